Context: an optimization exercise on an open-source flow, tuned for small area. The choices shown serve that exercise and are no tape-out recipe.
Only simulation tests tie the RTL to the original design; equivalence was not proved.
The runs stand in the order in which they began. Some may have run side by side, so a run need not build on the results above it, and the first need not be the original design.
Not every run is shown, and edits may drop behaviour that the tests do not exercise.
The clock cells of runs 9 to 19 come from the design's own scripts or RTL, not from TritonCTS.
The clock input has no modelled driver; a real chip could not lean on it and would need a root buffer or a full tree.

===== flow/run.sh =====
#!/bin/bash
# synth_recipe.tcl (not shown) runs the flow's synth.tcl, then flattens the netlist and writes it again
# the make line also repeats each setting of config.mk as NAME=value (left out here)
make -C /OpenROAD-flow-scripts/flow DESIGN_CONFIG=/design/flow/config.mk WORK_HOME=/design/flow/orfs CLKGATE_MAP_FILE= SYNTH_SCRIPT=/design/flow/synth_recipe.tcl finish

===== flow/config.mk =====
export PLATFORM = sky130hd
export DESIGN_NAME = ds18b20_light
export DESIGN_NICKNAME = ds18b20_light
export VERILOG_FILES = /design/flow/design.v
export SDC_FILE = /design/flow/constraint.sdc
export NUM_CORES = 4
export LEC_CHECK = 0
export CAP_MARGIN = 20
export CORE_MARGIN = 2
export CORE_UTILIZATION = 40
export SLEW_MARGIN = 20

===== flow/constraint.sdc =====
create_clock -name core_clock -period 20.0 [get_ports {clk}]
set_input_delay 4.0000 -clock core_clock [delete_from_list [all_inputs] [get_ports {clk}]]
set_output_delay 4.0000 -clock core_clock [all_outputs]
set_load 0.01 [all_outputs]

===== flow/design.v =====
`timescale 1ns / 1ps
module BCD(clk,rst,DATA_IN,DATA_OUT);
input              clk;
input              rst;
input    [7 :0]    DATA_IN;
output   [11:0]    DATA_OUT;
  reg [11:0] DATA_OUT;
  wire[2:0]  c_in;
  wire[2:0]  c_out;
  reg [3:0]  dec_sreg0;
  reg [3:0]  dec_sreg1;
  reg [3:0]  dec_sreg2;
  wire[3:0]  next_sreg0,next_sreg1,next_sreg2;
  reg [3:0]  bit_cnt;
  reg [7:0]  bin_sreg;
wire load=~|bit_cnt;
wire convert_ready= (bit_cnt==4'h9);
wire convert_end= (bit_cnt==4'ha);
always @ (posedge clk or posedge rst)
begin
  if(rst) bit_cnt<=4'h0;
  else if(convert_end) bit_cnt<=4'h0;
  else bit_cnt<=bit_cnt+4'h1;
end
always @ (posedge clk or posedge rst)
begin
  if(rst) bin_sreg<=8'h00;
  else if(load) bin_sreg<=DATA_IN[7:0];
  else bin_sreg <={bin_sreg[6:0],1'b0};
end
assign c_in[0] =bin_sreg[7];
assign c_in[1] =(dec_sreg0>=5);
assign c_in[2] =(dec_sreg1>=5);
assign c_out[0]=c_in[1];
assign c_out[1]=c_in[2];
assign c_out[2]=(dec_sreg2>=5);
assign next_sreg0=c_out[0]? ({dec_sreg0[2:0],c_in[0]}+4'h6):({dec_sreg0[2:0],c_in[0]});
assign next_sreg1=c_out[1]? ({dec_sreg1[2:0],c_in[1]}+4'h6):({dec_sreg1[2:0],c_in[1]});
assign next_sreg2=c_out[2]? ({dec_sreg2[2:0],c_in[2]}+4'h6):({dec_sreg2[2:0],c_in[2]});
always @ (posedge clk or posedge rst)
begin
  if(rst)
    begin
      dec_sreg0<=4'h0;
      dec_sreg1<=4'h0;
      dec_sreg2<=4'h0;
    end
  else if(load)
    begin
      dec_sreg0<=4'h0;
      dec_sreg1<=4'h0;
      dec_sreg2<=4'h0;
    end
  else
    begin
      dec_sreg0<=next_sreg0;
      dec_sreg1<=next_sreg1;
      dec_sreg2<=next_sreg2;
    end
end
always @ (posedge clk or posedge rst)
begin
  if(rst)
      DATA_OUT<=12'h000;
  else if(convert_ready)
    begin
      DATA_OUT[3:0]<=dec_sreg0;
      DATA_OUT[7:4]<=dec_sreg1;
      DATA_OUT[11:8]<=dec_sreg2;
    end
end
endmodule
`timescale 1 ns / 1 ns
module btn_xd(i_clk, i_rst, i_btn, o_btn);
   parameter [18:0] n = 19'b1111010000100100000;
   input            i_clk;
   input            i_rst;
   input            i_btn;
   output           o_btn;
   reg              o_btn;
   reg [18:0]       count;
   always @(posedge i_clk or posedge i_rst)
      begin
         if (i_rst)
         begin
            count <= {19{1'b0}};
            o_btn <= 1'b0;
         end
         else if (i_btn == 1'b1)
         begin
            if (count == n)
               count <= count;
            else
               count <= count + 1;
            if (count == n - 1)
               o_btn <= 1'b1;
            else
               o_btn <= 1'b0;
         end
         else
            count <= {19{1'b0}};
      end
endmodule
`timescale 1ns / 1ps
module data_c(clk,rst,data_DS,data_Light,dataout,btn,flag);
input clk,rst,btn;
input [15:0] data_Light,data_DS;
output[15:0] dataout;
output flag;
reg flag;
reg [8:0] count;
reg [15:0] dataout;
always @(posedge clk or posedge rst) begin
	if (rst) begin
	flag <= 1'b1;
	end
	else if (btn) begin
	flag <= !flag;
	end
end
always @(posedge clk or posedge rst) begin
	if (rst) begin
	count <= 0;
	dataout <= 0;
	end
	else if (count[8] == 1'b1) begin
		if(flag)
		dataout <= data_DS;
		else begin
		dataout <= data_Light;
		end
	end
	else begin
	count <= count + 1'b1;
	end
end
endmodule
`timescale 1ns / 1ps
module ds18b20_drive(
  input         clk,                   
  input         rst,                  
  input         one_wire,              
  output        one_wire_pull,         
  output [15:0] temperature           
);
reg [5:0] cnt;                         
always @ (posedge clk or posedge rst)
  if (rst)
    cnt <= 0;
  else
    if (cnt == 49)
      cnt <= 0;
    else
      cnt <= cnt + 1'b1;
wire tick_1us = (cnt == 25);
reg [19:0] cnt_1us;                       
reg cnt_1us_clear;                        
always @ (posedge clk or posedge rst)
  if (rst)
    cnt_1us <= 0;
  else if (tick_1us)
  begin
    if (cnt_1us_clear)
      cnt_1us <= 0;
    else
      cnt_1us <= cnt_1us + 1'b1;
  end
parameter S00     = 5'h00;
parameter S0      = 5'h01;
parameter S1      = 5'h03;
parameter S2      = 5'h02;
parameter S3      = 5'h06;
parameter S4      = 5'h07;
parameter S5      = 5'h05;
parameter S6      = 5'h04;
parameter S7      = 5'h0C;
parameter WRITE0  = 5'h0D;
parameter WRITE1  = 5'h0F;
parameter WRITE00 = 5'h0E;
parameter WRITE01 = 5'h0A;
parameter READ0   = 5'h0B;
parameter READ1   = 5'h09;
parameter READ2   = 5'h08;
parameter READ3   = 5'h18;
reg [4:0] state;                       
reg one_wire_buf;                       
reg [15:0] temperature_buf;            
reg [5:0] step;                         
reg [3:0] bit_valid;                   
always @(posedge clk, posedge rst)
begin
  if (rst)
  begin
    one_wire_buf    <= 1'b1;
    step            <= 0;
    state           <= S00;
    cnt_1us_clear   <= 1;
    temperature_buf <= 0;
    bit_valid       <= 0;
  end
  else if (tick_1us)
  begin
    case (state)
      S00 : begin
              temperature_buf <= 16'h001F;
              state           <= S0;
            end
      S0 :  begin                       
              cnt_1us_clear <= 1;
              one_wire_buf  <= 0;
              state         <= S1;
            end
      S1 :  begin
              cnt_1us_clear <= 0;
              if (cnt_1us == 500)          
              begin
                cnt_1us_clear <= 1;
                one_wire_buf  <= 1'b1;  
                state         <= S2;
              end
            end
      S2 :  begin
              cnt_1us_clear <= 0;
              if (cnt_1us == 100)          
              begin
                cnt_1us_clear <= 1;
                state         <= S3;
              end
            end
      S3 :  if (~one_wire)               
              state <= S4;
            else if (one_wire)           
              state <= S0;
      S4 :  begin
              cnt_1us_clear <= 0;
              if (cnt_1us == 400)          
              begin
                cnt_1us_clear <= 1;
                state         <= S5;
              end
            end
      S5 :  begin                       
              if      (step == 0)        
              begin
                step  <= step + 1'b1;
                state <= WRITE0;
              end
              else if (step == 1)
              begin
                step  <= step + 1'b1;
                state <= WRITE0;
              end
              else if (step == 2)
              begin
                one_wire_buf <= 0;
                step         <= step + 1'b1;
                state        <= WRITE01;
              end
              else if (step == 3)
              begin
                one_wire_buf <= 0;
                step         <= step + 1'b1;
                state        <= WRITE01;
              end
              else if (step == 4)
              begin
                step  <= step + 1'b1;
                state <= WRITE0;
              end
              else if (step == 5)
              begin
                step  <= step + 1'b1;
                state <= WRITE0;
              end
              else if (step == 6)
              begin
                one_wire_buf <= 0;
                step         <= step + 1'b1;
                state        <= WRITE01;
              end
              else if (step == 7)
              begin
                one_wire_buf <= 0;
                step         <= step + 1'b1;
                state        <= WRITE01;
              end
              else if (step == 8)        
              begin
                step  <= step + 1'b1;
                state <= WRITE0;
              end
              else if (step == 9)
              begin
                step  <= step + 1'b1;
                state <= WRITE0;
              end
              else if (step == 10)
              begin
                one_wire_buf <= 0;
                step         <= step + 1'b1;
                state        <= WRITE01;
              end
              else if (step == 11)
              begin
                step  <= step + 1'b1;
                state <= WRITE0;
              end
              else if (step == 12)
              begin
                step  <= step + 1'b1;
                state <= WRITE0;
              end
              else if (step == 13)
              begin
                step  <= step + 1'b1;
                state <= WRITE0;
              end
              else if (step == 14)
              begin
                one_wire_buf <= 0;
                step         <= step + 1'b1;
                state        <= WRITE01;
              end
              else if (step == 15)
              begin
                step  <= step + 1'b1;
                state <= WRITE0;
              end
              else if (step == 16)
              begin
                one_wire_buf <= 1'b1;
                step         <= step + 1'b1;
                state        <= S6;
              end
              else if (step == 17)       
              begin
                step  <= step + 1'b1;
                state <= WRITE0;
              end
              else if (step == 18)
              begin
                step  <= step + 1'b1;
                state <= WRITE0;
              end
              else if (step == 19)
              begin
                one_wire_buf <= 0;
                step         <= step + 1'b1;
                state        <= WRITE01;
              end
              else if (step == 20)
              begin
                step  <= step + 1'b1;
                state <= WRITE01;
                one_wire_buf <= 0;
              end
              else if (step == 21)
              begin
                step  <= step + 1'b1;
                state <= WRITE0;
              end
              else if (step == 22)
              begin
                step  <= step + 1'b1;
                state <= WRITE0;
              end
              else if (step == 23)
              begin
                one_wire_buf <= 0;
                step         <= step + 1'b1;
                state        <= WRITE01;
              end
              else if (step == 24)
              begin
                one_wire_buf <= 0;
                step         <= step + 1'b1;
                state        <= WRITE01;
              end
              else if (step == 25)       
              begin
                step  <= step + 1'b1;
                state <= WRITE0;
              end
              else if (step == 26)
              begin
                one_wire_buf <= 0;
                step         <= step + 1'b1;
                state        <= WRITE01;
              end
              else if (step == 27)
              begin
                one_wire_buf <= 0;
                step         <= step + 1'b1;
                state        <= WRITE01;
              end
              else if (step == 28)
              begin
                one_wire_buf <= 0;
                step         <= step + 1'b1;
                state        <= WRITE01;
              end
              else if (step == 29)
              begin
                one_wire_buf <= 0;
                step         <= step + 1'b1;
                state        <= WRITE01;
              end
              else if (step == 30)
              begin
                one_wire_buf <= 0;
                step         <= step + 1'b1;
                state        <= WRITE01;
              end
              else if (step == 31)
              begin
                step  <= step + 1'b1;
                state <= WRITE0;
              end
              else if (step == 32)
              begin
                one_wire_buf <= 0;
                step         <= step + 1'b1;
                state        <= WRITE01;
              end
              else if (step == 33)
              begin
                step  <= step + 1'b1;
                state <= S7;
              end
            end
      S6 :  begin
              cnt_1us_clear <= 0;
              if (cnt_1us == 750000 | one_wire)      
              begin
                cnt_1us_clear <= 1;
                state         <= S0;     
              end
            end
      S7 :  begin                       
              if      (step == 34)
              begin
                bit_valid    <= 0;
                one_wire_buf <= 0;
                step         <= step + 1'b1;
                state        <= READ0;
              end
              else if (step == 35)
              begin
                bit_valid    <= bit_valid + 1'b1;
                one_wire_buf <= 0;
                step         <= step + 1'b1;
                state        <= READ0;
              end
              else if (step == 36)
              begin
                bit_valid    <= bit_valid + 1'b1;
                one_wire_buf <= 0;
                step         <= step + 1'b1;
                state        <= READ0;
              end
              else if (step == 37)
              begin
                bit_valid    <= bit_valid + 1'b1;
                one_wire_buf <= 0;
                step         <= step + 1'b1;
                state        <= READ0;
              end
              else if (step == 38)
              begin
                bit_valid    <= bit_valid + 1'b1;
                one_wire_buf <= 0;
                step         <= step + 1'b1;
                state        <= READ0;
              end
              else if (step == 39)
              begin
                bit_valid    <= bit_valid + 1'b1;
                one_wire_buf <= 0;
                step         <= step + 1'b1;
                state        <= READ0;
              end
              else if (step == 40)
              begin
                bit_valid    <= bit_valid + 1'b1;
                one_wire_buf <= 0;
                step         <= step + 1'b1;
                state        <= READ0;
              end
              else if (step == 41)
              begin
                bit_valid    <= bit_valid + 1'b1;
                one_wire_buf <= 0;
                step         <= step + 1'b1;
                state        <= READ0;
              end
              else if (step == 42)
              begin
                bit_valid    <= bit_valid + 1'b1;
                one_wire_buf <= 0;
                step         <= step + 1'b1;
                state        <= READ0;
              end
              else if (step == 43)
              begin
                bit_valid    <= bit_valid + 1'b1;
                one_wire_buf <= 0;
                step         <= step + 1'b1;
                state        <= READ0;
              end
              else if (step == 44)
              begin
                bit_valid    <= bit_valid + 1'b1;
                one_wire_buf <= 0;
                step         <= step + 1'b1;
                state        <= READ0;
              end
              else if (step == 45)
              begin
                bit_valid    <= bit_valid + 1'b1;
                one_wire_buf <= 0;
                step         <= step + 1'b1;
                state        <= READ0;
              end
              else if (step == 46)
              begin
                bit_valid    <= bit_valid + 1'b1;
                one_wire_buf <= 0;
                step         <= step + 1'b1;
                state        <= READ0;
              end
              else if (step == 47)
              begin
                bit_valid    <= bit_valid + 1'b1;
                one_wire_buf <= 0;
                step         <= step + 1'b1;
                state        <= READ0;
              end
              else if (step == 48)
              begin
                bit_valid    <= bit_valid + 1'b1;
                one_wire_buf <= 0;
                step         <= step + 1'b1;
                state        <= READ0;
              end
              else if (step == 49)
              begin
                bit_valid    <= bit_valid + 1'b1;
                one_wire_buf <= 0;
                step         <= step + 1'b1;
                state        <= READ0;
              end
              else if (step == 50)
              begin
                step  <= 0;
                state <= S0;
              end
            end
      WRITE0 :
            begin
              cnt_1us_clear <= 0;
              one_wire_buf  <= 0;        
              if (cnt_1us == 80)         
              begin
                cnt_1us_clear <= 1;
                one_wire_buf  <= 1'b1;  
                state         <= WRITE00;
              end
            end
      WRITE00 :                         
              state <= S5;
      WRITE01 :                         
              state <= WRITE1;
      WRITE1 :
            begin
              cnt_1us_clear <= 0;
              one_wire_buf  <= 1'b1;     
              if (cnt_1us == 80)         
              begin
                cnt_1us_clear <= 1;
                state         <= S5;
              end
            end
      READ0 : state <= READ1;           
      READ1 :
            begin
              cnt_1us_clear <= 0;
              one_wire_buf  <= 1'b1;    
              if (cnt_1us == 10)         
              begin
                cnt_1us_clear <= 1;
                state         <= READ2;
              end
            end
      READ2 :                           
            begin
              temperature_buf[bit_valid] <= one_wire;
              state                      <= READ3;
            end
      READ3 :
            begin
              cnt_1us_clear <= 0;
              if (cnt_1us == 55)         
              begin
                cnt_1us_clear <= 1;
                state         <= S7;
              end
            end
      default : state <= S00;
    endcase
  end
end
assign one_wire_pull = ~one_wire_buf;   
reg [15:4] reg_temperature;
assign temperature[3 : 0] = (temperature_buf[3:0] * 10) >> 4;
assign temperature[15: 4] =  reg_temperature[15:4] ;
  wire[2:0] c_in;
  wire[2:0] c_out;
  reg [3:0] dec_sreg0;
  reg [3:0] dec_sreg1;
  reg [3:0] dec_sreg2;
  wire[3:0] next_sreg0,next_sreg1,next_sreg2;
  reg [3:0] bit_cnt;
  reg [7:0] bin_sreg;
wire load=~|bit_cnt;
wire convert_ready= (bit_cnt==4'h9);
wire convert_end= (bit_cnt==4'ha);
always @ (posedge clk or posedge rst)
begin
  if(rst) bit_cnt<=4'h0;
  else if(convert_end) bit_cnt<=4'h0;
  else bit_cnt<=bit_cnt+4'h1;
end
always @ (posedge clk or posedge rst)
begin
  if(rst) bin_sreg<=8'h00;
  else if(load) bin_sreg<=temperature_buf[11:4];
  else bin_sreg <={bin_sreg[6:0],1'b0};
end
assign c_in[0] =bin_sreg[7];
assign c_in[1] =(dec_sreg0>=5);
assign c_in[2] =(dec_sreg1>=5);
assign c_out[0]=c_in[1];
assign c_out[1]=c_in[2];
assign c_out[2]=(dec_sreg2>=5);
assign next_sreg0=c_out[0]? ({dec_sreg0[2:0],c_in[0]}+4'h6):({dec_sreg0[2:0],c_in[0]});
assign next_sreg1=c_out[1]? ({dec_sreg1[2:0],c_in[1]}+4'h6):({dec_sreg1[2:0],c_in[1]});
assign next_sreg2=c_out[2]? ({dec_sreg2[2:0],c_in[2]}+4'h6):({dec_sreg2[2:0],c_in[2]});
always @ (posedge clk or posedge rst)
begin
  if(rst)
    begin
      dec_sreg0<=4'h0;
      dec_sreg1<=4'h0;
      dec_sreg2<=4'h0;
    end
  else if(load)
    begin
      dec_sreg0<=4'h0;
      dec_sreg1<=4'h0;
      dec_sreg2<=4'h0;
    end
  else
    begin
      dec_sreg0<=next_sreg0;
      dec_sreg1<=next_sreg1;
      dec_sreg2<=next_sreg2;
    end
end
always @ (posedge clk or posedge rst)
begin
  if(rst)
      reg_temperature<=12'h000;
  else if(convert_ready)
    begin
      reg_temperature[7:4]<=dec_sreg0;
      reg_temperature[11:8]<=dec_sreg1;
      reg_temperature[15:12]<=dec_sreg2;
    end
end
endmodule
`timescale 1ns / 1ps
module seg_drive(
  input         i_clk,
  input         i_rst,
  input  [3:0]  i_turn_off,              
  input  [3:0]  i_dp,                    
  input  [15:0] i_data,                  
  output [7:0]  o_seg,                  
  output [3:0]  o_sel                   
);
reg [10:0] cnt;
always @ (posedge i_clk or posedge i_rst)
  if (i_rst)
    cnt <= 0;
  else cnt <= cnt + 1'b1;
wire seg7_clk_rise = (cnt == 11'h3FF);
reg [2:0]  seg7_addr;                    
always @ (posedge i_clk or posedge i_rst)
  if (i_rst)
    seg7_addr <= 0;
  else if (seg7_clk_rise)
    seg7_addr <= seg7_addr + 1'b1;
reg [3:0] o_sel_r;                      
always @ (seg7_addr)
	begin
        o_sel_r = 4'b1111;
  case (seg7_addr)
    0 : o_sel_r = 4'b1110;
    1 : o_sel_r = 4'b1101;
    2 : o_sel_r = 4'b1011;
    3 : o_sel_r = 4'b0111;
  endcase
  end
reg turn_off_r;                         
always @ (seg7_addr or i_turn_off)
begin
        turn_off_r = 1'b0;
  case (seg7_addr)
    0 : turn_off_r = i_turn_off[0];
    1 : turn_off_r = i_turn_off[1];
    2 : turn_off_r = i_turn_off[2];
    3 : turn_off_r = i_turn_off[3];
  endcase
end
reg dp_r;                               
always @ (seg7_addr or i_dp)
  begin
        dp_r = 1'b0;
  case (seg7_addr)
    0 : dp_r = i_dp[0];
    1 : dp_r = i_dp[1];
    2 : dp_r = i_dp[2];
    3 : dp_r = i_dp[3];
  endcase
  end
reg [3:0] seg_data_r;                   
always @ (seg7_addr or i_data)
  begin
        seg_data_r = 4'b0000;
  case (seg7_addr)
    0 : seg_data_r = i_data[3:0];
    1 : seg_data_r = i_data[7:4];
    2 : seg_data_r = i_data[11:8];
    3 : seg_data_r = i_data[15:12];
  endcase
  end
reg [7:0] o_seg_r;                      
always @ (posedge i_clk or posedge i_rst)
  if (i_rst)
    o_seg_r <= 8'hFF;                   
  else
    if(turn_off_r)                      
      o_seg_r <= 8'hFF;
    else
      if(!dp_r)
      begin
        case(seg_data_r)                
          4'h0 : o_seg_r <= 8'hC0;
          4'h1 : o_seg_r <= 8'hF9;
          4'h2 : o_seg_r <= 8'hA4;
          4'h3 : o_seg_r <= 8'hB0;
          4'h4 : o_seg_r <= 8'h99;
          4'h5 : o_seg_r <= 8'h92;
          4'h6 : o_seg_r <= 8'h82;
          4'h7 : o_seg_r <= 8'hF8;
          4'h8 : o_seg_r <= 8'h80;
          4'h9 : o_seg_r <= 8'h90;
          4'hA : o_seg_r <= 8'hFE;
          4'hB : o_seg_r <= 8'hFD;
          4'hC : o_seg_r <= 8'hFB;
          4'hD : o_seg_r <= 8'hF7;
          4'hE : o_seg_r <= 8'hEF;
          4'hF : o_seg_r <= 8'hDF;
        endcase
      end
      else
      begin
        case(seg_data_r)                
          4'h0 : o_seg_r <= 8'hC0 ^ 8'h80;
          4'h1 : o_seg_r <= 8'hF9 ^ 8'h80;
          4'h2 : o_seg_r <= 8'hA4 ^ 8'h80;
          4'h3 : o_seg_r <= 8'hB0 ^ 8'h80;
          4'h4 : o_seg_r <= 8'h99 ^ 8'h80;
          4'h5 : o_seg_r <= 8'h92 ^ 8'h80;
          4'h6 : o_seg_r <= 8'h82 ^ 8'h80;
          4'h7 : o_seg_r <= 8'hF8 ^ 8'h80;
          4'h8 : o_seg_r <= 8'h80 ^ 8'h80;
          4'h9 : o_seg_r <= 8'h90 ^ 8'h80;
          4'hA : o_seg_r <= 8'hFE ^ 8'h80;
          4'hB : o_seg_r <= 8'hFD ^ 8'h80;
          4'hC : o_seg_r <= 8'hFB ^ 8'h80;
          4'hD : o_seg_r <= 8'hF7 ^ 8'h80;
          4'hE : o_seg_r <= 8'hEF ^ 8'h80;
          4'hF : o_seg_r <= 8'hDF ^ 8'h80;
        endcase
      end
assign o_sel = o_sel_r;                 
assign o_seg = o_seg_r;                 
endmodule
module tlc549_drive(clk,cs,sdate,clk_ad,reset,dateout);
input          clk,reset,sdate;
output         cs,clk_ad;
output  [7:0]  dateout;
reg            cs,clk_ad_r,clk_r;
reg     [7:0]  dateout, dateout_r;
reg     [7:0]  count;
reg     [2:0]  temp;
reg     [3:0]  cnt;
reg     [2:0]  c_st;
reg            mark;
reg            flag;
parameter [2:0]s0=0,s1=1,s2=2;
wire clk_r_rise  = ~(count<119) & ~clk_r;
wire clk_ad_rise = ~clk_ad_r & ~clk_r;
always@(posedge clk or negedge reset)
begin
    if(!reset) begin
        count<=0;
        clk_r<=0;
    end
    else if(count<119)
        count<=count+1;
    else begin
        clk_r<=~clk_r;
        count<=0;
    end
end
always@(posedge clk or negedge reset)
begin
    if(!reset)
        clk_ad_r<=1;
    else
        clk_ad_r<=~clk_r;
end
assign clk_ad=clk_ad_r;
always@(posedge clk or negedge reset)
begin
    if(!reset) begin
        c_st<=s0;
        cs<=1;
        mark<=0;
        temp<=0;
    end
    else if(clk_r_rise)
        case(c_st)
            s0:
            begin
                cs<=1;
                mark<=0;
                if(temp==3)
                begin
                    temp<=0;
                    c_st<=s1;
                end
                else begin
                    temp<=temp+1;
                    c_st<=s0;
                end
            end
            s1:
            begin
                cs<=0;
                mark<=1;
                c_st<=s2;
            end
            s2:
            begin
                cs<=0;
                mark<=1;
                if(flag==1)
                    c_st<=s0;
                else
                    c_st<=s2;
            end
            default:c_st<=s0;
        endcase
end
always@(posedge clk or negedge reset)
begin
    if(!reset) begin
        cnt<=0;
        flag<=0;
    end
    else if(clk_ad_rise & mark==1)
    if(cnt==8)
        begin
            cnt<=0;
            flag<=1;
        end
   else
        begin
            cnt<=cnt+1;
            flag<=0;
        end
end
always@(posedge clk or negedge reset)
begin
    if(!reset) begin
        dateout<=0;
        dateout_r<=0;
    end
    else if(clk_ad_rise & mark==1)
    if(flag==1)
        dateout<=dateout_r;
    else
        dateout_r<={dateout_r[6:0],sdate};
end
endmodule
`timescale 1ns / 1ps
module ds18b20_light(clk,rst,ds18b20_in,ds18b20_pull,the_btn,SEG7_SEG,SEG7_SEL,ADC549_DATA,ADC549_CLK,ADC549_CS_N,led);
input  clk,rst,the_btn,ADC549_DATA;
input  ds18b20_in;      
output ds18b20_pull;    
output ADC549_CLK,ADC549_CS_N;
output [7:0] led;
output [7:0] SEG7_SEG;
output [3:0] SEG7_SEL;
wire [15:0] t_buf_inside;
reg [7:0] led;
ds18b20_drive ds18b20_0(
	.clk(clk),
	.rst(rst),
	.one_wire(ds18b20_in),
	.one_wire_pull(ds18b20_pull),
	.temperature(t_buf_inside));
wire   [7 :0] ad_data;
wire   [15:0] segdata;
wire   [11:0] wire_bcd;
wire   [7 :0] change;
assign change = 8'b11111111-ad_data;
assign segdata = {4'b0000,wire_bcd};
tlc549_drive tlc549(
    .clk              (clk),
    .reset            (~rst),
    .dateout          (ad_data),
    .cs               (ADC549_CS_N),
    .clk_ad           (ADC549_CLK),
    .sdate            (ADC549_DATA));
BCD bcd(
    .clk              (clk),
    .rst              (rst),
    .DATA_IN          (change),
    .DATA_OUT         (wire_bcd));
wire xd_btn;
btn_xd btn_xd(
	.i_clk(clk),
	.i_rst(rst),
	.i_btn(the_btn),
	.o_btn(xd_btn));
wire [15:0] data_display;
wire flag;
data_c data(
	.clk(clk),
	.rst(rst),
	.flag(flag),
	.data_DS(t_buf_inside),
	.data_Light(segdata),
	.dataout(data_display),
	.btn(xd_btn));
wire [3:0] dp_in,turn_off_in;
assign dp_in = flag?(4'b0010):(4'b0000) ;
assign turn_off_in =4'b0000;
seg_drive seg(
  .i_clk            (clk),
  .i_rst            (rst),
  .i_turn_off       (turn_off_in),
  .i_dp             (dp_in),
  .i_data           (data_display),
  .o_seg            (SEG7_SEG),
  .o_sel            (SEG7_SEL)
);
always @(*) begin
	led = 0;
	if (rst) begin
	led = 0;
	end
	else if (change>8'b11011111) begin led[7:0] = 8'b11111111; end
	else if (change>8'b10111111) begin led[6:0] = 7'b1111111; end
	else if (change>8'b10011111) begin led[5:0] = 6'b111111; end
	else if (change>8'b01111111) begin led[4:0] = 5'b11111; end
	else if (change>8'b01011111) begin led[3:0] = 4'b1111; end
	else if (change>8'b00111111) begin led[2:0] = 3'b111; end
	else if (change>8'b00011111) begin led[1:0] = 2'b11; end
	else if (change>8'b00000010) begin led[0:0] = 1'b1; end
	else led = 1'b0;
end
endmodule

==> impl_metrics.py, run 1 <==
metrics = {
    "outcome": {
        "status": "complete, no violations",
    },
    "die": {
        "num_io_pins": 28,
        "die_w_um": 180,
        "core-area_um2": 30500,
        "num_rows": 64,
        "die_area_um2": 32300,
        "initial_core_util": 0.404,
        "dieHeight_um": 180,
    },
    "cts": {
        "cts_tree": "yes",
        "path_clk_slew_ns": 0.06,
        "ctsResizeCount": 0,
        "clockBufferDepth": 3,
        "hold_buffers": 0,
        "post_cts_buffers": 0,
        "cts_root_buffer": "clkbuf_16",
        "cts_made_buffers": 26,
        "clk_latency_ns": 0.52,
        "cts_max_level": 1,
        "cts_sinks": 233,
    },
    "yosys": {
        "avgSynthCellArea_um2": 9.87,
        "synth_commonest_cells": "220 x dfrtp_1, 122 x nor2_1, 98 x nand2_1",
        "yosysWarnings": 7,
        "yosysTopAreaCellShare": 0.446,
        "async_flop_share": 1.00,
        "synth_area_um2": 12300,
        "ys.flop_type": "dfrtp_1",
        "syn_inst": 1250,
        "synth.most_common_cell": "dfrtp_1",
        "synth.distinct_cells": 78,
        "synth_seq_area_share": 0.474,
        "yosys-top-cells-area": "dfrtp_1 45%, ha_1 5.3%, mux2_2 4.9%",
        "yosysTopAreaCell": "dfrtp_1",
        "synth_edf_count": 0,
        "ys_seq_elements": 233,
        "synthesis.nets": 1308,
    },
    "global_routing": {
        "grt_pass1_vias": 8678,
        "grt_pass1_wl_um": 42300,
        "antenna_found_initial": 0,
        "gr-total-overflow": 0,
        "track_usage": 0.151,
        "grt_max_degree": 91,
    },
    "final_layout": {
        "diodes": 0,
        "multi_input_area_um2": 6080,
        "fill_cells": 2870,
        "regArea_um2": 5850,
        "stdcell_area_um2": 13800,
        "fin_nets": 1318,
        "layout-drive-gt1-share": 0.109,
        "syn_to_final_growth_pct": 12.0,
    },
    "routing": {
        "vias_per_cell": 5.36,
        "drc": 0,
        "drt_iter0_drc": 621,
        "postRouteAntennaNets": 0,
        "num_vias": 8972,
        "wirelength_um": 23800,
        "routedWlPerCell_um": 14.2,
        "drtPass1Iterations": 5,
    },
    "timing": {
        "worst_slew_pin_slew_ns": 1.05,
        "max_slew_margin": 0.296,
        "setup_viol": 0,
        "min_period_ns": 9.85,
        "layout_worst_path_cycle_share": 0.492,
        "max_freq_mhz": 102,
        "slew_violations": 0,
        "finClkSkew_ns": 0.0124,
        "rsz0062_at_grt": "false",
        "setup_tns_ns": 0,
        "hold_viol_final": 0,
        "holdWs_ns": 0.448,
    },
    "worst_setup_path": {
        "crit_arrival_ns": 5.85,
        "crit_path_end_kind": "output port",
        "critPathSlowestCell": "clkdlybuf4s50_1",
        "cp_cell_sequence": "clkdlybuf4s50_1 > inv_8 > a21o_1 > clkdlybuf4s50_1",
        "worstSetupStartpointType": "input port",
        "path_buf_inv": 3,
        "r2r_setup_slack_ns": 16.76,
        "crit_required_ns": 16.00,
        "path_class": "in2out",
        "path_common_cell": "clkdlybuf4s50_1",
        "slowest_delay_ns": 0.60,
        "critPathMaxFanout": 90,
        "path_delay_family": "buffers and inverters",
    },
    "placed_design": {
        "gp_congestion": 0.853,
        "portBuffers": 27,
        "dp_hpwl_um": 16000,
        "place_area_um2": 13000,
    },
    "job": {
        "max_cap_violations": 0,
    },
    "worst_hold_path": {
        "hold_path_class": "reg2reg",
    },
}
## state kept, by name, indices dropped and copies added, names as in the netlist, 9 cells and up
signal                     flops
ds18b20_0.reg_temperature     12
ds18b20_0.temperature_buf     12
ds18b20_0.cnt_1us             20
data.count                     9
btn_xd.count                  19
bcd.DATA_OUT                  12
seg.cnt                       11
data.dataout                  16
## metrics by stage
step	utilization	cells	setup slack (ns)
6_report	0.453	1674	10.15
5_1_grt	0.453	1674	9.97
2_1_floorplan	-	1250	6.65
3_3_place_gp	0.425	1628	10.09
3_5_place_dp	0.425	1628	10.07
4_1_cts	0.453	1674	10.07
## logic make-up after synthesis
logic type | after synthesis | share of synthesized area
adders and majority gates | 53 | 0.0544
AOI/OAI and AO/OA | 262 | 0.136
and+or+nand+nor | 459 | 0.193
xor gates and xnor gates | 64 | 0.0454
DFF | 233 | 0.474
buffers and inverters | 107 | 0.0337
other | 1 | 0.000304
muxes | 71 | 0.0635
## worst register-to-register path: stages, from the launching register on
cell and delay [ns]:
dfrtp_1 0.46, inv_1 0.11, ha_1 0.58, mux2i_1 0.23, o2111ai_1 0.41, a311oi_1 0.27, a211oi_1 0.63, nand3_1 0.17
o31ai_1 0.28
## cell usage in the layout, fill, tap and decap left out, drive strengths merged, types with 15 or more instances in the layout
cell	n
xnor2	38
clkbuf	39
nand2b	23
clkdlybuf4s50	27
nand2	98
and3	15
or3	17
and2	28
dfrtp	220
ha	52
o21ai	68
inv	57
nor4	16
a21oi	77
nor3	25
nand4	16
nand3	47
xor2	26
nor2	122
mux2	58
## final timing paths
path | from | endpoint | depth (start not counted)
worst max-delay path | rst | led[0] | 4
worst min-delay path | btn_xd.o_btn | data.flag | 1
worst max register to register | ds18b20_0.step[0] | ds18b20_0.step[3] | 8
worst min register to register | btn_xd.o_btn | data.flag | 1
max in group asynchronous | rst | btn_xd.count[2] | 4
min in group asynchronous | rst | tlc549.dateout[7] | 2
## area by class of cell
cell class | instances | share of cell area
timing repair buffer | 33 | 0.0231
inverter | 56 | 0.0158
sequential | 233 | 0.423
tap | 396 | 0.0359
clock buffer | 39 | 0.0565
clock inverter | 7 | 0.00543
multi-input combinational | 910 | 0.440
## layer usage
layer,track usage,vias up,share of wire
met1,0.217,4341,0.49
met4,0.0325,0,0.018
met3,0.0213,33,0.036
li1,-,4449,-
met2,0.242,149,0.46
met5,0,-,0
Power of run 1 is not shown: the default activity estimate is doubtful for this run.
==> run 2, diff against run 1 <==
==> flow/design.v (replaced) <==
`timescale 1ns / 1ps
module ds18b20_light(clk,rst,ds18b20_in,ds18b20_pull,the_btn,SEG7_SEG,SEG7_SEL,ADC549_DATA,ADC549_CLK,ADC549_CS_N,led);
input  clk,rst,the_btn,ADC549_DATA;
input  ds18b20_in;      
output ds18b20_pull;    
output ADC549_CLK,ADC549_CS_N;
output [7:0] led;
output [7:0] SEG7_SEG;
output [3:0] SEG7_SEL;
reg [3:0] bc;
always @(posedge clk or posedge rst)
  if (rst) bc <= 4'd0;
  else if (bc == 4'd10) bc <= 4'd0;
  else bc <= bc + 4'd1;
wire bc0 = (bc == 4'd0);
reg [13:0] u;
always @(posedge clk or posedge rst)
  if (rst) u <= 14'd1023;
  else u <= u + 14'd1;
reg started;                           
always @(posedge clk or posedge rst)
  if (rst) started <= 1'b0;
  else if (u[10] & u[8]) started <= 1'b1;
wire first = ~started & (&u[9:0]);     
wire [2:0] a_now = u[13:11] + {2'b00, &u[10:0]};
assign SEG7_SEL = (a_now == 3'd0) ? 4'b1110 :
                  (a_now == 3'd1) ? 4'b1101 :
                  (a_now == 3'd2) ? 4'b1011 :
                  (a_now == 3'd3) ? 4'b0111 : 4'b1111;
reg [18:0] bcount;
reg        o_btn;
always @(posedge clk or posedge rst)
  if (rst) begin
    bcount <= 19'd0;
    o_btn  <= 1'b0;
  end else if (the_btn) begin
    if (bcount != 19'd500000) bcount <= bcount + 19'd1;
    o_btn <= (bcount == 19'd499999);
  end else
    bcount <= 19'd0;
reg flag0, flag1, flag2;
always @(posedge clk or posedge rst)
  if (rst) begin
    flag0 <= 1'b1; flag1 <= 1'b1; flag2 <= 1'b1;
  end else begin
    flag0 <= flag0 ^ o_btn;
    flag1 <= flag0;
    flag2 <= flag1;
  end
reg [6:0] c120;
reg       clk_r;
reg [3:0] slot;
reg       f1;                           
always @(posedge clk or posedge rst)
  if (rst) begin
    c120 <= 7'd0; clk_r <= 1'b0; slot <= 4'd0; f1 <= 1'b1;
  end else if (c120 == 7'd119) begin
    c120 <= 7'd0;
    clk_r <= ~clk_r;
    if (clk_r) begin
      if (slot == 4'd13) slot <= 4'd0;
      else if (slot == 4'd4) begin
        slot <= f1 ? 4'd5 : 4'd6;
        f1 <= 1'b0;
      end else slot <= slot + 4'd1;
    end
  end else
    c120 <= c120 + 7'd1;
reg clk_ad_r;
always @(posedge clk or posedge rst)
  if (rst) clk_ad_r <= 1'b1;
  else clk_ad_r <= ~clk_r;
assign ADC549_CLK = clk_ad_r;
wire a_ev = (c120 == 7'd119) & ~clk_r;    
wire b_ev = (c120 == 7'd0) & ~clk_r;      
reg cs;
always @(posedge clk or posedge rst)
  if (rst) cs <= 1'b1;
  else if (a_ev & (slot == 4'd0)) cs <= 1'b1;
  else if (a_ev & (slot == 4'd4)) cs <= 1'b0;
assign ADC549_CS_N = cs;
wire ad_load  = b_ev & (slot == 4'd0);
wire ad_shift = b_ev & (slot >= 4'd5);
reg [7:0] ad_sr;                       
always @(posedge clk or posedge rst)
  if (rst) ad_sr <= 8'd0;
  else if (ad_shift) ad_sr <= {ad_sr[6:0], ADC549_DATA};
reg [1:0] pl;                           
reg [7:0] ad_d;
always @(posedge clk or posedge rst)
  if (rst) begin
    pl <= 2'd0; ad_d <= 8'd0;
  end else if (ad_load) pl <= 2'd1;
  else if (bc0) begin
    if (pl == 2'd1) pl <= 2'd2;
    else if (pl == 2'd2) begin
      pl <= 2'd0;
      ad_d <= ad_sr;
    end
  end
wire [7:0] ad_data = (pl != 2'd0) ? ad_sr : ad_d;
wire [7:0] change = ~ad_data;
assign led = rst ? 8'h00 :
             (change > 8'hDF) ? 8'hFF :
             (change > 8'hBF) ? 8'h7F :
             (change > 8'h9F) ? 8'h3F :
             (change > 8'h7F) ? 8'h1F :
             (change > 8'h5F) ? 8'h0F :
             (change > 8'h3F) ? 8'h07 :
             (change > 8'h1F) ? 8'h03 :
             (change > 8'h02) ? 8'h01 : 8'h00;
reg [5:0] c50;
always @(posedge clk or posedge rst)
  if (rst) c50 <= 6'd0;
  else if (c50 == 6'd49) c50 <= 6'd0;
  else c50 <= c50 + 6'd1;
wire tick = (c50 == 6'd25);
localparam [4:0] S00 = 5'd0,  S0 = 5'd1,  S1 = 5'd2,  S2 = 5'd3,  S3 = 5'd4,
                 S4 = 5'd5,  S5 = 5'd6,  S6 = 5'd7,  S7 = 5'd8,
                 WR0 = 5'd9, WR00 = 5'd10, WR01 = 5'd11, WR1 = 5'd12,
                 RD0 = 5'd13, RD1 = 5'd14, RD2 = 5'd15, RD3 = 5'd16;
reg [4:0]  st;
reg [19:0] k;           
reg [5:0]  sp;          
reg        owb;         
reg        pbit;        
reg [1:0]  pt;          
reg [3:0]  tl;          
reg [7:0]  th;          
wire k501 = (k == 20'd501);
wire k101 = (k == 20'd101);
wire k401 = (k == 20'd401);
wire k81  = (k == 20'd81);
wire k11  = (k == 20'd11);
wire k56  = (k == 20'd56);
wire kend = (k == 20'd750001);
reg wbit;
always @(*)
  case (sp)
    6'd15, 6'd16, 6'd19, 6'd20, 6'd23, 6'd27,
    6'd32, 6'd33, 6'd36, 6'd37, 6'd39, 6'd40, 6'd41, 6'd42, 6'd43, 6'd45: wbit = 1'b1;
    default: wbit = 1'b0;
  endcase
reg       adv;        
reg [4:0] nst;
always @(*) begin
  adv = 1'b1;
  nst = st;
  case (st)
    S00:  nst = S0;
    S0:   nst = S1;
    S1:   begin adv = k501; nst = S2; end
    S2:   begin adv = k101; nst = S3; end
    S3:   nst = ds18b20_in ? S0 : S4;
    S4:   begin adv = k401; nst = S5; end
    S5:   if (sp == 6'd29) nst = S6;
          else if (sp == 6'd46) nst = S7;
          else nst = wbit ? WR01 : WR0;
    S6:   begin adv = kend | ds18b20_in; nst = S0; end
    S7:   nst = (sp == 6'd63) ? S0 : RD0;
    WR0:  begin adv = k81; nst = WR00; end
    WR00: nst = S5;
    WR01: nst = WR1;
    WR1:  begin adv = k81; nst = S5; end
    RD0:  nst = RD1;
    RD1:  begin adv = k11; nst = RD2; end
    RD2:  nst = RD3;
    RD3:  begin adv = k56; nst = S7; end
    default: nst = S00;
  endcase
end
always @(posedge clk or posedge rst)
  if (rst) begin
    st <= S00; k <= 20'd0; sp <= 6'd13; owb <= 1'b1;
  end else if (tick) begin
    k <= adv ? 20'd0 : k + 20'd1;
    if (adv) st <= nst;
    case (st)
      S0:   owb <= 1'b0;
      S1:   if (k501) owb <= 1'b1;
      S5:   begin
              sp <= sp + 6'd1;
              if (sp == 6'd29) owb <= 1'b1;
              else if (sp != 6'd46 && wbit) owb <= 1'b0;
            end
      S7:   if (sp == 6'd63) sp <= 6'd13;
            else begin sp <= sp + 6'd1; owb <= 1'b0; end
      WR0:  owb <= k81;
      WR1:  owb <= 1'b1;
      RD1:  owb <= 1'b1;
      default: ;
    endcase
  end
assign ds18b20_pull = ~owb;
wire rd_ev = tick & (st == RD2);
always @(posedge clk)
  if (rd_ev) pbit <= ds18b20_in;
always @(posedge clk or posedge rst)
  if (rst) pt <= 2'd0;
  else if (rd_ev) pt <= 2'd1;
  else if (bc0) begin
    if (pt == 2'd1) pt <= 2'd2;
    else if (pt == 2'd2) pt <= 2'd0;
  end
wire [3:0] idx = sp[3:0];
wire commit_lo = (pt != 2'd0) & (c50 == 6'd27) & (idx[3:2] == 2'd0);
wire commit_hi = (pt == 2'd2) & bc0;
always @(posedge clk or posedge rst)
  if (rst) tl <= 4'hF;
  else if (commit_lo) tl[idx[1:0]] <= pbit;
always @(posedge clk or posedge rst)
  if (rst) th <= 8'h01;
  else if (commit_hi && idx >= 4'd4 && idx <= 4'd11) th[idx - 4'd4] <= pbit;
wire [2:0] a = u[13:11];           
wire [7:0] x = flag2 ? th : ~ad_d;
function [3:0] add3;
  input [3:0] v;
  add3 = (v >= 4'd5) ? v + 4'd3 : v;
endfunction
wire [3:0] d1 = add3({1'b0, x[7:5]});
wire [3:0] d2 = add3({d1[2:0], x[4]});
wire [3:0] d3 = add3({d2[2:0], x[3]});
wire [3:0] d4 = add3({d3[2:0], x[2]});
wire [3:0] d5 = add3({d4[2:0], x[1]});
wire [3:0] e1 = add3({1'b0, d1[3], d2[3], d3[3]});
wire [3:0] e2 = add3({e1[2:0], d4[3]});
wire [3:0] ones = {d5[2:0], x[0]};
wire [3:0] tens = {e2[2:0], d5[3]};
wire [3:0] hund = {2'b00, e1[3], e2[3]};
wire [7:0] fr = {tl, 3'b000} + {2'b00, tl, 1'b0};
wire [3:0] frac = fr[7:4];
reg [3:0] nib;
always @(*)
  if (!started || a[2]) nib = 4'd0;
  else if (flag2)
    case (a[1:0])
      2'd0: nib = frac;
      2'd1: nib = ones;
      2'd2: nib = tens;
      default: nib = hund;
    endcase
  else
    case (a[1:0])
      2'd0: nib = ones;
      2'd1: nib = tens;
      2'd2: nib = hund;
      default: nib = 4'd0;
    endcase
reg [6:0] seg;
always @(*)
  case (nib)
    4'h0: seg = 7'h40;
    4'h1: seg = 7'h79;
    4'h2: seg = 7'h24;
    4'h3: seg = 7'h30;
    4'h4: seg = 7'h19;
    4'h5: seg = 7'h12;
    4'h6: seg = 7'h02;
    4'h7: seg = 7'h78;
    4'h8: seg = 7'h00;
    4'h9: seg = 7'h10;
    4'hA: seg = 7'h7E;
    4'hB: seg = 7'h7D;
    4'hC: seg = 7'h7B;
    4'hD: seg = 7'h77;
    4'hE: seg = 7'h6F;
    default: seg = 7'h5F;
  endcase
wire dp = flag1 & (a == 3'd1);
assign SEG7_SEG = first ? 8'hFF : {~dp, seg};
endmodule
==> run 2 against run 1 <==
Compared with the run above: still clean; final area fell by 28%; core utilization rose by 0.44 points; non-clock buffer count fell by 2; hold slack got worse by 0.076 ns; global-route usage rose by 2.1 points; die area fell by 28%; cell count fell by 22%; largest cell class unchanged.
==> impl_metrics.py, run 2 <==
metrics = {
    "global_routing": {
        "grt_pass1_vias": 6744,
        "grt_pass1_wl_um": 33400,
        "antenna_found_initial": 0,
        "gr-total-overflow": 0,
        "track_usage": 0.171,
        "grt_max_degree": 77,
    },
    "timing": {
        "hold_viol_final": 0,
        "min_period_ns": 12.16,
        "setup_tns_ns": 0,
        "worst_slew_pin_slew_ns": 1.01,
        "max_slew_margin": 0.308,
        "rsz0062_at_grt": "false",
        "finClkSkew_ns": 0.00905,
        "setup_viol": 0,
        "layout_worst_path_cycle_share": 0.608,
        "max_freq_mhz": 82.3,
        "slew_violations": 0,
    },
    "final_layout": {
        "regArea_um2": 3240,
        "diodes": 0,
        "layout-drive-gt1-share": 0.116,
        "largest_register": "k",
        "largest_reg_flops": 20,
        "layout_common_cells": "103 x nand2_1, 102 x dfrtp_1, 89 x nor2_1, 50 x o21ai_0, 45 x a21oi_1",
        "fin_nets": 1050,
        "fin_cells": 1298,
        "final_common_cell": "nand2_1",
        "syn_to_final_growth_pct": 13.0,
        "fill_cells": 2067,
        "top_regs": "k (20), bcount (19), u (14)",
        "multi_input_area_um2": 5180,
        "stdcell_area_um2": 9910,
    },
    "yosys": {
        "async_flop_share": 0.992,
        "synthesis.nets": 1038,
        "syn_inst": 993,
        "synth_area_um2": 8770,
        "synth_seq_area_share": 0.369,
        "yosys-top-cells-area": "dfrtp_1 29%, dfstp_2 7.5%, ha_1 5.6%",
        "synth_edf_count": 1,
        "synth.most_common_cell": "nand2_1",
        "ys_seq_elements": 128,
        "synth_commonest_cells": "103 x nand2_1, 102 x dfrtp_1, 89 x nor2_1",
        "ys.flop_type": "dfrtp_1",
        "yosysTopAreaCellShare": 0.291,
        "yosysTopAreaCell": "dfrtp_1",
        "avgSynthCellArea_um2": 8.83,
        "yosysWarnings": 1,
        "synth.distinct_cells": 92,
    },
    "worst_setup_path": {
        "crit_path_end_kind": "output port",
        "r2r_cells": 10,
        "slowest_delay_ns": 0.90,
        "path_common_cell": "ha_1",
        "crit_required_ns": 16.00,
        "reg2reg_from": "st[1]",
        "worstSetupStartpointType": "register",
        "r2r_end": "st[3]",
        "critPathMaxFanout": 34,
        "crit_arrival_ns": 8.16,
        "path_class": "reg2out",
        "critPathSlowestCell": "dfstp_2",
        "r2r_setup_slack_ns": 15.84,
    },
    "cts": {
        "clk_latency_ns": 0.42,
        "hold_buffers": 0,
        "cts_sinks": 128,
        "cts_made_buffers": 17,
        "cts_max_level": 4,
        "clockBufferDepth": 2,
        "path_clk_slew_ns": 0.06,
        "cts_tree": "yes",
        "ctsResizeCount": 0,
        "post_cts_buffers": 0,
        "cts_root_buffer": "clkbuf_16",
    },
    "worst_hold_path": {
        "holdCritStartpoint": "flag1",
        "whs_path_depth": 0,
        "hold_path_class": "reg2reg",
        "hold_path_end": "flag2",
    },
    "routing": {
        "drc": 0,
        "drtPass1Iterations": 5,
        "routedWlPerCell_um": 14.7,
        "postRouteAntennaNets": 0,
        "wirelength_um": 19100,
        "num_vias": 7150,
        "drt_iter0_drc": 431,
        "vias_per_cell": 5.51,
    },
    "die": {
        "die_area_um2": 23100,
        "die_w_um": 152,
        "num_io_pins": 28,
        "initial_core_util": 0.404,
        "num_rows": 54,
        "dieHeight_um": 152,
        "core-area_um2": 21700,
    },
    "placed_design": {
        "place_area_um2": 9250,
        "placedCellCount": 1266,
        "gp_congestion": 0.852,
        "dp_hpwl_um": 13800,
        "portBuffers": 27,
    },
    "outcome": {
        "status": "complete, no violations",
    },
    "job": {
        "max_cap_violations": 0,
    },
}
-- run 2: cell types whose count changed after synthesis, sizes merged, moves of 9 or more --
cell    change
inv         -9
mux2       -29
dfrtp     -118
a21oi      -28
dfstp      +12
ha         -13
nor2       -32
o21ai      -15
clkbuf     -13
-- run 2: final cells by class --
type / count / share of cell area
Clock inverter: 10 / 0.0183
Timing Repair Buffer: 31 / 0.0303
Sequential cell: 128 / 0.327
Inverter: 48 / 0.0184
Multi-Input combinational cell: 779 / 0.523
Tap cell: 280 / 0.0353
Clock buffer: 22 / 0.0480
-- run 2: worst max path at each step --
stage	startpoint	end
after floorplan	rst	led[3]
after global placement	flag2	SEG7_SEG[0]
after detailed placement	flag2	SEG7_SEG[0]
after CTS	flag2	SEG7_SEG[0]
after global routing	flag2	SEG7_SEG[0]
final	flag2	SEG7_SEG[0]
-- run 2: worst max-delay path, delay by kind of cell (launching register included) --
family / cells / cell delay [ns]
AO/OA/AOI/OAI: 10 / 2.55
adder cells (fa/ha/maj): 4 / 0.89
buffers and inverters: 5 / 0.85
flip-flops: 1 / 0.90
multiplexers: 2 / 1.24
AND/OR/NAND/NOR: 7 / 1.28
-- run 2: cells by family after synthesis --
logic type,synth area share
simple gates,0.237
compound gates,0.180
flops,0.369
buf+inv,0.0402
xor+xnor,0.0618
mux,0.0532
fa+ha+maj,0.0591
-- run 2: through the flow --
step           hold slack, ns   util  setup slack [ns]
3_3_place_gp            0.370  0.427              8.58
5_1_grt                 0.380  0.457              7.09
4_1_cts                 0.376  0.457              7.87
2_1_floorplan           0.351      -              8.43
3_5_place_dp            0.371  0.427              8.33
6_report                0.372  0.457              7.84
-- run 2: per-layer routing --
metal | share of wire | track usage | up-vias
li1 | - | - | 3628
met1 | 0.50 | 0.246 | 3398
met2 | 0.45 | 0.265 | 107
met3 | 0.035 | 0.0337 | 17
met4 | 0.013 | 0.0432 | 0
met5 | 0 | 0 | -
Power of run 2 is not shown: the default activity estimate is doubtful for this run.
==> run 3, diff against run 2 <==
==> flow/design.v (replaced) <==
`timescale 1ns / 1ps
module ds_time(
  input        clk, rst,
  output [2:0] pos_prev,      
  output [2:0] pos_now,       
  output reg   started,       
  output       first,         
  output reg [2:0] a5,        
  output       tick,          
  output       tick2,         
  output       upd,           
  output       a_ev,          
  output       b_ev,          
  output       s_ev,          
  output       h_ev,          
  output       bc0            
);
reg [13:0] u;
reg [2:0]  b5;
reg [1:0]  m3;
reg [3:0]  bc;
always @(posedge clk or posedge rst)
  if (rst) begin
    u <= 14'd1023; a5 <= 3'd0; b5 <= 3'd0; m3 <= 2'd0; bc <= 4'd0; started <= 1'b0;
  end else begin
    u  <= u + 14'd1;
    a5 <= (a5 == 3'd4) ? 3'd0 : a5 + 3'd1;
    if (a5 == 3'd4) b5 <= (b5 == 3'd4) ? 3'd0 : b5 + 3'd1;
    m3 <= (m3 == 2'd2) ? 2'd0 : m3 + 2'd1;
    bc <= (bc == 4'd10) ? 4'd0 : bc + 4'd1;
    if (u[10] & u[8]) started <= 1'b1;
  end
assign pos_prev = u[13:11];
assign pos_now  = u[13:11] + {2'b00, &u[10:0]};
assign first    = ~started & (&u[9:0]);
wire   h     = ~u[0] ^ a5[0] ^ b5[0];
assign tick  = ~u[0] & (a5 == 3'd0) & (b5 == 3'd0);
assign tick2 = ~u[0] & (a5 == 3'd2) & (b5 == 3'd0);
assign upd   = h & (b5 == 3'd1);
wire   m14   = (m3 == 2'd2) & (a5 == 3'd4);      
assign a_ev  = m14 & (u[3:0] == 4'd6);
assign s_ev  = m14 & (u[3:0] == 4'd14);
assign h_ev  = m14 & (u[2:0] == 3'd6);
assign b_ev  = (m3 == 2'd0) & (a5 == 3'd0) & (u[3:0] == 4'd15);
assign bc0   = (bc == 4'd0);
endmodule
module ds_btn(
  input      clk, rst, btn,
  output reg o_btn
);
reg [18:0] lf;
reg        sat;
wire hit = (lf == 19'h2b44b);          
wire run = btn & ~rst;
always @(posedge clk)
  if (run) begin
    lf  <= {lf[17:0], ~(lf[18] ^ lf[17] ^ lf[16] ^ lf[13])};
    sat <= sat | hit;
  end else begin
    lf  <= 19'd0;
    sat <= 1'b0;
  end
always @(posedge clk or posedge rst)
  if (rst) o_btn <= 1'b0;
  else if (btn) o_btn <= hit & ~sat;
endmodule
module ds_adc(
  input            clk, rst, sdata,
  input            a_ev, b_ev, s_ev, h_ev, bc0,
  output reg       clk_ad,
  output reg       cs,
  output [7:0]     sample,       
  output reg [7:0] sample_d      
);
reg       clk_r;
reg [3:0] slot;
reg       f1;                     
always @(posedge clk or posedge rst)
  if (rst) begin
    clk_r <= 1'b0; slot <= 4'd0; f1 <= 1'b1; clk_ad <= 1'b1; cs <= 1'b1;
  end else begin
    if (h_ev) clk_r <= ~clk_r;
    if (s_ev) begin
      if (slot == 4'd13) slot <= 4'd0;
      else if (slot == 4'd4) begin
        slot <= f1 ? 4'd5 : 4'd6;
        f1 <= 1'b0;
      end else slot <= slot + 4'd1;
    end
    clk_ad <= ~clk_r;
    if (a_ev & (slot == 4'd0)) cs <= 1'b1;
    else if (a_ev & (slot == 4'd4)) cs <= 1'b0;
  end
wire ad_load  = b_ev & (slot == 4'd0) & ~f1;
wire ad_shift = b_ev & (slot >= 4'd5);
reg [7:0] sr;
always @(posedge clk)
  if (ad_shift) sr <= {sr[6:0], sdata};
reg [1:0] pl;                      
always @(posedge clk or posedge rst)
  if (rst) begin
    pl <= 2'd0; sample_d <= 8'd0;
  end else if (ad_load) pl <= 2'd1;
  else if (bc0) begin
    if (pl == 2'd1) pl <= 2'd2;
    else if (pl == 2'd2) begin
      pl <= 2'd0;
      sample_d <= sr;
    end
  end
assign sample = (pl != 2'd0) ? sr : sample_d;
endmodule
module ds_ow(
  input            clk, rst, bus, tick, tick2, upd, bc0,
  input      [2:0] a5,
  output           pull,
  output reg [3:0] tl,           
  output reg [7:0] th            
);
localparam [4:0] S00 = 5'd0,  S0 = 5'd1,  S1 = 5'd2,  S2 = 5'd3,  S3 = 5'd4,
                 S4 = 5'd5,  S5 = 5'd6,  S6 = 5'd7,  S7 = 5'd8,
                 WR0 = 5'd9, WR00 = 5'd10, WR01 = 5'd11, WR1 = 5'd12,
                 RD0 = 5'd13, RD1 = 5'd14, RD2 = 5'd15, RD3 = 5'd16;
reg [4:0]  st;
reg [5:0]  sp;          
reg        owb;         
reg        pbit;        
reg [1:0]  pt;          
reg        adv;         
reg [4:0]  nst;
reg [19:0] kr;
reg        kc, clr, km;
wire       j0 = (a5 == 3'd0);
wire       cin = j0 | kc;
wire [4:0] ksum = {1'b0, kr[3:0]} + {4'd0, cin};
wire [3:0] knew = upd ? (clr ? 4'd0 : ksum[3:0]) : kr[3:0];
reg [19:0] kw;
always @(*)
  case (st)
    S1:       kw = 20'd501;
    S2:       kw = 20'd101;
    S4:       kw = 20'd401;
    S6:       kw = 20'd750001;
    WR0, WR1: kw = 20'd81;
    RD1:      kw = 20'd11;
    RD3:      kw = 20'd56;
    default:  kw = 20'd0;
  endcase
reg [3:0] kwn;
always @(*)
  case (a5)
    3'd0: kwn = kw[3:0];
    3'd1: kwn = kw[7:4];
    3'd2: kwn = kw[11:8];
    3'd3: kwn = kw[15:12];
    default: kwn = kw[19:16];
  endcase
always @(posedge clk) begin
  kr <= {knew, kr[19:4]};
  kc <= ksum[4];
  km <= (j0 | km) & (&(kr[3:0] | ~kwn));
  if (tick) clr <= adv;
end
wire k501 = km, k101 = km, k401 = km, k81 = km, k11 = km, k56 = km, kend = km;
reg wbit;
always @(*)
  case (sp)
    6'd15, 6'd16, 6'd19, 6'd20, 6'd23, 6'd27,
    6'd32, 6'd33, 6'd36, 6'd37, 6'd39, 6'd40, 6'd41, 6'd42, 6'd43, 6'd45: wbit = 1'b1;
    default: wbit = 1'b0;
  endcase
always @(*) begin
  adv = 1'b1;
  nst = st;
  case (st)
    S00:  nst = S0;
    S0:   nst = S1;
    S1:   begin adv = k501; nst = S2; end
    S2:   begin adv = k101; nst = S3; end
    S3:   nst = bus ? S0 : S4;
    S4:   begin adv = k401; nst = S5; end
    S5:   if (sp == 6'd29) nst = S6;
          else if (sp == 6'd46) nst = S7;
          else nst = wbit ? WR01 : WR0;
    S6:   begin adv = kend | bus; nst = S0; end
    S7:   nst = (sp == 6'd63) ? S0 : RD0;
    WR0:  begin adv = k81; nst = WR00; end
    WR00: nst = S5;
    WR01: nst = WR1;
    WR1:  begin adv = k81; nst = S5; end
    RD0:  nst = RD1;
    RD1:  begin adv = k11; nst = RD2; end
    RD2:  nst = RD3;
    RD3:  begin adv = k56; nst = S7; end
    default: nst = S00;
  endcase
end
always @(posedge clk or posedge rst)
  if (rst) begin
    st <= S00; sp <= 6'd13; owb <= 1'b1;
  end else if (tick) begin
    if (adv) st <= nst;
    case (st)
      S0:   owb <= 1'b0;
      S1:   if (k501) owb <= 1'b1;
      S5:   begin
              sp <= sp + 6'd1;
              if (sp == 6'd29) owb <= 1'b1;
              else if (sp != 6'd46 && wbit) owb <= 1'b0;
            end
      S7:   if (sp == 6'd63) sp <= 6'd13;
            else begin sp <= sp + 6'd1; owb <= 1'b0; end
      WR0:  owb <= k81;
      WR1:  owb <= 1'b1;
      RD1:  owb <= 1'b1;
      default: ;
    endcase
  end
assign pull = ~owb;
wire rd_ev = tick & (st == RD2);
always @(posedge clk)
  if (rd_ev) pbit <= bus;
always @(posedge clk or posedge rst)
  if (rst) pt <= 2'd0;
  else if (rd_ev) pt <= 2'd1;
  else if (bc0) begin
    if (pt == 2'd1) pt <= 2'd2;
    else if (pt == 2'd2) pt <= 2'd0;
  end
wire [3:0] idx = sp[3:0];
wire commit_lo = (pt != 2'd0) & tick2 & (idx[3:2] == 2'd0);
wire commit_hi = (pt == 2'd2) & bc0;
always @(posedge clk or posedge rst)
  if (rst) tl <= 4'hF;
  else if (commit_lo) tl[idx[1:0]] <= pbit;
always @(posedge clk or posedge rst)
  if (rst) th <= 8'h01;
  else if (commit_hi && idx >= 4'd4 && idx <= 4'd11) th[idx - 4'd4] <= pbit;
endmodule
module ds_disp(
  input        clk, rst, btn, started, first,
  input  [2:0] a,
  input  [3:0] tl,
  input  [7:0] th,
  input  [7:0] sample_d,
  output [7:0] seg_out
);
reg flag0, flag1, flag2;
always @(posedge clk or posedge rst)
  if (rst) begin
    flag0 <= 1'b1; flag1 <= 1'b1; flag2 <= 1'b1;
  end else begin
    flag0 <= flag0 ^ btn;
    flag1 <= flag0;
    flag2 <= flag1;
  end
wire [7:0] x = flag2 ? th : ~sample_d;
function [3:0] add3;
  input [3:0] v;
  add3 = (v >= 4'd5) ? v + 4'd3 : v;
endfunction
wire [3:0] d1 = add3({1'b0, x[7:5]});
wire [3:0] d2 = add3({d1[2:0], x[4]});
wire [3:0] d3 = add3({d2[2:0], x[3]});
wire [3:0] d4 = add3({d3[2:0], x[2]});
wire [3:0] d5 = add3({d4[2:0], x[1]});
wire [3:0] e1 = add3({1'b0, d1[3], d2[3], d3[3]});
wire [3:0] e2 = add3({e1[2:0], d4[3]});
wire [3:0] ones = {d5[2:0], x[0]};
wire [3:0] tens = {e2[2:0], d5[3]};
wire [3:0] hund = {2'b00, e1[3], e2[3]};
wire [7:0] fr = {tl, 3'b000} + {2'b00, tl, 1'b0};
wire [3:0] frac = fr[7:4];
reg [3:0] nib;
always @(*)
  if (!started || a[2]) nib = 4'd0;
  else if (flag2)
    case (a[1:0])
      2'd0: nib = frac;
      2'd1: nib = ones;
      2'd2: nib = tens;
      default: nib = hund;
    endcase
  else
    case (a[1:0])
      2'd0: nib = ones;
      2'd1: nib = tens;
      2'd2: nib = hund;
      default: nib = 4'd0;
    endcase
reg [6:0] seg;
always @(*)
  case (nib)
    4'h0: seg = 7'h40;
    4'h1: seg = 7'h79;
    4'h2: seg = 7'h24;
    4'h3: seg = 7'h30;
    4'h4: seg = 7'h19;
    4'h5: seg = 7'h12;
    4'h6: seg = 7'h02;
    4'h7: seg = 7'h78;
    4'h8: seg = 7'h00;
    4'h9: seg = 7'h10;
    4'hA: seg = 7'h7E;
    4'hB: seg = 7'h7D;
    4'hC: seg = 7'h7B;
    4'hD: seg = 7'h77;
    4'hE: seg = 7'h6F;
    default: seg = 7'h5F;
  endcase
wire dp = flag1 & (a == 3'd1);
assign seg_out = first ? 8'hFF : {~dp, seg};
endmodule
module ds18b20_light(clk,rst,ds18b20_in,ds18b20_pull,the_btn,SEG7_SEG,SEG7_SEL,ADC549_DATA,ADC549_CLK,ADC549_CS_N,led);
input  clk,rst,the_btn,ADC549_DATA;
input  ds18b20_in;      
output ds18b20_pull;    
output ADC549_CLK,ADC549_CS_N;
output [7:0] led;
output [7:0] SEG7_SEG;
output [3:0] SEG7_SEL;
wire [2:0] pos_prev, pos_now;
wire started, first, tick, tick2, upd, a_ev, b_ev, s_ev, h_ev, bc0;
wire [2:0] a5;
ds_time tm(.clk(clk), .rst(rst), .pos_prev(pos_prev), .pos_now(pos_now), .started(started),
  .first(first), .a5(a5), .tick(tick), .tick2(tick2), .upd(upd), .a_ev(a_ev), .b_ev(b_ev), .s_ev(s_ev), .h_ev(h_ev), .bc0(bc0));
assign SEG7_SEL = (pos_now == 3'd0) ? 4'b1110 :
                  (pos_now == 3'd1) ? 4'b1101 :
                  (pos_now == 3'd2) ? 4'b1011 :
                  (pos_now == 3'd3) ? 4'b0111 : 4'b1111;
wire o_btn;
ds_btn bt(.clk(clk), .rst(rst), .btn(the_btn), .o_btn(o_btn));
wire [7:0] sample, sample_d;
ds_adc ad(.clk(clk), .rst(rst), .sdata(ADC549_DATA), .a_ev(a_ev), .b_ev(b_ev), .s_ev(s_ev),
  .h_ev(h_ev), .bc0(bc0), .clk_ad(ADC549_CLK), .cs(ADC549_CS_N), .sample(sample), .sample_d(sample_d));
wire [7:0] change = ~sample;
assign led = rst ? 8'h00 :
             (change > 8'hDF) ? 8'hFF :
             (change > 8'hBF) ? 8'h7F :
             (change > 8'h9F) ? 8'h3F :
             (change > 8'h7F) ? 8'h1F :
             (change > 8'h5F) ? 8'h0F :
             (change > 8'h3F) ? 8'h07 :
             (change > 8'h1F) ? 8'h03 :
             (change > 8'h02) ? 8'h01 : 8'h00;
wire [3:0] tl;
wire [7:0] th;
ds_ow ow(.clk(clk), .rst(rst), .bus(ds18b20_in), .tick(tick), .tick2(tick2), .upd(upd), .a5(a5), .bc0(bc0),
  .pull(ds18b20_pull), .tl(tl), .th(th));
ds_disp dsp(.clk(clk), .rst(rst), .btn(o_btn), .started(started), .first(first), .a(pos_prev),
  .tl(tl), .th(th), .sample_d(sample_d), .seg_out(SEG7_SEG));
endmodule
==> run 3 against run 2 <==
Compared with the run above: still clean; via count down 14%; fmax down 2.6%; non-clock buffer count down 1; sequential share of layout area up 1.1 points; die area down 9.7%; hold slack worse by 0.047 ns; clock-buffer cell count down 3; global-route usage down 0.35 points; synthesized cell count down 14%; final area down 9.0%; sequential cell count down 1; critical path depth up 5; critical path type unchanged; critical endpoint is now SEG7_SEG[3]; largest cell class unchanged.
==> impl_metrics.py, run 3 <==
metrics = {
    "yosys": {
        "synth_seq_area_share": 0.386,
        "synthesis.nets": 917,
        "ys_seq_elements": 127,
        "synth_commonest_cells": "73 x nand2_1, 65 x nor2_1, 55 x ha_1",
        "yosysTopAreaCellShare": 0.158,
        "synth_area_um2": 7900,
        "async_flop_share": 0.591,
        "synth.distinct_cells": 93,
        "yosys-top-cells-area": "dfrtp_1 16%, dfxtp_1 11%, ha_1 8.7%",
        "ys.flop_type": "dfrtp_1",
        "synth.most_common_cell": "nand2_1",
        "syn_inst": 856,
        "yosysTopAreaCell": "dfrtp_1",
        "synth_edf_count": 10,
        "avgSynthCellArea_um2": 9.23,
        "yosysWarnings": 5,
    },
    "worst_setup_path": {
        "r2r_cells": 8,
        "crit_required_ns": 16.00,
        "crit_path_end_kind": "output port",
        "r2r_end": "ad.sample_d[2]",
        "crit_arrival_ns": 8.48,
        "slowest_delay_ns": 0.89,
        "crit_path_start": "dsp.flag2",
        "path_common_cell": "ha_1",
        "crit_path_end": "SEG7_SEG[3]",
        "reg2reg_from": "tm.a5[0]",
        "worstSetupStartpointType": "register",
        "path_class": "reg2out",
        "critPathSlowestCell": "dfstp_2",
        "critPathMaxFanout": 32,
        "r2r_setup_slack_ns": 17.19,
    },
    "die": {
        "num_io_pins": 28,
        "core-area_um2": 19400,
        "die_area_um2": 20900,
        "initial_core_util": 0.407,
        "dieHeight_um": 145,
        "die_w_um": 145,
        "num_rows": 51,
    },
    "cts": {
        "cts_tree": "yes",
        "clockBufferDepth": 2,
        "cts_root_buffer": "clkbuf_16",
        "cts_max_level": 4,
        "hold_buffers": 0,
        "ctsResizeCount": 0,
        "path_clk_slew_ns": 0.06,
        "clk_latency_ns": 0.42,
        "cts_sinks": 127,
        "post_cts_buffers": 0,
        "cts_made_buffers": 17,
    },
    "global_routing": {
        "gr-total-overflow": 0,
        "grt_max_degree": 77,
        "track_usage": 0.168,
        "grt_pass1_wl_um": 27900,
        "antenna_found_initial": 0,
        "grt_pass1_vias": 5694,
    },
    "timing": {
        "setup_tns_ns": 0,
        "finClkSkew_ns": 0.00898,
        "holdWs_ns": 0.324,
        "worst_slew_pin_slew_ns": 0.966,
        "hold_viol_final": 0,
        "min_period_ns": 12.48,
        "slew_violations": 0,
        "max_freq_mhz": 80.1,
        "layout_worst_path_cycle_share": 0.624,
        "setup_viol": 0,
        "max_slew_margin": 0.355,
        "rsz0062_at_grt": "false",
    },
    "final_layout": {
        "layout-drive-gt1-share": 0.131,
        "diodes": 0,
        "largest_register": "ow.kr",
        "fin_nets": 943,
        "top_regs": "ow.kr (20), bt.lf (19), tm.u (14)",
        "fill_cells": 1912,
        "layout_common_cells": "73 x nand2_1, 65 x nor2_1, 55 x ha_1, 53 x o21ai_0, 51 x a21oi_1",
        "final_common_cell": "nand2_1",
        "largest_reg_flops": 20,
        "syn_to_final_growth_pct": 14.2,
    },
    "worst_hold_path": {
        "hold_path_class": "reg2reg",
    },
    "placed_design": {
        "portBuffers": 27,
        "gp_congestion": 0.845,
        "dp_hpwl_um": 11900,
    },
    "routing": {
        "num_vias": 6176,
        "routedWlPerCell_um": 14.3,
        "drt_iter0_drc": 465,
        "drtPass1Iterations": 5,
        "vias_per_cell": 5.33,
        "drc": 0,
        "wirelength_um": 16600,
        "postRouteAntennaNets": 0,
    },
    "outcome": {
        "status": "complete, no violations",
    },
    "job": {
        "max_cap_violations": 0,
    },
}
run 3: critical path, delay by kind of cell, from the launching register on:
kind	cells	cell delay, ns
AO/OA/AOI/OAI	9	1.46
XOR/XNOR	4	1.03
adder cells (fa/ha/maj)	5	1.48
buffers and inverters	2	0.70
flip-flops	1	0.89
AND/OR/NAND/NOR	13	2.43
run 3: layer usage:
| metal | part of all wire | routed length, um | vias up | global-route usage |
|---|---|---|---|---|
| met5 | 0 | 0 | - | 0 |
| met4 | 0.0088 | 145 | 0 | 0.0496 |
| met3 | 0.031 | 521 | 11 | 0.0344 |
| met2 | 0.45 | 7410 | 94 | 0.249 |
| met1 | 0.51 | 8490 | 2948 | 0.245 |
| li1 | - | - | 3123 | - |
run 3: cells by family after synthesis:
family,share of synthesized area
XOR/XNOR,0.0407
AND/OR/NAND/NOR,0.213
AO/OA/AOI/OAI,0.190
flip-flops,0.386
adder cells (fa/ha/maj),0.0896
buffers and inverters,0.0374
multiplexers,0.0424
run 3: cell type report:
type / instances / area [um^2] / area share
multi-input cells: 653 / 4560 / 0.505
flip-flops and latches: 127 / 3050 / 0.338
clock buffers: 19 / 475 / 0.0527
well taps: 265 / 332 / 0.0367
repair buffers: 30 / 293 / 0.0324
inverters: 53 / 200 / 0.0222
clock inverters: 12 / 119 / 0.0132
run 3: through the flow:
stage	std cells	area [um^2]	util	setup WS [ns]
final	1159	9020	0.465	7.52
after global routing	1159	9020	0.465	6.76
after CTS	1159	9020	0.465	7.52
after detailed placement	1128	8430	0.435	8.01
after global placement	1128	8430	0.435	8.17
after floorplan	856	7900	-	9.45
run 3: worst min path at each step:
stage	startpoint	to	slack, ns	cells after the start
2_1_floorplan	ow.kr[4]	ow.kr[0]	0.31	0
3_3_place_gp	ow.kr[8]	ow.kr[4]	0.31	0
3_5_place_dp	ow.kr[12]	ow.kr[8]	0.31	0
4_1_cts	ow.kr[14]	ow.kr[10]	0.33	0
5_1_grt	ow.kr[17]	ow.kr[13]	0.33	0
6_report	ow.kr[14]	ow.kr[10]	0.32	0
Power of run 3 is not shown: the default activity estimate is doubtful for this run.
==> run 4, diff against run 3 <==
--- a/flow/config.mk
+++ b/flow/config.mk
@@ -8,4 +8,5 @@
 export CAP_MARGIN = 20
 export CORE_MARGIN = 2
 export CORE_UTILIZATION = 40
+export CTS_BUF_LIST = sky130_fd_sc_hd__clkbuf_4
 export SLEW_MARGIN = 20
==> run 4 against run 3 <==
Compared with the run above: largest cell class unchanged; sequential cell count unchanged; synthesized cell count unchanged; critical path depth is the same; global-route usage down 0.25 points; die area unchanged; cell count hardly changed; core utilization decreased by 1.5 points; wire length decreased by 1.0%; non-clock buffer count is the same.
==> impl_metrics.py, run 4 <==
metrics = {
    "outcome": {
        "status": "complete, no violations",
    },
    "yosys": {
        "synth_area_um2": 7900,
        "synth.most_common_cell": "nand2_1",
        "ys.flop_type": "dfrtp_1",
        "yosys-top-cells-area": "dfrtp_1 16%, dfxtp_1 11%, ha_1 8.7%",
        "yosysTopAreaCellShare": 0.158,
        "async_flop_share": 0.591,
        "synth_commonest_cells": "73 x nand2_1, 65 x nor2_1, 55 x ha_1",
        "yosysTopAreaCell": "dfrtp_1",
        "syn_inst": 856,
        "avgSynthCellArea_um2": 9.23,
        "ys_seq_elements": 127,
        "synth_seq_area_share": 0.386,
        "synth_edf_count": 10,
        "synth.distinct_cells": 93,
        "synthesis.nets": 917,
        "yosysWarnings": 5,
    },
    "final_layout": {
        "fin_nets": 943,
        "regArea_um2": 3050,
        "syn_to_final_growth_pct": 10.6,
        "layout_common_cells": "73 x nand2_1, 65 x nor2_1, 55 x ha_1, 53 x o21ai_0, 51 x a21oi_1",
        "fill_cells": 1949,
        "largest_register": "ow.kr",
        "largest_reg_flops": 20,
        "post-route-util": 0.451,
        "final_common_cell": "nand2_1",
        "layout-drive-gt1-share": 0.131,
        "top_regs": "ow.kr (20), bt.lf (19), tm.u (14)",
        "multi_input_area_um2": 4560,
    },
    "worst_hold_path": {
        "hold_path_end": "ow.kr[2]",
        "hold_path_class": "reg2reg",
        "whs_path_depth": 0,
        "holdCritStartpoint": "ow.kr[6]",
    },
    "global_routing": {
        "grt_pass1_wl_um": 27600,
        "grt_pass1_vias": 5678,
        "antenna_found_initial": 1,
        "grt_max_degree": 77,
        "track_usage": 0.165,
        "gr-total-overflow": 0,
    },
    "timing": {
        "setup_tns_ns": 0,
        "setup_viol": 0,
        "layout_worst_path_cycle_share": 0.631,
        "hold_viol_final": 0,
        "max_slew_margin": 0.358,
        "min_period_ns": 12.62,
        "worst_slew_pin_slew_ns": 0.962,
        "slew_violations": 0,
        "finClkSkew_ns": 0.0118,
        "rsz0062_at_grt": "false",
        "max_freq_mhz": 79.2,
    },
    "die": {
        "dieHeight_um": 145,
        "die_w_um": 145,
        "num_rows": 51,
        "core-area_um2": 19400,
        "die_area_um2": 20900,
        "num_io_pins": 28,
        "initial_core_util": 0.407,
    },
    "worst_setup_path": {
        "path_class": "reg2out",
        "path_common_cell": "ha_1",
        "r2r_end": "ad.sample_d[2]",
        "crit_required_ns": 16.00,
        "r2r_cells": 8,
        "crit_path_end_kind": "output port",
        "r2r_setup_slack_ns": 17.18,
        "critPathMaxFanout": 32,
        "reg2reg_from": "tm.a5[0]",
        "slowest_delay_ns": 0.91,
        "worstSetupStartpointType": "register",
        "crit_arrival_ns": 8.62,
        "critPathSlowestCell": "dfstp_2",
    },
    "cts": {
        "clk_latency_ns": 0.54,
        "clockBufferDepth": 2,
        "cts_max_level": 4,
        "hold_buffers": 0,
        "ctsResizeCount": 0,
        "cts_root_buffer": "clkbuf_4",
        "cts_sinks": 127,
        "cts_tree": "yes",
        "path_clk_slew_ns": 0.11,
        "post_cts_buffers": 0,
        "cts_made_buffers": 17,
    },
    "routing": {
        "drt_iter0_drc": 522,
        "vias_per_cell": 5.31,
        "met1Wirelength_um": 8330,
        "routedWlPerCell_um": 14.1,
        "drtPass1Iterations": 5,
        "routed-wl-met3_um": 539,
        "wirelength_um": 16400,
        "top_layer": "met4",
        "num_vias": 6158,
        "postRouteAntennaNets": 0,
        "wl_met2_um": 7360,
        "drc": 0,
    },
    "placed_design": {
        "dp_hpwl_um": 11900,
        "gp_congestion": 0.845,
        "portBuffers": 27,
    },
    "job": {
        "max_cap_violations": 0,
    },
}
-- run 4: cell counts after synthesis --
No cell type changed its count.
-- run 4: cells by family after synthesis --
family	count (synthesis)	synth area share
AOI/OAI and AO/OA	215	0.190
adders and majority gates	56	0.0896
DFF	127	0.386
and+or+nand+nor	317	0.213
muxes	30	0.0424
xor gates and xnor gates	35	0.0407
buffers and inverters	76	0.0374
-- run 4: how the worst max path moves through the flow --
stage | startpoint | endpoint | slack, ns | cells after the start
after floorplan | ad.sample_d[7] | SEG7_SEG[3] | 9.45 | 32
after global placement | dsp.flag2 | SEG7_SEG[3] | 8.17 | 33
after detailed placement | dsp.flag2 | SEG7_SEG[3] | 8.01 | 33
after CTS | dsp.flag2 | SEG7_SEG[3] | 7.35 | 33
after global routing | dsp.flag2 | SEG7_SEG[3] | 6.58 | 33
final | dsp.flag2 | SEG7_SEG[3] | 7.38 | 33
-- run 4: critical path, delay by kind of cell (launching register included) --
| kind | cells | cell delay (ns) |
|---|---|---|
| buf+inv | 2 | 0.70 |
| fa+ha+maj | 5 | 1.49 |
| xor+xnor | 4 | 1.03 |
| simple gates | 13 | 2.43 |
| compound gates | 9 | 1.46 |
| flops | 1 | 0.91 |
-- run 4: cell type report --
cell class	count	share of cell area
Clock inverter	14	0.0205
Sequential cell	127	0.349
Timing Repair Buffer	30	0.0335
Inverter	53	0.0229
Multi-Input combinational cell	653	0.521
Clock buffer	17	0.0146
Antenna cell	1	0.000286
Tap cell	265	0.0379
-- run 4: per-layer routing --
metal,vias up,global-route usage
met5,-,0
met1,2922,0.242
met2,99,0.246
met4,0,0.0485
met3,16,0.0328
li1,3121,-
-- run 4: through the flow --
step                area, um^2  setup slack (ns)  std cells  hold WS (ns)
floorplan                 7900              9.45        856         0.310
global placement          8430              8.17       1128         0.310
detailed placement        8430              8.01       1128         0.313
CTS                       8740              7.35       1159         0.341
global route              8740              6.58       1160         0.346
finish                    8740              7.38       1160         0.338
Power of run 4 is not shown: the default activity estimate is doubtful for this run.
==> run 5, diff against run 4 <==
--- a/flow/config.mk
+++ b/flow/config.mk
@@ -7,6 +7,8 @@
 export LEC_CHECK = 0
 export CAP_MARGIN = 20
 export CORE_MARGIN = 2
-export CORE_UTILIZATION = 40
-export CTS_BUF_LIST = sky130_fd_sc_hd__clkbuf_4
+export CORE_UTILIZATION = 60
+export CTS_BUF_LIST = sky130_fd_sc_hd__clkbuf_8
+export CTS_CLUSTER_DIAMETER = 150
+export CTS_CLUSTER_SIZE = 40
 export SLEW_MARGIN = 20
==> run 5 against run 4 <==
Compared with the run above: die area is 33% lower; sequential share of layout area is 0.055 points higher; clock-buffer cell count is the same; global-route usage grew 8.9 points; fmax is 0.63% lower; clock skew down 0.0042 ns; cell count shrank 8.1%; sequential cell count is the same; critical path type unchanged; critical endpoint unchanged.
==> impl_metrics.py, run 5 <==
metrics = {
    "yosys": {
        "syn_inst": 856,
        "yosysTopAreaCellShare": 0.158,
        "synth_edf_count": 10,
        "synth_area_um2": 7900,
        "synth_commonest_cells": "73 x nand2_1, 65 x nor2_1, 55 x ha_1",
        "yosysWarnings": 5,
        "ys.flop_type": "dfrtp_1",
        "yosys-top-cells-area": "dfrtp_1 16%, dfxtp_1 11%, ha_1 8.7%",
        "yosysTopAreaCell": "dfrtp_1",
        "async_flop_share": 0.591,
        "synthesis.nets": 917,
        "synth_seq_area_share": 0.386,
        "synth.distinct_cells": 93,
        "synth.most_common_cell": "nand2_1",
        "ys_seq_elements": 127,
        "avgSynthCellArea_um2": 9.23,
    },
    "die": {
        "num_io_pins": 28,
        "die_w_um": 119,
        "die_area_um2": 14100,
        "num_rows": 41,
        "initial_core_util": 0.621,
        "core-area_um2": 12700,
        "dieHeight_um": 119,
    },
    "routing": {
        "drt_iter0_drc": 533,
        "drc": 0,
        "routedWlPerCell_um": 16.3,
        "drtPass1Iterations": 5,
        "vias_per_cell": 5.96,
        "wirelength_um": 17400,
        "num_vias": 6354,
        "postRouteAntennaNets": 0,
    },
    "cts": {
        "post_cts_buffers": 0,
        "cts_sinks": 127,
        "cts_max_level": 4,
        "clockBufferDepth": 2,
        "cts_made_buffers": 17,
        "hold_buffers": 0,
        "path_clk_slew_ns": 0.09,
        "cts_tree": "yes",
        "clk_latency_ns": 0.46,
        "ctsResizeCount": 0,
        "cts_root_buffer": "clkbuf_8",
    },
    "worst_setup_path": {
        "worstSetupStartpointType": "register",
        "path_class": "reg2out",
        "path_common_cell": "ha_1",
        "critPathMaxFanout": 32,
        "crit_path_end_kind": "output port",
        "crit_arrival_ns": 8.70,
        "slowest_delay_ns": 0.88,
        "crit_required_ns": 16.00,
        "critPathSlowestCell": "dfstp_2",
    },
    "final_layout": {
        "syn_to_final_growth_pct": 10.4,
        "diodes": 0,
        "fin_nets": 942,
        "fill_cells": 1046,
        "layout-drive-gt1-share": 0.131,
        "multi_input_area_um2": 4560,
        "largest_reg_flops": 20,
        "final_common_cell": "nand2_1",
        "regArea_um2": 3050,
        "largest_register": "ow.kr",
        "top_regs": "ow.kr (20), bt.lf (19), tm.u (14)",
        "layout_common_cells": "73 x nand2_1, 65 x nor2_1, 55 x ha_1, 53 x o21ai_0, 51 x a21oi_1",
    },
    "timing": {
        "worst_slew_pin_slew_ns": 1.01,
        "min_period_ns": 12.70,
        "holdWs_ns": 0.327,
        "slew_violations": 0,
        "setup_viol": 0,
        "rsz0062_at_grt": "false",
        "finClkSkew_ns": 0.00760,
        "max_slew_margin": 0.320,
        "max_freq_mhz": 78.7,
        "setup_tns_ns": 0,
        "layout_worst_path_cycle_share": 0.635,
        "hold_viol_final": 0,
    },
    "global_routing": {
        "grtUsageMet2": 0.408,
        "grt_util_met1": 0.348,
        "gr-max-usage-layer": "met2",
        "grt_pass1_vias": 6125,
        "met3_usage": 0.0565,
        "gr-total-overflow": 0,
        "grt_pass1_wl_um": 29300,
        "antenna_found_initial": 0,
        "grt_max_degree": 76,
        "track_usage": 0.254,
    },
    "outcome": {
        "status": "complete, no violations",
    },
    "job": {
        "max_cap_violations": 0,
    },
    "placed_design": {
        "dp_hpwl_um": 12600,
        "gp_congestion": 0.899,
        "portBuffers": 27,
    },
    "worst_hold_path": {
        "hold_path_class": "reg2reg",
    },
}
run 5: worst max-delay path, delay by kind of cell, from the launching register on:
family / cells / cell delay, ns
simple gates: 13 / 2.45
compound gates: 9 / 1.57
fa+ha+maj: 5 / 1.55
xor+xnor: 4 / 1.10
flops: 1 / 0.88
buf+inv: 2 / 0.71
run 5: metrics by stage:
stage	setup slack, ns	cell area (um^2)	instances	utilization
final	7.30	8730	1066	0.686
after global routing	6.67	8730	1066	0.686
after CTS	7.33	8730	1066	0.686
after detailed placement	7.91	8310	1034	0.653
after global placement	8.21	8310	1034	0.653
after floorplan	9.45	7900	856	-
run 5: final timing paths:
| path | slack (ns) | cells past startpoint | from | to |
|---|---|---|---|---|
| max in group asynchronous | 14.99 | 3 | rst | ow.th[6] |
| worst min-delay path | 0.33 | 0 | ow.kr[10] | ow.kr[6] |
| worst min register to register | 0.33 | 0 | ow.kr[10] | ow.kr[6] |
| worst max-delay path | 7.30 | 33 | dsp.flag2 | SEG7_SEG[3] |
| worst max register to register | 16.93 | 7 | tm.bc[1] | ow.th[4] |
| min in group asynchronous | 4.42 | 3 | rst | tm.u[13] |
run 5: cells by family (layout without fill, tap and decap cells):
| logic type | after synthesis | in the layout | share of synthesized area |
|---|---|---|---|
| fa+ha+maj | 56 | 56 | 0.0896 |
| xor+xnor | 35 | 35 | 0.0407 |
| flops | 127 | 127 | 0.386 |
| compound gates | 215 | 215 | 0.190 |
| simple gates | 317 | 317 | 0.213 |
| mux | 30 | 30 | 0.0424 |
| buf+inv | 76 | 114 | 0.0374 |
run 5: metal layers:
layer  vias up  wire length (um)
met2       141              8250
met5         -                 0
met1      3075              8260
li1       3118                 -
met4         0               229
met3        20               668
run 5: final cells by class:
class                           count  share of cell area
Multi-Input combinational cell    653               0.522
Sequential cell                   127               0.349
Timing Repair Buffer               29              0.0327
Clock buffer                       17              0.0268
Tap cell                          172              0.0247
Inverter                           53              0.0228
Clock inverter                     15              0.0214
Power of run 5 is not shown: the default activity estimate is doubtful for this run.
==> run 6, diff against run 5 <==
==> flow/flow/run.sh (new file) <==
#!/bin/bash
# Layout: the standard ORFS flow with two changes:
#  * ports are buffered with sky130_fd_sc_hd__buf_1 (the smallest buffer)
#  * CTS uses clkbuf_8 and inserts no dummy loads
# make's full output goes to make.log; each ORFS step logs under orfs/logs.
set -euo pipefail
CTS="-sink_clustering_enable -repair_clock_nets -dont_use_dummy_load -buf_list sky130_fd_sc_hd__clkbuf_8"
BUF="-buffer_cell sky130_fd_sc_hd__buf_1"
export CTS_ARGS="$CTS" BUFFER_PORTS_ARGS="$BUF"
bash standard.sh "CTS_ARGS=$CTS" "BUFFER_PORTS_ARGS=$BUF" finish > make.log 2>&1
==> flow/standard.sh (new file) <==
#!/bin/bash
# synth_recipe.tcl (not shown) runs the flow's synth.tcl, then flattens the netlist and writes it again
# the make line also repeats each setting of config.mk as NAME=value (left out here)
make -C /OpenROAD-flow-scripts/flow DESIGN_CONFIG=/design/flow/config.mk WORK_HOME=/design/flow/orfs CLKGATE_MAP_FILE= SYNTH_SCRIPT=/design/flow/synth_recipe.tcl "${@:-finish}"
--- a/flow/config.mk
+++ b/flow/config.mk
@@ -7,8 +7,5 @@
 export LEC_CHECK = 0
 export CAP_MARGIN = 20
 export CORE_MARGIN = 2
-export CORE_UTILIZATION = 60
-export CTS_BUF_LIST = sky130_fd_sc_hd__clkbuf_8
-export CTS_CLUSTER_DIAMETER = 150
-export CTS_CLUSTER_SIZE = 40
+export CORE_UTILIZATION = 40
 export SLEW_MARGIN = 20
removed: flow/run.sh
==> run 6 against run 5 <==
Compared with the run above: hold slack improved by 0.0039 ns; core utilization fell by 25 points; critical path depth did not move; die area rose by 48%; cell count rose by 7.4%; first-iteration DRC count fell by 23%; wire length fell by 7.5%; critical endpoint unchanged.
==> impl_metrics.py, run 6 <==
metrics = {
    "routing": {
        "num_vias": 6067,
        "drc": 0,
        "postRouteAntennaNets": 0,
        "routedWlPerCell_um": 14.1,
        "drt_iter0_drc": 409,
        "vias_per_cell": 5.30,
        "wirelength_um": 16100,
        "drtPass1Iterations": 5,
    },
    "outcome": {
        "status": "complete, no violations",
    },
    "yosys": {
        "synth.most_common_cell": "nand2_1",
        "avgSynthCellArea_um2": 9.23,
        "ys_seq_elements": 127,
        "yosysTopAreaCell": "dfrtp_1",
        "yosysTopAreaCellShare": 0.158,
        "synth_seq_area_share": 0.386,
        "synthesis.nets": 917,
        "syn_inst": 856,
        "async_flop_share": 0.591,
        "synth.distinct_cells": 93,
        "yosys-top-cells-area": "dfrtp_1 16%, dfxtp_1 11%, ha_1 8.7%",
        "synth_area_um2": 7900,
        "ys.flop_type": "dfrtp_1",
        "yosysWarnings": 5,
        "synth_edf_count": 10,
        "synth_commonest_cells": "73 x nand2_1, 65 x nor2_1, 55 x ha_1",
    },
    "final_layout": {
        "syn_to_final_growth_pct": 7.52,
        "layout_common_cells": "73 x nand2_1, 65 x nor2_1, 55 x ha_1, 53 x o21ai_0, 51 x a21oi_1",
        "largest_reg_flops": 20,
        "multi_input_area_um2": 4560,
        "fill_cells": 1961,
        "fin_nets": 943,
        "final_common_cell": "nand2_1",
        "regArea_um2": 3050,
        "layout-drive-gt1-share": 0.117,
        "top_regs": "ow.kr (20), bt.lf (19), tm.u (14)",
        "diodes": 0,
        "largest_register": "ow.kr",
    },
    "placed_design": {
        "gp_congestion": 0.861,
        "dp_hpwl_um": 11800,
        "dp_slack_ns": 8.38,
        "portBuffers": 27,
    },
    "die": {
        "core-area_um2": 19400,
        "num_io_pins": 28,
        "die_area_um2": 20900,
        "dieHeight_um": 145,
        "initial_core_util": 0.407,
        "die_w_um": 145,
        "num_rows": 51,
    },
    "worst_setup_path": {
        "path_common_cell": "ha_1",
        "critPathSlowestCell": "dfstp_2",
        "crit_required_ns": 16.00,
        "path_class": "reg2out",
        "worstSetupStartpointType": "register",
        "critPathMaxFanout": 32,
        "path_delay_family": "simple AND/OR/NAND/NOR gates",
        "crit_arrival_ns": 8.09,
        "slowest_delay_ns": 0.88,
        "crit_path_end_kind": "output port",
        "path_buf_inv": 2,
    },
    "cts": {
        "cts_made_buffers": 17,
        "clockBufferDepth": 2,
        "cts_sinks": 127,
        "cts_root_buffer": "clkbuf_8",
        "ctsResizeCount": 0,
        "clk_latency_ns": 0.42,
        "post_cts_buffers": 0,
        "hold_buffers": 0,
        "cts_max_level": 4,
        "cts_tree": "yes",
        "path_clk_slew_ns": 0.07,
    },
    "global_routing": {
        "grt_pass1_wl_um": 27400,
        "grt_max_degree": 77,
        "grt_pass1_vias": 5708,
        "track_usage": 0.161,
        "antenna_found_initial": 0,
        "gr-total-overflow": 0,
    },
    "timing": {
        "setup_viol": 0,
        "layout_worst_path_cycle_share": 0.605,
        "worst_slew_pin_slew_ns": 0.951,
        "hold_viol_final": 0,
        "max_slew_margin": 0.366,
        "setup_tns_ns": 0,
        "finClkSkew_ns": 0.0151,
        "max_freq_mhz": 82.7,
        "slew_violations": 0,
        "holdWs_ns": 0.331,
        "setup_ws_ns": 7.91,
        "min_period_ns": 12.09,
        "rsz0062_at_grt": "false",
    },
    "worst_hold_path": {
        "hold_path_class": "reg2reg",
    },
    "job": {
        "max_cap_violations": 0,
    },
}
run 6: area by class of cell:
cell class,instances,share of cell area
Multi-Input combinational cell,653,0.536
Sequential cell,127,0.359
Tap cell,265,0.0390
Clock buffer,17,0.0275
Inverter,53,0.0236
Timing Repair Buffer,30,0.0146
run 6: worst register-to-register path: stages (launching register included):
cell	delay [ns]
dfrtp_1	0.44
inv_1	0.11
ha_1	0.28
nand2_1	0.20
or4_1	0.55
nor4_1	0.52
nor4bb_1	0.12
buf_4	0.20
mux2_2	0.27
run 6: path summary, 6_finish.rpt:
kind / from / to / slack [ns] / cells past startpoint
worst min-delay path: ow.kr[6] / ow.kr[2] / 0.33 / 0
worst min register to register: ow.kr[6] / ow.kr[2] / 0.33 / 0
worst max register to register: tm.a5[0] / ad.sample_d[6] / 17.20 / 8
min in group asynchronous: rst / bt.o_btn / 3.94 / 3
max in group asynchronous: rst / ad.sample_d[2] / 15.44 / 3
worst max-delay path: dsp.flag2 / SEG7_SEG[3] / 7.91 / 33
run 6: per-layer routing:
metal  track usage  wire length [um]  part of all wire
met5             0                 0                 0
met1         0.231              8150              0.51
met4        0.0414               198             0.012
met3        0.0311               505             0.031
met2         0.251              7240              0.45
run 6: through the flow:
stage	std cells	utilization	area [um^2]
after detailed placement	1128	0.426	8260
after CTS	1145	0.438	8500
after global routing	1145	0.438	8500
after global placement	1128	0.426	8260
after floorplan	856	-	7900
final	1145	0.438	8500
run 6: cells by family after synthesis:
family | Yosys count | synth area share
xor gates and xnor gates | 35 | 0.0407
DFF | 127 | 0.386
muxes | 30 | 0.0424
buffers and inverters | 76 | 0.0374
AOI/OAI and AO/OA | 215 | 0.190
adders and majority gates | 56 | 0.0896
and+or+nand+nor | 317 | 0.213
Power of run 6 is not shown: the default activity estimate is doubtful for this run.
==> run 7, diff against run 6 <==
==> flow/flow/run.sh (replaced) <==
#!/bin/bash
# Layout: the standard ORFS flow (standard.sh) with these changes:
#  * synthesis maps the logic with an area-oriented ABC script
#    (flow/abc_area.script, used through a copy of ORFS's scripts folder;
#    registers are mapped by the standard steps and left as they are)
#  * ports are buffered with sky130_fd_sc_hd__buf_1
#  * CTS uses clkbuf_8 and inserts no dummy loads
# make's full output goes to make.log; each ORFS step logs under orfs/logs.
set -euo pipefail
here=$(pwd)
rm -rf "$here/scripts_area"
cp -r "$FLOW_HOME/scripts" "$here/scripts_area"
cp "$here/flow/abc_area.script" "$here/scripts_area/abc_area.script"
CTS="-sink_clustering_enable -repair_clock_nets -dont_use_dummy_load -buf_list sky130_fd_sc_hd__clkbuf_8"
BUF="-buffer_cell sky130_fd_sc_hd__buf_1"
export CTS_ARGS="$CTS" BUFFER_PORTS_ARGS="$BUF"
bash standard.sh "SCRIPTS_DIR=$here/scripts_area" "ABC_AREA=1" "CTS_ARGS=$CTS" "BUFFER_PORTS_ARGS=$BUF" finish > make.log 2>&1
==> flow/flow/abc_area.script (new file) <==
strash
&get -n
&deepsyn -T 20
&put
&get -n
&dch
&nf -R 1000
&put
topo
==> run 7 against run 6 <==
Compared with the run above: still clean on timing, DRC and antenna; wire length down 17%; setup slack better by 0.77 ns; core utilization up 0.50 points; synthesized area down 16%; clock skew up 0.011 ns; sequential share of layout area up 5.9 points; final area down 14%; synthesized cell count down 19%; critical path depth down 3; critical path type unchanged; critical endpoint unchanged.
==> impl_metrics.py, run 7 <==
metrics = {
    "outcome": {
        "status": "complete, no violations",
    },
    "cts": {
        "ctsResizeCount": 0,
        "cts_made_buffers": 17,
        "cts_tree": "yes",
        "cts_root_buffer": "clkbuf_8",
        "cts_sinks": 127,
        "clockBufferDepth": 2,
        "cts_max_level": 4,
        "path_clk_slew_ns": 0.06,
        "post_cts_buffers": 0,
        "hold_buffers": 0,
        "clk_latency_ns": 0.42,
    },
    "routing": {
        "drc": 0,
        "drtPass1Iterations": 5,
        "vias_per_cell": 5.29,
        "routedWlPerCell_um": 13.9,
        "postRouteAntennaNets": 0,
        "num_vias": 5070,
        "wirelength_um": 13300,
        "drt_iter0_drc": 219,
    },
    "yosys": {
        "avgSynthCellArea_um2": 9.64,
        "synth_top_family_by_area": "simple AND/OR/NAND/NOR gates",
        "synth_fa_ha_area_frac": 0.106,
        "synth_commonest_cells": "61 x nor2_1, 58 x nand2_1, 55 x ha_1",
        "yosysTopAreaCell": "dfrtp_1",
        "synth.distinct_cells": 56,
        "synthesis.nets": 753,
        "async_flop_share": 0.591,
        "synth-xor-area-share": 0.0394,
        "ys.flop_type": "dfrtp_1",
        "synth_area_um2": 6670,
        "synth.most_common_cell": "nor2_1",
        "synthSimpleGateAreaFrac": 0.187,
        "yosys-top-cells-area": "dfrtp_1 19%, dfxtp_1 13%, ha_1 10%",
        "yosysTopAreaCellShare": 0.188,
        "synth_seq_area_share": 0.457,
        "synth_edf_count": 10,
        "synth-compound-area-share": 0.151,
        "yosysWarnings": 5,
        "ys_seq_elements": 127,
        "syn_inst": 692,
        "synthMuxAreaShare": 0.0295,
    },
    "worst_setup_path": {
        "critPathMaxFanout": 20,
        "r2r_cells": 8,
        "crit_arrival_ns": 7.32,
        "path_buf_inv": 4,
        "crit_required_ns": 16.00,
        "crit_path_start": "dsp.flag2",
        "critPathSlowestCell": "dfstp_2",
        "slowest_delay_ns": 0.72,
        "worstSetupStartpointType": "register",
        "reg2reg_from": "tm.a5[0]",
        "path_class": "reg2out",
        "r2r_end": "ad.slot[3]",
        "crit_path_end_kind": "output port",
        "r2r_setup_slack_ns": 17.04,
        "path_delay_family": "simple AND/OR/NAND/NOR gates",
        "path_common_cell": "ha_1",
    },
    "global_routing": {
        "track_usage": 0.160,
        "antenna_found_initial": 0,
        "grt_max_degree": 39,
        "grt_pass1_wl_um": 23300,
        "gr-total-overflow": 0,
        "grt_pass1_vias": 5021,
    },
    "die": {
        "dieHeight_um": 133,
        "num_io_pins": 28,
        "die_w_um": 133,
        "core-area_um2": 16500,
        "num_rows": 47,
        "initial_core_util": 0.405,
        "die_area_um2": 17700,
    },
    "final_layout": {
        "fin_nets": 801,
        "largest_register": "ow.kr",
        "layout_common_cells": "61 x nor2_1, 58 x nand2_1, 55 x ha_1, 53 x a21oi_1, 52 x clkinv_1",
        "final_common_cell": "nor2_1",
        "top_regs": "ow.kr (20), bt.lf (19), tm.u (14)",
        "layout-drive-gt1-share": 0.0610,
        "syn_to_final_growth_pct": 9.38,
        "diodes": 0,
        "stdcell_area_um2": 7290,
        "largest_reg_flops": 20,
    },
    "timing": {
        "max_freq_mhz": 88.3,
        "setup_viol": 0,
        "setup_tns_ns": 0,
        "layout_worst_path_cycle_share": 0.566,
        "min_period_ns": 11.32,
        "rsz0062_at_grt": "false",
        "setup_ws_ns": 8.68,
        "hold_viol_final": 0,
        "max_slew_margin": 0.449,
        "finClkSkew_ns": 0.0261,
        "slew_violations": 0,
        "worst_slew_pin_slew_ns": 0.824,
    },
    "worst_hold_path": {
        "whs_path_depth": 0,
        "hold_path_class": "reg2reg",
        "holdCritStartpoint": "ow.kr[18]",
        "hold_path_end": "ow.kr[14]",
    },
    "placed_design": {
        "portBuffers": 27,
        "place_area_um2": 7050,
        "dp_hpwl_um": 9890,
        "gp_congestion": 0.866,
        "dp_slack_ns": 9.20,
    },
    "job": {
        "max_cap_violations": 0,
    },
}
## run 7: through the flow
step | utilization | instances | hold slack [ns]
global placement | 0.428 | 940 | 0.310
global route | 0.443 | 958 | 0.331
floorplan | - | 692 | 0.310
CTS | 0.442 | 957 | 0.328
finish | 0.443 | 958 | 0.326
detailed placement | 0.428 | 940 | 0.312
## run 7: per-layer routing
layer | vias up | GRT usage | part of all wire
met5 | - | 0 | 0
met4 | 0 | 0.0473 | 0.011
met3 | 12 | 0.0400 | 0.028
met2 | 82 | 0.271 | 0.49
met1 | 2432 | 0.203 | 0.47
li1 | 2544 | - | -
## run 7: layout make-up
type,count,area [um^2]
well taps,220,275
repair buffers,29,116
multi-input cells,512,3420
flip-flops and latches,127,3050
fillers,1576,9170
inverters,53,199
clock buffers,17,234
## run 7: how the worst max path moves through the flow
| stage | to | slack (ns) | cells after the start |
|---|---|---|---|
| final | SEG7_SEG[3] | 8.68 | 30 |
| after global routing | SEG7_SEG[5] | 7.81 | 30 |
| after CTS | SEG7_SEG[3] | 8.70 | 30 |
| after detailed placement | SEG7_SEG[3] | 9.20 | 30 |
| after global placement | SEG7_SEG[3] | 9.63 | 30 |
| after floorplan | SEG7_SEG[3] | 10.09 | 29 |
## run 7: cells by family (layout without fill, tap and decap cells)
family	count (synthesis)	after routing
and+or+nand+nor	246	246
AOI/OAI and AO/OA	162	162
DFF	127	127
adders and majority gates	56	56
buffers and inverters	53	99
xor gates and xnor gates	30	30
muxes	18	18
Power of run 7 is not shown: the default activity estimate is doubtful for this run.
==> run 8, diff against run 7 <==
--- a/flow/design.v
+++ b/flow/design.v
@@ -117,17 +117,15 @@
   output reg [3:0] tl,           
   output reg [7:0] th            
 );
-localparam [4:0] S00 = 5'd0,  S0 = 5'd1,  S1 = 5'd2,  S2 = 5'd3,  S3 = 5'd4,
-                 S4 = 5'd5,  S5 = 5'd6,  S6 = 5'd7,  S7 = 5'd8,
-                 WR0 = 5'd9, WR00 = 5'd10, WR01 = 5'd11, WR1 = 5'd12,
-                 RD0 = 5'd13, RD1 = 5'd14, RD2 = 5'd15, RD3 = 5'd16;
-reg [4:0]  st;
+localparam [3:0] S00 = 4'd0, S1 = 4'd1, S2 = 4'd2, S4 = 4'd3, S5 = 4'd4, S6 = 4'd5,
+                 S7 = 4'd6, WR0 = 4'd7, WR1 = 4'd8, RD1 = 4'd9, RD3 = 4'd10;
+reg [3:0]  st;
 reg [5:0]  sp;          
 reg        owb;         
 reg        pbit;        
 reg [1:0]  pt;          
 reg        adv;         
-reg [4:0]  nst;
+reg [3:0]  nst;
 reg [19:0] kr;
 reg        kc, clr, km;
 wire       j0 = (a5 == 3'd0);
@@ -137,14 +135,15 @@
 reg [19:0] kw;
 always @(*)
   case (st)
-    S1:       kw = 20'd501;
-    S2:       kw = 20'd101;
-    S4:       kw = 20'd401;
-    S6:       kw = 20'd750001;
-    WR0, WR1: kw = 20'd81;
-    RD1:      kw = 20'd11;
-    RD3:      kw = 20'd56;
-    default:  kw = 20'd0;
+    S1:      kw = 20'd502;
+    S2:      kw = 20'd102;
+    S4:      kw = 20'd401;
+    S6:      kw = 20'd750001;
+    WR0:     kw = 20'd81;
+    WR1:     kw = 20'd82;
+    RD1:     kw = 20'd12;
+    RD3:     kw = 20'd57;
+    default: kw = 20'd0;
   endcase
 reg [3:0] kwn;
 always @(*)
@@ -161,7 +160,6 @@
   km <= (j0 | km) & (&(kr[3:0] | ~kwn));
   if (tick) clr <= adv;
 end
-wire k501 = km, k101 = km, k401 = km, k81 = km, k11 = km, k56 = km, kend = km;
 reg wbit;
 always @(*)
   case (sp)
@@ -173,25 +171,19 @@
   adv = 1'b1;
   nst = st;
   case (st)
-    S00:  nst = S0;
-    S0:   nst = S1;
-    S1:   begin adv = k501; nst = S2; end
-    S2:   begin adv = k101; nst = S3; end
-    S3:   nst = bus ? S0 : S4;
-    S4:   begin adv = k401; nst = S5; end
+    S00:  nst = S1;
+    S1:   begin adv = km; nst = S2; end
+    S2:   begin adv = km; nst = bus ? S1 : S4; end
+    S4:   begin adv = km; nst = S5; end
     S5:   if (sp == 6'd29) nst = S6;
           else if (sp == 6'd46) nst = S7;
-          else nst = wbit ? WR01 : WR0;
-    S6:   begin adv = kend | bus; nst = S0; end
-    S7:   nst = (sp == 6'd63) ? S0 : RD0;
-    WR0:  begin adv = k81; nst = WR00; end
-    WR00: nst = S5;
-    WR01: nst = WR1;
-    WR1:  begin adv = k81; nst = S5; end
-    RD0:  nst = RD1;
-    RD1:  begin adv = k11; nst = RD2; end
-    RD2:  nst = RD3;
-    RD3:  begin adv = k56; nst = S7; end
+          else nst = wbit ? WR1 : WR0;
+    S6:   begin adv = km | bus; nst = S1; end
+    S7:   nst = (sp == 6'd63) ? S1 : RD1;
+    WR0:  begin adv = owb & ~clr; nst = S5; end
+    WR1:  begin adv = km; nst = S5; end
+    RD1:  begin adv = km; nst = RD3; end
+    RD3:  begin adv = km; nst = S7; end
     default: nst = S00;
   endcase
 end
@@ -201,8 +193,8 @@
   end else if (tick) begin
     if (adv) st <= nst;
     case (st)
-      S0:   owb <= 1'b0;
-      S1:   if (k501) owb <= 1'b1;
+      S1:   if (clr) owb <= 1'b0;
+            else if (km) owb <= 1'b1;
       S5:   begin
               sp <= sp + 6'd1;
               if (sp == 6'd29) owb <= 1'b1;
@@ -210,14 +202,15 @@
             end
       S7:   if (sp == 6'd63) sp <= 6'd13;
             else begin sp <= sp + 6'd1; owb <= 1'b0; end
-      WR0:  owb <= k81;
-      WR1:  owb <= 1'b1;
-      RD1:  owb <= 1'b1;
+      WR0:  if (clr) owb <= 1'b0;
+            else if (km) owb <= 1'b1;
+      WR1:  if (!clr) owb <= 1'b1;
+      RD1:  if (!clr) owb <= 1'b1;
       default: ;
     endcase
   end
 assign pull = ~owb;
-wire rd_ev = tick & (st == RD2);
+wire rd_ev = tick & (st == RD3) & clr;
 always @(posedge clk)
   if (rd_ev) pbit <= bus;
 always @(posedge clk or posedge rst)
==> flow/flow/run.sh (replaced) <==
#!/bin/bash
# Layout: the standard ORFS flow (standard.sh) with these changes:
#  * synthesis maps the logic with an area-oriented ABC script
#    (flow/abc_area.script, used through a copy of ORFS's scripts folder)
#    and without the adder extraction step (ADDER_MAP_FILE empty), so ABC
#    also optimises the counters; registers are mapped by the standard
#    steps and left as they are
#  * ports are buffered with sky130_fd_sc_hd__buf_1
#  * CTS uses clkbuf_8 and inserts no dummy loads
# make's full output goes to make.log; each ORFS step logs under orfs/logs.
set -euo pipefail
here=$(pwd)
rm -rf "$here/scripts_area"
cp -r "$FLOW_HOME/scripts" "$here/scripts_area"
cp "$here/flow/abc_area.script" "$here/scripts_area/abc_area.script"
CTS="-sink_clustering_enable -repair_clock_nets -dont_use_dummy_load -buf_list sky130_fd_sc_hd__clkbuf_8"
BUF="-buffer_cell sky130_fd_sc_hd__buf_1"
export CTS_ARGS="$CTS" BUFFER_PORTS_ARGS="$BUF"
bash standard.sh "SCRIPTS_DIR=$here/scripts_area" "ABC_AREA=1" "ADDER_MAP_FILE=" \
  "CTS_ARGS=$CTS" "BUFFER_PORTS_ARGS=$BUF" finish > make.log 2>&1
==> flow/flow/abc_area.script (replaced) <==
strash
&get -n
&deepsyn -T 30
&put
dch
amap
strash
dch
amap
topo
==> run 8 against run 7 <==
Compared with the run above: sequential share of layout area grew 7.7 points; register-to-register slack better by 0.09 ns; still clean; wire length down 17%; clock-buffer cell count unchanged; global-route usage increased by 0.26 points; critical path type unchanged; synthesized cell count is 7.7% lower; final area is 16% lower; clock skew hardly changed; setup slack gained 1.2 ns; non-clock buffer count is 1 lower.
==> impl_metrics.py, run 8 <==
metrics = {
    "outcome": {
        "status": "complete, no violations",
    },
    "worst_setup_path": {
        "crit_path_start": "dsp.flag2",
        "path_class": "reg2out",
        "worstSetupStartpointType": "register",
        "reg2reg_from": "tm.u[0]",
        "crit_arrival_ns": 6.12,
        "r2r_end": "tm.u[13]",
        "crit_path_end_kind": "output port",
        "crit_required_ns": 16.00,
        "r2r_setup_slack_ns": 17.13,
        "r2r_cells": 14,
        "critPathMaxFanout": 10,
    },
    "cts": {
        "cts_tree": "yes",
        "clk_latency_ns": 0.42,
        "clockBufferDepth": 2,
        "hold_buffers": 0,
        "cts_root_buffer": "clkbuf_8",
        "ctsResizeCount": 0,
        "path_clk_slew_ns": 0.08,
        "cts_sinks": 126,
        "cts_made_buffers": 17,
        "cts_max_level": 4,
        "post_cts_buffers": 0,
    },
    "yosys": {
        "synth_commonest_cells": "139 x nor2_1, 92 x clkinv_1, 49 x dfrtp_1",
        "synth.distinct_cells": 42,
        "synthesis.nets": 644,
        "synth-xor-area-share": 0,
        "synthSimpleGateAreaFrac": 0.212,
        "async_flop_share": 0.587,
        "ys_seq_elements": 126,
        "ys.flop_type": "dfrtp_1",
        "synthMuxAreaShare": 0,
        "syn_inst": 639,
        "yosysTopAreaCell": "dfrtp_1",
        "yosys-top-cells-area": "dfrtp_1 22%, dfxtp_1 15%, dfstp_2 12%",
        "synth_fa_ha_area_frac": 0,
        "synth_area_um2": 5540,
        "synth_seq_area_share": 0.546,
        "synth.most_common_cell": "nor2_1",
        "yosysTopAreaCellShare": 0.221,
        "synth_edf_count": 10,
        "avgSynthCellArea_um2": 8.66,
        "synth_top_family_by_area": "simple AND/OR/NAND/NOR gates",
        "yosysWarnings": 5,
        "synth-compound-area-share": 0.179,
    },
    "final_layout": {
        "layout_common_cells": "139 x nor2_1, 91 x clkinv_1, 49 x dfrtp_1, 47 x nand2_1, 42 x dfxtp_1",
        "diodes": 0,
        "stdcell_area_um2": 6100,
        "fin_nets": 691,
        "largest_reg_flops": 20,
        "multi_input_area_um2": 2170,
        "fill_cells": 1329,
        "regArea_um2": 3020,
        "layout-drive-gt1-share": 0.0658,
        "syn_to_final_growth_pct": 10.3,
        "top_regs": "ow.kr (20), bt.lf (19), tm.u (14)",
        "final_common_cell": "nor2_1",
        "fin_cells": 860,
        "largest_register": "ow.kr",
    },
    "timing": {
        "setup_viol": 0,
        "max_slew_margin": 0.374,
        "min_period_ns": 10.12,
        "max_freq_mhz": 98.8,
        "finClkSkew_ns": 0.0266,
        "slew_violations": 0,
        "layout_worst_path_cycle_share": 0.506,
        "hold_viol_final": 0,
        "worst_slew_pin_slew_ns": 0.939,
        "setup_tns_ns": 0,
        "holdWs_ns": 0.311,
        "rsz0062_at_grt": "false",
    },
    "global_routing": {
        "grt_pass1_wl_um": 19500,
        "gr-max-usage-layer": "met2",
        "grt_pass1_vias": 4256,
        "gr-total-overflow": 0,
        "track_usage": 0.162,
        "grtUsageMet2": 0.262,
        "grt_max_degree": 78,
        "antenna_found_initial": 0,
        "met3_usage": 0.0346,
        "grt_util_met1": 0.218,
    },
    "die": {
        "die_area_um2": 14800,
        "core-area_um2": 13400,
        "die_w_um": 122,
        "dieHeight_um": 122,
        "num_rows": 42,
        "initial_core_util": 0.413,
        "num_io_pins": 28,
    },
    "worst_hold_path": {
        "holdCritStartpoint": "ow.kr[16]",
        "hold_path_end": "ow.kr[12]",
        "hold_path_class": "reg2reg",
        "whs_path_depth": 0,
    },
    "placed_design": {
        "place_area_um2": 5870,
        "portBuffers": 27,
        "placedCellCount": 843,
        "gp_congestion": 0.879,
        "dp_hpwl_um": 8170,
    },
    "routing": {
        "drtPass1Iterations": 5,
        "routedWlPerCell_um": 12.9,
        "drc": 0,
        "drt_iter0_drc": 251,
        "postRouteAntennaNets": 0,
        "vias_per_cell": 5.22,
        "wirelength_um": 11100,
        "num_vias": 4492,
    },
    "job": {
        "max_cap_violations": 0,
    },
}
==> run 8: cell count changes after synthesis, sizes merged, moves of 12 or more <==
| cell | previous run | this run |
|---|---|---|
| nor2 | 61 | 139 |
| a21oi | 53 | 27 |
| o22ai | 6 | 24 |
| clkinv | 53 | 92 |
| ha | 55 | 0 |
| and2 | 26 | 2 |
| xnor2 | 19 | 0 |
| nor3 | 9 | 21 |
| mux2 | 13 | 0 |
==> run 8: kinds of logic (layout without fill, tap and decap cells) <==
| group | after synthesis | in the layout |
|---|---|---|
| AOI/OAI and AO/OA | 153 | 153 |
| buffers and inverters | 92 | 137 |
| and+or+nand+nor | 268 | 268 |
| DFF | 126 | 126 |
==> run 8: metal layers <==
metal  vias up  part of all wire
li1       2293                 -
met1      2092              0.48
met2        95              0.47
met3        12             0.036
met4         0             0.011
met5         -                 0
==> run 8: worst max-delay path: stages, from the launching register on <==
cell	delay, ns
dfstp_2	0.63
clkinv_1	0.27
o22ai_1	0.38
clkinv_1	0.15
nand2_1	0.14
clkinv_1	0.11
nor4_1	0.39
nor2_1	0.12
o22ai_1	0.32
o21ai_0	0.22
nor2b_1	0.20
nor2_1	0.23
clkinv_1	0.17
o22ai_1	0.26
nor2_1	0.08
o21ai_0	0.28
clkinv_1	0.17
nand2_1	0.09
a31oi_1	0.08
nor3_1	0.37
nand2b_1	0.16
nand2_1	0.14
nor2_1	0.05
o21ai_0	0.22
nor2b_1	0.20
o21bai_1	0.13
buf_1	0.16
==> run 8: cell type report <==
cell class,count,share of cell area
timing repair buffer,28,0.0178
tap,176,0.0361
multi-input combinational,421,0.356
inverter,92,0.0566
sequential,126,0.495
clock buffer,17,0.0383
==> run 8: how the worst max path moves through the flow <==
stage	to	slack, ns	cells after the start
floorplan	led[0]	9.05	4
CTS	SEG7_SEG[3]	9.95	26
global route	SEG7_SEG[3]	9.14	26
global placement	led[0]	10.12	7
detailed placement	led[0]	10.04	7
finish	SEG7_SEG[3]	9.88	26
==> run 8: through the flow <==
step                worst slack [ns]  utilization
floorplan                       9.05            -
global placement               10.12        0.438
detailed placement             10.04        0.438
CTS                             9.95        0.455
global route                    9.14        0.456
finish                          9.88        0.456
Power of run 8 is not shown: the default activity estimate is doubtful for this run.
==> run 9, diff against run 8 <==
==> flow/flow/run.sh (replaced) <==
#!/bin/bash
# Layout: the standard ORFS flow (standard.sh) with these changes:
#  * synthesis maps the logic with an area-oriented ABC script
#    (flow/abc_area.script, used through a copy of ORFS's scripts folder)
#    and without the adder extraction step (ADDER_MAP_FILE empty), so ABC
#    also optimises the counters; registers are mapped by the standard
#    steps and left as they are
#  * ports are buffered with sky130_fd_sc_hd__buf_1
#  * the clock tree is built by flow/mcts.tcl (run before CTS): the clock
#    port drives one clkbuf_8, which drives 8 clkbuf_8, one for each eighth
#    of the registers by placement
# make's full output goes to make.log; each ORFS step logs under orfs/logs.
set -euo pipefail
here=$(pwd)
rm -rf "$here/scripts_area"
cp -r "$FLOW_HOME/scripts" "$here/scripts_area"
cp "$here/flow/abc_area.script" "$here/scripts_area/abc_area.script"
BUF="-buffer_cell sky130_fd_sc_hd__buf_1"
export BUFFER_PORTS_ARGS="$BUF" PRE_CTS_TCL="$here/flow/mcts.tcl"
bash standard.sh "SCRIPTS_DIR=$here/scripts_area" "ABC_AREA=1" "ADDER_MAP_FILE=" \
  "PRE_CTS_TCL=$here/flow/mcts.tcl" "BUFFER_PORTS_ARGS=$BUF" finish > make.log 2>&1
==> flow/flow/mcts.tcl (new file) <==
proc mcts_split { items n } {
  set groups [list $items]
  set axis 1
  while {[llength $groups] < $n} {
    set ng {}
    foreach g $groups {
      set s [lsort -real -index $axis $g]
      set h [expr {[llength $s] / 2}]
      lappend ng [lrange $s 0 [expr {$h - 1}]] [lrange $s $h end]
    }
    set groups $ng
    set axis [expr {3 - $axis}]
  }
  return $groups
}
proc mcts_centre { g } {
  set sx 0.0; set sy 0.0
  foreach e $g { set sx [expr {$sx + [lindex $e 1]}]; set sy [expr {$sy + [lindex $e 2]}] }
  set n [llength $g]
  return [list [expr {int($sx / $n)}] [expr {int($sy / $n)}]]
}
proc mcts_buffer { name cell innet x y } {
  set block [ord::get_db_block]
  set inst [odb::dbInst_create $block [[ord::get_db] findMaster $cell] $name]
  set net [odb::dbNet_create $block "${name}_net"]
  $net setSigType CLOCK
  [$inst findITerm A] connect $innet
  [$inst findITerm X] connect $net
  $inst setLocation $x $y
  $inst setPlacementStatus PLACED
  return $net
}
proc mcts_build { nl leafcell nr rootcell } {
  set block [ord::get_db_block]
  set clknet [$block findNet clk]
  set sinks {}
  foreach it [$clknet getITerms] {
    set bb [[$it getInst] getBBox]
    lappend sinks [list $it [expr {([$bb xMin] + [$bb xMax]) / 2.0}] [expr {([$bb yMin] + [$bb yMax]) / 2.0}]]
  }
  foreach it [$clknet getITerms] { $it disconnect }
  set leaves [mcts_split $sinks $nl]
  # leaf centres, grouped for the roots
  set lc {}
  set i 0
  foreach g $leaves { lappend lc [concat [list $i] [mcts_centre $g]]; incr i }
  if {$nr > 0} {
    set rgroups [mcts_split $lc $nr]
  } else {
    set rgroups [list $lc]
  }
  set r 0
  foreach rg $rgroups {
    if {$nr > 0} {
      set c [mcts_centre $rg]
      set innet [mcts_buffer "mcts_root_$r" $rootcell $clknet [lindex $c 0] [lindex $c 1]]
    } else {
      set innet $clknet
    }
    foreach e $rg {
      set li [lindex $e 0]
      set net [mcts_buffer "mcts_leaf_$li" $leafcell $innet [lindex $e 1] [lindex $e 2]]
      foreach s [lindex $leaves $li] { [lindex $s 0] connect $net }
    }
    incr r
  }
  puts "mcts: [llength $sinks] clock pins, $nl leaf buffers ($leafcell), $nr root buffers ($rootcell)"
}

# Used as ORFS's PRE_CTS_TCL: build the tree, then make the step's
# clock_tree_synthesis call a no-op (the rest of the CTS step, timing repair
# and legalisation, runs as usual).
mcts_build 8 sky130_fd_sc_hd__clkbuf_8 1 sky130_fd_sc_hd__clkbuf_8
set_propagated_clock [all_clocks]
proc clock_tree_synthesis { args } {
  puts "clock_tree_synthesis skipped: the clock tree was built by flow/mcts.tcl"
}
==> run 9 against run 8 <==
Compared with the run above: synthesized area did not move; fmax up 0.28%; setup slack gained 0.028 ns; sequential share of layout area is 0.91 points higher; final area shrank 1.8%; cell count shrank 0.93%; first-iteration DRC count rose by 3.6%; core utilization is 0.82 points lower; register-to-register slack worse by 0.02 ns; hold slack gained 0.011 ns; clock skew shrank 0.013 ns; critical endpoint unchanged.
==> impl_metrics.py, run 9 <==
metrics = {
    "outcome": {
        "status": "complete, no violations",
    },
    "worst_setup_path": {
        "slowest_delay_ns": 0.64,
        "path_common_cell": "clkinv_1",
        "crit_required_ns": 16.00,
        "crit_path_end_kind": "output port",
        "critPathSlowestCell": "dfstp_2",
        "crit_arrival_ns": 6.09,
        "r2r_cells": 14,
        "path_delay_family": "simple AND/OR/NAND/NOR gates",
        "reg2reg_from": "tm.u[0]",
        "path_buf_inv": 6,
        "r2r_end": "tm.u[13]",
        "path_class": "reg2out",
        "worstSetupStartpointType": "register",
        "critPathMaxFanout": 10,
        "path_depth": 26,
        "r2r_setup_slack_ns": 17.11,
    },
    "final_layout": {
        "top_regs": "ow.kr (20), bt.lf (19), tm.u (14)",
        "diodes": 0,
        "layout-drive-gt1-share": 0.0547,
        "largest_register": "ow.kr",
        "final_common_cell": "nor2_1",
        "largest_reg_flops": 20,
        "fin_cells": 852,
        "layout_common_cells": "139 x nor2_1, 91 x clkinv_1, 49 x dfrtp_1, 47 x nand2_1, 42 x dfxtp_1",
        "fin_nets": 683,
        "syn_to_final_growth_pct": 8.27,
    },
    "routing": {
        "vias_per_cell": 5.23,
        "wirelength_um": 10900,
        "num_vias": 4452,
        "drtPass1Iterations": 4,
        "postRouteAntennaNets": 0,
        "routedWlPerCell_um": 12.8,
        "drc": 0,
        "drt_iter0_drc": 260,
    },
    "die": {
        "die_area_um2": 14800,
        "core-area_um2": 13400,
        "die_w_um": 122,
        "num_rows": 42,
        "initial_core_util": 0.413,
        "dieHeight_um": 122,
        "num_io_pins": 28,
    },
    "yosys": {
        "synthMuxAreaShare": 0,
        "synth.most_common_cell": "nor2_1",
        "synth_area_um2": 5540,
        "ys_seq_elements": 126,
        "syn_inst": 639,
        "ys.flop_type": "dfrtp_1",
        "yosys-top-cells-area": "dfrtp_1 22%, dfxtp_1 15%, dfstp_2 12%",
        "avgSynthCellArea_um2": 8.66,
        "synthSimpleGateAreaFrac": 0.212,
        "async_flop_share": 0.587,
        "synth-compound-area-share": 0.179,
        "synth_fa_ha_area_frac": 0,
        "yosysTopAreaCellShare": 0.221,
        "yosysTopAreaCell": "dfrtp_1",
        "synth_edf_count": 10,
        "synth_top_family_by_area": "simple AND/OR/NAND/NOR gates",
        "synth_commonest_cells": "139 x nor2_1, 92 x clkinv_1, 49 x dfrtp_1",
        "synthesis.nets": 644,
        "synth_seq_area_share": 0.546,
        "synth-xor-area-share": 0,
        "yosysWarnings": 5,
        "synth.distinct_cells": 42,
    },
    "cts": {
        "ctsResizeCount": 0,
        "post_cts_buffers": 0,
        "clk_latency_ns": 0.38,
        "hold_buffers": 0,
        "path_clk_slew_ns": 0.10,
    },
    "timing": {
        "finClkSkew_ns": 0.0139,
        "min_period_ns": 10.09,
        "max_slew_margin": 0.380,
        "setup_tns_ns": 0,
        "layout_worst_path_cycle_share": 0.504,
        "worst_slew_pin_slew_ns": 0.930,
        "max_freq_mhz": 99.1,
        "slew_violations": 0,
        "hold_viol_final": 0,
        "holdWs_ns": 0.322,
        "setup_viol": 0,
        "rsz0062_at_grt": "false",
    },
    "worst_hold_path": {
        "holdCritStartpoint": "ow.kr[5]",
        "hold_path_class": "reg2reg",
        "whs_path_depth": 0,
        "hold_path_end": "ow.kr[1]",
    },
    "placed_design": {
        "dp_hpwl_um": 8170,
        "gp_congestion": 0.879,
        "portBuffers": 27,
        "placedCellCount": 843,
    },
    "global_routing": {
        "grt_pass1_vias": 4157,
        "grt_pass1_wl_um": 19100,
        "track_usage": 0.151,
        "gr-total-overflow": 0,
        "antenna_found_initial": 0,
        "grt_max_degree": 78,
    },
    "job": {
        "max_cap_violations": 0,
    },
}
[run 9: layout make-up]
type                       instances  area [um^2]
multi-input combinational        421         2170
buffer                             9          124
tap                              176          220
fill                            1349         7410
sequential                       126         3020
timing repair buffer              28          109
inverter                          92          345
[run 9: worst max-delay path by stage]
stage | from | to | slack, ns
after floorplan | rst | led[0] | 9.05
after global placement | rst | led[0] | 10.12
after detailed placement | rst | led[0] | 10.04
after CTS | dsp.flag2 | SEG7_SEG[3] | 9.96
after global routing | dsp.flag2 | SEG7_SEG[3] | 9.16
final | dsp.flag2 | SEG7_SEG[3] | 9.91
[run 9: logic make-up (layout without fill, tap and decap cells)]
group / Yosys count / count (layout)
simple gates: 268 / 268
compound gates: 153 / 153
flops: 126 / 126
buf+inv: 92 / 129
[run 9: worst register-to-register path, cell delays in order (launching register included)]
cell and delay (ns):
dfstp_2 0.55, clkinv_1 0.14, nor2_1 0.19, clkinv_1 0.10, nor2_1 0.24, and2_0 0.22, and3_1 0.21, nand2_1 0.14
nor2_1 0.19, nand2_1 0.13, nor2_1 0.18, nand2_1 0.11, nor2_1 0.18, nor2_1 0.06, a21oi_1 0.17
[run 9: metal layers]
| layer | GRT usage | wire length, um | vias up |
|---|---|---|---|
| li1 | - | - | 2281 |
| met1 | 0.210 | 5220 | 2070 |
| met2 | 0.262 | 5090 | 85 |
| met3 | 0.0131 | 386 | 16 |
| met4 | 0.0237 | 173 | 0 |
| met5 | 0 | 0 | - |
[run 9: metrics by stage]
stage / setup WS (ns) / instance area, um^2 / utilization
4_1_cts: 9.96 / 5990 / 0.447
3_3_place_gp: 10.12 / 5870 / 0.438
5_1_grt: 9.16 / 5990 / 0.447
6_report: 9.91 / 5990 / 0.447
3_5_place_dp: 10.04 / 5870 / 0.438
2_1_floorplan: 9.05 / 5540 / -
Power of run 9 is not shown: the default activity estimate is doubtful for this run.
==> run 10, diff against run 9 <==
--- a/flow/design.v
+++ b/flow/design.v
@@ -126,40 +126,41 @@
 reg [1:0]  pt;          
 reg        adv;         
 reg [3:0]  nst;
-reg [19:0] kr;
+reg [14:0] kr;
 reg        kc, clr, km;
 wire       j0 = (a5 == 3'd0);
 wire       cin = j0 | kc;
-wire [4:0] ksum = {1'b0, kr[3:0]} + {4'd0, cin};
-wire [3:0] knew = upd ? (clr ? 4'd0 : ksum[3:0]) : kr[3:0];
-reg [19:0] kw;
+wire [3:0] ksum = {1'b0, kr[2:0]} + {3'd0, cin};
+wire [2:0] knew = upd ? (clr ? 3'd0 : ksum[2:0]) : kr[2:0];
+reg [14:0] kw;
 always @(*)
   case (st)
-    S1:      kw = 20'd502;
-    S2:      kw = 20'd102;
-    S4:      kw = 20'd401;
-    S6:      kw = 20'd750001;
-    WR0:     kw = 20'd81;
-    WR1:     kw = 20'd82;
-    RD1:     kw = 20'd12;
-    RD3:     kw = 20'd57;
-    default: kw = 20'd0;
+    S1:      kw = 15'd502;
+    S2:      kw = 15'd102;
+    S4:      kw = 15'd401;
+    S6:      kw = 15'd29105;       
+    WR0:     kw = 15'd81;
+    WR1:     kw = 15'd82;
+    RD1:     kw = 15'd12;
+    RD3:     kw = 15'd57;
+    default: kw = 15'd0;
   endcase
-reg [3:0] kwn;
+reg [2:0] kwn;
 always @(*)
   case (a5)
-    3'd0: kwn = kw[3:0];
-    3'd1: kwn = kw[7:4];
-    3'd2: kwn = kw[11:8];
-    3'd3: kwn = kw[15:12];
-    default: kwn = kw[19:16];
+    3'd0: kwn = kw[2:0];
+    3'd1: kwn = kw[5:3];
+    3'd2: kwn = kw[8:6];
+    3'd3: kwn = kw[11:9];
+    default: kwn = kw[14:12];
   endcase
 always @(posedge clk) begin
-  kr <= {knew, kr[19:4]};
-  kc <= ksum[4];
-  km <= (j0 | km) & (&(kr[3:0] | ~kwn));
+  kr <= {knew, kr[14:3]};
+  kc <= ksum[3];
+  km <= (j0 | km) & (&(kr[2:0] | ~kwn));
   if (tick) clr <= adv;
 end
+wire s6end = km & (sp == 6'd52);
 reg wbit;
 always @(*)
   case (sp)
@@ -178,7 +179,7 @@
     S5:   if (sp == 6'd29) nst = S6;
           else if (sp == 6'd46) nst = S7;
           else nst = wbit ? WR1 : WR0;
-    S6:   begin adv = km | bus; nst = S1; end
+    S6:   begin adv = s6end | bus; nst = S1; end
     S7:   nst = (sp == 6'd63) ? S1 : RD1;
     WR0:  begin adv = owb & ~clr; nst = S5; end
     WR1:  begin adv = km; nst = S5; end
@@ -200,6 +201,8 @@
               if (sp == 6'd29) owb <= 1'b1;
               else if (sp != 6'd46 && wbit) owb <= 1'b0;
             end
+      S6:   if (adv) sp <= 6'd30;
+            else if (kc) sp <= sp + 6'd1;
       S7:   if (sp == 6'd63) sp <= 6'd13;
             else begin sp <= sp + 6'd1; owb <= 1'b0; end
       WR0:  if (clr) owb <= 1'b0;
==> run 10 against run 9 <==
Compared with the run above: sequential share of layout area decreased by 0.62 points; sequential cell count fell by 5; core utilization decreased by 0.42 points; register-to-register slack got worse by 0.49 ns; critical path type is now in2out; clock skew is 0.0033 ns lower.
==> impl_metrics.py, run 10 <==
metrics = {
    "global_routing": {
        "grt_max_degree": 78,
        "grtUsageMet2": 0.270,
        "gr-total-overflow": 0,
        "grt_util_met1": 0.218,
        "track_usage": 0.157,
        "grt_pass1_wl_um": 19400,
        "grt_pass1_vias": 4229,
        "antenna_found_initial": 0,
        "met3_usage": 0.0165,
        "gr-max-usage-layer": "met2",
    },
    "routing": {
        "num_vias": 4480,
        "routedWlPerCell_um": 13.2,
        "drt_iter0_drc": 235,
        "drtPass1Iterations": 4,
        "drc": 0,
        "wirelength_um": 11100,
        "vias_per_cell": 5.31,
        "postRouteAntennaNets": 0,
    },
    "timing": {
        "worst_slew_pin_slew_ns": 0.936,
        "min_period_ns": 10.01,
        "rsz0062_at_grt": "false",
        "max_freq_mhz": 99.9,
        "finClkSkew_ns": 0.0106,
        "slew_violations": 0,
        "hold_viol_final": 0,
        "setup_viol": 0,
        "setup_tns_ns": 0,
        "max_slew_margin": 0.376,
        "layout_worst_path_cycle_share": 0.500,
    },
    "worst_setup_path": {
        "crit_arrival_ns": 6.01,
        "crit_required_ns": 16.00,
        "r2r_setup_slack_ns": 16.62,
        "path_class": "in2out",
        "reg2reg_from": "ow.st[0]",
        "critPathMaxFanout": 77,
        "r2r_cells": 12,
        "crit_path_end_kind": "output port",
        "r2r_end": "ow.sp[3]",
        "worstSetupStartpointType": "input port",
    },
    "cts": {
        "clk_latency_ns": 0.37,
        "path_clk_slew_ns": 0.09,
        "hold_buffers": 0,
        "ctsResizeCount": 0,
        "post_cts_buffers": 0,
    },
    "placed_design": {
        "portBuffers": 27,
        "dp_hpwl_um": 8400,
        "placedCellCount": 835,
        "gp_congestion": 0.872,
    },
    "yosys": {
        "synth_commonest_cells": "139 x nor2_1, 88 x clkinv_1, 49 x dfrtp_1",
        "synth_seq_area_share": 0.540,
        "avgSynthCellArea_um2": 8.58,
        "synth.most_common_cell": "nor2_1",
        "synth.distinct_cells": 43,
        "synth_fa_ha_area_frac": 0,
        "synth_area_um2": 5420,
        "synth-compound-area-share": 0.174,
        "synthMuxAreaShare": 0,
        "synth_edf_count": 10,
        "yosys-top-cells-area": "dfrtp_1 23%, dfxtp_1 14%, dfstp_2 12%",
        "yosysTopAreaCellShare": 0.226,
        "synthesis.nets": 636,
        "synth_top_family_by_area": "simple AND/OR/NAND/NOR gates",
        "ys.flop_type": "dfrtp_1",
        "yosysTopAreaCell": "dfrtp_1",
        "synth-xor-area-share": 0,
        "syn_inst": 631,
        "synthSimpleGateAreaFrac": 0.225,
        "async_flop_share": 0.612,
        "ys_seq_elements": 121,
        "yosysWarnings": 5,
    },
    "die": {
        "num_rows": 42,
        "core-area_um2": 13200,
        "die_area_um2": 14500,
        "dieHeight_um": 120,
        "num_io_pins": 28,
        "initial_core_util": 0.409,
        "die_w_um": 120,
    },
    "final_layout": {
        "fin_cells": 844,
        "largest_register": "bt.lf",
        "syn_to_final_growth_pct": 8.36,
        "layout-drive-gt1-share": 0.0539,
        "fin_nets": 675,
        "largest_reg_flops": 19,
        "diodes": 0,
        "layout_common_cells": "139 x nor2_1, 87 x clkinv_1, 49 x dfrtp_1, 43 x nand2_1, 41 x o21ai_0",
        "top_regs": "bt.lf (19), ow.kr (15), tm.u (14)",
        "final_common_cell": "nor2_1",
    },
    "worst_hold_path": {
        "whs_path_depth": 0,
        "hold_path_class": "reg2reg",
        "holdCritStartpoint": "ow.kr[14]",
        "hold_path_end": "ow.kr[11]",
    },
    "outcome": {
        "status": "complete, no violations",
    },
    "job": {
        "max_cap_violations": 0,
    },
}
run 10: cell count changes after synthesis, moves of 3 or more:
cell,previous run,this run
o21a_1,12,8
o22ai_1,24,18
or2_0,12,4
clkinv_1,92,88
a21oi_1,27,31
dfxtp_1,42,37
nand2_1,47,43
a211oi_1,3,6
o22a_1,11,3
a31oi_1,12,8
or3_1,4,8
o21ai_0,34,41
nor2b_1,13,18
run 10: how the worst max path moves through the flow:
stage	startpoint	endpoint	cells after the start
2_1_floorplan	rst	led[0]	4
3_3_place_gp	rst	led[0]	7
6_report	rst	led[0]	7
4_1_cts	rst	led[0]	7
3_5_place_dp	rst	led[0]	7
5_1_grt	rst	led[0]	7
run 10: routing by layer:
metal / wire [um] / vias up
met5: 0 / -
met4: 195 / 0
met3: 430 / 17
met2: 5210 / 89
met1: 5290 / 2114
li1: - / 2260
run 10: area by class of cell:
| class | count | area (um^2) |
|---|---|---|
| plain buffers | 9 | 124 |
| well taps | 176 | 220 |
| repair buffers | 28 | 109 |
| inverters | 88 | 330 |
| fillers | 1333 | 7370 |
| multi-input cells | 422 | 2160 |
| flip-flops and latches | 121 | 2920 |
run 10: metrics by stage:
| step | cell area (um^2) | utilization | setup WS, ns | hold slack [ns] |
|---|---|---|---|---|
| after CTS | 5870 | 0.443 | 9.87 | 0.326 |
| after global routing | 5870 | 0.443 | 9.59 | 0.327 |
| after global placement | 5740 | 0.434 | 9.96 | 0.311 |
| final | 5870 | 0.443 | 9.99 | 0.326 |
| after floorplan | 5420 | - | 9.05 | 0.310 |
| after detailed placement | 5740 | 0.434 | 9.88 | 0.314 |
run 10: worst max-delay path, cell delays in order:
cell	delay, ns
buf_1	0.10
inv_2	0.05
buf_4	0.70
o221ai_1	0.48
o21ai_0	0.29
a31o_1	0.20
buf_1	0.17
run 10: kinds of logic after synthesis:
group	count (synthesis)
AO/OA/AOI/OAI	149
buffers and inverters	88
flip-flops	121
AND/OR/NAND/NOR	273
Power of run 10 is not shown: the default activity estimate is doubtful for this run.
==> run 11, diff against run 10 <==
--- a/flow/design.v
+++ b/flow/design.v
@@ -15,15 +15,19 @@
   output       h_ev,          
   output       bc0            
 );
-reg [13:0] u;
+reg [13:10] uh;
+reg [9:0]  un;                          
+wire [13:0] u = {uh, ~un};
+wire [13:0] u1 = u + 14'd1;
 reg [2:0]  b5;
 reg [1:0]  m3;
 reg [3:0]  bc;
 always @(posedge clk or posedge rst)
   if (rst) begin
-    u <= 14'd1023; a5 <= 3'd0; b5 <= 3'd0; m3 <= 2'd0; bc <= 4'd0; started <= 1'b0;
+    uh <= 4'd0; un <= 10'd0; a5 <= 3'd0; b5 <= 3'd0; m3 <= 2'd0; bc <= 4'd0; started <= 1'b0;
   end else begin
-    u  <= u + 14'd1;
+    uh <= u1[13:10];
+    un <= ~u1[9:0];
     a5 <= (a5 == 3'd4) ? 3'd0 : a5 + 3'd1;
     if (a5 == 3'd4) b5 <= (b5 == 3'd4) ? 3'd0 : b5 + 3'd1;
     m3 <= (m3 == 2'd2) ? 2'd0 : m3 + 2'd1;
@@ -48,16 +52,16 @@
   input      clk, rst, btn,
   output reg o_btn
 );
-reg [18:0] lf;
+reg [18:0] q;
 reg        sat;
-wire hit = (lf == 19'h2b44b);          
+wire hit = (q == (19'h2b44b ^ 19'h2AAAA));    
 wire run = btn & ~rst;
 always @(posedge clk)
   if (run) begin
-    lf  <= {lf[17:0], ~(lf[18] ^ lf[17] ^ lf[16] ^ lf[13])};
+    q   <= {~q[17:0], ~(q[18] ^ q[17] ^ q[16] ^ q[13])};
     sat <= sat | hit;
   end else begin
-    lf  <= 19'd0;
+    q   <= 19'h2AAAA;
     sat <= 1'b0;
   end
 always @(posedge clk or posedge rst)
==> run 11 against run 10 <==
Compared with the run above: critical endpoint is now SEG7_SEG[4]; highest routed layer unchanged; final area increased by 0.92%; setup slack got worse by 0.30 ns; hold slack improved by 0.0058 ns; synthesized area increased by 0.90%; die area increased by 0.87%; sequential cell count unchanged; first-iteration DRC count increased by 29%; critical path depth increased by 22; still clean on timing, DRC and antenna.
==> impl_metrics.py, run 11 <==
metrics = {
    "outcome": {
        "status": "complete, no violations",
    },
    "placed_design": {
        "place_area_um2": 5790,
        "placedCellCount": 858,
        "gp_congestion": 0.897,
        "portBuffers": 27,
        "dp_hpwl_um": 8950,
    },
    "global_routing": {
        "grt_pass1_vias": 4451,
        "grt_pass1_wl_um": 20600,
        "grt_util_met1": 0.235,
        "met3_usage": 0.0132,
        "antenna_found_initial": 0,
        "gr-max-usage-layer": "met2",
        "grtUsageMet2": 0.281,
        "track_usage": 0.165,
        "gr-total-overflow": 0,
        "grt_max_degree": 76,
    },
    "worst_setup_path": {
        "path_delay_family": "simple AND/OR/NAND/NOR gates",
        "crit_required_ns": 16.00,
        "critPathSlowestCell": "dfstp_2",
        "slowest_delay_ns": 0.67,
        "path_class": "reg2out",
        "crit_arrival_ns": 6.30,
        "path_common_cell": "clkinv_1",
        "path_buf_inv": 8,
        "worstSetupStartpointType": "register",
        "crit_path_end_kind": "output port",
        "critPathMaxFanout": 13,
    },
    "yosys": {
        "yosysWarnings": 5,
        "yosysTopAreaCellShare": 0.270,
        "synthesis.nets": 659,
        "yosys-top-cells-area": "dfrtp_1 27%, dfxtp_1 14%, nor2_1 10%",
        "yosysTopAreaCell": "dfrtp_1",
        "synth_edf_count": 10,
        "syn_inst": 654,
        "ys_seq_elements": 121,
        "synth_area_um2": 5460,
        "synth_seq_area_share": 0.533,
        "synth_commonest_cells": "150 x nor2_1, 93 x clkinv_1, 59 x dfrtp_1",
        "ys.flop_type": "dfrtp_1",
        "synth.most_common_cell": "nor2_1",
        "synth.distinct_cells": 43,
        "avgSynthCellArea_um2": 8.35,
        "async_flop_share": 0.612,
    },
    "cts": {
        "path_clk_slew_ns": 0.11,
        "hold_buffers": 0,
        "clk_latency_ns": 0.38,
        "ctsResizeCount": 0,
        "post_cts_buffers": 0,
    },
    "worst_hold_path": {
        "hold_path_class": "reg2reg",
    },
    "routing": {
        "drt_iter0_drc": 302,
        "num_vias": 4559,
        "drc": 0,
        "routedWlPerCell_um": 13.8,
        "vias_per_cell": 5.25,
        "drtPass1Iterations": 5,
        "wirelength_um": 11900,
        "postRouteAntennaNets": 0,
    },
    "final_layout": {
        "fin_cells": 868,
        "top_regs": "bt.q (19), ow.kr (15), tm.un (10)",
        "stdcell_area_um2": 5920,
        "largest_register": "bt.q",
        "diodes": 0,
        "final_common_cell": "nor2_1",
        "layout_common_cells": "150 x nor2_1, 92 x clkinv_1, 59 x dfrtp_1, 58 x nand2_1, 37 x dfxtp_1",
        "syn_to_final_growth_pct": 8.38,
        "largest_reg_flops": 19,
        "layout-drive-gt1-share": 0.0390,
        "fill_cells": 1303,
        "fin_nets": 699,
    },
    "timing": {
        "layout_worst_path_cycle_share": 0.515,
        "finClkSkew_ns": 0.0167,
        "max_slew_margin": 0.360,
        "rsz0062_at_grt": "false",
        "hold_viol_final": 0,
        "min_period_ns": 10.30,
        "setup_viol": 0,
        "slew_violations": 0,
        "max_freq_mhz": 97.1,
        "worst_slew_pin_slew_ns": 0.961,
        "setup_tns_ns": 0,
    },
    "die": {
        "num_rows": 42,
        "core-area_um2": 13300,
        "die_w_um": 121,
        "initial_core_util": 0.411,
        "dieHeight_um": 121,
        "num_io_pins": 28,
        "die_area_um2": 14600,
    },
    "job": {
        "max_cap_violations": 0,
    },
}
run 11: cell count changes after synthesis, sizes merged, moves of 5 or more:
| cell | previous run | this run |
|---|---|---|
| nor2b | 18 | 2 |
| a21oi | 31 | 36 |
| dfstp | 25 | 15 |
| nor2 | 139 | 150 |
| o22ai | 18 | 27 |
| or2 | 4 | 16 |
| o21ai | 41 | 32 |
| dfrtp | 49 | 59 |
| nand2 | 43 | 58 |
| nand3 | 12 | 17 |
| clkinv | 88 | 93 |
run 11: final timing paths:
path / start / end / slack (ns) / cells past startpoint
min reg2reg: ow.kr[4] / ow.kr[1] / 0.33 / 0
min: ow.kr[4] / ow.kr[1] / 0.33 / 0
max: dsp.flag2 / SEG7_SEG[4] / 9.70 / 29
max in group asynchronous: rst / ad.clk_r / 15.40 / 3
min in group asynchronous: rst / ad.sample_d[0] / 3.97 / 3
max reg2reg: ow.st[0] / ow.sp[5] / 16.42 / 12
run 11: cell type report:
class,instances,area (um^2),share of cell area
tap,176,220,0.0372
buffer,9,124,0.0209
sequential,121,2910,0.492
multi-input combinational,440,2200,0.372
inverter,93,349,0.0589
timing repair buffer,29,114,0.0192
run 11: stage by stage:
step           hold WS, ns   util  setup slack (ns)
3_3_place_gp         0.311  0.436             10.64
3_5_place_dp         0.313  0.436             10.28
2_1_floorplan        0.310      -              9.05
6_report             0.332  0.445              9.70
5_1_grt              0.342  0.445              9.02
4_1_cts              0.334  0.445              9.82
run 11: cell families (layout without fill, tap and decap cells):
group,after synthesis,after routing,synth area share
AO/OA/AOI/OAI,150,150,0.175
buffers and inverters,93,131,0.0639
flip-flops,121,121,0.533
AND/OR/NAND/NOR,290,290,0.228
run 11: layer usage:
metal,part of all wire,wire (um),vias up
li1,-,-,2314
met1,0.47,5660,2118
met2,0.46,5510,112
met3,0.050,593,15
met4,0.015,174,0
met5,0,0,-
Power of run 11 is not shown: the default activity estimate is doubtful for this run.
==> run 12, diff against run 11 <==
--- a/flow/design.v
+++ b/flow/design.v
@@ -230,11 +230,12 @@
 wire [3:0] idx = sp[3:0];
 wire commit_lo = (pt != 2'd0) & tick2 & (idx[3:2] == 2'd0);
 wire commit_hi = (pt == 2'd2) & bc0;
-always @(posedge clk or posedge rst)
-  if (rst) tl <= 4'hF;
+wire init = tick & (st == S00);
+always @(posedge clk)
+  if (init) tl <= 4'hF;
   else if (commit_lo) tl[idx[1:0]] <= pbit;
-always @(posedge clk or posedge rst)
-  if (rst) th <= 8'h01;
+always @(posedge clk)
+  if (init) th <= 8'h01;
   else if (commit_hi && idx >= 4'd4 && idx <= 4'd11) th[idx - 4'd4] <= pbit;
 endmodule
 module ds_disp(
==> flow/flow/run.sh (replaced) <==
#!/bin/bash
# Layout: the standard ORFS flow (standard.sh) with these changes:
#  * synthesis: the logic is mapped by ABC with area-oriented scripts
#    (flow/abc_area_N.script, four seeds of the same script; flow/multi_abc.tcl
#    keeps the smallest result), without ORFS's adder extraction step
#    (ADDER_MAP_FILE empty), through a copy of ORFS's scripts folder; the
#    registers are mapped by the standard steps and left as they are
#  * ports are buffered with sky130_fd_sc_hd__buf_1
#  * the clock tree is built by flow/mcts.tcl (run before CTS): the clock
#    port drives one clkbuf_8, which drives 8 clkbuf_8, one for each eighth
#    of the registers by placement
# make's full output goes to make.log; each ORFS step logs under orfs/logs.
set -euo pipefail
here=$(pwd)
rm -rf "$here/scripts_area"
cp -r "$FLOW_HOME/scripts" "$here/scripts_area"
cp "$here"/flow/abc_area_*.script "$here/scripts_area/"
cp "$here/flow/abc_area_1.script" "$here/scripts_area/abc_area.script"
sed -i "s|^  log_cmd abc {\*}\$abc_args\$|  source $here/flow/multi_abc.tcl|" "$here/scripts_area/synth.tcl"
grep -q "multi_abc.tcl" "$here/scripts_area/synth.tcl"
BUF="-buffer_cell sky130_fd_sc_hd__buf_1"
export BUFFER_PORTS_ARGS="$BUF" PRE_CTS_TCL="$here/flow/mcts.tcl"
bash standard.sh "SCRIPTS_DIR=$here/scripts_area" "ABC_AREA=1" "ADDER_MAP_FILE=" \
  "PRE_CTS_TCL=$here/flow/mcts.tcl" "BUFFER_PORTS_ARGS=$BUF" finish > make.log 2>&1
==> flow/flow/abc_area_1.script (new file) <==
strash
&get -n
&deepsyn -T 30 -S 1
&put
dch
amap
strash
dch
amap
topo
==> flow/flow/abc_area_2.script (new file) <==
strash
&get -n
&deepsyn -T 30 -S 2
&put
dch
amap
strash
dch
amap
topo
==> flow/flow/abc_area_3.script (new file) <==
strash
&get -n
&deepsyn -T 30 -S 3
&put
dch
amap
strash
dch
amap
topo
==> flow/flow/abc_area_4.script (new file) <==
strash
&get -n
&deepsyn -T 30 -S 4
&put
dch
amap
strash
dch
amap
topo
==> flow/flow/multi_abc.tcl (new file) <==
# Sourced by synth.tcl in place of its single ABC call: map the logic with
# each flow/abc_area_N.script (the same script with different seeds) and keep
# the smallest result. ABC maps only the logic; the registers, mapped before
# this step, are the same in every result.
design -save my_pre_abc
set my_best ""
set my_best_area 0
foreach my_sc [lsort [glob $::env(SCRIPTS_DIR)/abc_area_*.script]] {
  design -load my_pre_abc
  set my_args $abc_args
  lset my_args [expr {[lsearch -exact $my_args -script] + 1}] $my_sc
  log_cmd abc {*}$my_args
  set my_stat [tee -q -s result.string stat {*}$lib_args]
  regexp {Chip area for module[^:]*:\s*([0-9.]+)} $my_stat -> my_area
  puts "multi-abc: $my_sc area $my_area"
  if {$my_best eq "" || $my_area < $my_best_area} {
    set my_best $my_sc
    set my_best_area $my_area
    design -save my_best_abc
  }
}
design -load my_best_abc
puts "multi-abc: kept $my_best, area $my_best_area"
removed: flow/flow/abc_area.script
==> run 12 against run 11 <==
Compared with the run above: synthesized cell count is 1.4% lower; via count is 0.86% lower; critical path depth is 7 lower; critical endpoint is now SEG7_SEG[3].
==> impl_metrics.py, run 12 <==
metrics = {
    "outcome": {
        "status": "complete, no violations",
    },
    "final_layout": {
        "layout_common_cells": "136 x nor2_1, 84 x clkinv_1, 66 x nand2_1, 52 x dfrtp_1, 49 x dfxtp_1",
        "fin_nets": 689,
        "multi_input_area_um2": 2200,
        "diodes": 0,
        "syn_to_final_growth_pct": 8.54,
        "layout-drive-gt1-share": 0.0323,
        "top_regs": "bt.q (19), ow.kr (15), tm.un (10)",
        "final_common_cell": "nor2_1",
        "regArea_um2": 2850,
        "largest_reg_flops": 19,
        "fill_cells": 1315,
        "largest_register": "bt.q",
    },
    "die": {
        "num_io_pins": 28,
        "dieHeight_um": 120,
        "die_w_um": 120,
        "die_area_um2": 14300,
        "num_rows": 42,
        "core-area_um2": 13200,
        "initial_core_util": 0.406,
    },
    "yosys": {
        "synth_edf_count": 10,
        "synth.distinct_cells": 42,
        "ys_seq_elements": 121,
        "synth_commonest_cells": "136 x nor2_1, 85 x clkinv_1, 66 x nand2_1",
        "synth_area_um2": 5360,
        "yosysWarnings": 5,
        "avgSynthCellArea_um2": 8.31,
        "yosysTopAreaCell": "dfrtp_1",
        "synth_seq_area_share": 0.531,
        "yosysTopAreaCellShare": 0.243,
        "async_flop_share": 0.512,
        "ys.flop_type": "dfrtp_1",
        "synthesis.nets": 650,
        "syn_inst": 645,
        "synth.most_common_cell": "nor2_1",
        "yosys-top-cells-area": "dfrtp_1 24%, dfxtp_1 18%, nor2_1 9.5%",
    },
    "global_routing": {
        "grt_pass1_vias": 4329,
        "grt_util_met1": 0.212,
        "track_usage": 0.158,
        "met3_usage": 0.0162,
        "grt_max_degree": 66,
        "gr-total-overflow": 0,
        "antenna_found_initial": 0,
        "grtUsageMet2": 0.278,
        "grt_pass1_wl_um": 19500,
        "gr-max-usage-layer": "met2",
    },
    "cts": {
        "ctsResizeCount": 0,
        "post_cts_buffers": 0,
        "path_clk_slew_ns": 0.09,
        "clk_latency_ns": 0.37,
        "hold_buffers": 0,
    },
    "placed_design": {
        "gp_congestion": 0.886,
        "portBuffers": 27,
        "dp_hpwl_um": 8560,
    },
    "routing": {
        "drtPass1Iterations": 5,
        "num_vias": 4520,
        "routedWlPerCell_um": 13.3,
        "drc": 0,
        "postRouteAntennaNets": 0,
        "wirelength_um": 11400,
        "drt_iter0_drc": 254,
        "vias_per_cell": 5.27,
    },
    "timing": {
        "rsz0062_at_grt": "false",
        "setup_tns_ns": 0,
        "layout_worst_path_cycle_share": 0.468,
        "min_period_ns": 9.36,
        "hold_viol_final": 0,
        "setup_viol": 0,
        "slew_violations": 0,
        "worst_slew_pin_slew_ns": 0.817,
        "max_slew_margin": 0.455,
        "max_freq_mhz": 107,
        "finClkSkew_ns": 0.0104,
        "holdWs_ns": 0.327,
    },
    "worst_setup_path": {
        "path_class": "reg2out",
        "critPathMaxFanout": 11,
        "worstSetupStartpointType": "register",
        "crit_path_end_kind": "output port",
        "crit_arrival_ns": 5.36,
        "crit_required_ns": 16.00,
    },
    "job": {
        "max_cap_violations": 0,
    },
    "worst_hold_path": {
        "hold_path_class": "reg2reg",
    },
}
-- run 12: critical path: stages, from the launching register on --
cell	delay, ns
dfstp_2	0.64
clkinv_1	0.26
o22ai_1	0.51
nor2_1	0.17
nor2_1	0.24
nand3_1	0.12
o31ai_1	0.12
o21ai_0	0.12
nand3_1	0.13
a31oi_1	0.07
nor2_1	0.17
clkinv_1	0.09
a21oi_1	0.29
or2_0	0.20
nor2_1	0.05
a2111oi_0	0.38
a211oi_1	0.13
or3_1	0.39
o21ai_0	0.28
o21ai_0	0.14
nor3_1	0.19
or2_0	0.13
buf_1	0.14
-- run 12: per-layer routing --
layer | up-vias | wire length (um)
li1 | 2314 | -
met1 | 2090 | 5330
met2 | 96 | 5340
met3 | 20 | 493
met4 | 0 | 239
met5 | - | 0
-- run 12: layout make-up --
cell class                 instances  share of cell area
buffer                             9              0.0213
multi-input combinational        439               0.378
sequential                       121               0.489
timing repair buffer              28              0.0187
inverter                          85              0.0548
tap                              176              0.0378
-- run 12: path summary, 6_finish.rpt --
path                            slack [ns]  depth (start not counted)           to       from
min in group asynchronous             3.87                          3     tm.un[9]        rst
worst min register to register        0.33                          0     ow.kr[4]   ow.kr[7]
worst max register to register       16.86                          9    tm.uh[13]   tm.un[0]
worst max-delay path                 10.64                         22  SEG7_SEG[3]  dsp.flag2
worst min-delay path                  0.33                          0     ow.kr[4]   ow.kr[7]
max in group asynchronous            15.59                          3     tm.b5[1]        rst
-- run 12: cells by family after synthesis --
group,Yosys count,share of synthesized area
compound gates,155,0.179
flops,121,0.531
simple gates,284,0.230
buf+inv,85,0.0595
-- run 12: per-stage QoR --
stage / cell area (um^2) / setup WS (ns) / util / cells
global route: 5820 / 9.97 / 0.441 / 858
floorplan: 5360 / 10.04 / - / 645
CTS: 5810 / 10.65 / 0.441 / 858
finish: 5820 / 10.64 / 0.441 / 858
detailed placement: 5690 / 10.64 / 0.431 / 849
global placement: 5690 / 10.70 / 0.431 / 849
Power of run 12 is not shown: the default activity estimate is doubtful for this run.
==> run 13, diff against run 12 <==
--- a/flow/config.mk
+++ b/flow/config.mk
@@ -7,5 +7,5 @@
 export LEC_CHECK = 0
 export CAP_MARGIN = 20
 export CORE_MARGIN = 2
-export CORE_UTILIZATION = 40
+export CORE_UTILIZATION = 65
 export SLEW_MARGIN = 20
==> run 13 against run 12 <==
Compared with the run above: hold slack worse by 0.0040 ns; synthesized area is the same; setup slack got worse by 0.058 ns; fmax is 0.61% lower; critical path type unchanged; critical endpoint is now SEG7_SEG[5].
==> impl_metrics.py, run 13 <==
metrics = {
    "worst_setup_path": {
        "r2r_end": "tm.uh[13]",
        "critPathMaxFanout": 11,
        "path_common_cell": "nor2_1",
        "critPathSlowestCell": "dfstp_2",
        "cp_cell_sequence": "clkinv_1 > o22ai_1 > nor2_1 > nor2_1 > nand3_1 > o31ai_1 > o21ai_0 > nand3_1 > a31oi_1 > nor2_1 > clkinv_1 > a21oi_1 > or2_0 > nor2_1 > a2111oi_0 > a211oi_1 > or3_1 > nor3_1 > or2_0 > nand2_1 > o22ai_1 > buf_1",
        "crit_arrival_ns": 5.41,
        "worstSetupStartpointType": "register",
        "reg2reg_from": "tm.un[0]",
        "r2r_setup_slack_ns": 16.89,
        "path_delay_family": "simple AND/OR/NAND/NOR gates",
        "path_buf_inv": 3,
        "slowest_delay_ns": 0.66,
        "r2r_cells": 9,
        "path_class": "reg2out",
        "crit_required_ns": 16.00,
        "crit_path_end_kind": "output port",
    },
    "final_layout": {
        "largest_reg_flops": 19,
        "top_regs": "bt.q (19), ow.kr (15), tm.un (10)",
        "diodes": 0,
        "layout_common_cells": "136 x nor2_1, 84 x clkinv_1, 66 x nand2_1, 52 x dfrtp_1, 49 x dfxtp_1",
        "fin_nets": 689,
        "layout-drive-gt1-share": 0.0323,
        "final_common_cell": "nor2_1",
        "syn_to_final_growth_pct": 6.89,
        "largest_register": "bt.q",
    },
    "yosys": {
        "synth_commonest_cells": "136 x nor2_1, 85 x clkinv_1, 66 x nand2_1",
        "async_flop_share": 0.512,
        "avgSynthCellArea_um2": 8.31,
        "yosysWarnings": 5,
        "synth_area_um2": 5360,
        "syn_inst": 645,
        "synth_seq_area_share": 0.531,
        "synth.most_common_cell": "nor2_1",
        "yosysTopAreaCellShare": 0.243,
        "yosysTopAreaCell": "dfrtp_1",
        "synthesis.nets": 650,
        "ys_seq_elements": 121,
        "ys.flop_type": "dfrtp_1",
        "synth_edf_count": 10,
        "yosys-top-cells-area": "dfrtp_1 24%, dfxtp_1 18%, nor2_1 9.5%",
        "synth.distinct_cells": 42,
    },
    "timing": {
        "setup_viol": 0,
        "min_period_ns": 9.41,
        "hold_viol_final": 0,
        "worst_slew_pin_slew_ns": 0.789,
        "slew_violations": 0,
        "setup_tns_ns": 0,
        "max_freq_mhz": 106,
        "setup_ws_ns": 10.59,
        "max_slew_margin": 0.474,
        "finClkSkew_ns": 0.0152,
        "rsz0062_at_grt": "false",
        "layout_worst_path_cycle_share": 0.471,
    },
    "die": {
        "num_rows": 33,
        "die_w_um": 94.8,
        "dieHeight_um": 94.8,
        "die_area_um2": 8990,
        "num_io_pins": 28,
        "initial_core_util": 0.662,
        "core-area_um2": 8090,
    },
    "routing": {
        "routedWlPerCell_um": 13.8,
        "drc": 0,
        "num_vias": 4565,
        "drtPass1Iterations": 6,
        "drt_iter0_drc": 257,
        "postRouteAntennaNets": 0,
        "wirelength_um": 10800,
        "vias_per_cell": 5.80,
    },
    "outcome": {
        "status": "complete, no violations",
    },
    "cts": {
        "post_cts_buffers": 0,
        "path_clk_slew_ns": 0.10,
        "ctsResizeCount": 0,
        "clk_latency_ns": 0.37,
        "hold_buffers": 0,
    },
    "global_routing": {
        "track_usage": 0.250,
        "antenna_found_initial": 0,
        "grt_max_degree": 66,
        "grt_pass1_wl_um": 18600,
        "grt_pass1_vias": 4137,
        "gr-total-overflow": 0,
    },
    "placed_design": {
        "portBuffers": 27,
        "dp_hpwl_um": 8260,
        "dp_slack_ns": 10.65,
        "gp_congestion": 0.905,
    },
    "job": {
        "max_cap_violations": 0,
    },
    "worst_hold_path": {
        "hold_path_class": "reg2reg",
        "hold_path_end": "ow.kr[0]",
        "whs_path_depth": 0,
        "holdCritStartpoint": "ow.kr[3]",
    },
}
## run 13: cell counts in the layout (fill, tap and decap cells not counted)
No cell type changed its count.
## run 13: cell families (layout without fill, tap and decap cells)
kind of cell	Yosys count	in the layout	share of synthesized area
flip-flops	121	121	0.531
AO/OA/AOI/OAI	155	155	0.179
buffers and inverters	85	122	0.0595
AND/OR/NAND/NOR	284	284	0.230
## run 13: cell type report
| class | instances | area (um^2) |
|---|---|---|
| fill | 659 | 2360 |
| timing repair buffer | 28 | 109 |
| tap | 105 | 131 |
| buffer | 9 | 124 |
| inverter | 85 | 319 |
| multi-input combinational | 439 | 2200 |
| sequential | 121 | 2850 |
## run 13: through the flow
step | hold slack (ns) | utilization | std cells | cell area [um^2]
after CTS | 0.326 | 0.707 | 787 | 5720
after floorplan | 0.310 | - | 645 | 5360
after global routing | 0.333 | 0.708 | 787 | 5730
final | 0.323 | 0.708 | 787 | 5730
after global placement | 0.311 | 0.692 | 778 | 5600
after detailed placement | 0.312 | 0.692 | 778 | 5600
## run 13: worst max-delay path by stage
stage	from	to	slack, ns	cells past startpoint
floorplan	rst	led[0]	10.04	2
global placement	rst	led[3]	10.70	6
detailed placement	rst	led[3]	10.65	6
CTS	dsp.flag2	SEG7_SEG[5]	10.60	22
global route	dsp.flag2	SEG7_SEG[5]	9.93	22
finish	dsp.flag2	SEG7_SEG[5]	10.59	22
## run 13: metal layers
layer	up-vias	part of all wire	track usage
met2	118	0.48	0.432
met5	-	0	0
met1	2117	0.47	0.355
met3	15	0.045	0.0184
li1	2315	-	-
met4	0	0.012	0.0411
## run 13: worst reg2reg max path, cell delays in order (launching register included)
cell     delay (ns)
dfrtp_1        0.41
nor2_1         0.14
nand2_1        0.11
or3_1          0.40
or2_0          0.27
or3_1          0.44
or3_1          0.47
nor2_1         0.23
nand2_1        0.14
o32ai_1        0.38
Power of run 13 is not shown: the default activity estimate is doubtful for this run.
==> run 14, diff against run 13 <==
--- a/flow/design.v
+++ b/flow/design.v
@@ -9,7 +9,7 @@
   output       tick,          
   output       tick2,         
   output       upd,           
-  output       a_ev,          
+  output       z120,          
   output       b_ev,          
   output       s_ev,          
   output       h_ev,          
@@ -42,7 +42,7 @@
 assign tick2 = ~u[0] & (a5 == 3'd2) & (b5 == 3'd0);
 assign upd   = h & (b5 == 3'd1);
 wire   m14   = (m3 == 2'd2) & (a5 == 3'd4);      
-assign a_ev  = m14 & (u[3:0] == 4'd6);
+assign z120  = (m3 == 2'd0) & (a5 == 3'd0) & (u[2:0] == 3'd7);
 assign s_ev  = m14 & (u[3:0] == 4'd14);
 assign h_ev  = m14 & (u[2:0] == 3'd6);
 assign b_ev  = (m3 == 2'd0) & (a5 == 3'd0) & (u[3:0] == 4'd15);
@@ -69,19 +69,19 @@
   else if (btn) o_btn <= hit & ~sat;
 endmodule
 module ds_adc(
-  input            clk, rst, sdata,
-  input            a_ev, b_ev, s_ev, h_ev, bc0,
-  output reg       clk_ad,
-  output reg       cs,
+  input            clk, rst, sdata, first,
+  input            b_ev, s_ev, h_ev, z120, bc0,
+  output           clk_ad,
+  output           cs,
   output [7:0]     sample,       
   output reg [7:0] sample_d      
 );
-reg       clk_r;
+reg       clk_r;                  
 reg [3:0] slot;
 reg       f1;                     
 always @(posedge clk or posedge rst)
   if (rst) begin
-    clk_r <= 1'b0; slot <= 4'd0; f1 <= 1'b1; clk_ad <= 1'b1; cs <= 1'b1;
+    clk_r <= 1'b0; slot <= 4'd0; f1 <= 1'b1;
   end else begin
     if (h_ev) clk_r <= ~clk_r;
     if (s_ev) begin
@@ -91,10 +91,9 @@
         f1 <= 1'b0;
       end else slot <= slot + 4'd1;
     end
-    clk_ad <= ~clk_r;
-    if (a_ev & (slot == 4'd0)) cs <= 1'b1;
-    else if (a_ev & (slot == 4'd4)) cs <= 1'b0;
   end
+assign clk_ad = first | ~(clk_r ^ z120);
+assign cs = ~((clk_r & (slot >= 4'd4)) | (~clk_r & ((slot >= 4'd5) | ((slot == 4'd0) & ~f1))));
 wire ad_load  = b_ev & (slot == 4'd0) & ~f1;
 wire ad_shift = b_ev & (slot >= 4'd5);
 reg [7:0] sr;
@@ -321,10 +320,10 @@
 output [7:0] SEG7_SEG;
 output [3:0] SEG7_SEL;
 wire [2:0] pos_prev, pos_now;
-wire started, first, tick, tick2, upd, a_ev, b_ev, s_ev, h_ev, bc0;
+wire started, first, tick, tick2, upd, z120, b_ev, s_ev, h_ev, bc0;
 wire [2:0] a5;
 ds_time tm(.clk(clk), .rst(rst), .pos_prev(pos_prev), .pos_now(pos_now), .started(started),
-  .first(first), .a5(a5), .tick(tick), .tick2(tick2), .upd(upd), .a_ev(a_ev), .b_ev(b_ev), .s_ev(s_ev), .h_ev(h_ev), .bc0(bc0));
+  .first(first), .a5(a5), .tick(tick), .tick2(tick2), .upd(upd), .z120(z120), .b_ev(b_ev), .s_ev(s_ev), .h_ev(h_ev), .bc0(bc0));
 assign SEG7_SEL = (pos_now == 3'd0) ? 4'b1110 :
                   (pos_now == 3'd1) ? 4'b1101 :
                   (pos_now == 3'd2) ? 4'b1011 :
@@ -332,7 +331,7 @@
 wire o_btn;
 ds_btn bt(.clk(clk), .rst(rst), .btn(the_btn), .o_btn(o_btn));
 wire [7:0] sample, sample_d;
-ds_adc ad(.clk(clk), .rst(rst), .sdata(ADC549_DATA), .a_ev(a_ev), .b_ev(b_ev), .s_ev(s_ev),
+ds_adc ad(.clk(clk), .rst(rst), .sdata(ADC549_DATA), .first(first), .z120(z120), .b_ev(b_ev), .s_ev(s_ev),
   .h_ev(h_ev), .bc0(bc0), .clk_ad(ADC549_CLK), .cs(ADC549_CS_N), .sample(sample), .sample_d(sample_d));
 wire [7:0] change = ~sample;
 assign led = rst ? 8'h00 :
--- a/flow/config.mk
+++ b/flow/config.mk
@@ -7,5 +7,5 @@
 export LEC_CHECK = 0
 export CAP_MARGIN = 20
 export CORE_MARGIN = 2
-export CORE_UTILIZATION = 65
+export CORE_UTILIZATION = 40
 export SLEW_MARGIN = 20
==> run 14 against run 13 <==
Compared with the run above: synthesized area fell by 0.14%; global-route usage fell by 9.3 points; critical path depth rose by 6.
==> impl_metrics.py, run 14 <==
metrics = {
    "outcome": {
        "status": "complete, no violations",
    },
    "yosys": {
        "yosysTopAreaCell": "dfrtp_1",
        "synth.distinct_cells": 42,
        "syn_inst": 656,
        "ys.flop_type": "dfrtp_1",
        "yosysTopAreaCellShare": 0.243,
        "synth_edf_count": 10,
        "yosysWarnings": 5,
        "async_flop_share": 0.504,
        "synth-xor-area-share": 0,
        "synthSimpleGateAreaFrac": 0.234,
        "avgSynthCellArea_um2": 8.16,
        "synth_top_family_by_area": "simple AND/OR/NAND/NOR gates",
        "synth_area_um2": 5350,
        "synthesis.nets": 661,
        "synth.most_common_cell": "nor2_1",
        "synth_commonest_cells": "141 x nor2_1, 96 x clkinv_1, 66 x nand2_1",
        "synthMuxAreaShare": 0,
        "synth_seq_area_share": 0.522,
        "ys_seq_elements": 119,
        "yosys-top-cells-area": "dfrtp_1 24%, dfxtp_1 18%, nor2_1 9.9%",
        "synth_fa_ha_area_frac": 0,
        "synth-compound-area-share": 0.177,
    },
    "worst_setup_path": {
        "crit_path_end_kind": "output port",
        "path_common_cell": "nor2_1",
        "slowest_delay_ns": 0.65,
        "critPathMaxFanout": 11,
        "path_class": "reg2out",
        "crit_arrival_ns": 6.54,
        "path_delay_family": "compound AO/OA/AOI/OAI gates",
        "critPathSlowestCell": "dfstp_2",
        "path_buf_inv": 5,
        "crit_required_ns": 16.00,
        "worstSetupStartpointType": "register",
    },
    "final_layout": {
        "post-route-util": 0.442,
        "largest_register": "bt.q",
        "layout-drive-gt1-share": 0.0274,
        "fin_cells": 869,
        "stdcell_area_um2": 5810,
        "diodes": 0,
        "final_common_cell": "nor2_1",
        "syn_to_final_growth_pct": 8.46,
        "top_regs": "bt.q (19), ow.kr (15), tm.un (10)",
        "fin_nets": 700,
        "largest_reg_flops": 19,
        "fill_cells": 1334,
        "layout_common_cells": "141 x nor2_1, 95 x clkinv_1, 66 x nand2_1, 52 x dfrtp_1, 49 x dfxtp_1",
    },
    "routing": {
        "routedWlPerCell_um": 13.1,
        "wirelength_um": 11400,
        "drc": 0,
        "drt_iter0_drc": 349,
        "postRouteAntennaNets": 0,
        "vias_per_cell": 5.22,
        "num_vias": 4536,
        "drtPass1Iterations": 5,
    },
    "die": {
        "num_io_pins": 28,
        "die_w_um": 120,
        "num_rows": 42,
        "initial_core_util": 0.407,
        "dieHeight_um": 120,
        "core-area_um2": 13100,
        "die_area_um2": 14300,
    },
    "timing": {
        "setup_tns_ns": 0,
        "rsz0062_at_grt": "false",
        "min_period_ns": 10.54,
        "finClkSkew_ns": 0.0166,
        "layout_worst_path_cycle_share": 0.527,
        "max_slew_margin": 0.310,
        "hold_viol_final": 0,
        "max_freq_mhz": 94.9,
        "worst_slew_pin_slew_ns": 1.03,
        "slew_violations": 0,
        "setup_viol": 0,
    },
    "cts": {
        "ctsResizeCount": 0,
        "path_clk_slew_ns": 0.10,
        "clk_latency_ns": 0.38,
        "hold_buffers": 0,
        "post_cts_buffers": 0,
    },
    "global_routing": {
        "antenna_found_initial": 0,
        "grt_pass1_wl_um": 19400,
        "grt_pass1_vias": 4241,
        "grt_max_degree": 62,
        "met3_usage": 0.0190,
        "grtUsageMet2": 0.273,
        "grt_util_met1": 0.216,
        "gr-max-usage-layer": "met2",
        "gr-total-overflow": 0,
        "track_usage": 0.158,
    },
    "placed_design": {
        "placedCellCount": 860,
        "portBuffers": 27,
        "gp_congestion": 0.887,
        "place_area_um2": 5680,
        "dp_hpwl_um": 8660,
    },
    "worst_hold_path": {
        "hold_path_class": "reg2reg",
    },
    "job": {
        "max_cap_violations": 0,
    },
}
## run 14: changes by cell type after synthesis, moves of 4 or more
cell      previous run  this run
o22ai_1             11        25
nor4_1               5        11
a221oi_1             4         0
nand4_1              7         3
o221ai_1             0         4
nand3_1             13         7
a31oi_1             15         6
o21a_1               8         3
nor2_1             136       141
clkinv_1            85        96
## run 14: path summary, 6_finish.rpt
check / start / to / slack, ns / cells past startpoint
setup reg to reg: tm.un[0] / ow.th[7] / 16.71 / 8
min in group asynchronous: rst / ad.sample_d[6] / 3.87 / 3
setup / recovery: dsp.flag2 / SEG7_SEG[0] / 9.46 / 28
hold / removal: ow.kr[3] / ow.kr[0] / 0.33 / 0
hold reg to reg: ow.kr[3] / ow.kr[0] / 0.33 / 0
max in group asynchronous: rst / ad.slot[1] / 15.58 / 3
## run 14: worst register-to-register path, stage by stage, from the launching register on
cell and delay [ns]:
dfrtp_1 0.35, clkinv_1 0.17, or4_1 0.58, nor2_1 0.21
clkinv_1 0.18, nor3_1 0.81, clkinv_1 0.41, nand2_1 0.30
o32ai_1 0.13
## run 14: area by class of cell
cell class	instances	area (um^2)	area share
timing repair buffer	28	109	0.0187
buffer	9	124	0.0213
tap	176	220	0.0379
multi-input combinational	441	2200	0.379
sequential	119	2790	0.481
inverter	96	360	0.0621
## run 14: kinds of logic (layout without fill, tap and decap cells)
| group | Yosys count | in the layout |
|---|---|---|
| simple gates | 287 | 287 |
| compound gates | 154 | 154 |
| flops | 119 | 119 |
| buf+inv | 96 | 133 |
## run 14: per-layer routing
| metal | part of all wire | routed length, um |
|---|---|---|
| met3 | 0.047 | 538 |
| met2 | 0.47 | 5350 |
| met1 | 0.47 | 5350 |
| met5 | 0 | 0 |
| met4 | 0.013 | 153 |
## run 14: through the flow
stage	setup WS, ns	hold WS (ns)
after floorplan	9.44	0.310
after global placement	10.39	0.312
after detailed placement	10.05	0.312
after CTS	9.60	0.334
after global routing	8.63	0.339
final	9.46	0.328
Power of run 14 is not shown: the default activity estimate is doubtful for this run.
==> run 15, diff against run 14 <==
--- a/flow/flow/run.sh
+++ b/flow/flow/run.sh
@@ -1,7 +1,7 @@
 #!/bin/bash
 # Layout: the standard ORFS flow (standard.sh) with these changes:
 #  * synthesis: the logic is mapped by ABC with area-oriented scripts
-#    (flow/abc_area_N.script, four seeds of the same script; flow/multi_abc.tcl
+#    (flow/abc_area_NN.script, twelve seeds of the same script; flow/multi_abc.tcl
 #    keeps the smallest result), without ORFS's adder extraction step
 #    (ADDER_MAP_FILE empty), through a copy of ORFS's scripts folder; the
 #    registers are mapped by the standard steps and left as they are
@@ -15,7 +15,7 @@
 rm -rf "$here/scripts_area"
 cp -r "$FLOW_HOME/scripts" "$here/scripts_area"
 cp "$here"/flow/abc_area_*.script "$here/scripts_area/"
-cp "$here/flow/abc_area_1.script" "$here/scripts_area/abc_area.script"
+cp "$here/flow/abc_area_01.script" "$here/scripts_area/abc_area.script"
 sed -i "s|^  log_cmd abc {\*}\$abc_args\$|  source $here/flow/multi_abc.tcl|" "$here/scripts_area/synth.tcl"
 grep -q "multi_abc.tcl" "$here/scripts_area/synth.tcl"
 BUF="-buffer_cell sky130_fd_sc_hd__buf_1"
==> flow/flow/abc_area_01.script (new file) <==
strash
&get -n
&deepsyn -T 30 -S 1
&put
dch
amap
strash
dch
amap
topo
==> flow/flow/abc_area_02.script (new file) <==
strash
&get -n
&deepsyn -T 30 -S 2
&put
dch
amap
strash
dch
amap
topo
==> flow/flow/abc_area_03.script (new file) <==
strash
&get -n
&deepsyn -T 30 -S 3
&put
dch
amap
strash
dch
amap
topo
==> flow/flow/abc_area_04.script (new file) <==
strash
&get -n
&deepsyn -T 30 -S 4
&put
dch
amap
strash
dch
amap
topo
==> flow/flow/abc_area_05.script (new file) <==
strash
&get -n
&deepsyn -T 30 -S 5
&put
dch
amap
strash
dch
amap
topo
==> flow/flow/abc_area_06.script (new file) <==
strash
&get -n
&deepsyn -T 30 -S 6
&put
dch
amap
strash
dch
amap
topo
==> flow/flow/abc_area_07.script (new file) <==
strash
&get -n
&deepsyn -T 30 -S 7
&put
dch
amap
strash
dch
amap
topo
==> flow/flow/abc_area_08.script (new file) <==
strash
&get -n
&deepsyn -T 30 -S 8
&put
dch
amap
strash
dch
amap
topo
==> flow/flow/abc_area_09.script (new file) <==
strash
&get -n
&deepsyn -T 30 -S 9
&put
dch
amap
strash
dch
amap
topo
==> flow/flow/abc_area_10.script (new file) <==
strash
&get -n
&deepsyn -T 30 -S 10
&put
dch
amap
strash
dch
amap
topo
==> flow/flow/abc_area_11.script (new file) <==
strash
&get -n
&deepsyn -T 30 -S 11
&put
dch
amap
strash
dch
amap
topo
==> flow/flow/abc_area_12.script (new file) <==
strash
&get -n
&deepsyn -T 30 -S 12
&put
dch
amap
strash
dch
amap
topo
removed: flow/flow/abc_area_1.script
removed: flow/flow/abc_area_2.script
removed: flow/flow/abc_area_3.script
removed: flow/flow/abc_area_4.script
==> run 15 against run 14 <==
Compared with the run above: cell count down 2.0%; highest routed layer unchanged; wire length down 3.4%; sequential share of layout area up 0.40 points; die area down 0.86%; synthesized area down 0.89%; synthesized cell count down 2.6%; hold slack worse by 0.017 ns; first-iteration DRC count down 27%; final area down 0.82%.
==> impl_metrics.py, run 15 <==
metrics = {
    "outcome": {
        "status": "complete, no violations",
    },
    "yosys": {
        "synthesis.nets": 644,
        "synth.distinct_cells": 42,
        "yosys-top-cells-area": "dfrtp_1 25%, dfxtp_1 18%, nor2_1 9.0%",
        "async_flop_share": 0.504,
        "synth_seq_area_share": 0.526,
        "syn_inst": 639,
        "synth.most_common_cell": "nor2_1",
        "synth_commonest_cells": "127 x nor2_1, 84 x clkinv_1, 69 x nand2_1",
        "synth_area_um2": 5310,
        "synth_edf_count": 10,
        "ys_seq_elements": 119,
        "avgSynthCellArea_um2": 8.30,
        "yosysTopAreaCell": "dfrtp_1",
        "yosysWarnings": 5,
        "yosysTopAreaCellShare": 0.245,
        "ys.flop_type": "dfrtp_1",
    },
    "timing": {
        "max_slew_margin": 0.457,
        "worst_slew_pin_slew_ns": 0.806,
        "setup_viol": 0,
        "setup_tns_ns": 0,
        "max_freq_mhz": 106,
        "layout_worst_path_cycle_share": 0.472,
        "rsz0062_at_grt": "false",
        "finClkSkew_ns": 0.0185,
        "min_period_ns": 9.44,
        "slew_violations": 0,
        "hold_viol_final": 0,
    },
    "worst_setup_path": {
        "crit_required_ns": 16.00,
        "crit_arrival_ns": 5.44,
        "path_class": "reg2out",
        "critPathMaxFanout": 13,
        "slowest_delay_ns": 0.67,
        "cp_cell_sequence": "clkinv_1 > o22ai_1 > clkinv_1 > a22oi_1 > nor2_1 > o32ai_1 > clkinv_1 > o22ai_1 > clkinv_1 > nor3_1 > o22ai_1 > nor2_1 > nor4_1 > nor4_1 > o21a_1 > nor2_1 > o21ai_0 > nor2_1 > o21ai_0 > nor2b_1 > nor2b_1 > buf_1",
        "worstSetupStartpointType": "register",
        "crit_path_end_kind": "output port",
        "critPathSlowestCell": "dfstp_2",
    },
    "global_routing": {
        "antenna_found_initial": 0,
        "grt_pass1_wl_um": 19300,
        "gr-total-overflow": 0,
        "grt_max_degree": 64,
        "track_usage": 0.157,
        "grt_pass1_vias": 4367,
    },
    "job": {
        "max_cap_violations": 0,
    },
    "routing": {
        "routedWlPerCell_um": 12.9,
        "vias_per_cell": 5.22,
        "drc": 0,
        "drt_iter0_drc": 255,
        "drtPass1Iterations": 4,
        "postRouteAntennaNets": 0,
        "num_vias": 4448,
        "wirelength_um": 11000,
    },
    "final_layout": {
        "syn_to_final_growth_pct": 8.54,
        "largest_reg_flops": 19,
        "fin_nets": 683,
        "diodes": 0,
        "top_regs": "bt.q (19), ow.kr (15), tm.un (10)",
        "layout-drive-gt1-share": 0.0281,
        "final_common_cell": "nor2_1",
        "largest_register": "bt.q",
        "fill_cells": 1301,
        "layout_common_cells": "127 x nor2_1, 83 x clkinv_1, 69 x nand2_1, 52 x dfrtp_1, 49 x dfxtp_1",
    },
    "placed_design": {
        "portBuffers": 27,
        "dp_hpwl_um": 8430,
        "gp_congestion": 0.868,
    },
    "cts": {
        "clk_latency_ns": 0.39,
        "hold_buffers": 0,
        "post_cts_buffers": 0,
        "ctsResizeCount": 0,
        "path_clk_slew_ns": 0.10,
    },
    "die": {
        "num_io_pins": 28,
        "die_area_um2": 14200,
        "die_w_um": 119,
        "num_rows": 42,
        "initial_core_util": 0.405,
        "core-area_um2": 13100,
        "dieHeight_um": 119,
    },
    "worst_hold_path": {
        "hold_path_class": "reg2reg",
    },
}
[run 15: cell types whose count changed in the layout (fill, tap and decap cells not counted), sizes merged, moves of 4 or more]
cell    delta
nor2      -14
o21ai      +5
clkinv    -12
a221oi     +4
nor2b      +7
o32ai      -4
o22ai      -4
[run 15: per-layer routing]
layer | global-route usage | part of all wire | vias up
li1 | - | - | 2284
met3 | 0.0139 | 0.037 | 16
met2 | 0.286 | 0.48 | 81
met5 | 0 | 0 | -
met4 | 0.0335 | 0.021 | 0
met1 | 0.202 | 0.46 | 2067
[run 15: area by class of cell]
| cell class | count | area, um^2 | area share |
|---|---|---|---|
| Sequential cell | 119 | 2790 | 0.485 |
| Multi-Input combinational cell | 436 | 2200 | 0.382 |
| Timing Repair Buffer | 28 | 109 | 0.0189 |
| Inverter | 84 | 315 | 0.0548 |
| Tap cell | 176 | 220 | 0.0382 |
| Buffer | 9 | 124 | 0.0215 |
[run 15: path summary, 6_finish.rpt]
path / depth (start not counted) / endpoint / slack, ns / start
max in group asynchronous: 3 / ad.slot[2] / 15.63 / rst
worst min-delay path: 0 / ow.kr[2] / 0.31 / ow.kr[5]
worst max register to register: 13 / ow.sp[2] / 16.16 / ow.sp[0]
min in group asynchronous: 3 / ow.sp[5] / 3.85 / rst
worst max-delay path: 22 / SEG7_SEG[0] / 10.56 / dsp.flag2
worst min register to register: 0 / ow.kr[2] / 0.31 / ow.kr[5]
[run 15: per-stage QoR]
step	instance area (um^2)	hold slack (ns)	cells	util	worst slack [ns]
after floorplan	5310	0.310	639	-	10.09
after global placement	5630	0.312	843	0.431	10.72
after detailed placement	5630	0.314	843	0.431	10.67
after CTS	5760	0.313	852	0.440	10.62
after global routing	5760	0.316	852	0.440	9.95
final	5760	0.310	852	0.440	10.56
[run 15: kinds of logic after synthesis]
| family | share of synthesized area |
|---|---|
| AND/OR/NAND/NOR | 0.231 |
| AO/OA/AOI/OAI | 0.183 |
| flip-flops | 0.526 |
| buffers and inverters | 0.0594 |
[run 15: worst max-delay path, delay by kind of cell, from the launching register on]
family                 cells  cell delay, ns
and+or+nand+nor            9            1.25
buffers and inverters      5            0.98
AOI/OAI and AO/OA          8            2.15
DFF                        1            0.67
Power of run 15 is not shown: the default activity estimate is doubtful for this run.
==> run 16, diff against run 15 <==
--- a/flow/flow/run.sh
+++ b/flow/flow/run.sh
@@ -7,8 +7,8 @@
 #    registers are mapped by the standard steps and left as they are
 #  * ports are buffered with sky130_fd_sc_hd__buf_1
 #  * the clock tree is built by flow/mcts.tcl (run before CTS): the clock
-#    port drives one clkbuf_8, which drives 8 clkbuf_8, one for each eighth
-#    of the registers by placement
+#    port drives 4 clkbuf_16, one for each quarter of the registers by
+#    placement
 # make's full output goes to make.log; each ORFS step logs under orfs/logs.
 set -euo pipefail
 here=$(pwd)
--- a/flow/flow/mcts.tcl
+++ b/flow/flow/mcts.tcl
@@ -70,7 +70,7 @@
 # Used as ORFS's PRE_CTS_TCL: build the tree, then make the step's
 # clock_tree_synthesis call a no-op (the rest of the CTS step, timing repair
 # and legalisation, runs as usual).
-mcts_build 8 sky130_fd_sc_hd__clkbuf_8 1 sky130_fd_sc_hd__clkbuf_8
+mcts_build 4 sky130_fd_sc_hd__clkbuf_16 0 none
 set_propagated_clock [all_clocks]
 proc clock_tree_synthesis { args } {
   puts "clock_tree_synthesis skipped: the clock tree was built by flow/mcts.tcl"
==> run 16 against run 15 <==
Compared with the run above: via count about the same; die area unchanged; synthesized cell count unchanged; final area down 0.41%; critical path depth down 16; global-route usage down 0.17 points; clock skew down 0.0084 ns; register-to-register slack about the same; wire length unchanged; core utilization down 0.18 points; first-iteration DRC count down 2.4%.
==> impl_metrics.py, run 16 <==
metrics = {
    "global_routing": {
        "grt_pass1_wl_um": 19100,
        "gr-total-overflow": 0,
        "grt_max_degree": 64,
        "antenna_found_initial": 0,
        "track_usage": 0.155,
        "grt_pass1_vias": 4291,
    },
    "worst_setup_path": {
        "path_common_cell": "buf_1",
        "path_class": "in2out",
        "crit_arrival_ns": 5.29,
        "critPathSlowestCell": "buf_4",
        "crit_path_end_kind": "output port",
        "reg2reg_from": "ow.sp[0]",
        "cp_cell_sequence": "buf_1 > inv_2 > buf_4 > nand2_1 > o21ai_0 > buf_1",
        "r2r_setup_slack_ns": 16.16,
        "critPathMaxFanout": 63,
        "r2r_cells": 13,
        "crit_required_ns": 16.00,
        "path_delay_family": "buffers and inverters",
        "slowest_delay_ns": 0.62,
        "r2r_end": "ow.sp[2]",
        "path_buf_inv": 4,
        "worstSetupStartpointType": "input port",
    },
    "placed_design": {
        "portBuffers": 27,
        "gp_congestion": 0.868,
        "dp_hpwl_um": 8430,
    },
    "final_layout": {
        "fill_cells": 1301,
        "top_regs": "bt.q (19), ow.kr (15), tm.un (10)",
        "diodes": 0,
        "largest_reg_flops": 19,
        "largest_register": "bt.q",
        "final_common_cell": "nor2_1",
        "layout-drive-gt1-share": 0.0209,
        "syn_to_final_growth_pct": 8.09,
        "fin_nets": 678,
        "layout_common_cells": "127 x nor2_1, 83 x clkinv_1, 69 x nand2_1, 52 x dfrtp_1, 49 x dfxtp_1",
    },
    "die": {
        "die_area_um2": 14200,
        "core-area_um2": 13100,
        "die_w_um": 119,
        "initial_core_util": 0.405,
        "dieHeight_um": 119,
        "num_io_pins": 28,
        "num_rows": 42,
    },
    "timing": {
        "setup_tns_ns": 0,
        "max_freq_mhz": 108,
        "slew_violations": 0,
        "setup_viol": 0,
        "layout_worst_path_cycle_share": 0.465,
        "min_period_ns": 9.29,
        "max_slew_margin": 0.469,
        "worst_slew_pin_slew_ns": 0.789,
        "hold_viol_final": 0,
        "rsz0062_at_grt": "false",
        "finClkSkew_ns": 0.0101,
    },
    "yosys": {
        "yosysWarnings": 5,
        "yosys-top-cells-area": "dfrtp_1 25%, dfxtp_1 18%, nor2_1 9.0%",
        "synth.most_common_cell": "nor2_1",
        "synth_area_um2": 5310,
        "synth_seq_area_share": 0.526,
        "syn_inst": 639,
        "yosysTopAreaCellShare": 0.245,
        "yosysTopAreaCell": "dfrtp_1",
        "ys.flop_type": "dfrtp_1",
        "synthesis.nets": 644,
        "synth_commonest_cells": "127 x nor2_1, 84 x clkinv_1, 69 x nand2_1",
        "async_flop_share": 0.504,
        "ys_seq_elements": 119,
        "synth_top_family_by_area": "simple AND/OR/NAND/NOR gates",
        "synth-xor-area-share": 0,
        "synth_edf_count": 10,
        "synthSimpleGateAreaFrac": 0.231,
        "synthMuxAreaShare": 0,
        "synth_fa_ha_area_frac": 0,
        "avgSynthCellArea_um2": 8.30,
        "synth-compound-area-share": 0.183,
        "synth.distinct_cells": 42,
    },
    "cts": {
        "path_clk_slew_ns": 0.11,
        "ctsResizeCount": 0,
        "hold_buffers": 0,
        "clk_latency_ns": 0.17,
        "post_cts_buffers": 0,
    },
    "routing": {
        "wirelength_um": 11000,
        "num_vias": 4445,
        "vias_per_cell": 5.25,
        "drc": 0,
        "drt_iter0_drc": 249,
        "wl_met2_um": 5250,
        "routedWlPerCell_um": 13.0,
        "drtPass1Iterations": 4,
        "routed-wl-met3_um": 386,
        "top_layer": "met4",
        "postRouteAntennaNets": 0,
        "met1Wirelength_um": 5170,
    },
    "job": {
        "max_cap_violations": 0,
    },
    "worst_hold_path": {
        "holdCritStartpoint": "ow.kr[8]",
        "hold_path_class": "reg2reg",
        "hold_path_end": "ow.kr[5]",
        "whs_path_depth": 0,
    },
    "outcome": {
        "status": "complete, no violations",
    },
}
run 16: cell counts after synthesis:
Identical to the previous run, type by type.
run 16: cells by family (layout without fill, tap and decap cells):
| group | count (synthesis) | count (layout) |
|---|---|---|
| compound gates | 157 | 157 |
| buf+inv | 84 | 116 |
| flops | 119 | 119 |
| simple gates | 279 | 279 |
run 16: how the worst max path moves through the flow:
stage	from	to	slack [ns]	cells past startpoint
6_report	rst	led[3]	10.71	6
3_5_place_dp	rst	led[3]	10.67	6
5_1_grt	dsp.flag2	SEG7_SEG[0]	10.18	22
3_3_place_gp	rst	led[3]	10.72	6
2_1_floorplan	rst	led[0]	10.09	2
4_1_cts	rst	led[3]	10.65	6
run 16: cell type report:
type / instances / area (um^2) / share of cell area
Tap cell: 176 / 220 / 0.0384
Timing Repair Buffer: 28 / 109 / 0.0190
Sequential cell: 119 / 2790 / 0.487
Multi-Input combinational cell: 436 / 2200 / 0.383
Inverter: 84 / 315 / 0.0550
Buffer: 4 / 100 / 0.0175
run 16: routing by layer:
layer,track usage,up-vias
li1,-,2269
met1,0.205,2075
met2,0.281,84
met3,0.0115,17
met4,0.0275,0
met5,0,-
run 16: stage by stage:
stage / worst slack [ns] / hold WS (ns) / utilization / cell area [um^2] / cells
after detailed placement: 10.67 / 0.314 / 0.431 / 5630 / 843
after floorplan: 10.09 / 0.310 / - / 5310 / 639
final: 10.71 / 0.337 / 0.438 / 5730 / 847
after CTS: 10.65 / 0.341 / 0.438 / 5730 / 847
after global placement: 10.72 / 0.312 / 0.431 / 5630 / 843
after global routing: 10.18 / 0.345 / 0.438 / 5730 / 847
Power of run 16 is not shown: the default activity estimate is doubtful for this run.
==> run 17, diff against run 16 <==
--- a/flow/config.mk
+++ b/flow/config.mk
@@ -7,5 +7,5 @@
 export LEC_CHECK = 0
 export CAP_MARGIN = 20
 export CORE_MARGIN = 2
-export CORE_UTILIZATION = 40
+export CORE_UTILIZATION = 70
 export SLEW_MARGIN = 20
==> run 17 against run 16 <==
Compared with the run above: still clean on timing, DRC and antenna; die area shrank 42%; first-iteration DRC count grew 36%; fmax shrank 0.46%; setup slack lost 0.043 ns; synthesized cell count is the same; wire length grew 12%; largest cell class unchanged.
==> impl_metrics.py, run 17 <==
metrics = {
    "outcome": {
        "status": "complete, no violations",
    },
    "cts": {
        "clk_latency_ns": 0.18,
        "path_clk_slew_ns": 0.10,
        "post_cts_buffers": 0,
        "hold_buffers": 0,
        "ctsResizeCount": 0,
    },
    "global_routing": {
        "antenna_found_initial": 0,
        "gr-total-overflow": 0,
        "grt_max_degree": 52,
        "grt_pass1_wl_um": 20600,
        "track_usage": 0.297,
        "grt_pass1_vias": 4518,
    },
    "yosys": {
        "yosysTopAreaCellShare": 0.245,
        "ys.flop_type": "dfrtp_1",
        "yosysWarnings": 5,
        "synth_commonest_cells": "127 x nor2_1, 84 x clkinv_1, 69 x nand2_1",
        "yosys-top-cells-area": "dfrtp_1 25%, dfxtp_1 18%, nor2_1 9.0%",
        "synth_seq_area_share": 0.526,
        "yosysTopAreaCell": "dfrtp_1",
        "synthesis.nets": 644,
        "async_flop_share": 0.504,
        "avgSynthCellArea_um2": 8.30,
        "ys_seq_elements": 119,
        "synth.most_common_cell": "nor2_1",
        "syn_inst": 639,
        "synth.distinct_cells": 42,
        "synth_area_um2": 5310,
        "synth_edf_count": 10,
    },
    "routing": {
        "drc": 0,
        "postRouteAntennaNets": 0,
        "drt_iter0_drc": 338,
        "wirelength_um": 12300,
        "vias_per_cell": 6.15,
        "drtPass1Iterations": 8,
        "num_vias": 4732,
        "routedWlPerCell_um": 16.0,
    },
    "timing": {
        "slew_violations": 0,
        "rsz0062_at_grt": "false",
        "min_period_ns": 9.34,
        "setup_viol": 0,
        "finClkSkew_ns": 0.0175,
        "max_slew_margin": 0.435,
        "setup_tns_ns": 0,
        "max_freq_mhz": 107,
        "hold_viol_final": 0,
        "layout_worst_path_cycle_share": 0.467,
        "worst_slew_pin_slew_ns": 0.839,
    },
    "placed_design": {
        "portBuffers": 27,
        "gp_congestion": 0.964,
        "dp_hpwl_um": 9300,
    },
    "worst_setup_path": {
        "r2r_cells": 13,
        "crit_required_ns": 16.00,
        "crit_path_end_kind": "output port",
        "critPathMaxFanout": 51,
        "path_class": "in2out",
        "crit_arrival_ns": 5.34,
        "reg2reg_from": "ow.sp[0]",
        "r2r_setup_slack_ns": 16.07,
        "worstSetupStartpointType": "input port",
        "r2r_end": "ow.sp[2]",
        "crit_path_start": "rst",
    },
    "final_layout": {
        "fin_nets": 678,
        "top_regs": "bt.q (19), ow.kr (15), tm.un (10)",
        "largest_reg_flops": 19,
        "final_common_cell": "nor2_1",
        "layout_common_cells": "127 x nor2_1, 83 x clkinv_1, 69 x nand2_1, 52 x dfrtp_1, 49 x dfxtp_1",
        "layout-drive-gt1-share": 0.0209,
        "syn_to_final_growth_pct": 6.27,
        "diodes": 0,
        "largest_register": "bt.q",
    },
    "worst_hold_path": {
        "whs_path_depth": 0,
        "hold_path_class": "reg2reg",
        "holdCritStartpoint": "ow.kr[3]",
        "hold_path_end": "ow.kr[0]",
    },
    "die": {
        "initial_core_util": 0.728,
        "num_rows": 31,
        "core-area_um2": 7290,
        "die_area_um2": 8290,
        "dieHeight_um": 91.1,
        "die_w_um": 91.1,
        "num_io_pins": 28,
    },
    "job": {
        "max_cap_violations": 0,
    },
}
[run 17: area by class of cell]
class | instances | area, um^2
timing repair buffer | 28 | 109
multi-input combinational | 436 | 2200
fill | 527 | 1650
tap | 99 | 124
buffer | 4 | 100
sequential | 119 | 2790
inverter | 84 | 315
[run 17: critical path, cell delays in order]
cell	delay (ns)
buf_1	0.11
inv_2	0.22
buf_4	0.58
a31o_1	0.25
buf_1	0.15
[run 17: routing by layer]
metal  up-vias  track usage  wire, um
li1       2269            -         -
met1      2226        0.398      5150
met2       201        0.528      6110
met3        36       0.0199       725
met4         0       0.0795       362
met5         -            0         0
[run 17: logic make-up after synthesis]
family,Yosys count,synth area share
simple gates,279,0.231
compound gates,157,0.183
flops,119,0.526
buf+inv,84,0.0594
[run 17: through the flow]
step                hold slack, ns  std cells  cell area (um^2)  setup slack [ns]   util
global route                 0.344        770              5640             10.14  0.773
floorplan                    0.310        639              5310             10.09      -
global placement             0.311        766              5540             10.64  0.759
detailed placement           0.314        766              5540             10.60  0.759
CTS                          0.338        770              5640             10.60  0.773
finish                       0.336        770              5640             10.66  0.773
[run 17: how the worst max path moves through the flow]
stage                        endpoint  slack (ns)  cells past startpoint
final                          led[0]       10.66                      5
after global placement         led[0]       10.64                      5
after CTS                      led[0]       10.60                      5
after global routing      SEG7_SEG[0]       10.14                     22
after floorplan                led[0]       10.09                      2
after detailed placement       led[0]       10.60                      5
Power of run 17 is not shown: the default activity estimate is doubtful for this run.
==> run 18, diff against run 17 <==
--- a/flow/design.v
+++ b/flow/design.v
@@ -219,13 +219,9 @@
 wire rd_ev = tick & (st == RD3) & clr;
 always @(posedge clk)
   if (rd_ev) pbit <= bus;
-always @(posedge clk or posedge rst)
-  if (rst) pt <= 2'd0;
-  else if (rd_ev) pt <= 2'd1;
-  else if (bc0) begin
-    if (pt == 2'd1) pt <= 2'd2;
-    else if (pt == 2'd2) pt <= 2'd0;
-  end
+always @(posedge clk)
+  if (rd_ev) pt <= 2'd1;
+  else if (bc0) pt <= (pt == 2'd1) ? 2'd2 : 2'd0;
 wire [3:0] idx = sp[3:0];
 wire commit_lo = (pt != 2'd0) & tick2 & (idx[3:2] == 2'd0);
 wire commit_hi = (pt == 2'd2) & bc0;
@@ -273,7 +269,8 @@
 wire [3:0] frac = fr[7:4];
 reg [3:0] nib;
 always @(*)
-  if (!started || a[2]) nib = 4'd0;
+  if (first) nib = 4'hF;                  
+  else if (!started || a[2]) nib = 4'd0;
   else if (flag2)
     case (a[1:0])
       2'd0: nib = frac;
@@ -301,15 +298,15 @@
     4'h7: seg = 7'h78;
     4'h8: seg = 7'h00;
     4'h9: seg = 7'h10;
-    4'hA: seg = 7'h7E;
-    4'hB: seg = 7'h7D;
-    4'hC: seg = 7'h7B;
-    4'hD: seg = 7'h77;
-    4'hE: seg = 7'h6F;
-    default: seg = 7'h5F;
+    4'hA: seg = 7'h00;                   
+    4'hB: seg = 7'h10;
+    4'hC: seg = 7'h00;
+    4'hD: seg = 7'h10;
+    4'hE: seg = 7'h00;
+    default: seg = 7'h7F;                
   endcase
 wire dp = flag1 & (a == 3'd1);
-assign seg_out = first ? 8'hFF : {~dp, seg};
+assign seg_out = {~dp, seg};
 endmodule
 module ds18b20_light(clk,rst,ds18b20_in,ds18b20_pull,the_btn,SEG7_SEG,SEG7_SEL,ADC549_DATA,ADC549_CLK,ADC549_CS_N,led);
 input  clk,rst,the_btn,ADC549_DATA;
--- a/flow/config.mk
+++ b/flow/config.mk
@@ -7,5 +7,5 @@
 export LEC_CHECK = 0
 export CAP_MARGIN = 20
 export CORE_MARGIN = 2
-export CORE_UTILIZATION = 70
+export CORE_UTILIZATION = 40
 export SLEW_MARGIN = 20
==> run 18 against run 17 <==
Compared with the run above: wire length is 8.5% lower; die area rose by 70%; fmax is 5.4% lower; cell count is 9.5% higher; largest cell class unchanged; sequential cell count unchanged; setup slack worse by 0.53 ns; synthesized area decreased by 0.59%; clock skew down 0.0030 ns; first-iteration DRC count decreased by 29%; critical path type is now reg2out; sequential share of layout area decreased by 0.70 points; synthesized cell count unchanged; hold slack better by 0.0031 ns; critical endpoint is now SEG7_SEG[2]; still clean.
==> impl_metrics.py, run 18 <==
metrics = {
    "final_layout": {
        "largest_reg_flops": 19,
        "layout_common_cells": "122 x nor2_1, 92 x clkinv_1, 69 x nand2_1, 51 x dfxtp_1, 50 x dfrtp_1",
        "final_common_cell": "nor2_1",
        "largest_register": "bt.q",
        "diodes": 0,
        "top_regs": "bt.q (19), ow.kr (15), tm.un (10)",
        "fin_nets": 678,
        "fill_cells": 1331,
        "layout-drive-gt1-share": 0.0209,
        "stdcell_area_um2": 5700,
        "post-route-util": 0.448,
        "fin_cells": 843,
        "syn_to_final_growth_pct": 8.04,
    },
    "timing": {
        "slew_violations": 0,
        "setup_viol": 0,
        "rsz0062_at_grt": "false",
        "layout_worst_path_cycle_share": 0.494,
        "worst_slew_pin_slew_ns": 0.859,
        "hold_viol_final": 0,
        "setup_tns_ns": 0,
        "max_slew_margin": 0.423,
        "finClkSkew_ns": 0.0145,
        "max_freq_mhz": 101,
        "min_period_ns": 9.87,
    },
    "yosys": {
        "synth_commonest_cells": "122 x nor2_1, 93 x clkinv_1, 69 x nand2_1",
        "synthesis.nets": 644,
        "ys_seq_elements": 119,
        "synth_seq_area_share": 0.528,
        "yosys-top-cells-area": "dfrtp_1 24%, dfxtp_1 19%, nor2_1 8.7%",
        "async_flop_share": 0.487,
        "yosysWarnings": 5,
        "ys.flop_type": "dfxtp_1",
        "avgSynthCellArea_um2": 8.25,
        "synth.distinct_cells": 42,
        "yosysTopAreaCell": "dfrtp_1",
        "synth_edf_count": 10,
        "synth.most_common_cell": "nor2_1",
        "syn_inst": 639,
        "synth_area_um2": 5270,
        "yosysTopAreaCellShare": 0.237,
    },
    "routing": {
        "postRouteAntennaNets": 0,
        "drtPass1Iterations": 5,
        "vias_per_cell": 5.26,
        "drc": 0,
        "routedWlPerCell_um": 13.4,
        "num_vias": 4438,
        "drt_iter0_drc": 239,
        "wirelength_um": 11300,
    },
    "worst_setup_path": {
        "r2r_setup_slack_ns": 16.73,
        "r2r_cells": 8,
        "crit_required_ns": 16.00,
        "path_class": "reg2out",
        "worstSetupStartpointType": "register",
        "crit_arrival_ns": 5.87,
        "critPathMaxFanout": 12,
        "reg2reg_from": "tm.a5[0]",
        "r2r_end": "ow.th[2]",
        "crit_path_end_kind": "output port",
    },
    "cts": {
        "ctsResizeCount": 0,
        "hold_buffers": 0,
        "clk_latency_ns": 0.17,
        "path_clk_slew_ns": 0.11,
        "post_cts_buffers": 0,
    },
    "global_routing": {
        "grt_pass1_vias": 4176,
        "gr-max-usage-layer": "met2",
        "track_usage": 0.159,
        "antenna_found_initial": 0,
        "met3_usage": 0.0120,
        "grtUsageMet2": 0.276,
        "gr-total-overflow": 0,
        "grt_pass1_wl_um": 19300,
        "grt_max_degree": 62,
        "grt_util_met1": 0.216,
    },
    "die": {
        "die_area_um2": 14100,
        "die_w_um": 119,
        "num_io_pins": 28,
        "core-area_um2": 12700,
        "num_rows": 41,
        "initial_core_util": 0.415,
        "dieHeight_um": 119,
    },
    "outcome": {
        "status": "complete, no violations",
    },
    "job": {
        "max_cap_violations": 0,
    },
    "worst_hold_path": {
        "hold_path_class": "reg2reg",
        "hold_path_end": "ow.kr[0]",
        "holdCritStartpoint": "ow.kr[3]",
        "whs_path_depth": 0,
    },
    "placed_design": {
        "dp_hpwl_um": 8750,
        "place_area_um2": 5600,
        "gp_congestion": 0.917,
        "placedCellCount": 839,
        "portBuffers": 27,
    },
}
-- run 18: cell count changes in the layout (fill, tap and decap cells not counted), sizes merged, moves of 4 or more --
| cell | delta |
|---|---|
| clkinv | +9 |
| o21ai | -5 |
| nor2b | -5 |
| a211oi | -5 |
| a31oi | +4 |
| nor2 | -5 |
| or2 | -4 |
| nand3 | +7 |
-- run 18: layout make-up --
| class | instances | area [um^2] | area share |
|---|---|---|---|
| sequential | 119 | 2780 | 0.488 |
| multi-input combinational | 427 | 2140 | 0.376 |
| buffer | 4 | 100 | 0.0176 |
| tap | 172 | 215 | 0.0378 |
| inverter | 93 | 349 | 0.0613 |
| timing repair buffer | 28 | 109 | 0.0191 |
-- run 18: worst max path at each step --
stage / startpoint / endpoint / slack (ns) / cells after the start
2_1_floorplan: rst / led[0] / 9.50 / 4
3_3_place_gp: rst / led[0] / 10.17 / 7
3_5_place_dp: rst / led[0] / 10.11 / 7
4_1_cts: rst / led[0] / 10.10 / 7
5_1_grt: dsp.flag2 / SEG7_SEG[2] / 9.28 / 26
6_report: dsp.flag2 / SEG7_SEG[2] / 10.13 / 26
-- run 18: stage by stage --
stage          hold WS [ns]  setup WS, ns
2_1_floorplan         0.310          9.50
3_3_place_gp          0.312         10.17
3_5_place_dp          0.312         10.11
4_1_cts               0.339         10.10
5_1_grt               0.343          9.28
6_report              0.339         10.13
-- run 18: kinds of logic after synthesis --
group / synth area share
AOI/OAI and AO/OA: 0.181
buffers and inverters: 0.0662
and+or+nand+nor: 0.225
DFF: 0.528
-- run 18: metal layers --
metal | part of all wire | vias up
met4 | 0.031 | 0
met3 | 0.032 | 30
met2 | 0.47 | 91
met1 | 0.46 | 2061
li1 | - | 2256
met5 | 0 | -
-- run 18: worst max-delay path, stage by stage (launching register included) --
cell	delay, ns
dfstp_2	0.66
clkinv_1	0.25
o22ai_1	0.46
nor2_1	0.17
clkinv_1	0.09
nor3_1	0.06
nor3_1	0.26
clkinv_1	0.13
o21ai_0	0.25
nand2_1	0.08
o21ai_0	0.17
o21ai_0	0.24
nor3_1	0.46
nor2_1	0.15
o21ai_0	0.19
a21oi_1	0.05
nor4_1	0.53
nor2_1	0.09
o22a_1	0.23
nor2_1	0.16
clkinv_1	0.10
o21ai_0	0.26
nor2_1	0.12
a21oi_1	0.16
a31oi_1	0.08
nor2_1	0.12
buf_1	0.16
Power of run 18 is not shown: the default activity estimate is doubtful for this run.
==> run 19, diff against run 18 <==
--- a/flow/flow/run.sh
+++ b/flow/flow/run.sh
@@ -1,7 +1,7 @@
 #!/bin/bash
 # Layout: the standard ORFS flow (standard.sh) with these changes:
 #  * synthesis: the logic is mapped by ABC with area-oriented scripts
-#    (flow/abc_area_NN.script, twelve seeds of the same script; flow/multi_abc.tcl
+#    (flow/abc_area_NN.script, 24 seeds of the same script; flow/multi_abc.tcl
 #    keeps the smallest result), without ORFS's adder extraction step
 #    (ADDER_MAP_FILE empty), through a copy of ORFS's scripts folder; the
 #    registers are mapped by the standard steps and left as they are
==> flow/flow/abc_area_13.script (new file) <==
strash
&get -n
&deepsyn -T 30 -S 13
&put
dch
amap
strash
dch
amap
topo
==> flow/flow/abc_area_14.script (new file) <==
strash
&get -n
&deepsyn -T 30 -S 14
&put
dch
amap
strash
dch
amap
topo
==> flow/flow/abc_area_15.script (new file) <==
strash
&get -n
&deepsyn -T 30 -S 15
&put
dch
amap
strash
dch
amap
topo
==> flow/flow/abc_area_16.script (new file) <==
strash
&get -n
&deepsyn -T 30 -S 16
&put
dch
amap
strash
dch
amap
topo
==> flow/flow/abc_area_17.script (new file) <==
strash
&get -n
&deepsyn -T 30 -S 17
&put
dch
amap
strash
dch
amap
topo
==> flow/flow/abc_area_18.script (new file) <==
strash
&get -n
&deepsyn -T 30 -S 18
&put
dch
amap
strash
dch
amap
topo
==> flow/flow/abc_area_19.script (new file) <==
strash
&get -n
&deepsyn -T 30 -S 19
&put
dch
amap
strash
dch
amap
topo
==> flow/flow/abc_area_20.script (new file) <==
strash
&get -n
&deepsyn -T 30 -S 20
&put
dch
amap
strash
dch
amap
topo
==> flow/flow/abc_area_21.script (new file) <==
strash
&get -n
&deepsyn -T 30 -S 21
&put
dch
amap
strash
dch
amap
topo
==> flow/flow/abc_area_22.script (new file) <==
strash
&get -n
&deepsyn -T 30 -S 22
&put
dch
amap
strash
dch
amap
topo
==> flow/flow/abc_area_23.script (new file) <==
strash
&get -n
&deepsyn -T 30 -S 23
&put
dch
amap
strash
dch
amap
topo
==> flow/flow/abc_area_24.script (new file) <==
strash
&get -n
&deepsyn -T 30 -S 24
&put
dch
amap
strash
dch
amap
topo
==> run 19 against run 18 <==
Compared with the run above: hold slack got worse by 0.0018 ns; final area about the same; clock skew is 0.0023 ns lower; register-to-register slack got worse by 0.14 ns; critical endpoint is now led[0]; largest cell class unchanged.
==> impl_metrics.py, run 19 <==
metrics = {
    "outcome": {
        "status": "complete, no violations",
    },
    "die": {
        "num_rows": 41,
        "die_w_um": 119,
        "num_io_pins": 28,
        "dieHeight_um": 119,
        "initial_core_util": 0.414,
        "die_area_um2": 14100,
        "core-area_um2": 12700,
    },
    "routing": {
        "drtPass1Iterations": 4,
        "drt_iter0_drc": 232,
        "vias_per_cell": 5.19,
        "postRouteAntennaNets": 0,
        "num_vias": 4362,
        "wirelength_um": 10500,
        "routedWlPerCell_um": 12.5,
        "drc": 0,
    },
    "yosys": {
        "synth-xor-area-share": 0,
        "yosys-top-cells-area": "dfrtp_1 24%, dfxtp_1 19%, nor2_1 8.8%",
        "ys.flop_type": "dfxtp_1",
        "synth_edf_count": 10,
        "synth_area_um2": 5270,
        "yosysTopAreaCell": "dfrtp_1",
        "synth_seq_area_share": 0.528,
        "synthSimpleGateAreaFrac": 0.219,
        "syn_inst": 635,
        "async_flop_share": 0.487,
        "synth_top_family_by_area": "simple AND/OR/NAND/NOR gates",
        "synth-compound-area-share": 0.193,
        "ys_seq_elements": 119,
        "avgSynthCellArea_um2": 8.30,
        "synth.distinct_cells": 44,
        "synth_fa_ha_area_frac": 0,
        "synthMuxAreaShare": 0,
        "yosysWarnings": 5,
        "synth_commonest_cells": "124 x nor2_1, 84 x clkinv_1, 72 x nand2_1",
        "synth.most_common_cell": "nor2_1",
        "yosysTopAreaCellShare": 0.237,
        "synthesis.nets": 640,
    },
    "worst_setup_path": {
        "cp_cell_sequence": "buf_1 > inv_2 > buf_4 > o221ai_1 > o21ai_0 > a31o_1 > buf_1",
        "critPathSlowestCell": "buf_4",
        "path_common_cell": "buf_1",
        "critPathMaxFanout": 61,
        "crit_required_ns": 16.00,
        "crit_path_end_kind": "output port",
        "worstSetupStartpointType": "input port",
        "slowest_delay_ns": 0.56,
        "r2r_cells": 8,
        "crit_arrival_ns": 5.71,
        "path_class": "in2out",
    },
    "timing": {
        "max_slew_margin": 0.270,
        "worst_slew_pin_slew_ns": 1.09,
        "max_freq_mhz": 103,
        "finClkSkew_ns": 0.0122,
        "min_period_ns": 9.71,
        "rsz0062_at_grt": "false",
        "layout_worst_path_cycle_share": 0.486,
        "setup_viol": 0,
        "slew_violations": 0,
        "setup_tns_ns": 0,
        "hold_viol_final": 0,
    },
    "global_routing": {
        "antenna_found_initial": 0,
        "grt_pass1_wl_um": 18000,
        "grt_pass1_vias": 3962,
        "grt_max_degree": 62,
        "track_usage": 0.146,
        "gr-total-overflow": 0,
    },
    "cts": {
        "ctsResizeCount": 0,
        "path_clk_slew_ns": 0.10,
        "post_cts_buffers": 0,
        "clk_latency_ns": 0.17,
        "hold_buffers": 0,
    },
    "placed_design": {
        "gp_congestion": 0.943,
        "portBuffers": 27,
        "dp_hpwl_um": 8120,
    },
    "final_layout": {
        "layout-drive-gt1-share": 0.0225,
        "fin_nets": 675,
        "final_common_cell": "nor2_1",
        "layout_common_cells": "124 x nor2_1, 83 x clkinv_1, 72 x nand2_1, 51 x dfxtp_1, 50 x dfrtp_1",
        "diodes": 0,
        "top_regs": "bt.q (19), ow.kr (15), tm.un (10)",
        "syn_to_final_growth_pct": 8.19,
        "largest_register": "bt.q",
        "largest_reg_flops": 19,
    },
    "worst_hold_path": {
        "whs_path_depth": 0,
        "hold_path_class": "reg2reg",
    },
    "job": {
        "max_cap_violations": 0,
    },
}
[run 19: cell types whose count changed after synthesis, moves of 4 or more]
cell,delta
clkinv_1,-9
a211oi_1,+7
a21oi_1,-5
nor3_1,-5
o21a_1,+5
o32ai_1,-5
o21ai_0,+4
or3_1,-4
[run 19: cell families after synthesis]
| kind of cell | after synthesis |
|---|---|
| flip-flops | 119 |
| buffers and inverters | 84 |
| AND/OR/NAND/NOR | 268 |
| AO/OA/AOI/OAI | 164 |
[run 19: cell type report]
class / instances / area [um^2]
fillers: 1257 / 7020
flip-flops and latches: 119 / 2780
multi-input cells: 432 / 2170
inverters: 84 / 315
well taps: 172 / 215
repair buffers: 29 / 116
plain buffers: 4 / 100
[run 19: worst max-delay path: cells and delay by family]
kind	cells	cell delay [ns]
buffers and inverters	4	0.86
AOI/OAI and AO/OA	3	0.84
[run 19: layer usage]
layer  vias up  global-route usage  wire length (um)
met1      2011               0.204              5180
met3        14              0.0116               313
met4         0              0.0290               157
li1       2265                   -                 -
met2        72               0.248              4830
met5         -                   0                 0
[run 19: path summary, 6_finish.rpt]
check,from,end,slack [ns]
worst min-delay path,ow.kr[6],ow.kr[3],0.34
worst max-delay path,rst,led[0],10.29
min in group asynchronous,rst,ad.sample_d[5],4.02
worst min register to register,ow.kr[6],ow.kr[3],0.34
worst max register to register,tm.b5[1],ow.th[4],16.59
max in group asynchronous,rst,tm.started,15.46
[run 19: through the flow]
step           hold WS (ns)   util  std cells  setup WS (ns)  instance area [um^2]
2_1_floorplan         0.310      -        635           9.50                  5270
3_3_place_gp          0.311  0.440        836          10.21                  5600
3_5_place_dp          0.314  0.440        836          10.17                  5600
4_1_cts               0.339  0.448        840          10.16                  5700
5_1_grt               0.341  0.448        840           9.94                  5700
6_report              0.337  0.448        840          10.29                  5700
Power of run 19 is not shown: the default activity estimate is doubtful for this run.

==> re-timing with driven ports <==
How much do the figures lean on ideal ports? The routed layouts below were timed once more, with nothing changed but the port constraints. Step 1, drivers: a clkbuf_16 drives clk and a buf_2 each remaining input, both assumed. Step 2 also shifts input and output timing later by t, the mid clock arrival at the registers, as if the neighbouring blocks saw the same clock. Three values: no drivers, after step 1, after step 2; two values: the first two.
run | t (ns) | slack for setup (ns) | worst setup path at the end | latest minus earliest clock arrival (ns) | worst slew at a driven data input, ns
run 1 | 0.561 | 10.152 / 10.124 / 10.124 | input to output | 0.013 / 0.013 | 0.04
run 2 | 0.455 | 7.845 / 7.802 / 8.257 | register to output | 0.010 / 0.010 | 0.03
run 3 | 0.455 | 7.523 / 7.483 / 7.938 | register to output | 0.013 / 0.013 | 0.03
run 4 | 0.570 | 7.376 / 7.341 / 7.911 | register to output | 0.015 / 0.015 | 0.03
run 5 | 0.489 | 7.296 / 7.259 / 7.748 | register to output | 0.009 / 0.009 | 0.04
run 6 | 0.451 | 7.909 / 7.874 / 8.325 | register to output | 0.023 / 0.022 | 0.03
run 7 | 0.445 | 8.676 / 8.640 / 9.085 | register to output | 0.028 / 0.029 | 0.03
run 8 | 0.438 | 9.883 / 9.850 / 10.109 | input to output | 0.030 / 0.029 | 0.03
run 9 | 0.398 | 9.911 / 9.883 / 10.112 | input to output | 0.018 / 0.018 | 0.03
run 10 | 0.395 | 9.993 / 9.962 / 9.962 | input to output | 0.011 / 0.011 | 0.04
run 11 | 0.406 | 9.697 / 9.666 / 10.072 | register to output | 0.018 / 0.018 | 0.03
run 12 | 0.398 | 10.645 / 10.616 / 10.697 | input to output | 0.010 / 0.010 | 0.03
run 13 | 0.397 | 10.587 / 10.557 / 10.701 | input to output | 0.016 / 0.016 | 0.03
run 14 | 0.402 | 9.465 / 9.434 / 9.836 | register to output | 0.017 / 0.017 | 0.03
run 15 | 0.414 | 10.556 / 10.524 / 10.704 | input to output | 0.018 / 0.018 | 0.03
run 16 | 0.252 | 10.708 / 10.677 / 10.686 | input to output | 0.010 / 0.010 | 0.03
run 17 | 0.251 | 10.664 / 10.617 / 10.641 | input to output | 0.018 / 0.018 | 0.03
run 18 | 0.243 | 10.129 / 10.048 / 10.204 | input to output | 0.015 / 0.015 | 0.03
run 19 | 0.247 | 10.286 / 10.266 / 10.266 | input to output | 0.014 / 0.014 | 0.03
After both steps setup and hold are still met in every run listed. The setup slack of run 10, which loses most, moves by -0.031 ns with the drivers and by -0.031 ns with both steps.
